From an optimization exercise on the open Yosys and OpenROAD flow, aimed at small area; shortcuts taken in it are not production practice. Where RTL was checked, it was by simulation tests only, not by an equivalence proof against the original. Order is by start time. A run may have started before the one above it ended, and the first run may already hold edits. The series may have gaps, and a smaller design here may also do less where the tests do not look. For run 4, only the layout was checked, not whether the RTL still works.

==> flow/config.mk <==
export PLATFORM = sky130hd
export DESIGN_NAME = lcd_fsm
export DESIGN_NICKNAME = lcd_fsm
export VERILOG_FILES = /design/flow/design.v
export SDC_FILE = /design/flow/constraint.sdc
export NUM_CORES = 4
export LEC_CHECK = 0
export CAP_MARGIN = 20
export CORE_MARGIN = 2
export CORE_UTILIZATION = 40
export PLACE_DENSITY = 0.6
export SLEW_MARGIN = 20
==> flow/constraint.sdc <==
create_clock -name core_clock -period 5.0 [get_ports {clk}]
set_input_delay 1.0000 -clock core_clock [delete_from_list [all_inputs] [get_ports {clk}]]
set_output_delay 1.0000 -clock core_clock [all_outputs]
set_load 0.01 [all_outputs]
==> flow/design.v <==
`timescale 1ns / 1ps
module lcd_fsm(
    input clk,
    input reset,
    input play_sw,
    input mov_up, 
    input mov_dwn, 
    input sel, 
    input vol_dwn, 
    input vol_up,
    input wrt_ack,
    input audio_rdy,
    input data_present_bro,
    input ram_rdy,
    output reg wrt_req,
    output reg write_enb,
    output reg read_req,
    output reg read_ack,
    output reg[7:0] lcd_state, 
    output reg[4:0] vol_level,
    output reg[25:0] addr,
    output reg[7:0] leds
    );
    reg[25:0] tr1_end;
    reg[25:0] tr2_end;
    reg[25:0] tr3_end;
    reg[25:0] tr4_end;
    reg[25:0] tr5_end;
	parameter send_request =	    6'b000000;
	parameter get_ack =			    6'b000001;
	parameter hello =			    6'b000010;
	parameter play = 			    6'b000011;
	parameter record = 			    6'b000100;
	parameter delete =			    6'b000101;
	parameter delete_all = 		    6'b000110;
	parameter volume =			    6'b000111;
	parameter vol_lvl_1 =		    6'b001000;
	parameter vol_lvl_2 =		    6'b001001;
	parameter vol_lvl_3 =		    6'b001010;
    parameter memfull =             6'b001011;
    parameter trk_1_play =          6'b001100;
    parameter trk_2_play =          6'b001101;
    parameter trk_3_play =          6'b001110;
    parameter trk_4_play =          6'b001111;
    parameter trk_5_play =          6'b010000;
    parameter trk_1_del =           6'b010001;
    parameter trk_2_del =           6'b010010;
    parameter trk_3_del =           6'b010011;
    parameter trk_4_del =           6'b010100;
    parameter trk_5_del =           6'b010101;
    parameter back_play =           6'b010110;
    parameter back_del =            6'b010111;
    parameter write =               6'b011000;
    parameter write_disable =       6'b011001;
    parameter tr1_read_request =    6'b011010;
    parameter tr1_read_data =       6'b011011;
    parameter tr2_read_request =    6'b011100;
    parameter tr2_read_data =       6'b011101;
    parameter tr3_read_request =    6'b011110;
    parameter tr3_read_data =       6'b011111;
    parameter tr4_read_request =    6'b100000;
    parameter tr4_read_data =       6'b100001;
    parameter tr5_read_request =    6'b100010;
    parameter tr5_read_data =       6'b100011;
    parameter trk_1_rec =           6'b100100;
    parameter trk_2_rec =           6'b100101;
    parameter trk_3_rec =           6'b100110;
    parameter trk_4_rec =           6'b100111;
    parameter trk_5_rec =           6'b101000;
    parameter tr1_write =           6'b101001;
    parameter tr1_write_disable =   6'b101010;
    parameter tr2_write =           6'b101011;
    parameter tr2_write_disable =   6'b101100;
    parameter tr3_write =           6'b101101;
    parameter tr3_write_disable =   6'b101110;
    parameter tr4_write =           6'b101111;
    parameter tr4_write_disable =   6'b110000;
    parameter tr5_write =           6'b110001;
    parameter tr5_write_disable =   6'b110010;
    parameter back_rec =            6'b110011;
	reg[5:0] state;
	reg[5:0] return_state;
	always@ (posedge clk) begin
		if (reset) begin
			state <= hello;
			return_state <= play;
            lcd_state <= 8'h00;
			wrt_req <= 0;
			vol_level <= 0;
            write_enb <= 0;
            read_req <= 0;
            read_ack <= 0;
            addr <= 0;
            leds <= 0;
            tr1_end <= 0;
            tr2_end <= 0;
            tr3_end <= 0;
            tr4_end <= 0;
            tr5_end <= 0;
		end else begin
			case (state)
				hello: begin
					if (sel && ram_rdy) begin	
						state <= send_request;
						return_state <= play;
						lcd_state <= 8'h00;
                        vol_level <= 0;
                        wrt_req <= 0;
                        write_enb <= 0;
                        read_req <= 0;
                        read_ack <= 0;
                        addr <= 0;
                        leds <= 0;
					end
				end
				play: begin
					if (!mov_up && mov_dwn && !sel) begin
						state <= send_request;
						return_state <= record;
						lcd_state <= 8'h01;
					end else if (sel) begin
                        state <= send_request;
                        return_state <= trk_1_play;
                        lcd_state <= 8'h09;
                        addr <= 0;
                        write_enb <= 0;
                        read_req <= 1'b0;
                        read_ack <= 1'b0;
                        leds <= 0; 
					end
				end
				record: begin
					if (mov_up && !mov_dwn && !sel) begin
						state <= send_request;
						return_state <= play;
						lcd_state <= 8'h00;
					end else if (!mov_up && mov_dwn && !sel) begin
						state <= send_request;
						return_state <= delete;
						lcd_state <= 8'h02;
					end else if (sel) begin
                        state <= send_request;
                        return_state <= trk_1_rec;
                        lcd_state <= 8'h09;
					end
				end	              
				delete: begin
					if (mov_up && !mov_dwn && !sel) begin
						state <= send_request;
						return_state <= record;
						lcd_state <= 8'h01;
					end else if (!mov_up && mov_dwn && !sel) begin
						state <= send_request;
						return_state <= delete_all;
						lcd_state <= 8'h03;
					end else if (sel) begin
                        state <= send_request;
                        return_state <= trk_1_del;
                        lcd_state <= 8'h09;
					end
				end
				delete_all: begin
					if (mov_up && !mov_dwn && !sel) begin
						state <= send_request;
						return_state <= delete;
						lcd_state <= 8'h02;
					end else if (!mov_up && mov_dwn && !sel) begin
						state <= send_request;
						return_state <= volume;
						lcd_state <= 8'h04;
					end else if (sel) begin
                        tr1_end <= 0;
                        tr2_end <= 0;
                        tr3_end <= 0;
                        tr4_end <= 0;
                        tr5_end <= 0;
					end
				end
				volume: begin
					if (mov_up && !mov_dwn && !sel) begin
						state <= send_request;
						return_state <= delete_all;
						lcd_state <= 8'h03;
					end else if (sel) begin
						state <= send_request;
						case (vol_level)
							5'b00000: begin
								return_state <= vol_lvl_1;
								lcd_state <= 8'h05;
							end
							5'b00110: begin
								return_state <= vol_lvl_2;
								lcd_state <= 8'h06;
							end
							5'b01100: begin
								return_state <= vol_lvl_3;
								lcd_state <= 8'h07;
							end
							default: begin
								return_state <= vol_lvl_1;
								lcd_state <= 8'h05;
							end
						endcase	
					end
				end
				vol_lvl_1: begin
					if (vol_up && !sel) begin
						state <= send_request;
						return_state <= vol_lvl_2;
						lcd_state <= 8'h06;
					end else if (sel) begin
						state <= send_request;
						return_state <= volume;
						lcd_state <= 8'h04;
						vol_level <= 5'b00000;
					end
				end
				vol_lvl_2: begin
					if (vol_dwn && !vol_up && !sel) begin
						state <= send_request;
						return_state <= vol_lvl_1;
						lcd_state <= 8'h05;
					end else if (!vol_dwn && vol_up && !sel) begin
						state <= send_request;
						return_state <= vol_lvl_3;
						lcd_state <= 8'h07;
					end else if (sel) begin
						state <= send_request;
						return_state <= volume;
						lcd_state <= 8'h04;
						vol_level <= 5'b00110;
					end
				end
				vol_lvl_3: begin
					if (vol_dwn && !sel) begin
						state <= send_request;
						return_state <= vol_lvl_2;
						lcd_state <= 8'h06;
					end else if (sel) begin
						state <= send_request;
						return_state <= volume;
						lcd_state <= 8'h04;
						vol_level <= 5'b01100;
					end
				end
                trk_1_play: begin
                   if (!mov_up && mov_dwn) begin
						state <= send_request;
						return_state <= trk_2_play;
						lcd_state <= 8'h0A;
					end else if (play_sw) begin
                        addr <= 0;
                        state <= tr1_read_request;
					end
                end
                tr1_read_request: begin
                    write_enb <= 0;
                    read_ack <= 1'b0;
                    if (audio_rdy && (addr < tr1_end)) begin
                        read_req <= 1'b1;
                        state <= tr1_read_data;
                    end else if (addr == tr1_end || !play_sw) begin
                        state <= send_request;
                        return_state <= trk_1_play;
                        lcd_state <= 8'h09;
                    end
                end
                tr1_read_data: begin
                    write_enb <= 0;
                    read_req <= 1'b0;
                    if (data_present_bro && play_sw) begin
                        read_ack <= 1'b1;
                        addr <= addr + 1'b1;
                        leds <= leds + 1'b1;
                        state <= tr1_read_request;
                    end else if (!play_sw) begin
                        state <= send_request;
                        return_state <= trk_1_play;
                        lcd_state <= 8'h09;
                    end
                end
               trk_2_play: begin
                   if (mov_up && !mov_dwn) begin
						state <= send_request;
						return_state <= trk_1_play;
						lcd_state <= 8'h09;
					end else if (!mov_up && mov_dwn) begin
						state <= send_request;
						return_state <= trk_3_play;
						lcd_state <= 8'h0B;
					end else if (play_sw) begin
                        addr <= 8259553;
                        state <= tr2_read_request; 
					end
               end
               tr2_read_request: begin
                    write_enb <= 0;
                    read_ack <= 1'b0;
                    if (audio_rdy && (addr < tr2_end)) begin
                        read_req <= 1'b1;
                        state <= tr2_read_data;
                    end else if (addr == tr2_end || !play_sw) begin
                        state <= send_request;
                        return_state <= trk_2_play;
                        lcd_state <= 8'h0A;
                    end
                end
                tr2_read_data: begin
                    write_enb <= 0;
                    read_req <= 1'b0;
                    if (data_present_bro && play_sw) begin
                        read_ack <= 1'b1;
                        addr <= addr + 1'b1;
                        leds <= leds + 1'b1;
                        state <= tr2_read_request;
                    end else if (!play_sw) begin
                        state <= send_request;
                        return_state <= trk_2_play;
                        lcd_state <= 8'h0A;
                    end
                end
               trk_3_play: begin
                   if (mov_up && !mov_dwn) begin
						state <= send_request;
						return_state <= trk_2_play;
						lcd_state <= 8'h0A;
					end else if (!mov_up && mov_dwn) begin
						state <= send_request;
						return_state <= trk_4_play;
						lcd_state <= 8'h0C;
					end else if (play_sw) begin
                        addr <= 16519105;
                        state <= tr3_read_request;
					end
               end
               tr3_read_request: begin
                    write_enb <= 0;
                    read_ack <= 1'b0;
                    if (audio_rdy && (addr < tr3_end)) begin
                        read_req <= 1'b1;
                        state <= tr3_read_data;
                    end else if (addr == tr3_end || !play_sw) begin
                        state <= send_request;
                        return_state <= trk_3_play;
                        lcd_state <= 8'h0B;
                    end
                end
                tr3_read_data: begin
                    write_enb <= 0;
                    read_req <= 1'b0;
                    if (data_present_bro && play_sw) begin
                        read_ack <= 1'b1;
                        addr <= addr + 1'b1;
                        leds <= leds + 1'b1;
                        state <= tr3_read_request;
                    end else if (!play_sw) begin
                        state <= send_request;
                        return_state <= trk_3_play;
                        lcd_state <= 8'h0B;
                    end
                end
               trk_4_play: begin
                   if (mov_up && !mov_dwn) begin
						state <= send_request;
						return_state <= trk_3_play;
						lcd_state <= 8'h0B;
					end else if (!mov_up && mov_dwn) begin
						state <= send_request;
						return_state <= trk_5_play;
						lcd_state <= 8'h0D;
					end else if (play_sw) begin
                        addr <= 24778657;
                        state <= tr4_read_request; 
					end
               end
               tr4_read_request: begin
                    write_enb <= 0;
                    read_ack <= 1'b0;
                    if (audio_rdy && (addr < tr4_end)) begin
                        read_req <= 1'b1;
                        state <= tr4_read_data;
                    end else if (addr == tr4_end || !play_sw) begin
                        state <= send_request;
                        return_state <= trk_4_play;
                        lcd_state <= 8'h0C;
                    end
                end
                tr4_read_data: begin
                    write_enb <= 0;
                    read_req <= 1'b0;
                    if (data_present_bro && play_sw) begin
                        read_ack <= 1'b1;
                        addr <= addr + 1'b1;
                        leds <= leds + 1'b1;
                        state <= tr4_read_request;
                    end else if (!play_sw) begin
                        state <= send_request;
                        return_state <= trk_4_play;
                        lcd_state <= 8'h0C;
                    end
                end
               trk_5_play: begin
                   if (mov_up && !mov_dwn) begin
						state <= send_request;
						return_state <= trk_4_play;
						lcd_state <= 8'h0C;
					end else if (!mov_up && mov_dwn) begin
						state <= send_request;
						return_state <= back_play;
						lcd_state <= 8'h0E;
					end else if (play_sw) begin
                        addr <= 33038209;
                        state <= tr5_read_request;
					end
                end
               tr5_read_request: begin
                    write_enb <= 0;
                    read_ack <= 1'b0;
                    if (audio_rdy && (addr < tr5_end)) begin
                        read_req <= 1'b1;
                        state <= tr5_read_data;
                    end else if (addr == tr5_end || !play_sw) begin
                        state <= send_request;
                        return_state <= trk_5_play;
                        lcd_state <= 8'h0D;
                    end
                end
                tr5_read_data: begin
                    write_enb <= 0;
                    read_req <= 1'b0;
                    if (data_present_bro && play_sw) begin
                        read_ack <= 1'b1;
                        addr <= addr + 1'b1;
                        leds <= leds + 1'b1;
                        state <= tr5_read_request;
                    end else if (!play_sw) begin
                        state <= send_request;
                        return_state <= trk_5_play;
                        lcd_state <= 8'h0D;
                    end
                end
               back_play: begin
                    if (mov_up && !mov_dwn && !sel) begin
                        state <= send_request;
                        return_state <= trk_5_play;
                        lcd_state <= 8'h0D;
                    end else if (sel) begin
                        state <= send_request;
                        return_state <= play;
                        lcd_state <= 8'h00;
					end
               end
               memfull: begin
                    if (sel) begin
                        state <= send_request;
                        return_state <= play;
                        lcd_state <= 8'h00;
                    end
               end
               trk_1_rec: begin
                   if (!mov_up && mov_dwn && !sel) begin
						state <= send_request;
						return_state <= trk_2_rec;
						lcd_state <= 8'h0A;
					end else if (sel) begin
                        state <= send_request;
                        lcd_state <= 8'h08;
                        return_state <= tr1_write;
                        addr <= 0;
                        write_enb <= 0;
                        read_req <= 1'b0;
                        read_ack <= 1'b0;
					end
               end
                tr1_write: begin
                    if (sel) begin
                        state <= send_request;
                        return_state <= record;
                        lcd_state <= 8'h01;
                        tr1_end <= addr;
                    end else if (addr == 2999) begin
                        state <= send_request;
                        return_state <= memfull;
                        lcd_state <= 8'h0F;
                        tr1_end <= addr;
                    end else if (audio_rdy && (addr < 2999)) begin
                        write_enb <= 1'b1;
                        addr <= addr + 1'b1;
                        leds <= leds + 1'b1;
                        state <= tr1_write_disable;
                    end
                end
                tr1_write_disable: begin
                    write_enb <= 1'b0;
                    state <= tr1_write;
                end
               trk_2_rec: begin
                   if (mov_up && !mov_dwn && !sel) begin
						state <= send_request;
						return_state <= trk_1_rec;
						lcd_state <= 8'h09;
					end else if (!mov_up && mov_dwn && !sel) begin
						state <= send_request;
						return_state <= trk_3_rec;
						lcd_state <= 8'h0B;
					end else if (sel) begin
                        state <= send_request;
                        lcd_state <= 8'h08;
                        return_state <= tr2_write;
                        addr <= 8259553;
                        write_enb <= 0;
                        read_req <= 1'b0;
                        read_ack <= 1'b0;
					end
                end
               tr2_write: begin
                    if (sel) begin
                        state <= send_request;
                        return_state <= record;
                        lcd_state <= 8'h01;
                        tr2_end <= addr;
                    end else if (addr == 8262552) begin
                        state <= send_request;
                        return_state <= memfull;
                        lcd_state <= 8'h0F;
                        tr2_end <= addr;   
                    end else if (audio_rdy && (addr < 8262552)) begin
                        write_enb <= 1'b1;
                        addr <= addr + 1'b1;
                        leds <= leds + 1'b1;
                        state <= tr2_write_disable;
                    end
                end
                tr2_write_disable: begin
                    write_enb <= 1'b0;
                    state <= tr2_write;
                end
               trk_3_rec: begin
                   if (mov_up && !mov_dwn && !sel) begin
						state <= send_request;
						return_state <= trk_2_rec;
						lcd_state <= 8'h0A;
					end else if (!mov_up && mov_dwn && !sel) begin
						state <= send_request;
						return_state <= trk_4_rec;
						lcd_state <= 8'h0C;
					end else if (sel) begin
                        state <= send_request;
                        lcd_state <= 8'h08;
                        return_state <= tr3_write;
                        addr <= 16519105;
                        write_enb <= 0;
                        read_req <= 1'b0;
                        read_ack <= 1'b0;                    
					end
                end
               tr3_write: begin
                    if (sel) begin
                        state <= send_request;
                        return_state <= record;
                        lcd_state <= 8'h01;
                        tr3_end <= addr;
                    end else if (addr == 16522104) begin
                        state <= send_request;
                        return_state <= memfull;
                        lcd_state <= 8'h0F;
                        tr3_end <= addr;
                    end else if (audio_rdy && (addr < 16522104)) begin
                        write_enb <= 1'b1;
                        addr <= addr + 1'b1;
                        leds <= leds + 1'b1;
                        state <= tr3_write_disable;
                    end
                end
                tr3_write_disable: begin
                    write_enb <= 1'b0;
                    state <= tr3_write;
                end
               trk_4_rec: begin
                   if (mov_up && !mov_dwn && !sel) begin
						state <= send_request;
						return_state <= trk_3_rec;
						lcd_state <= 8'h0B;
					end else if (!mov_up && mov_dwn && !sel) begin
						state <= send_request;
						return_state <= trk_5_rec;
						lcd_state <= 8'h0D;
					end else if (sel) begin
                        state <= send_request;
                        lcd_state <= 8'h08;
                        return_state <= tr4_write;
                        addr <= 24778657;
                        write_enb <= 0;
                        read_req <= 1'b0;
                        read_ack <= 1'b0;
					end
                end
               tr4_write: begin
                    if (sel) begin
                        state <= send_request;
                        return_state <= record;
                        lcd_state <= 8'h01;
                        tr4_end <= addr;
                    end else if (addr == 24781656) begin
                        state <= send_request;
                        return_state <= memfull;
                        lcd_state <= 8'h0F;
                        tr4_end <= addr;
                    end else if (audio_rdy && (addr < 24781656)) begin
                        write_enb <= 1'b1;
                        addr <= addr + 1'b1;
                        leds <= leds + 1'b1;
                        state <= tr4_write_disable;
                    end
                end
                tr4_write_disable: begin
                    write_enb <= 1'b0;
                    state <= tr4_write;
                end
               trk_5_rec: begin
                   if (mov_up && !mov_dwn && !sel) begin
						state <= send_request;
						return_state <= trk_4_rec;
						lcd_state <= 8'h0C;
					end else if (!mov_up && mov_dwn && !sel) begin
						state <= send_request;
						return_state <= back_rec;
						lcd_state <= 8'h0E;
					end else if (sel) begin
                        state <= send_request;
                        lcd_state <= 8'h08;
                        return_state <= tr5_write;
                        addr <= 33038209;
                        write_enb <= 0;
                        read_req <= 1'b0;
                        read_ack <= 1'b0;
					end
               end
               tr5_write: begin
                    if (sel) begin
                        state <= send_request;
                        return_state <= record;
                        lcd_state <= 8'h01;
                        tr5_end <= addr;
                    end else if (addr == 33041208) begin
                        state <= send_request;
                        return_state <= memfull;
                        lcd_state <= 8'h0F;
                        tr5_end <= addr;
                    end else if (audio_rdy && (addr < 33041208)) begin
                        write_enb <= 1'b1;
                        addr <= addr + 1'b1;
                        leds <= leds + 1'b1;
                        state <= tr5_write_disable;
                    end
                end
                tr5_write_disable: begin
                    write_enb <= 1'b0;
                    state <= tr5_write;
                end
               back_rec: begin
                    if (mov_up && !mov_dwn && !sel) begin
                        state <= send_request;
                        return_state <= trk_5_rec;
                        lcd_state <= 8'h0D;
                    end else if (sel) begin
                        state <= send_request;
                        return_state <= record;
                        lcd_state <= 8'h01;
					end
               end
               trk_1_del: begin
                   if (!mov_up && mov_dwn && !sel) begin
						state <= send_request;
						return_state <= trk_2_del;
						lcd_state <= 8'h0A;
					end else if (sel) begin
                        tr1_end <= 0;
					end
                end
               trk_2_del: begin
                   if (mov_up && !mov_dwn && !sel) begin
						state <= send_request;
						return_state <= trk_1_del;
						lcd_state <= 8'h09;
					end else if (!mov_up && mov_dwn && !sel) begin
						state <= send_request;
						return_state <= trk_3_del;
						lcd_state <= 8'h0B;
					end else if (sel) begin
                        tr2_end <= 0;
					end
                end
               trk_3_del: begin
                   if (mov_up && !mov_dwn && !sel) begin
						state <= send_request;
						return_state <= trk_2_del;
						lcd_state <= 8'h0A;
					end else if (!mov_up && mov_dwn && !sel) begin
						state <= send_request;
						return_state <= trk_4_del;
						lcd_state <= 8'h0C;
					end else if (sel) begin
                        tr3_end <= 0;
					end
                end
               trk_4_del: begin
                   if (mov_up && !mov_dwn && !sel) begin
						state <= send_request;
						return_state <= trk_3_del;
						lcd_state <= 8'h0B;
					end else if (!mov_up && mov_dwn && !sel) begin
						state <= send_request;
						return_state <= trk_5_del;
						lcd_state <= 8'h0D;
					end else if (sel) begin
                        tr4_end <= 0;
					end
                end
               trk_5_del: begin
                   if (mov_up && !mov_dwn && !sel) begin
						state <= send_request;
						return_state <= trk_4_del;
						lcd_state <= 8'h0C;
					end else if (!mov_up && mov_dwn && !sel) begin
						state <= send_request;
						return_state <= back_del;
						lcd_state <= 8'h0E;
					end else if (sel) begin
                        tr5_end <= 0;
					end
                end
               back_del: begin
                    if (mov_up && !mov_dwn && !sel) begin
                        state <= send_request;
                        return_state <= trk_5_del;
                        lcd_state <= 8'h0D;
                    end else if (sel) begin
                        state <= send_request;
                        return_state <= delete;
                        lcd_state <= 8'h02;
					end
               end
				send_request: begin
					if (!mov_up && !mov_dwn && !sel && !vol_dwn && !vol_up) begin
						wrt_req <= 1'b1;
						state <= get_ack;
					end
				end
				get_ack: begin
					if (wrt_ack) begin
						wrt_req <= 1'b0;
						state <= return_state;
					end
				end
				default: begin
					state <= hello;
					return_state <= play;
					wrt_req <= 1'b0;
					lcd_state <= 8'h00;
                    write_enb <= 0;
                    read_req <= 0;
                    read_ack <= 0;
                    vol_level <= 0;
                    addr <= 0;
                    leds <= 0;
				end
			endcase
		end
	end
endmodule
==> flow/run.sh <==
#!/bin/bash
# synth_recipe.tcl (not shown) runs the flow's synth.tcl, then flattens the netlist and writes it again
# the make line also repeats each setting of config.mk as NAME=value (left out here)
make -C /OpenROAD-flow-scripts/flow DESIGN_CONFIG=/design/flow/config.mk WORK_HOME=/design/flow/orfs CLKGATE_MAP_FILE= SYNTH_SCRIPT=/design/flow/synth_recipe.tcl finish
==> qor.csv, run 1 <==
metric,value,unit
CTS tree,done,
area growth from synthesis to layout,12.7,%
Tcrit/Tclk final,0.785,
Final nets,2296,
Worst setup SP type,flip-flop,
Die Ht,199,um
setup bufs post-CTS,0,
fmax,255,MHz
die width,199,um
first-pass GRT wire length,94800,um
CP startpoint,state[5],
row cnt,71,
Total GRT Usage,0.314,
CTS Root Buffer Type,clkbuf_16,
drc violations,0,
routability cong.,1.03,
Boundary Pins,63,
"Setup violations, final",0,
sequential area share after synthesis,0.252,
Netlist cell types,91,
H-tree depth,4,
RR Startpoint,state[5],
post-DP HPWL,43900,um
post-route ant nets,0,
CP endpoint,read_req,
Die ar.,39600,um2
RSZ-0062 raised after global routing,false,
largest net degree at the start of global routing,101,
Worst Hold Class,flip-flop to flip-flop,
Core Area,37600,um2
Worst-path clk slew,0.07,ns
min cycle time layout,3.93,ns
Worst slew margin,0.286,
mean post-synth cell area,7.11,um2
CP arrival,4.32,ns
share of cells above drive strength 1,0.0838,
reg2reg path depth,8,
Post-Layout Inst Area,17100,um2
vias in the first global route,15800,
diode count,0,
nature of the critical path endpoint,flip-flop,
DRT iter0 DRCs,1842,
"Req. time, crit path",5.39,ns
fraction of registers with async set/reset,0,
"Hold Vio Cnt, Final",0,
Syn Inst Count,2137,
global route overflow,0,
routed wire length per instance,23.2,um
clock latency on the worst-skew pair,0.47,ns
Initial DRT Pass Iterations,8,
hold_ws,0.451,ns
max cap viols,0,
Hold Path Depth,2,
Max Transition Viols Final,0,
pre-CTS setup slack,0.924,ns
number of flops mapped to enable cells by yosys,0,
Worst Tran Pin Value,1.06,ns
Syn Std Cell Area,15200,um2
reg-to-reg endpoint,read_req,
"reg-to-reg slack, setup",1.07,ns
status,no timing/DRC/antenna violations,
initial antenna violation count,1,
vias per cell,6.28,
Vias,16800,
clk sink count,191,
leading register cell type out of synthesis,dfxtp_1,
hold-fix buffers at CTS,0,
"Cell Area, Placed",16500,um2
Synthesis Warnings,1,
crit-path max FO,21,
buffer depth of the longest clock path,2,
Final Skew,0.0188,ns
Port-buffer cells,60,
Initial Util,0.404,
post-cts repair resize count,0,
Post-Route WL,61900,um
worst setup margin,1.07,ns
#FFs+latches synth,191,
CTS buffer count,17,
CP Class,flip-flop to flip-flop,
TNS Setup,0,ns
FILL cells,3829,
[Yosys cell counts, types with 12 or more instances]
master / number / share of area
nand4_1: 44 / 0.018
and2_1: 14 / 0.0058
dfxtp_1: 191 / 0.25
ha_1: 136 / 0.11
nand3_1: 178 / 0.059
a21o_1: 15 / 0.0074
nand2b_1: 22 / 0.0091
nand2_1: 262 / 0.065
clkbuf_1: 102 / 0.025
nor4_1: 32 / 0.013
a21oi_1: 283 / 0.093
or3_1: 15 / 0.0062
nor2b_1: 26 / 0.011
a31oi_1: 21 / 0.0086
inv_1: 145 / 0.036
buf_2: 45 / 0.015
a211oi_1: 17 / 0.0084
o22ai_1: 12 / 0.0049
nor2_1: 103 / 0.025
nor3b_1: 13 / 0.0064
o21ai_0: 128 / 0.042
nor3_1: 44 / 0.014
a22oi_1: 15 / 0.0074
or4_1: 18 / 0.0089
and3_1: 16 / 0.0066
[through the flow]
stage / instances / utilization
CTS: 2671 / 0.454
finish: 2672 / 0.456
detailed placement: 2639 / 0.439
global placement: 2639 / 0.439
global route: 2672 / 0.456
floorplan: 2138 / -
[layout make-up]
type                       instances  area, um2  area share
clock buffer                      25        515      0.0301
clock inverter                     7       73.8     0.00431
inverter                         148        556      0.0325
multi-input combinational       1629      10100       0.591
sequential                       191       3830       0.224
tap                              511        639      0.0374
timing repair buffer             161       1390      0.0811
[worst min path at each step]
stage                startpoint  slack (ns)          end
finish              tr1_end[14]        0.45  tr1_end[14]
floorplan           tr1_end[11]        0.43  tr1_end[11]
detailed placement  tr1_end[14]        0.44  tr1_end[14]
CTS                 tr1_end[14]        0.45  tr1_end[14]
global route        tr5_end[14]        0.47  tr5_end[14]
global placement     tr1_end[5]        0.44   tr1_end[5]
[sequential cells by signal, indices dropped and copies added, names as in the netlist]
| signal | count |
|---|---|
| addr | 26 |
| tr1_end | 26 |
| tr2_end | 26 |
| tr3_end | 26 |
| tr4_end | 26 |
| tr5_end | 26 |
| lcd_state | 8 |
| leds | 8 |
| return_state | 6 |
| state | 6 |
| vol_level | 3 |
| read_ack | 1 |
| read_req | 1 |
| write_enb | 1 |
| wrt_req | 1 |
[cells in the final DEF (no fill, tap or decap), types with 11 or more instances in the layout]
| cell type | count |
|---|---|
| a21oi_1 | 280 |
| nand2_1 | 262 |
| dfxtp_1 | 189 |
| nand3_1 | 178 |
| inv_1 | 145 |
| ha_1 | 136 |
| o21ai_0 | 128 |
| nor2_1 | 103 |
| buf_4 | 99 |
| clkdlybuf4s50_1 | 58 |
| nand4_1 | 44 |
| nor3_1 | 44 |
| nor4_1 | 31 |
| nor2b_1 | 26 |
| nand2b_1 | 22 |
| a31oi_1 | 21 |
| or4_1 | 18 |
| clkbuf_16 | 17 |
| and3_1 | 16 |
| a211oi_1 | 16 |
| or3_1 | 15 |
| a21o_1 | 15 |
| a22oi_1 | 15 |
| and2_1 | 14 |
| nor3b_1 | 13 |
| o211ai_1 | 11 |
| o31ai_1 | 11 |
[worst max-delay path, cell delays in order, from the launching register on]
cell       delay, ns
dfxtp_1         0.83
clkinv_1        0.60
nor2_1          0.41
o21ai_0         0.30
nor3b_1         0.25
a211oi_2        0.41
o2111ai_1       0.31
or4b_1          0.56
a21oi_1         0.17
[routing by layer]
layer / vias up / track usage / wire length [um]
li1: 7763 / - / -
met1: 7943 / 0.391 / 25200
met2: 854 / 0.508 / 28100
met3: 230 / 0.0532 / 4580
met4: 0 / 0.186 / 3990
met5: - / 0 / 0
[cells by family after synthesis]
family | synth area share
flops | 0.252
compound gates | 0.249
buf+inv | 0.0867
fa+ha+maj | 0.112
simple gates | 0.294
mux | 0.00461
xor+xnor | 0.00173
other cells | 0.000247
Power of run 1 is not shown: the default activity estimate is doubtful for this run.
==> run 2: changes to the inputs <==
==> flow/design.v (replaced) <==
`timescale 1ns / 1ps
module lcd_fsm(
    input clk,
    input reset,
    input play_sw,
    input mov_up,
    input mov_dwn,
    input sel,
    input vol_dwn,
    input vol_up,
    input wrt_ack,
    input audio_rdy,
    input data_present_bro,
    input ram_rdy,
    output wrt_req,
    output write_enb,
    output reg read_req,
    output reg read_ack,
    output [7:0] lcd_state,
    output [4:0] vol_level,
    output [25:0] addr,
    output reg [7:0] leds
    );
    localparam [2:0] P_HELLO = 3'd0;    
    localparam [2:0] P_AT    = 3'd1;    
    localparam [2:0] P_SEND  = 3'd2;    
    localparam [2:0] P_ACK   = 3'd3;    
    localparam [2:0] P_WDIS  = 3'd4;    
    localparam [2:0] P_RREQ  = 3'd5;    
    localparam [2:0] P_RDATA = 3'd6;    
    localparam [1:0] K_PLAY = 2'd0;
    localparam [1:0] K_REC  = 2'd1;
    localparam [1:0] K_DEL  = 2'd2;
    reg [2:0]  ph;
    reg [3:0]  scr;         
    reg [1:0]  kind;        
    reg        v6, v12;     
    reg [2:0]  trk;         
    reg [11:0] alow;        
    reg [59:0] tend;        
    assign wrt_req   = (ph == P_ACK);
    assign write_enb = (ph == P_WDIS);
    assign lcd_state = {4'b0000, scr};
    assign vol_level = {1'b0, v12, v6 | v12, v6, 1'b0};
    wire wrapA = ~alow[11] & ~alow[10];
    wire wrapB = ~(alow[11] & alow[10]);
    reg [13:0] ahi;
    always @(*) begin
        case (trk)
            3'd1:    ahi = wrapA ? 14'd2017 : 14'd2016;
            3'd2:    ahi = wrapB ? 14'd4033 : 14'd4032;
            3'd3:    ahi = wrapA ? 14'd6050 : 14'd6049;
            3'd4:    ahi = wrapB ? 14'd8066 : 14'd8065;
            default: ahi = 14'd0;
        endcase
    end
    assign addr = {ahi, alow};
    function [11:0] base_low(input [2:0] t);
        case (t)
            3'd1:    base_low = 12'h7E1;
            3'd2:    base_low = 12'hFC1;
            3'd3:    base_low = 12'h7A1;
            3'd4:    base_low = 12'hF81;
            default: base_low = 12'h000;
        endcase
    endfunction
    reg [11:0] lim_low;
    always @(*) begin
        case (trk)
            3'd1:    lim_low = 12'h398;
            3'd2:    lim_low = 12'hB78;
            3'd3:    lim_low = 12'h358;
            3'd4:    lim_low = 12'hB38;
            default: lim_low = 12'hBB7;
        endcase
    end
    function [11:0] clr_val(input integer t);
        case (t)
            1, 3:    clr_val = 12'h400;
            2, 4:    clr_val = 12'hC00;
            default: clr_val = 12'h000;
        endcase
    endfunction
    reg [11:0] cur_end;
    always @(*) begin
        case (trk)
            3'd1:    cur_end = tend[23:12];
            3'd2:    cur_end = tend[35:24];
            3'd3:    cur_end = tend[47:36];
            3'd4:    cur_end = tend[59:48];
            default: cur_end = tend[11:0];
        endcase
    end
    wire end_empty = (trk != 3'd0) &&
                     (cur_end[11:9] == ((trk == 3'd1 || trk == 3'd3) ? 3'b010 : 3'b110));
    wire at_end    = (alow == cur_end);
    wire before_end = ~at_end & ~end_empty;
    wire up_only = mov_up & ~mov_dwn & ~sel;
    wire dn_only = ~mov_up & mov_dwn & ~sel;
    wire released = ~(mov_up | mov_dwn | sel | vol_dwn | vol_up);
    wire [2:0] pos = scr[2:0] - 3'd1;
    integer i;
    always @(posedge clk) begin
        if (reset) begin
            ph       <= P_HELLO;
            scr      <= 4'd0;
            v6       <= 1'b0;
            v12      <= 1'b0;
            trk      <= 3'd0;
            alow     <= 12'd0;
            leds     <= 8'd0;
            read_req <= 1'b0;
            read_ack <= 1'b0;
            for (i = 0; i < 5; i = i + 1)
                tend[i*12 +: 12] <= clr_val(i);
        end else begin
            read_req <= 1'b0;
            read_ack <= 1'b0;
            case (ph)
                P_HELLO:
                    if (sel && ram_rdy)
                        ph <= P_SEND;
                P_SEND:
                    if (released)
                        ph <= P_ACK;
                P_ACK:
                    if (wrt_ack)
                        ph <= P_AT;
                P_WDIS:
                    ph <= P_AT;
                P_RREQ:
                    if (audio_rdy && before_end) begin
                        read_req <= 1'b1;
                        ph <= P_RDATA;
                    end else if (at_end || !play_sw) begin
                        ph <= P_SEND;
                    end
                P_RDATA:
                    if (data_present_bro && play_sw) begin
                        read_ack <= 1'b1;
                        alow <= alow + 1'b1;
                        leds <= leds + 1'b1;
                        ph <= P_RREQ;
                    end else if (!play_sw) begin
                        ph <= P_SEND;
                    end
                default: begin  
                    case (scr)
                        4'd0:
                            if (dn_only) begin
                                ph <= P_SEND; scr <= 4'd1;
                            end else if (sel) begin
                                ph <= P_SEND; scr <= 4'd9; kind <= K_PLAY;
                                trk <= 3'd0; alow <= 12'd0; leds <= 8'd0;
                            end
                        4'd1:
                            if (up_only) begin
                                ph <= P_SEND; scr <= 4'd0;
                            end else if (dn_only) begin
                                ph <= P_SEND; scr <= 4'd2;
                            end else if (sel) begin
                                ph <= P_SEND; scr <= 4'd9; kind <= K_REC;
                            end
                        4'd2:
                            if (up_only) begin
                                ph <= P_SEND; scr <= 4'd1;
                            end else if (dn_only) begin
                                ph <= P_SEND; scr <= 4'd3;
                            end else if (sel) begin
                                ph <= P_SEND; scr <= 4'd9; kind <= K_DEL;
                            end
                        4'd3:
                            if (up_only) begin
                                ph <= P_SEND; scr <= 4'd2;
                            end else if (dn_only) begin
                                ph <= P_SEND; scr <= 4'd4;
                            end else if (sel) begin
                                for (i = 0; i < 5; i = i + 1)
                                    tend[i*12 +: 12] <= clr_val(i);
                            end
                        4'd4:
                            if (up_only) begin
                                ph <= P_SEND; scr <= 4'd3;
                            end else if (sel) begin
                                ph <= P_SEND; scr <= {2'b01, v6 | v12, ~v6};
                            end
                        4'd5:
                            if (vol_up && !sel) begin
                                ph <= P_SEND; scr <= 4'd6;
                            end else if (sel) begin
                                ph <= P_SEND; scr <= 4'd4; v6 <= 1'b0; v12 <= 1'b0;
                            end
                        4'd6:
                            if (vol_dwn && !vol_up && !sel) begin
                                ph <= P_SEND; scr <= 4'd5;
                            end else if (!vol_dwn && vol_up && !sel) begin
                                ph <= P_SEND; scr <= 4'd7;
                            end else if (sel) begin
                                ph <= P_SEND; scr <= 4'd4; v6 <= 1'b1; v12 <= 1'b0;
                            end
                        4'd7:
                            if (vol_dwn && !sel) begin
                                ph <= P_SEND; scr <= 4'd6;
                            end else if (sel) begin
                                ph <= P_SEND; scr <= 4'd4; v6 <= 1'b0; v12 <= 1'b1;
                            end
                        4'd8:  
                            if (sel) begin
                                ph <= P_SEND; scr <= 4'd1;
                                for (i = 0; i < 5; i = i + 1)
                                    if (trk == i) tend[i*12 +: 12] <= alow;
                            end else if (alow == lim_low) begin
                                ph <= P_SEND; scr <= 4'd15;
                                for (i = 0; i < 5; i = i + 1)
                                    if (trk == i) tend[i*12 +: 12] <= alow;
                            end else if (audio_rdy) begin
                                ph <= P_WDIS;
                                alow <= alow + 1'b1;
                                leds <= leds + 1'b1;
                            end
                        4'd15:  
                            if (sel) begin
                                ph <= P_SEND; scr <= 4'd0;
                            end
                        default:  
                            if (pos == 3'd5) begin
                                if (up_only) begin
                                    ph <= P_SEND; scr <= 4'd13;
                                end else if (sel) begin
                                    ph <= P_SEND;
                                    scr <= (kind == K_PLAY) ? 4'd0 :
                                           (kind == K_REC)  ? 4'd1 : 4'd2;
                                end
                            end else if (kind == K_PLAY) begin
                                if (!mov_up && mov_dwn) begin
                                    ph <= P_SEND; scr <= scr + 4'd1;
                                end else if (mov_up && !mov_dwn && pos != 3'd0) begin
                                    ph <= P_SEND; scr <= scr - 4'd1;
                                end else if (play_sw) begin
                                    ph <= P_RREQ;
                                    trk <= pos;
                                    alow <= base_low(pos);
                                end
                            end else begin
                                if (dn_only) begin
                                    ph <= P_SEND; scr <= scr + 4'd1;
                                end else if (up_only && pos != 3'd0) begin
                                    ph <= P_SEND; scr <= scr - 4'd1;
                                end else if (sel) begin
                                    if (kind == K_REC) begin
                                        ph <= P_SEND; scr <= 4'd8;
                                        trk <= pos;
                                        alow <= base_low(pos);
                                    end else begin
                                        for (i = 0; i < 5; i = i + 1)
                                            if (pos == i) tend[i*12 +: 12] <= clr_val(i);
                                    end
                                end
                            end
                    endcase
                end
            endcase
        end
    end
endmodule
==> run 2 against run 1 <==
Effect of this change: still clean on timing, DRC and antenna; register-to-register slack got worse by 0.06 ns; first-iteration DRC count shrank 63%; non-clock buffer count shrank 89; highest routed layer unchanged.
==> qor.csv, run 2 <==
metric,value,unit,change
Port-buffer cells,52,,was 60
Boundary Pins,63,,unchanged
Final nets,890,,was 2296
Initial Util,0.407,,was 0.404
Core Area,16500,um2,was 37600 um2
Synthesis Warnings,1,,unchanged
sequential area share after synthesis,0.289,,was 0.252
drc violations,0,,unchanged
die width,134,um,was 199 um
number of flops mapped to enable cells by yosys,2,,was 0
Worst Tran Pin Value,1.06,ns,about the same
Worst setup SP type,flip-flop,,unchanged
Worst slew margin,0.291,,was 0.286
vias in the first global route,6105,,was 15800
"Hold Vio Cnt, Final",0,,unchanged
Max Transition Viols Final,0,,unchanged
largest net degree at the start of global routing,48,,was 101
clk sink count,96,,was 191
routed wire length per instance,20.1,um,was 23.2 um
Synth top area share,0.280,,was 0.252
setup bufs post-CTS,0,,unchanged
min cycle time layout,3.99,ns,was 3.93 ns
Post-Route WL,22000,um,was 61900 um
Tcrit/Tclk final,0.798,,was 0.785
Final Skew,0.0116,ns,was 0.0188 ns
row cnt,47,,was 71
Die Ht,134,um,was 199 um
crit path cell chain,"inv_1, ha_1, nor2b_1, buf_4, and2_1, a21oi_1, a21oi_1, nand4_4, a221oi_4, mux2i_1, nor2_1",,"was clkinv_1, nor2_1, o21ai_0, nor3b_1, a211oi_2, o2111ai_1, or4b_1, a21oi_1"
max cap viols,0,,unchanged
Netlist cell types,82,,was 91
CP max stage cell,a221oi_4,,was dfxtp_1
"most common cell after layout, fill and taps aside",nor2_1,,was a21oi_1
routability cong.,0.954,,was 1.03
#FFs+latches synth,96,,was 191
Total GRT Usage,0.249,,was 0.314
clock latency on the worst-skew pair,0.36,ns,was 0.47 ns
initial antenna violation count,0,,was 1
"commonest non-fill, non-tap cells in the layout","nor2_1, dfxtp_1, nand2_1, mux2i_1, clkdlybuf4s50_1",,"was a21oi_1, nand2_1, dfxtp_1, nand3_1, inv_1"
global route overflow,0,,unchanged
buffer depth of the longest clock path,2,,unchanged
mean post-synth cell area,7.88,um2,was 7.11 um2
Worst-path clk slew,0.08,ns,was 0.07 ns
CTS buffer count,9,,was 17
Initial DRT Pass Iterations,6,,was 8
biggest regs,"tend x60, alow x12, leds x8",,
"Setup violations, final",0,,unchanged
DRT iter0 DRCs,683,,was 1842
Vias,6634,,was 16800
fraction of registers with async set/reset,0,,unchanged
fmax,251,MHz,was 255 MHz
RSZ-0062 raised after global routing,false,,unchanged
leading register cell type out of synthesis,dfxtp_1,,unchanged
CTS Root Buffer Type,clkbuf_16,,unchanged
Synth area leaders,"dfxtp_1, mux2i_1, nor2_1, nand2_1, a21oi_1",,"was dfxtp_1, ha_1, a21oi_1, nand2_1, nand3_1"
post-route ant nets,0,,unchanged
TNS Setup,0,ns,unchanged
status,no timing/DRC/antenna violations,,unchanged
"count leader, synth",nor2_1,,was a21oi_1
H-tree depth,3,,was 4
most frequent CP cell,a21oi_1,,
Slowest Stage Delay on Critical Path,0.85,ns,was 0.83 ns
Syn Inst Count,853,,was 2137
diode count,0,,unchanged
Die ar.,17900,um2,was 39600 um2
hold-fix buffers at CTS,0,,unchanged
vias per cell,6.06,,was 6.28
CTS tree,done,,unchanged
Biggest register,tend,,
share of cells above drive strength 1,0.0778,,was 0.0838
crit-path max FO,14,,was 21
"Req. time, crit path",5.23,ns,was 5.39 ns
first-pass GRT wire length,35000,um,was 94800 um
Worst Hold Class,flip-flop to flip-flop,,unchanged
post-DP HPWL,15000,um,was 43900 um
area growth from synthesis to layout,13.1,%,was 12.7%
Syn Std Cell Area,6720,um2,was 15200 um2
largest area contributor in the netlist,dfxtp_1,,unchanged
post-cts repair resize count,0,,unchanged
synth cell count leaders,"nor2_1, dfxtp_1, mux2i_1, nand2_1, a21oi_1",,"was a21oi_1, nand2_1, dfxtp_1, nand3_1, inv_1"
CP arrival,4.21,ns,was 4.32 ns
nature of the critical path endpoint,flip-flop,,unchanged
CP Class,flip-flop to flip-flop,,unchanged
max FFs per register,60,,
## run 2: cell count changes in the layout (fill, tap and decap cells not counted), moves of 96 or more
cell,change
a21oi_1,-233
o21ai_0,-96
nand2_1,-189
nand3_1,-147
ha_1,-127
inv_1,-126
## run 2: cell type report
cell class | count | area (um2)
clock buffers | 11 | 253
clock inverters | 5 | 37.5
fillers | 1670 | 8920
inverters | 22 | 82.6
multi-input cells | 668 | 4340
flip-flops and latches | 96 | 1940
well taps | 220 | 275
repair buffers | 72 | 666
## run 2: logic make-up (layout without fill, tap and decap cells)
logic type / after synthesis / in the layout / share of synthesized area
AND/OR/NAND/NOR: 338 / 338 / 0.247
AO/OA/AOI/OAI: 212 / 212 / 0.233
multiplexers: 75 / 75 / 0.112
flip-flops: 96 / 96 / 0.289
other: 1 / 10 / 0.000558
XOR/XNOR: 24 / 24 / 0.0313
buffers and inverters: 98 / 110 / 0.0704
adder cells (fa/ha/maj): 9 / 9 / 0.0168
## run 2: worst paths after layout
kind             from        to  slack, ns  depth (start not counted)
max            scr[0]   tend[1]       1.01                         11
min          tend[22]  tend[22]       0.49                          2
max reg2reg    scr[0]   tend[1]       1.01                         11
min reg2reg  tend[22]  tend[22]       0.49                          2
## run 2: per-stage QoR
step | instance area (um2) | util | hold WS, ns | cells | setup WS [ns]
after floorplan | 6760 | - | 0.441 | 862 | 2.12
after detailed placement | 7310 | 0.442 | 0.462 | 1078 | 0.991
after CTS | 7600 | 0.460 | 0.480 | 1094 | 1.11
after global routing | 7600 | 0.460 | 0.514 | 1094 | 0.814
final | 7600 | 0.460 | 0.487 | 1094 | 1.01
after global placement | 7310 | 0.442 | 0.460 | 1078 | 1.06
## run 2: routing by layer
layer,GRT usage,wire [um]
met1,0.357,10400
met4,0.103,643
met5,0,0
met2,0.372,9630
met3,0.0369,1410
## run 2: critical path, delay by kind of cell (launching register included)
kind | cells | cell delay, ns
fa+ha+maj | 1 | 0.47
compound gates | 3 | 1.35
flops | 1 | 0.48
simple gates | 4 | 0.73
buf+inv | 2 | 0.52
mux | 1 | 0.28
Power of run 2 is not shown: the default activity estimate is doubtful for this run.
==> run 3: changes to the inputs <==
--- a/flow/config.mk
+++ b/flow/config.mk
@@ -7,6 +7,7 @@
 export LEC_CHECK = 0
+export ABC_AREA = 1
 export CAP_MARGIN = 20
 export CORE_MARGIN = 2
-export CORE_UTILIZATION = 40
-export PLACE_DENSITY = 0.6
+export CORE_UTILIZATION = 70
+export PLACE_DENSITY = 0.8
 export SLEW_MARGIN = 20
==> run 3 against run 2 <==
Effect of this change: synthesized area down 1.9%; non-clock buffer count down 17; critical path depth down 5; sequential share of layout area up 1.5 points; utilization up 32 points; wire length down 5.0%; die area down 43%; critical path type is now flip-flop to output port; critical endpoint is now addr[22].
==> qor.csv, run 3 <==
metric,value,unit,change
Initial Util,0.717,,was 0.407
first-pass GRT wire length,33200,um,was 35000 um
largest area contributor in the netlist,dfxtp_1,,unchanged
Worst slew margin,0.403,,was 0.291
crit-path max FO,15,,was 14
Netlist cell types,54,,was 82
Syn Inst Count,1065,,was 853
fmax,245,MHz,was 251 MHz
routability cong.,1.00,,was 0.954
mean post-synth cell area,6.19,um2,was 7.88 um2
global route overflow,0,,unchanged
biggest regs,"tend x60, alow x12, leds x8",,unchanged
Final Skew,0.00911,ns,was 0.0116 ns
#FFs+latches synth,96,,unchanged
vias per cell,6.28,,was 6.06
Die ar.,10200,um2,was 17900 um2
hold-fix buffers at CTS,0,,unchanged
Worst Tran Pin Value,0.891,ns,was 1.06 ns
crit path cell chain,"nor2_1, nand2_1, nand2_4, nor2_8, inv_2, clkdlybuf4s50_1",,"was inv_1, ha_1, nor2b_1, buf_4, and2_1, a21oi_1, a21oi_1, nand4_4, a221oi_4, mux2i_1, nor2_1"
Final nets,1104,,was 890
leading register cell type out of synthesis,dfxtp_1,,unchanged
M1 wire length,7850,um,was 10400 um
Boundary Pins,63,,unchanged
diode count,0,,unchanged
Syn Std Cell Area,6590,um2,was 6720 um2
DRT iter0 DRCs,918,,was 683
share of cells above drive strength 1,0.0625,,was 0.0778
fraction of registers with async set/reset,0,,unchanged
largest net degree at the start of global routing,68,,was 48
Worst-path clk slew,0.11,ns,was 0.08 ns
"reg-to-reg slack, setup",1.55,ns,was 1.01 ns
Total GRT Usage,0.413,,was 0.249
xor/xnor share of the synthesized area,0.0186,,was 0.0313
nature of the critical path endpoint,output port,,was flip-flop
CP endpoint,addr[22],,was tend[1]
Synth top area share,0.285,,was 0.280
max cap viols,0,,unchanged
Die Ht,101,um,was 134 um
multi-input logic area,3970,um2,was 4340 um2
CP startpoint,trk[0],,was scr[0]
"Req. time, crit path",4.00,ns,was 5.23 ns
"Setup violations, final",0,,unchanged
status,no timing/DRC/antenna violations,,unchanged
Worst Hold Class,flip-flop to flip-flop,,unchanged
largest family of logic cells by synthesized area,simple AND/OR/NAND/NOR gates,,unchanged
vias in the first global route,6781,,was 6105
initial antenna violation count,0,,unchanged
post-route ant nets,0,,unchanged
max FFs per register,60,,unchanged
"Hold Vio Cnt, Final",0,,unchanged
Seq. cell area,1940,um2,unchanged
CP arrival,3.07,ns,was 4.21 ns
multiplexer area fraction after synthesis,0,,was 0.112
reg2reg path depth,13,,was 11
Biggest register,tend,,unchanged
CTS Root Buffer Type,clkbuf_8,,was clkbuf_16
clk sink count,96,,unchanged
Initial DRT Pass Iterations,9,,was 6
Vias,7535,,was 6634
CP max stage cell,nor2_1,,was a221oi_4
RSZ-0062 raised after global routing,false,,unchanged
Worst setup SP type,flip-flop,,unchanged
Post-Route WL,20900,um,was 22000 um
Core Area,9200,um2,was 16500 um2
Port-buffer cells,52,,unchanged
TNS Setup,0,ns,unchanged
"commonest non-fill, non-tap cells in the layout","nand2_1, nor2_1, nand3_1, a21oi_1, dfxtp_1",,"was nor2_1, dfxtp_1, nand2_1, mux2i_1, clkdlybuf4s50_1"
Slowest Stage Delay on Critical Path,0.60,ns,was 0.85 ns
area growth from synthesis to layout,8.92,%,was 13.1%
"most common cell after layout, fill and taps aside",nand2_1,,was nor2_1
sequential area share after synthesis,0.294,,was 0.289
Synth Area in Compound Gates,0.151,,was 0.233
post-cts repair resize count,0,,unchanged
setup bufs post-CTS,0,,unchanged
H-tree depth,3,,unchanged
min cycle time layout,4.07,ns,was 3.99 ns
simple-gate area share of the yosys netlist,0.410,,was 0.247
WL met3,2570,um,was 1410 um
reg-to-reg endpoint,tend[17],,was tend[1]
"count leader, synth",nand2_1,,was nor2_1
post-DP HPWL,14900,um,was 15000 um
row cnt,35,,was 47
synth cell count leaders,"nand2_1, nor2_1, a21oi_1, nand3_1, dfxtp_1",,"was nor2_1, dfxtp_1, mux2i_1, nand2_1, a21oi_1"
Synthesis Warnings,1,,unchanged
Tcrit/Tclk final,0.815,,was 0.798
FILL cells,735,,was 1670
CP Class,flip-flop to output port,,was flip-flop to flip-flop
DR top layer,met4,,unchanged
die width,101,um,was 134 um
buffer depth of the longest clock path,2,,unchanged
DR WL met2,9140,um,was 9630 um
Max Transition Viols Final,0,,unchanged
CTS buffer count,9,,unchanged
CTS tree,done,,unchanged
routed wire length per instance,17.5,um,was 20.1 um
Synth Area in Adders,0.0171,,was 0.0168
RR Startpoint,trk[0],,was scr[0]
Synth area leaders,"dfxtp_1, nand2_1, a21oi_1, nand3_1, nor2_1",,"was dfxtp_1, mux2i_1, nor2_1, nand2_1, a21oi_1"
number of flops mapped to enable cells by yosys,2,,unchanged
clock latency on the worst-skew pair,0.39,ns,was 0.36 ns
drc violations,0,,unchanged
[run 3: changes by cell type in the layout (fill, tap and decap cells not counted), sizes merged, moves of 10 or more]
cell	delta
xnor2	-12
nor2b	-10
and2	-11
nand2b	-13
nand3	+69
inv	+77
nand4	+23
buf	-17
a21oi	+52
mux2i	-73
o21ai	+16
nand2	+261
and3	-18
[run 3: worst min-delay path by stage]
stage               cells after the start       end  slack (ns)  startpoint
floorplan                               2  tend[28]        0.43    tend[28]
CTS                                     2   tend[6]        0.47     tend[6]
detailed placement                      2   tend[6]        0.45     tend[6]
global route                            2  tend[31]        0.48    tend[31]
finish                                  2  tend[30]        0.47    tend[30]
global placement                        2  tend[54]        0.44    tend[54]
[run 3: worst max-delay path, delay by kind of cell (launching register included)]
family	cells	cell delay, ns
AND/OR/NAND/NOR	4	1.53
buffers and inverters	2	0.70
flip-flops	1	0.46
[run 3: cell type report]
cell class	instances	share of cell area
tap	111	0.0193
multi-input combinational	824	0.553
inverter	97	0.0512
timing repair buffer	55	0.0749
clock inverter	6	0.0120
clock buffer	10	0.0192
sequential	96	0.270
[run 3: kinds of logic (layout without fill, tap and decap cells)]
| group | Yosys count | after routing |
|---|---|---|
| AOI/OAI and AO/OA | 178 | 178 |
| xor gates and xnor gates | 14 | 14 |
| adders and majority gates | 9 | 9 |
| buffers and inverters | 154 | 168 |
| DFF | 96 | 96 |
| other | 1 | 10 |
| and+or+nand+nor | 613 | 613 |
[run 3: through the flow]
stage          cells   util  worst slack (ns)  instance area, um2  hold WS [ns]
2_1_floorplan   1074      -              2.56                6630         0.425
3_3_place_gp    1183  0.757              1.30                6960         0.444
3_5_place_dp    1183  0.757              1.16                6960         0.453
4_1_cts         1199  0.781              1.04                7180         0.469
5_1_grt         1199  0.781             0.753                7180         0.481
6_report        1199  0.781             0.925                7180         0.469
[run 3: routing by layer]
layer | GRT usage | up-vias
met5 | 0.0103 | -
met4 | 0.244 | 0
met3 | 0.106 | 135
met2 | 0.643 | 546
met1 | 0.514 | 3340
li1 | - | 3514
Power of run 3 is not shown: the default activity estimate is doubtful for this run.
==> run 4: changes to the inputs <==
==> flow/design.v (replaced) <==
`timescale 1ns / 1ps
module lcd_fsm(
    input clk,
    input reset,
    input play_sw,
    input mov_up,
    input mov_dwn,
    input sel,
    input vol_dwn,
    input vol_up,
    input wrt_ack,
    input audio_rdy,
    input data_present_bro,
    input ram_rdy,
    output wrt_req,
    output write_enb,
    output reg read_req,
    output reg read_ack,
    output [7:0] lcd_state,
    output [4:0] vol_level,
    output [25:0] addr,
    output reg [7:0] leds
    );
    localparam [2:0] P_HELLO = 3'd0;    
    localparam [2:0] P_AT    = 3'd1;    
    localparam [2:0] P_SEND  = 3'd2;    
    localparam [2:0] P_ACK   = 3'd3;    
    localparam [2:0] P_WDIS  = 3'd4;    
    localparam [2:0] P_RREQ  = 3'd5;    
    localparam [2:0] P_RDATA = 3'd6;    
    localparam [1:0] K_PLAY = 2'd0;
    localparam [1:0] K_REC  = 2'd1;
    localparam [1:0] K_DEL  = 2'd2;
    reg [2:0]  ph;
    reg [3:0]  scr;         
    reg [1:0]  kind;        
    reg        v6, v12;     
    reg [2:0]  trk;         
    reg [11:0] alow;        
    reg [11:0] tend0, tend1, tend2, tend3, tend4;    
    assign wrt_req   = (ph == P_ACK);
    assign write_enb = (ph == P_WDIS);
    assign lcd_state = {4'b0000, scr};
    assign vol_level = {1'b0, v12, v6 | v12, v6, 1'b0};
    wire wrapA = ~alow[11] & ~alow[10];
    wire wrapB = ~(alow[11] & alow[10]);
    reg [13:0] ahi;
    always @(*) begin
        case (trk)
            3'd1:    ahi = wrapA ? 14'd2017 : 14'd2016;
            3'd2:    ahi = wrapB ? 14'd4033 : 14'd4032;
            3'd3:    ahi = wrapA ? 14'd6050 : 14'd6049;
            3'd4:    ahi = wrapB ? 14'd8066 : 14'd8065;
            default: ahi = 14'd0;
        endcase
    end
    assign addr = {ahi, alow};
    reg [11:0] lim_low;
    always @(*) begin
        case (trk)
            3'd1:    lim_low = 12'h398;
            3'd2:    lim_low = 12'hB78;
            3'd3:    lim_low = 12'h358;
            3'd4:    lim_low = 12'hB38;
            default: lim_low = 12'hBB7;
        endcase
    end
    wire at_lim = (alow == lim_low);
    wire [4:0] toh = {trk == 3'd4, trk == 3'd3, trk == 3'd2, trk == 3'd1, trk == 3'd0};
    wire [11:0] cur_end = ({12{toh[0]}} & tend0) | ({12{toh[1]}} & tend1) | ({12{toh[2]}} & tend2) |
                          ({12{toh[3]}} & tend3) | ({12{toh[4]}} & tend4);
    wire end_empty = (trk != 3'd0) &&
                     (cur_end[11:9] == ((trk == 3'd1 || trk == 3'd3) ? 3'b010 : 3'b110));
    wire at_end    = (alow == cur_end);
    wire before_end = ~at_end & ~end_empty;
    wire up_only = mov_up & ~mov_dwn & ~sel;
    wire dn_only = ~mov_up & mov_dwn & ~sel;
    wire released = ~(mov_up | mov_dwn | sel | vol_dwn | vol_up);
    wire at     = (ph == P_AT);
    wire s_list = scr[3] & (scr[2:0] != 3'd0) & (scr[2:0] != 3'd7);    
    wire s_back = (scr == 4'd14);
    wire s_trk  = s_list & ~s_back;                                     
    wire s_first = (scr == 4'd9);
    wire k_play = (kind == K_PLAY);
    wire k_rec  = (kind == K_REC);
    wire k_del  = ~k_play & ~k_rec;
    wire [2:0] pos = scr[2:0] - 3'd1;       
    reg m_inc, m_dec;
    always @(*) begin
        m_inc = 1'b0;
        m_dec = 1'b0;
        case (scr)
            4'd0:       m_inc = dn_only;
            4'd1, 4'd2, 4'd3: begin
                        m_inc = dn_only;
                        m_dec = up_only;
            end
            4'd4:       m_dec = up_only;
            4'd5:       m_inc = vol_up & ~sel;
            4'd6: begin
                        m_inc = ~vol_dwn & vol_up & ~sel;
                        m_dec = vol_dwn & ~vol_up & ~sel;
            end
            4'd7:       m_dec = vol_dwn & ~sel;
            4'd14:      m_dec = up_only;
            4'd9, 4'd10, 4'd11, 4'd12, 4'd13: begin
                if (k_play) begin
                        m_inc = ~mov_up & mov_dwn;
                        m_dec = mov_up & ~mov_dwn & ~s_first;
                end else begin
                        m_inc = dn_only;
                        m_dec = up_only & ~s_first;
                end
            end
            default: ;
        endcase
    end
    reg m_jmp;
    reg [3:0] jmp_to;
    always @(*) begin
        m_jmp = sel;
        case (scr)
            4'd0, 4'd1, 4'd2: jmp_to = 4'd9;
            4'd4:             jmp_to = {2'b01, v6 | v12, ~v6};
            4'd5, 4'd6, 4'd7: jmp_to = 4'd4;
            4'd8: begin
                              m_jmp  = sel | at_lim;
                              jmp_to = sel ? 4'd1 : 4'd15;
            end
            4'd14:            jmp_to = {2'b00, kind};
            4'd15:            jmp_to = 4'd0;
            4'd3:       begin m_jmp = 1'b0; jmp_to = 4'd0; end
            default:    begin m_jmp = sel & k_rec; jmp_to = 4'd8; end   
        endcase
    end
    wire go_send  = at & (m_inc | m_dec | m_jmp);
    wire rec_step = at & (scr == 4'd8) & ~sel & ~at_lim & audio_rdy;
    wire rec_stop = at & (scr == 4'd8) & (sel | at_lim);
    wire play_go  = at & s_trk & k_play & ~m_inc & ~m_dec & play_sw;
    wire rec_go   = at & s_trk & k_rec & sel;
    wire del_one  = at & s_trk & k_del & sel;
    wire del_all  = at & (scr == 4'd3) & sel;
    wire play_step = (ph == P_RDATA) & data_present_bro & play_sw;
    wire play_menu = at & (scr == 4'd0) & sel;
    wire step = rec_step | play_step;
    wire load_base = play_go | rec_go;
    reg [11:0] base_low;
    always @(*) begin
        case (pos)
            3'd1:    base_low = 12'h7E1;
            3'd2:    base_low = 12'hFC1;
            3'd3:    base_low = 12'h7A1;
            3'd4:    base_low = 12'hF81;
            default: base_low = 12'h000;
        endcase
    end
    always @(posedge clk) begin
        if (reset) begin
            ph       <= P_HELLO;
            scr      <= 4'd0;
            v6       <= 1'b0;
            v12      <= 1'b0;
            trk      <= 3'd0;
            alow     <= 12'd0;
            leds     <= 8'd0;
            read_req <= 1'b0;
            read_ack <= 1'b0;
        end else begin
            read_req <= (ph == P_RREQ) & audio_rdy & before_end;
            read_ack <= play_step;
            case (ph)
                P_HELLO: if (sel && ram_rdy) ph <= P_SEND;
                P_SEND:  if (released) ph <= P_ACK;
                P_ACK:   if (wrt_ack) ph <= P_AT;
                P_WDIS:  ph <= P_AT;
                P_RREQ:
                    if (audio_rdy && before_end) ph <= P_RDATA;
                    else if (at_end || !play_sw) ph <= P_SEND;
                P_RDATA:
                    if (data_present_bro && play_sw) ph <= P_RREQ;
                    else if (!play_sw) ph <= P_SEND;
                default:  
                    if (m_inc | m_dec | m_jmp) ph <= P_SEND;
                    else if (rec_step) ph <= P_WDIS;
                    else if (play_go) ph <= P_RREQ;
            endcase
            if (at) begin
                if (m_inc) scr <= scr + 4'd1;
                else if (m_dec) scr <= scr - 4'd1;
                else if (m_jmp) scr <= jmp_to;
            end
            if (at && sel && scr == 4'd0) kind <= K_PLAY;
            if (at && sel && scr == 4'd1) kind <= K_REC;
            if (at && sel && scr == 4'd2) kind <= K_DEL;
            if (at && sel && scr == 4'd5) begin v6 <= 1'b0; v12 <= 1'b0; end
            if (at && sel && scr == 4'd6) begin v6 <= 1'b1; v12 <= 1'b0; end
            if (at && sel && scr == 4'd7) begin v6 <= 1'b0; v12 <= 1'b1; end
            if (play_menu) begin
                trk  <= 3'd0;
                alow <= 12'd0;
            end else if (load_base) begin
                trk  <= pos;
                alow <= base_low;
            end else if (step) begin
                alow <= alow + 1'b1;
            end
            if (play_menu) leds <= 8'd0;
            else if (step) leds <= leds + 1'b1;
        end
    end
    wire clr_any = reset | del_all | del_one;
    wire [11:0] bus0 = alow & {12{~clr_any}};
    wire [11:0] busA = {bus0[11], alow[10] | clr_any, bus0[9:0]};             
    wire [11:0] busB = {alow[11] | clr_any, alow[10] | clr_any, bus0[9:0]};   
    wire [4:0] en;
    genvar g;
    generate
        for (g = 0; g < 5; g = g + 1) begin : g_en
            assign en[g] = reset | del_all | (del_one && pos == g) | (rec_stop && trk == g);
        end
    endgenerate
    always @(posedge clk) begin
        if (en[0]) tend0 <= bus0;
        if (en[1]) tend1 <= busA;
        if (en[2]) tend2 <= busB;
        if (en[3]) tend3 <= busA;
        if (en[4]) tend4 <= busB;
    end
endmodule
==> flow/flow/run.sh (new file) <==
#!/bin/bash
# Standard synthesis, then an area re-mapping of its combinational logic,
# then the standard layout with small port buffers.
set -euo pipefail
export BUFFER_PORTS_ARGS="-buffer_cell sky130_fd_sc_hd__buf_1"
bash standard.sh synth > synth.log 2>&1
R=$PWD/orfs/results/sky130hd/lcd_fsm/base
cp $R/1_2_yosys.v std_synth.v
REMAP_IN=$PWD/std_synth.v REMAP_OUT=$PWD/remapped.v REMAP_SCRIPT=$PWD/flow/area.abc \
  yosys -c flow/remap.tcl > remap.log 2>&1
cp remapped.v $R/1_2_yosys.v
bash standard.sh > layout.log 2>&1
==> flow/flow/area.abc (new file) <==
strash
dch -f
amap
==> flow/flow/remap.tcl (new file) <==
# Re-map the combinational logic of the standard synthesis netlist for area.
# Registers and tie cells are kept as they are (same cells, same names).
yosys -import
set lib $::env(FLOW_HOME)/platforms/sky130hd/lib/sky130_fd_sc_hd__tt_025C_1v80.lib
read_liberty -ignore_miss_func $lib
read_verilog $::env(REMAP_IN)
hierarchy -top $::env(FLOW_TOP)
blackbox sky130_fd_sc_hd__*df* sky130_fd_sc_hd__conb_1
flatten
opt -purge
abc -liberty $lib -dont_use *lpflow* -dont_use *probe* -script $::env(REMAP_SCRIPT)
opt_clean -purge
splitnets
opt_clean -purge
hilomap -singleton -hicell sky130_fd_sc_hd__conb_1 HI -locell sky130_fd_sc_hd__conb_1 LO
tee -o remap_stat.log stat -liberty $lib
write_verilog -noattr -nohex -nodec $::env(REMAP_OUT)
==> flow/standard.sh (new file) <==
#!/bin/bash
# synth_recipe.tcl (not shown) runs the flow's synth.tcl, then flattens the netlist and writes it again
# the make line also repeats each setting of config.mk as NAME=value (left out here)
make -C /OpenROAD-flow-scripts/flow DESIGN_CONFIG=/design/flow/config.mk WORK_HOME=/design/flow/orfs CLKGATE_MAP_FILE= SYNTH_SCRIPT=/design/flow/synth_recipe.tcl "${@:-finish}"
--- a/flow/config.mk
+++ b/flow/config.mk
@@ -7,7 +7,6 @@
 export LEC_CHECK = 0
-export ABC_AREA = 1
 export CAP_MARGIN = 20
 export CORE_MARGIN = 2
-export CORE_UTILIZATION = 70
-export PLACE_DENSITY = 0.8
+export CORE_UTILIZATION = 40
+export PLACE_DENSITY = 0.6
 export SLEW_MARGIN = 20
removed: flow/run.sh
==> run 4 against run 3 <==
Effect of this change: worst hold slack improved by 0.023 ns; critical endpoint is now alow[11]; largest cell class is now registers; sequential cell count unchanged; still clean; wire length decreased by 38%; clock skew about the same; synthesized area decreased by 31%; critical path depth increased by 15; final area decreased by 25%; synthesized cell count decreased by 55%; count of clock-buffer cells in the layout decreased by 1.
==> qor.csv, run 4 <==
metric,value,unit,change
status,no timing/DRC/antenna violations,,unchanged
clock latency on the worst-skew pair,0.35,ns,was 0.39 ns
Initial DRT Pass Iterations,5,,was 9
Worst Hold Class,flip-flop to flip-flop,,unchanged
CTS buffer count,9,,unchanged
post-route ant nets,0,,unchanged
Boundary Pins,63,,unchanged
RSZ-0062 raised after global routing,true,,was false
post-DP HPWL,9540,um,was 14900 um
"commonest non-fill, non-tap cells in the layout","nor2_1, clkinv_1, edfxtp_1, buf_1, nand2_1",,"was nand2_1, nor2_1, nand3_1, a21oi_1, dfxtp_1"
"Hold Vio Cnt, Final",0,,unchanged
routed wire length per instance,18.3,um,was 17.5 um
die width,110,um,was 101 um
CTS Root Buffer Type,clkbuf_16,,was clkbuf_8
fmax,215,MHz,was 245 MHz
Total GRT Usage,0.225,,was 0.413
Hold Path Depth,2,,unchanged
vias in the first global route,3703,,was 6781
Tcrit/Tclk final,0.930,,was 0.815
Die ar.,12200,um2,was 10200 um2
Post-Layout Inst Area,5360,um2,was 7180 um2
Slowest Stage Delay on Critical Path,0.76,ns,was 0.60 ns
Syn Inst Count,482,,was 1065
Max Transition Viols Final,0,,unchanged
global route overflow,0,,unchanged
CP arrival,4.88,ns,was 3.07 ns
nature of the critical path endpoint,flip-flop,,was output port
Worst slew margin,0.350,,was 0.403
drc violations,0,,unchanged
Final Skew,0.00866,ns,was 0.00911 ns
reg-to-reg endpoint,alow[11],,was tend[17]
crit-path max FO,13,,was 15
Buf/Inv on CP,4,,was 2
Vias,4148,,was 7535
Port-buffer cells,52,,unchanged
mean post-synth cell area,9.39,um2,was 6.19 um2
Syn Std Cell Area,4530,um2,was 6590 um2
reg2reg path depth,21,,was 13
Worst Tran Pin Value,0.950,ns,was 0.891 ns
CTS tree,done,,unchanged
vias per cell,5.83,,was 6.28
H-tree depth,3,,unchanged
share of cells above drive strength 1,0.0507,,was 0.0625
buffer depth of the longest clock path,2,,unchanged
min cycle time layout,4.65,ns,was 4.07 ns
clk sink count,96,,unchanged
CP top delay family,simple AND/OR/NAND/NOR gates,,unchanged
CP Class,flip-flop to flip-flop,,was flip-flop to output port
Cells after DPL,696,,was 1183
hold-fix buffers at CTS,0,,unchanged
Die Ht,110,um,was 101 um
area growth from synthesis to layout,18.5,%,was 8.92%
max cap viols,0,,unchanged
Worst setup SP type,flip-flop,,unchanged
"Cell Area, Placed",5030,um2,was 6960 um2
"Req. time, crit path",5.23,ns,was 4.00 ns
first-pass GRT wire length,20200,um,was 33200 um
Synthesis Warnings,1,,unchanged
initial antenna violation count,0,,unchanged
diode count,0,,unchanged
Core Area,10900,um2,was 9200 um2
crit path cell chain,"clkinv_1, nor2_1, clkinv_1, nor2_2, o2111ai_1, a31oi_1, a21oi_1, a2111oi_0, nor4_1, nor2_1, clkinv_1, nand2_1, nor2_1, clkinv_1, nor3_1, nand2_1, nor2_1, nand2_1, nor3_1, o2111ai_1, o31ai_1",,"was nor2_1, nand2_1, nand2_4, nor2_8, inv_2, clkdlybuf4s50_1"
"reg-to-reg slack, setup",0.35,ns,was 1.55 ns
Post-Route WL,13100,um,was 20900 um
CP max stage cell,a2111oi_0,,was nor2_1
hold path start,leds[3],,was tend[30]
RR Startpoint,trk[0],,unchanged
Non-Filler Instances,712,,was 1199
row cnt,38,,was 35
Initial Util,0.414,,was 0.717
DRT iter0 DRCs,437,,was 918
Hold Path Sink,leds[3],,was tend[30]
Worst-path clk slew,0.07,ns,was 0.11 ns
TNS Setup,0,ns,unchanged
"most common cell after layout, fill and taps aside",nor2_1,,was nand2_1
"Setup violations, final",0,,unchanged
Final nets,579,,was 1104
setup bufs post-CTS,0,,unchanged
routability cong.,0.953,,was 1.00
largest net degree at the start of global routing,18,,was 68
-- run 4: cell count changes in the layout (fill, tap and decap cells not counted), sizes merged, moves of 51 or more --
cell,previous run,this run
a21oi,100,26
inv,98,1
buf,4,65
dfxtp,94,34
nand3,100,7
nand2,334,36
edfxtp,2,62
clkdlybuf4s50,51,0
clkinv,4,64
-- run 4: how the worst max path moves through the flow --
stage | from | endpoint | slack [ns] | cells past startpoint
2_1_floorplan | trk[0] | tend0[0] | 1.08 | 12
3_3_place_gp | trk[0] | ph[2] | 0.36 | 15
3_5_place_dp | trk[0] | ph[2] | 0.20 | 15
4_1_cts | trk[0] | ph[2] | 0.16 | 15
5_1_grt | trk[1] | ph[2] | -0.03 | 18
6_report | trk[0] | alow[11] | 0.35 | 21
-- run 4: per-layer routing --
metal	GRT usage	up-vias	share of wire
met5	0	-	0
met4	0.0705	0	0.017
met3	0.0535	25	0.085
met2	0.319	222	0.43
met1	0.338	1940	0.46
li1	-	1961	-
-- run 4: what timing repair did --
item	in CTS	in global routing
endpoints found under the hold margin	0	0
resized for setup	0	2
endpoints found under the setup margin	0	11
-- run 4: stage by stage --
stage / setup slack (ns) / hold slack (ns) / util
floorplan: 1.08 / 0.484 / -
global placement: 0.363 / 0.459 / 0.460
detailed placement: 0.198 / 0.474 / 0.460
CTS: 0.160 / 0.492 / 0.490
global route: -0.0314 / 0.524 / 0.490
finish: 0.348 / 0.491 / 0.490
-- run 4: layout make-up --
class,instances,area [um2]
flip-flops and latches,96,2540
fillers,1056,5570
inverters,61,229
clock buffers,9,225
multi-input cells,334,1790
repair buffers,65,293
clock inverters,7,105
well taps,140,175
-- run 4: tightest hold or removal path, delay by kind of cell (launching register included) --
family                 cells  cell delay [ns]
buffers and inverters      1             0.06
AO/OA/AOI/OAI              1             0.06
flip-flops                 1             0.33
Power of run 4 is not shown: the default activity estimate is doubtful for this run.
==> run 5: changes to the inputs <==
--- a/flow/design.v
+++ b/flow/design.v
@@ -210,7 +210,3 @@
     end
-    wire clr_any = reset | del_all | del_one;
-    wire [11:0] bus0 = alow & {12{~clr_any}};
-    wire [11:0] busA = {bus0[11], alow[10] | clr_any, bus0[9:0]};             
-    wire [11:0] busB = {alow[11] | clr_any, alow[10] | clr_any, bus0[9:0]};   
-    wire [4:0] en;
+    wire [4:0] clr, ld, hold;
     genvar g;
@@ -218,11 +214,15 @@
         for (g = 0; g < 5; g = g + 1) begin : g_en
-            assign en[g] = reset | del_all | (del_one && pos == g) | (rec_stop && trk == g);
+            assign clr[g]  = reset | del_all | (del_one && pos == g);
+            assign ld[g]   = ~clr[g] & rec_stop & (trk == g);
+            assign hold[g] = ~clr[g] & ~ld[g];
         end
     endgenerate
+    wire [11:0] maskA = 12'h400;
+    wire [11:0] maskB = 12'hC00;
     always @(posedge clk) begin
-        if (en[0]) tend0 <= bus0;
-        if (en[1]) tend1 <= busA;
-        if (en[2]) tend2 <= busB;
-        if (en[3]) tend3 <= busA;
-        if (en[4]) tend4 <= busB;
+        tend0 <= ({12{ld[0]}} & alow) | ({12{hold[0]}} & tend0);
+        tend1 <= ({12{ld[1]}} & alow) | ({12{hold[1]}} & tend1) | ({12{clr[1]}} & maskA);
+        tend2 <= ({12{ld[2]}} & alow) | ({12{hold[2]}} & tend2) | ({12{clr[2]}} & maskB);
+        tend3 <= ({12{ld[3]}} & alow) | ({12{hold[3]}} & tend3) | ({12{clr[3]}} & maskA);
+        tend4 <= ({12{ld[4]}} & alow) | ({12{hold[4]}} & tend4) | ({12{clr[4]}} & maskB);
     end
--- a/flow/flow/run.sh
+++ b/flow/flow/run.sh
@@ -2,5 +2,7 @@
 # Standard synthesis, then an area re-mapping of its combinational logic,
-# then the standard layout with small port buffers.
+# then the standard layout with small port buffers and a clock tree without
+# dummy loads.
 set -euo pipefail
 export BUFFER_PORTS_ARGS="-buffer_cell sky130_fd_sc_hd__buf_1"
+export CTS_ARGS="-sink_clustering_enable -repair_clock_nets -buf_list sky130_fd_sc_hd__clkbuf_8 -dont_use_dummy_load"
 bash standard.sh synth > synth.log 2>&1
==> flow/flow/area.abc (replaced) <==
strash
&get -n
&deepsyn -T 60
&put
dch -f
amap
--- a/flow/config.mk
+++ b/flow/config.mk
@@ -7,6 +7,7 @@
 export LEC_CHECK = 0
-export CAP_MARGIN = 20
+export CAP_MARGIN = 0
 export CORE_MARGIN = 2
-export CORE_UTILIZATION = 40
-export PLACE_DENSITY = 0.6
-export SLEW_MARGIN = 20
+export CORE_UTILIZATION = 60
+export GPL_TIMING_DRIVEN = 0
+export PLACE_DENSITY = 0.75
+export SLEW_MARGIN = 0
==> run 5 against run 4 <==
Effect of this change: sequential share of layout area decreased by 6.9 points; register-to-register slack got worse by 0.02 ns; worst hold slack got worse by 0.036 ns; die area decreased by 36%; via count increased by 10%; synthesized cell count increased by 15%; non-clock buffer count decreased by 12.
==> qor.csv, run 5 <==
metric,value,unit,change
routability cong.,0.966,,was 0.953
drc violations,0,,unchanged
"Hold Vio Cnt, Final",0,,unchanged
routed wire length per instance,18.2,um,was 18.3 um
mean post-synth cell area,7.70,um2,was 9.39 um2
Worst Tran Pin Value,1.36,ns,was 0.950 ns
area growth from synthesis to layout,12.2,%,was 18.5%
Cells after DPL,713,,was 696
CTS buffer count,9,,unchanged
Core Area,6830,um2,was 10900 um2
share of cells above drive strength 1,0.0383,,was 0.0507
Synthesis Warnings,1,,unchanged
"most common cell after layout, fill and taps aside",clkinv_1,,was nor2_1
Worst setup SP type,flip-flop,,unchanged
CP max stage cell,a31oi_2,,was a2111oi_0
crit path cell chain,"nor2_2, clkinv_2, nor2_2, clkinv_2, nand2_1, nor2_1, clkinv_1, a21oi_1, nor4_1, nor2_1, nor3_1, nand3_1, a31oi_2, o22ai_1",,"was clkinv_1, nor2_1, clkinv_1, nor2_2, o2111ai_1, a31oi_1, a21oi_1, a2111oi_0, nor4_1, nor2_1, clkinv_1, nand2_1, nor2_1, clkinv_1, nor3_1, nand2_1, nor2_1, nand2_1, nor3_1, o2111ai_1, o31ai_1"
CP arrival,4.86,ns,was 4.88 ns
Post-Route WL,13100,um,about the same
vias per cell,6.34,,was 5.83
DRT iter0 DRCs,459,,was 437
Initial Util,0.625,,was 0.414
Total GRT Usage,0.343,,was 0.225
max cap viols,0,,unchanged
Worst slew margin,0.0918,,was 0.350
Worst-path clk slew,0.07,ns,about the same
Worst Hold Class,flip-flop to flip-flop,,unchanged
Initial DRT Pass Iterations,5,,unchanged
vias in the first global route,4150,,was 3703
row cnt,30,,was 38
Slowest Stage Delay on Critical Path,0.95,ns,was 0.76 ns
Buf/Inv on CP,3,,was 4
Die Ht,88.4,um,was 110 um
CP top delay family,simple AND/OR/NAND/NOR gates,,unchanged
Syn Std Cell Area,4270,um2,was 4530 um2
die width,88.4,um,was 110 um
Max Transition Viols Final,0,,unchanged
Vias,4576,,was 4148
H-tree depth,3,,unchanged
Syn Inst Count,555,,was 482
crit-path max FO,13,,unchanged
Seq. cell area,1940,um2,was 2540 um2
post-route ant nets,0,,unchanged
Final nets,640,,was 579
buffer depth of the longest clock path,2,,unchanged
Die ar.,7810,um2,was 12200 um2
first-pass GRT wire length,20400,um,was 20200 um
FILL cells,640,,was 1056
"Req. time, crit path",5.19,ns,was 5.23 ns
nature of the critical path endpoint,flip-flop,,unchanged
Boundary Pins,63,,unchanged
status,no timing/DRC/antenna violations,,unchanged
fmax,214,MHz,was 215 MHz
Final Skew,0.0226,ns,was 0.00866 ns
RR Startpoint,trk[1],,was trk[0]
min cycle time layout,4.67,ns,was 4.65 ns
CP startpoint,trk[1],,was trk[0]
CTS tree,done,,unchanged
multi-input logic area,1990,um2,was 1790 um2
diode count,0,,unchanged
CP Class,flip-flop to flip-flop,,unchanged
Non-Filler Instances,722,,was 712
post-DP HPWL,9200,um,was 9540 um
setup bufs post-CTS,0,,unchanged
global route overflow,0,,unchanged
Port-buffer cells,52,,unchanged
largest net degree at the start of global routing,16,,was 18
initial antenna violation count,0,,unchanged
clk sink count,96,,unchanged
CTS Root Buffer Type,clkbuf_8,,was clkbuf_16
clock latency on the worst-skew pair,0.37,ns,was 0.35 ns
"commonest non-fill, non-tap cells in the layout","clkinv_1, dfxtp_1, nor2_1, o22ai_1, buf_1",,"was nor2_1, clkinv_1, edfxtp_1, buf_1, nand2_1"
"Setup violations, final",0,,unchanged
hold path start,leds[7],,was leds[3]
Tcrit/Tclk final,0.935,,was 0.930
[run 5: layer usage]
metal / share of wire / track usage
met3: 0.090 / 0.0616
met4: 0.037 / 0.168
met5: 0 / 0
met2: 0.45 / 0.531
met1: 0.42 / 0.465
[run 5: area by class of cell]
cell class                      instances  share of cell area
Multi-Input combinational cell        359               0.415
Sequential cell                        96               0.405
Inverter                              109              0.0864
Timing Repair Buffer                   53              0.0423
Clock buffer                            9              0.0258
Tap cell                               96              0.0251
[run 5: final timing paths]
| kind | cells after the start | slack (ns) | end |
|---|---|---|---|
| setup reg to reg | 14 | 0.33 | tend1[5] |
| setup / recovery | 14 | 0.33 | tend1[5] |
| hold / removal | 1 | 0.45 | leds[7] |
| hold reg to reg | 1 | 0.45 | leds[7] |
[run 5: through the flow]
step                instance area, um2  setup WS, ns  hold slack, ns  TNS (ns)  utilization
global placement                  4620        -0.196           0.436     -2.27        0.677
finish                            4790         0.325           0.455         0        0.702
detailed placement                4630        -0.262           0.441     -2.71        0.678
floorplan                         4310         0.957           0.437         0            -
CTS                               4770         0.109           0.456         0        0.698
global route                      4790      -0.00250           0.475  -0.00250        0.702
[run 5: repair_timing]
item / CTS / global route
hold buffers: 0 / 0
gates resized for setup: 6 / 9
setup endpoints to repair: 14 / 32
pin swaps: 0 / 0
Power of run 5 is not shown: the default activity estimate is doubtful for this run.
==> run 6: changes to the inputs <==
--- a/flow/flow/run.sh
+++ b/flow/flow/run.sh
@@ -6,2 +6,3 @@
 export BUFFER_PORTS_ARGS="-buffer_cell sky130_fd_sc_hd__buf_1"
+export SKIP_REPAIR_TIE_FANOUT=1
 export CTS_ARGS="-sink_clustering_enable -repair_clock_nets -buf_list sky130_fd_sc_hd__clkbuf_8 -dont_use_dummy_load"
--- a/flow/config.mk
+++ b/flow/config.mk
@@ -9,5 +9,5 @@
 export CORE_MARGIN = 2
-export CORE_UTILIZATION = 60
+export CORE_UTILIZATION = 70
 export GPL_TIMING_DRIVEN = 0
-export PLACE_DENSITY = 0.75
+export PLACE_DENSITY = 0.85
 export SLEW_MARGIN = 0
==> run 6 against run 5 <==
Effect of this change: first-iteration DRC count rose by 27%; cell count fell by 4.2%; maximum frequency fell by 1.8%; still clean; worst hold slack better by 0.011 ns; clock skew is 0.0062 ns lower; via count rose by 4.1%; worst setup slack worse by 0.087 ns; wire length is 3.1% higher; count of clock-buffer cells in the layout stayed put; synthesized cell count unchanged; critical path depth down 1; highest routed layer unchanged.
==> qor.csv, run 6 <==
metric,value,unit,change
largest net degree at the start of global routing,16,,unchanged
Worst Hold Class,flip-flop to flip-flop,,unchanged
Initial DRT Pass Iterations,7,,was 5
CTS Root Buffer Type,clkbuf_8,,unchanged
Synthesis Warnings,1,,unchanged
CP endpoint,tend1[2],,was tend1[5]
DRT iter0 DRCs,581,,was 459
Syn Std Cell Area,4270,um2,unchanged
Tcrit/Tclk final,0.952,,was 0.935
CP Class,flip-flop to flip-flop,,unchanged
initial antenna violation count,0,,unchanged
global route overflow,0,,unchanged
reg-to-reg endpoint,tend1[2],,was tend1[5]
clk sink count,96,,unchanged
Max Transition Viols Final,0,,unchanged
H-tree depth,3,,unchanged
Boundary Pins,63,,unchanged
buffer depth of the longest clock path,2,,unchanged
CP arrival,4.97,ns,was 4.86 ns
Worst setup SP type,flip-flop,,unchanged
mean post-synth cell area,7.70,um2,unchanged
hold-fix buffers at CTS,0,,unchanged
"Hold Vio Cnt, Final",0,,unchanged
CTS buffer count,9,,unchanged
RSZ-0062 raised after global routing,false,,
drc violations,0,,unchanged
Final Skew,0.0165,ns,was 0.0226 ns
Worst slew margin,0.117,,was 0.0918
"most common cell after layout, fill and taps aside",clkinv_1,,unchanged
max cap viols,0,,unchanged
Core Area,5920,um2,was 6830 um2
first-pass GRT wire length,21100,um,was 20400 um
Die Ht,82.1,um,was 88.4 um
die width,82.1,um,was 88.4 um
clock latency on the worst-skew pair,0.38,ns,was 0.37 ns
reg2reg path depth,13,,was 14
diode count,0,,unchanged
Worst-path clk slew,0.09,ns,was 0.07 ns
post-route ant nets,0,,unchanged
vias per cell,6.89,,was 6.34
row cnt,28,,was 30
post-cts repair resize count,5,,was 6
fmax,210,MHz,was 214 MHz
Die ar.,6750,um2,was 7810 um2
FILL cells,392,,was 640
Post-Route WL,13500,um,was 13100 um
Worst Tran Pin Value,1.32,ns,was 1.36 ns
"Setup violations, final",0,,unchanged
Non-Filler Instances,692,,was 722
routability cong.,0.941,,was 0.966
setup bufs post-CTS,0,,unchanged
Vias,4765,,was 4576
"Req. time, crit path",5.21,ns,was 5.19 ns
"commonest non-fill, non-tap cells in the layout","clkinv_1, dfxtp_1, nor2_1, o22ai_1, buf_1",,unchanged
Initial Util,0.722,,was 0.625
routed wire length per instance,19.6,um,was 18.2 um
crit-path max FO,13,,unchanged
status,no timing/DRC/antenna violations,,unchanged
CP startpoint,trk[2],,was trk[1]
RR Startpoint,trk[2],,was trk[1]
area growth from synthesis to layout,11.0,%,was 12.2%
Cells after DPL,683,,was 713
nature of the critical path endpoint,flip-flop,,unchanged
CTS tree,done,,unchanged
Final nets,631,,was 640
vias in the first global route,4303,,was 4150
"reg-to-reg slack, setup",0.24,ns,was 0.33 ns
share of cells above drive strength 1,0.0373,,was 0.0383
Syn Inst Count,555,,unchanged
Total GRT Usage,0.418,,was 0.343
post-DP HPWL,9370,um,was 9200 um
Port-buffer cells,52,,unchanged
min cycle time layout,4.76,ns,was 4.67 ns
run 6: per-layer routing:
layer	GRT usage	routed length [um]	vias up
met5	0	0	-
met1	0.552	5230	2132
met3	0.0989	1790	100
li1	-	-	2135
met2	0.629	5740	398
met4	0.233	775	0
run 6: worst max-delay path, stage by stage (launching register included):
cell and delay [ns]:
dfxtp_1 0.59, clkinv_2 0.30, nor2_1 0.32, inv_4 0.14, nand2_1 0.14, nor2_1 0.05, clkinv_1 0.12, a21oi_1 0.09
nor4_1 0.34, nor2_1 0.13, nor3_1 0.52, nand3_1 0.67, a31oi_2 0.98, o22ai_1 0.20
run 6: area by class of cell:
class | count | area, um2 | share of cell area
Clock buffer | 9 | 124 | 0.0261
Timing Repair Buffer | 53 | 203 | 0.0427
Tap cell | 75 | 93.8 | 0.0198
Sequential cell | 96 | 1940 | 0.409
Multi-Input combinational cell | 350 | 1970 | 0.414
Inverter | 109 | 415 | 0.0876
run 6: worst min-delay path by stage:
stage | from | end | slack (ns) | cells after the start
CTS | tend4[2] | tend4[2] | 0.47 | 2
global placement | leds[7] | leds[7] | 0.43 | 1
detailed placement | tend0[0] | tend0[0] | 0.45 | 2
finish | tend0[0] | tend0[0] | 0.47 | 2
global route | tend4[2] | tend4[2] | 0.48 | 2
floorplan | tend2[8] | tend2[8] | 0.44 | 2
run 6: through the flow:
step	hold slack [ns]	cell area, um2	TNS [ns]	setup slack, ns	utilization
after detailed placement	0.450	4570	-2.26	-0.233	0.772
after floorplan	0.437	4270	0	0.957	-
after CTS	0.465	4700	0	0.00427	0.794
after global placement	0.434	4560	-3.05	-0.255	0.770
final	0.465	4740	0	0.238	0.801
after global routing	0.481	4740	0	0.0357	0.801
Power of run 6 is not shown: the default activity estimate is doubtful for this run.
==> run 7: changes to the inputs <==
--- a/flow/design.v
+++ b/flow/design.v
@@ -23,9 +23,9 @@
     );
-    localparam [2:0] P_HELLO = 3'd0;    
-    localparam [2:0] P_AT    = 3'd1;    
+    localparam [2:0] P_HELLO = 3'd6;    
+    localparam [2:0] P_AT    = 3'd0;    
     localparam [2:0] P_SEND  = 3'd2;    
     localparam [2:0] P_ACK   = 3'd3;    
-    localparam [2:0] P_WDIS  = 3'd4;    
-    localparam [2:0] P_RREQ  = 3'd5;    
-    localparam [2:0] P_RDATA = 3'd6;    
+    localparam [2:0] P_WDIS  = 3'd1;    
+    localparam [2:0] P_RREQ  = 3'd4;    
+    localparam [2:0] P_RDATA = 3'd5;    
     localparam [1:0] K_PLAY = 2'd0;
--- a/flow/flow/run.sh
+++ b/flow/flow/run.sh
@@ -1,5 +1,5 @@
 #!/bin/bash
-# Standard synthesis, then an area re-mapping of its combinational logic,
-# then the standard layout with small port buffers and a clock tree without
-# dummy loads.
+# Standard synthesis, then an area re-mapping of its combinational logic
+# (registers kept as they are), then the standard layout with small port
+# buffers, one shared tie cell and a clock tree without dummy loads.
 set -euo pipefail
@@ -13,3 +13,9 @@
   yosys -c flow/remap.tcl > remap.log 2>&1
-cp remapped.v $R/1_2_yosys.v
+# absorb inverters on register outputs; keep the result only if it is proven equal
+cp remapped.v final_synth.v
+if python3 flow/peephole.py remapped.v peephole.v > peephole.log 2>&1 && \
+   EQ_GOLD=$PWD/remapped.v EQ_GATE=$PWD/peephole.v yosys -c flow/equiv.tcl > equiv.log 2>&1; then
+  cp peephole.v final_synth.v
+fi
+cp final_synth.v $R/1_2_yosys.v
 bash standard.sh > layout.log 2>&1
==> flow/flow/equiv.tcl (new file) <==
# Prove that the peephole netlist does what the re-mapped netlist does
# (registers paired by name).
yosys -import
set lib $::env(FLOW_HOME)/platforms/sky130hd/lib/sky130_fd_sc_hd__tt_025C_1v80.lib
read_liberty -ignore_miss_func $lib
read_verilog $::env(EQ_GOLD)
rename $::env(FLOW_TOP) gold
read_verilog $::env(EQ_GATE)
rename $::env(FLOW_TOP) gate
flatten
opt_clean
equiv_make gold gate eq
hierarchy -top eq
equiv_simple -seq 2
equiv_induct
equiv_status -assert
==> flow/flow/peephole.py (new file) <==
#!/usr/bin/env python3
"""Absorb inverters on register outputs into the gates they feed.

Reads a flat gate-level netlist written by Yosys (one module, sky130hd
cells), and rewrites every

    inv(Q of a register) -> only load: one input of an o22ai

as a single o2bb2ai that takes the register output directly.  The partner
input of that o22ai input pair is needed inverted; it is taken from the input
of the inverter that drives it if there is one, else from a new inverter that
is shared by all the rewrites that need it.  The function of the netlist is
unchanged:

    o22ai:   Y = !((A1 | A2) & (B1 | B2))
    o2bb2ai: Y = !((!A1_N | !A2_N) & (B1 | B2))

usage: peephole.py IN.v OUT.v
"""
import re
import sys

P = "sky130_fd_sc_hd__"
CELL_RE = re.compile(r"^  (" + P + r"\w+) (\S+)\s+\((.*?)\n  \);\n", re.S | re.M)
PIN_RE = re.compile(r"\.(\w+)\(([^()]*?)\)")
OUT_PINS = ("X", "Y", "Q", "Q_N", "HI", "LO")


def esc(net):
    # escaped identifiers end at white space
    return net + " " if net.startswith("\\") else net


def main():
    src = open(sys.argv[1]).read()
    cells = []
    for m in CELL_RE.finditer(src):
        pins = {k: v.strip() for k, v in PIN_RE.findall(m.group(3))}
        cells.append({"type": m.group(1), "name": m.group(2), "pins": pins,
                      "span": m.span()})
    ports = set()
    for m in re.finditer(r"^\s*(?:input|output|inout)\s+(?:\[[^\]]*\]\s*)?(\w+)\s*;", src, re.M):
        ports.add(m.group(1))

    def base(net):
        return re.sub(r"\s*\[.*$", "", net.lstrip("\\")).strip()

    drv = {}
    loads = {}
    for c in cells:
        for k, v in c["pins"].items():
            if k in OUT_PINS:
                drv[v] = (c, k)
            else:
                loads.setdefault(v, []).append((c, k))
    # nets used by assign statements count as extra loads
    for m in re.finditer(r"^\s*assign\s+(.*?)\s*=\s*(.*?)\s*;", src, re.M):
        loads.setdefault(m.group(2).strip(), []).append((None, None))

    def is_inv(c):
        return re.match(P + r"(clk)?inv_\d+$", c["type"]) is not None

    def is_reg(c):
        return "df" in c["type"]

    new_invs = {}
    remove = set()
    replace = {}
    nrew = 0
    for c in cells:
        if not is_inv(c) or c["name"] in remove:
            continue
        q = c["pins"].get("A")
        nq = c["pins"].get("Y")
        if q not in drv or not is_reg(drv[q][0]):
            continue
        if base(nq) in ports:
            continue
        ld = loads.get(nq, [])
        if len(ld) != 1 or ld[0][0] is None:
            continue
        g, pin = ld[0]
        if not re.match(P + r"o22ai_1$", g["type"]) or g["name"] in replace:
            continue
        p = g["pins"]
        pair = {"A1": "A2", "A2": "A1", "B1": "B2", "B2": "B1"}
        partner = p[pair[pin]]
        other = ("B1", "B2") if pin in ("A1", "A2") else ("A1", "A2")
        # the partner, inverted
        if partner == nq:
            continue
        if partner in drv and is_inv(drv[partner][0]):
            npartner = drv[partner][0]["pins"]["A"]
        else:
            if partner not in new_invs:
                new_invs[partner] = "_peep_inv_%d_" % len(new_invs)
            npartner = new_invs[partner]
        replace[g["name"]] = {"A1_N": q, "A2_N": npartner,
                              "B1": p[other[0]], "B2": p[other[1]], "Y": p["Y"]}
        remove.add(c["name"])
        nrew += 1

    # rebuild the text
    out = []
    pos = 0
    for c in cells:
        s, e = c["span"]
        out.append(src[pos:s])
        pos = e
        if c["name"] in remove:
            continue
        if c["name"] in replace:
            r = replace[c["name"]]
            body = ",\n".join("    .%s(%s)" % (k, esc(r[k])) for k in ("A1_N", "A2_N", "B1", "B2", "Y"))
            out.append("  %so2bb2ai_1 _peep_%s_ (\n%s\n  );\n" % (P, c["name"].strip("\\_ "), body))
        else:
            out.append(src[s:e])
    out.append(src[pos:])
    text = "".join(out)
    if new_invs:
        decl = "".join("  wire %s;\n" % w for w in new_invs.values())
        insts = "".join("  %sinv_1 %s (\n    .A(%s),\n    .Y(%s)\n  );\n" % (P, w + "cell", esc(n), w)
                        for n, w in new_invs.items())
        i = text.index("\nendmodule")
        text = text[:i] + "\n" + insts + text[i:]
        # declarations right after the module header
        j = text.index(");\n", text.index("module ")) + 3
        text = text[:j] + decl + text[j:]
    open(sys.argv[2], "w").write(text)
    print("rewrites %d, new inverters %d" % (nrew, len(new_invs)))


if __name__ == "__main__":
    main()
==> run 7 against run 6 <==
Effect of this change: non-clock buffer count rose by 7; worst setup slack improved by 0.012 ns; global-route usage fell by 3.1 points; synthesized area fell by 0.73%; sequential share of layout area fell by 0.075 points; critical path depth rose by 9; register-to-register slack barely moved; die area fell by 0.70%; first-iteration DRC count fell by 12%; count of clock-buffer cells in the layout did not move.
==> qor.csv, run 7 <==
metric,value,unit,change
Initial Util,0.721,,was 0.722
Vias,4631,,was 4765
M1 wire length,4720,um,was 5230 um
Final nets,638,,was 631
first-pass GRT wire length,19500,um,was 21100 um
"commonest non-fill, non-tap cells in the layout","clkinv_1, dfxtp_1, nor2_1, o22ai_1, buf_1",,unchanged
reg2reg path depth,22,,was 13
Max Transition Viols Final,0,,unchanged
diode count,0,,unchanged
crit path cell chain,"clkinv_1, nor3_4, clkinvlp_4, nand3_1, nor2_1, a21oi_1, o21ai_1, nor3_1, a21oi_1, clkinv_1, nand2_1, nor2_1, nand2_1, nor2_1, nand2_1, nor2_1, clkinv_1, nor2_1, nand4_1, nor2_1, o21ai_0, o22ai_1",,"was clkinv_2, nor2_1, inv_4, nand2_1, nor2_1, clkinv_1, a21oi_1, nor4_1, nor2_1, nor3_1, nand3_1, a31oi_2, o22ai_1"
buffer depth of the longest clock path,2,,unchanged
Hold Path Depth,2,,unchanged
row cnt,28,,unchanged
drc violations,0,,unchanged
Post-Route WL,12800,um,was 13500 um
Hold Path Sink,tend3[7],,was tend0[0]
status,no timing/DRC/antenna violations,,unchanged
"most common cell after layout, fill and taps aside",clkinv_1,,unchanged
"Req. time, crit path",5.27,ns,was 5.21 ns
H-tree depth,3,,unchanged
largest net degree at the start of global routing,17,,was 16
die width,81.8,um,was 82.1 um
Boundary Pins,63,,unchanged
Worst Hold Class,flip-flop to flip-flop,,unchanged
Synthesis Warnings,1,,unchanged
DR WL met2,5830,um,was 5740 um
routed wire length per instance,18.2,um,was 19.6 um
reg-to-reg endpoint,alow[11],,was tend1[2]
vias in the first global route,3931,,was 4303
Syn Std Cell Area,4240,um2,was 4270 um2
global route overflow,0,,unchanged
post-DP HPWL,8700,um,was 9370 um
CTS tree,done,,unchanged
hold-fix buffers at CTS,0,,unchanged
vias per cell,6.63,,was 6.89
mean post-synth cell area,7.64,um2,was 7.70 um2
Port-buffer cells,52,,unchanged
routability cong.,0.961,,was 0.941
WL met3,1490,um,was 1790 um
post-route ant nets,0,,unchanged
CP max stage cell,nor3_4,,was a31oi_2
CP Class,flip-flop to flip-flop,,unchanged
Cells after DPL,686,,was 683
Syn Inst Count,555,,unchanged
fmax,211,MHz,was 210 MHz
Worst slew margin,0.252,,was 0.117
area growth from synthesis to layout,12.0,%,was 11.0%
CP arrival,5.02,ns,was 4.97 ns
"Setup violations, final",0,,unchanged
nature of the critical path endpoint,flip-flop,,unchanged
Worst setup SP type,flip-flop,,unchanged
Non-Filler Instances,699,,was 692
Worst Tran Pin Value,1.11,ns,was 1.32 ns
DRT iter0 DRCs,513,,was 581
share of cells above drive strength 1,0.0369,,was 0.0373
hold path start,tend3[7],,was tend0[0]
RR Startpoint,trk[2],,unchanged
max cap viols,0,,unchanged
Initial DRT Pass Iterations,6,,was 7
most frequent CP cell,nor2_1,,unchanged
crit-path max FO,11,,was 13
clk sink count,96,,unchanged
Total GRT Usage,0.387,,was 0.418
CTS buffer count,9,,unchanged
min cycle time layout,4.75,ns,was 4.76 ns
Die Ht,81.8,um,was 82.1 um
"reg-to-reg slack, setup",0.25,ns,was 0.24 ns
initial antenna violation count,0,,unchanged
"Hold Vio Cnt, Final",0,,unchanged
Die ar.,6700,um2,was 6750 um2
CTS Root Buffer Type,clkbuf_8,,unchanged
FILL cells,415,,was 392
Final Skew,0.0250,ns,was 0.0165 ns
Slowest Stage Delay on Critical Path,0.43,ns,was 0.98 ns
Tcrit/Tclk final,0.950,,was 0.952
Core Area,5890,um2,was 5920 um2
Worst-path clk slew,0.08,ns,was 0.09 ns
DR top layer,met4,,unchanged
clock latency on the worst-skew pair,0.36,ns,was 0.38 ns
==> run 7: what timing repair did <==
item,in CTS,in global routing
endpoints found under the hold margin,0,0
buffers inserted,0,4
setup endpoints to repair,5,23
resized for setup,1,7
pin swaps,0,0
==> run 7: worst max path at each step <==
stage	from	endpoint	slack, ns	cells after the start
after global routing	trk[1]	alow[11]	-0.008	22
after CTS	trk[0]	alow[11]	0.04	23
after floorplan	trk[2]	alow[11]	1.01	22
final	trk[2]	alow[11]	0.25	22
after detailed placement	trk[2]	alow[11]	-0.27	22
after global placement	trk[2]	alow[11]	-0.05	22
==> run 7: layout make-up <==
cell class | instances | area (um2) | share of cell area
multi-input cells | 346 | 1900 | 0.400
inverters | 113 | 432 | 0.0908
repair buffers | 60 | 259 | 0.0545
well taps | 75 | 93.8 | 0.0197
flip-flops and latches | 96 | 1940 | 0.409
clock buffers | 9 | 124 | 0.0261
==> run 7: through the flow <==
step	TNS [ns]	instance area [um2]	setup WS, ns	hold slack, ns	utilization
after floorplan	0	4240	1.01	0.445	-
after global placement	-0.0494	4530	-0.0494	0.446	0.770
after detailed placement	-0.583	4570	-0.271	0.455	0.776
after CTS	0	4700	0.0389	0.468	0.798
after global routing	-0.00833	4750	-0.00833	0.483	0.807
final	0	4750	0.250	0.470	0.807
==> run 7: worst max-delay path, delay by kind of cell, from the launching register on <==
family	cells	cell delay, ns
buffers and inverters	4	0.80
DFF	1	0.37
AOI/OAI and AO/OA	5	0.79
and+or+nand+nor	13	2.70
==> run 7: layer usage <==
layer	up-vias	track usage
li1	2113	-
met3	93	0.0593
met1	2044	0.501
met4	0	0.215
met5	-	0
met2	381	0.616
Power of run 7 is not shown: the default activity estimate is doubtful for this run.
==> run 8: changes to the inputs <==
--- a/flow/flow/run.sh
+++ b/flow/flow/run.sh
@@ -11,4 +11,17 @@
 cp $R/1_2_yosys.v std_synth.v
-REMAP_IN=$PWD/std_synth.v REMAP_OUT=$PWD/remapped.v REMAP_SCRIPT=$PWD/flow/area.abc \
-  yosys -c flow/remap.tcl > remap.log 2>&1
+# re-map with a few seeds of ABC's deep synthesis; keep the smallest
+for s in 1 2 3 4; do
+  sed "s/SEED/$s/" flow/area.abc > remap_$s.abc
+  REMAP_IN=$PWD/std_synth.v REMAP_OUT=$PWD/remapped_$s.v REMAP_SCRIPT=$PWD/remap_$s.abc \
+  REMAP_STAT=$PWD/remap_stat_$s.log yosys -c flow/remap.tcl > remap_$s.log 2>&1 &
+done
+wait
+best=""; besta=""
+for s in 1 2 3 4; do
+  a=$(awk '/Chip area/ {print $NF}' remap_stat_$s.log 2>/dev/null || true)
+  [[ -n "$a" ]] || continue
+  if [[ -z "$besta" ]] || awk "BEGIN {exit !($a < $besta)}"; then best=$s; besta=$a; fi
+done
+echo "seed $best area $besta" > remap_choice.log
+cp remapped_$best.v remapped.v
 # absorb inverters on register outputs; keep the result only if it is proven equal
==> flow/flow/area.abc (replaced) <==
strash
&get -n
&deepsyn -T 30 -S SEED
&put
dch -f
amap
--- a/flow/flow/equiv.tcl
+++ b/flow/flow/equiv.tcl
@@ -6,5 +6,5 @@
 read_verilog $::env(EQ_GOLD)
-rename $::env(FLOW_TOP) gold
+yosys rename $::env(FLOW_TOP) gold
 read_verilog $::env(EQ_GATE)
-rename $::env(FLOW_TOP) gate
+yosys rename $::env(FLOW_TOP) gate
 flatten
--- a/flow/flow/remap.tcl
+++ b/flow/flow/remap.tcl
@@ -15,3 +15,3 @@
 hilomap -singleton -hicell sky130_fd_sc_hd__conb_1 HI -locell sky130_fd_sc_hd__conb_1 LO
-tee -o remap_stat.log stat -liberty $lib
+tee -o $::env(REMAP_STAT) stat -liberty $lib
 write_verilog -noattr -nohex -nodec $::env(REMAP_OUT)
==> run 8 against run 7 <==
Effect of this change: sequential cell count unchanged; wire length down 3.5%; maximum frequency rose by 0.41%; final area shrank 1.6%; first-iteration DRC count is 6.6% higher; critical path depth shrank 3; die area is 1.1% lower; worst hold slack worse by 0.0042 ns; synthesized area is 1.2% lower; highest routed layer unchanged.
==> qor.csv, run 8 <==
metric,value,unit,change
mean post-synth cell area,7.85,um2,was 7.64 um2
Worst slew margin,0.175,,was 0.252
initial antenna violation count,0,,unchanged
CP startpoint,trk[0],,was trk[2]
hold_ws,0.465,ns,was 0.470 ns
grt peak-use layer,met2,,unchanged
Worst setup SP type,flip-flop,,unchanged
FILL cells,404,,was 415
reg-to-reg endpoint,ph[1],,was alow[11]
vias per cell,6.53,,was 6.63
fmax,211,MHz,about the same
reg2reg path depth,19,,was 22
CTS tree,done,,unchanged
first-pass GRT wire length,18700,um,was 19500 um
status,no timing/DRC/antenna violations,,unchanged
Vias,4411,,was 4631
Worst Tran Pin Value,1.22,ns,was 1.11 ns
RSZ-0062 raised after global routing,false,,
routability cong.,0.970,,was 0.961
"Cell Area, Placed",4500,um2,was 4570 um2
area growth from synthesis to layout,11.6,%,was 12.0%
diode count,0,,unchanged
share of cells above drive strength 1,0.0316,,was 0.0369
Boundary Pins,63,,unchanged
post-route ant nets,0,,unchanged
"Setup violations, final",0,,unchanged
Core Area,5850,um2,was 5890 um2
post-DP HPWL,8670,um,was 8700 um
CTS Root Buffer Type,clkbuf_8,,unchanged
max cap viols,0,,unchanged
"commonest non-fill, non-tap cells in the layout","dfxtp_1, clkinv_1, nor2_1, o22ai_1, buf_1",,"was clkinv_1, dfxtp_1, nor2_1, o22ai_1, buf_1"
met3 Use GR,0.0711,,was 0.0593
CTS buffer count,9,,unchanged
crit-path max FO,11,,unchanged
clock latency on the worst-skew pair,0.37,ns,was 0.36 ns
drc violations,0,,unchanged
Cells after DPL,662,,was 686
Final nets,615,,was 638
met1 usage,0.467,,was 0.501
DRT iter0 DRCs,547,,was 513
Die ar.,6620,um2,was 6700 um2
die width,81.4,um,was 81.8 um
CP endpoint,ph[1],,was alow[11]
met2 usage,0.611,,was 0.616
Post-Route WL,12300,um,was 12800 um
Final Skew,0.0258,ns,was 0.0250 ns
Die Ht,81.4,um,was 81.8 um
"Req. time, crit path",5.31,ns,was 5.27 ns
CP arrival,5.04,ns,was 5.02 ns
Tcrit/Tclk final,0.946,,was 0.950
CP Class,flip-flop to flip-flop,,unchanged
routed wire length per instance,18.2,um,about the same
row cnt,28,,unchanged
nature of the critical path endpoint,flip-flop,,unchanged
"Hold Vio Cnt, Final",0,,unchanged
Post-Layout Inst Area,4680,um2,was 4750 um2
Port-buffer cells,52,,unchanged
"most common cell after layout, fill and taps aside",dfxtp_1,,was clkinv_1
Syn Inst Count,534,,was 555
hold-fix buffers at CTS,0,,unchanged
H-tree depth,3,,unchanged
global route overflow,0,,unchanged
Worst Hold Class,flip-flop to flip-flop,,unchanged
Total GRT Usage,0.374,,was 0.387
"reg-to-reg slack, setup",0.27,ns,was 0.25 ns
RR Startpoint,trk[0],,was trk[2]
buffer depth of the longest clock path,2,,unchanged
vias in the first global route,3928,,was 3931
Initial Util,0.716,,was 0.721
Initial DRT Pass Iterations,5,,was 6
Syn Std Cell Area,4190,um2,was 4240 um2
largest net degree at the start of global routing,17,,unchanged
clk sink count,96,,unchanged
Worst-path clk slew,0.08,ns,about the same
Max Transition Viols Final,0,,unchanged
Non-Filler Instances,676,,was 699
Synthesis Warnings,1,,unchanged
min cycle time layout,4.73,ns,was 4.75 ns
## run 8: area by class of cell
class                      count  area [um2]  area share
sequential                    96        1940       0.415
multi-input combinational    342        1920       0.410
inverter                      96         360      0.0771
timing repair buffer          58         240      0.0514
clock buffer                   9         124      0.0265
tap                           75        93.8      0.0201
## run 8: stage by stage
stage	setup WS, ns	TNS (ns)	util
after floorplan	0.863	0	-
after global placement	-1.13	-4.50	0.766
after detailed placement	-0.391	-0.873	0.769
after CTS	0.0115	0	0.792
after global routing	0.0347	0	0.799
final	0.269	0	0.799
## run 8: how the worst min path moves through the flow
stage,start,endpoint,slack (ns),cells after the start
4_1_cts,tend0[7],tend0[7],0.47,2
3_3_place_gp,tend1[1],tend1[1],0.44,1
5_1_grt,tend4[5],tend4[5],0.48,1
6_report,tend0[7],tend0[7],0.47,2
2_1_floorplan,tend4[6],tend4[6],0.43,1
3_5_place_dp,tend4[8],tend4[8],0.45,1
## run 8: critical path: stages, from the launching register on
cell and delay [ns]:
dfxtp_1 0.41, clkinv_1 0.22, nor2_1 0.25, clkinv_1 0.26
nor2_1 0.36, clkinv_1 0.48, o22ai_1 0.32, a2111oi_1 0.11
nand2_1 0.09, o21ai_0 0.13, a221oi_1 0.25, o2111ai_1 0.15
nor4b_1 0.53, a211oi_1 0.19, o311ai_0 0.23, nand3_1 0.15
a21oi_1 0.20, clkinv_1 0.11, a21oi_1 0.12, or3_1 0.11
## run 8: layer usage
| layer | share of wire | vias up |
|---|---|---|
| met1 | 0.39 | 2009 |
| li1 | - | 2052 |
| met5 | 0 | - |
| met2 | 0.46 | 293 |
| met3 | 0.11 | 57 |
| met4 | 0.041 | 0 |
## run 8: what timing repair did
item	4_1_cts	5_1_grt
endpoints found under the hold margin	0	0
endpoints found under the setup margin	4	4
resized for setup	3	2
cloned	0	0
pin swaps	0	2
buffers inserted	0	5
Power of run 8 is not shown: the default activity estimate is doubtful for this run.
==> run 9: changes to the inputs <==
--- a/flow/design.v
+++ b/flow/design.v
@@ -39,3 +39,4 @@
     reg [11:0] alow;        
-    reg [11:0] tend0, tend1, tend2, tend3, tend4;    
+    reg [11:0] tendn0, tendn1, tendn2, tendn3, tendn4;
+    wire [11:0] tend0 = ~tendn0, tend1 = ~tendn1, tend2 = ~tendn2, tend3 = ~tendn3, tend4 = ~tendn4;
     assign wrt_req   = (ph == P_ACK);
@@ -222,7 +223,7 @@
     always @(posedge clk) begin
-        tend0 <= ({12{ld[0]}} & alow) | ({12{hold[0]}} & tend0);
-        tend1 <= ({12{ld[1]}} & alow) | ({12{hold[1]}} & tend1) | ({12{clr[1]}} & maskA);
-        tend2 <= ({12{ld[2]}} & alow) | ({12{hold[2]}} & tend2) | ({12{clr[2]}} & maskB);
-        tend3 <= ({12{ld[3]}} & alow) | ({12{hold[3]}} & tend3) | ({12{clr[3]}} & maskA);
-        tend4 <= ({12{ld[4]}} & alow) | ({12{hold[4]}} & tend4) | ({12{clr[4]}} & maskB);
+        tendn0 <= ({12{ld[0]}} & ~alow) | ({12{hold[0]}} & tendn0) | ({12{clr[0]}});
+        tendn1 <= ({12{ld[1]}} & ~alow) | ({12{hold[1]}} & tendn1) | ({12{clr[1]}} & ~maskA);
+        tendn2 <= ({12{ld[2]}} & ~alow) | ({12{hold[2]}} & tendn2) | ({12{clr[2]}} & ~maskB);
+        tendn3 <= ({12{ld[3]}} & ~alow) | ({12{hold[3]}} & tendn3) | ({12{clr[3]}} & ~maskA);
+        tendn4 <= ({12{ld[4]}} & ~alow) | ({12{hold[4]}} & tendn4) | ({12{clr[4]}} & ~maskB);
     end
==> flow/flow/area.abc (replaced) <==
strash
&get -n
&deepsyn -T 30 -S SEED
&put
dch -f
amap
strash
dch -f
amap
==> run 9 against run 8 <==
Effect of this change: via count is essentially flat; synthesized cell count unchanged; count of clock-buffer cells in the layout unchanged; first-iteration DRC count is 6.9% lower; sequential share of layout area increased by 0.99 points; global-route usage increased by 1.1 points; register-to-register slack worse by 0.03 ns.
==> qor.csv, run 9 <==
metric,value,unit,change
status,no timing/DRC/antenna violations,,unchanged
Core Area,5820,um2,was 5850 um2
Worst Hold Class,flip-flop to flip-flop,,unchanged
CP max stage cell,clkinv_1,,was nor4b_1
Synthesis Warnings,1,,unchanged
max cap viols,0,,unchanged
reg-to-reg endpoint,alow[11],,was ph[1]
CP arrival,4.98,ns,was 5.04 ns
global route overflow,0,,unchanged
post-cts repair resize count,0,,was 3
FILL cells,446,,was 404
Hold Path Sink,tendn3[10],,was tend0[7]
RSZ-0062 raised after global routing,false,,unchanged
hold path start,tendn3[10],,was tend0[7]
Final nets,610,,was 615
hold-fix buffers at CTS,0,,unchanged
Die ar.,6560,um2,was 6620 um2
Port-buffer cells,52,,unchanged
first-pass GRT wire length,19100,um,was 18700 um
Worst setup SP type,flip-flop,,unchanged
Final Skew,0.0225,ns,was 0.0258 ns
cell depth of the worst setup path,16,,was 19
CP Class,flip-flop to flip-flop,,unchanged
Worst-path clk slew,0.07,ns,was 0.08 ns
CP startpoint,trk[2],,was trk[0]
fmax,210,MHz,was 211 MHz
CTS Root Buffer Type,clkbuf_8,,unchanged
"Hold Vio Cnt, Final",0,,unchanged
CTS tree,done,,unchanged
mean post-synth cell area,7.76,um2,was 7.85 um2
most frequent CP cell,clkinv_1,,unchanged
Vias,4414,,was 4411
routability cong.,0.965,,was 0.970
die width,81.0,um,was 81.4 um
Worst slew margin,0.0611,,was 0.175
TNS Setup,0,ns,unchanged
"reg-to-reg slack, setup",0.24,ns,was 0.27 ns
post-DP HPWL,8510,um,was 8670 um
Die Ht,81.0,um,was 81.4 um
crit path cell chain,"clkinv_1, nor3_1, clkinv_1, a21oi_1, or4_1, o21ai_0, nor4_1, nor2b_1, nor3_1, nand3_1, nor4_1, nand4_1, nor2_1, clkinv_1, o221ai_1, o21ai_0",,"was clkinv_1, nor2_1, clkinv_1, nor2_1, clkinv_1, o22ai_1, a2111oi_1, nand2_1, o21ai_0, a221oi_1, o2111ai_1, nor4b_1, a211oi_1, o311ai_0, nand3_1, a21oi_1, clkinv_1, a21oi_1, or3_1"
post-route ant nets,0,,unchanged
Tcrit/Tclk final,0.952,,was 0.946
DRT iter0 DRCs,509,,was 547
"commonest non-fill, non-tap cells in the layout","nor2_1, dfxtp_1, a21oi_1, clkinv_1, buf_1",,"was dfxtp_1, clkinv_1, nor2_1, o22ai_1, buf_1"
nature of the critical path endpoint,flip-flop,,unchanged
CP top delay family,simple AND/OR/NAND/NOR gates,,was compound AO/OA/AOI/OAI gates
CTS buffer count,9,,unchanged
"most common cell after layout, fill and taps aside",nor2_1,,was dfxtp_1
Total GRT Usage,0.384,,was 0.374
Slowest Stage Delay on Critical Path,0.55,ns,was 0.53 ns
H-tree depth,3,,unchanged
vias in the first global route,3987,,was 3928
clock latency on the worst-skew pair,0.36,ns,was 0.37 ns
initial antenna violation count,0,,unchanged
reg2reg path depth,16,,was 19
Syn Std Cell Area,4150,um2,was 4190 um2
Worst Tran Pin Value,1.40,ns,was 1.22 ns
"Req. time, crit path",5.22,ns,was 5.31 ns
Post-Route WL,12300,um,about the same
crit-path max FO,14,,was 11
share of cells above drive strength 1,0.0168,,was 0.0316
Initial DRT Pass Iterations,5,,unchanged
vias per cell,6.58,,was 6.53
diode count,0,,unchanged
"Setup violations, final",0,,unchanged
Max Transition Viols Final,0,,unchanged
clk sink count,96,,unchanged
buffer depth of the longest clock path,2,,unchanged
min cycle time layout,4.76,ns,was 4.73 ns
routed wire length per instance,18.3,um,was 18.2 um
Initial Util,0.713,,was 0.716
Boundary Pins,63,,unchanged
Syn Inst Count,534,,unchanged
RR Startpoint,trk[2],,was trk[0]
largest net degree at the start of global routing,17,,unchanged
Buf/Inv on CP,3,,was 4
setup bufs post-CTS,0,,unchanged
drc violations,0,,unchanged
Hold Path Depth,2,,unchanged
area growth from synthesis to layout,10.1,%,was 11.6%
row cnt,28,,unchanged
[run 9: area by class of cell]
class / count / area (um2) / share of cell area
well taps: 75 / 93.8 / 0.0205
multi-input cells: 382 / 1990 / 0.437
repair buffers: 53 / 203 / 0.0444
inverters: 56 / 210 / 0.0460
flip-flops and latches: 96 / 1940 / 0.425
clock buffers: 9 / 124 / 0.0271
[run 9: worst register-to-register path: cells and delay by family (launching register included)]
| kind | cells | cell delay, ns |
|---|---|---|
| AO/OA/AOI/OAI | 4 | 0.71 |
| buffers and inverters | 3 | 0.83 |
| AND/OR/NAND/NOR | 9 | 2.69 |
| flip-flops | 1 | 0.41 |
[run 9: how the worst max path moves through the flow]
stage | to | slack [ns]
6_report | alow[11] | 0.24
5_1_grt | tendn2[6] | 0.06
4_1_cts | alow[11] | 0.46
3_5_place_dp | tendn1[9] | 0.40
3_3_place_gp | tendn1[1] | 0.49
2_1_floorplan | alow[11] | 1.53
[run 9: layer usage]
layer  global-route usage  wire [um]  vias to the layer above
met5                    0          0                        -
met4                0.193        575                        0
met3               0.0733       1340                       69
met2                0.622       5670                      297
met1                0.492       4710                     1990
li1                     -          -                     2058
[run 9: per-stage QoR]
| step | utilization | hold WS, ns | worst slack [ns] | instance area (um2) | instances |
|---|---|---|---|---|---|
| after detailed placement | 0.764 | 0.451 | 0.398 | 4440 | 662 |
| final | 0.785 | 0.465 | 0.238 | 4570 | 671 |
| after floorplan | - | 0.433 | 1.53 | 4150 | 534 |
| after CTS | 0.785 | 0.462 | 0.456 | 4570 | 671 |
| after global placement | 0.763 | 0.448 | 0.495 | 4440 | 661 |
| after global routing | 0.785 | 0.488 | 0.0583 | 4570 | 671 |
Power of run 9 is not shown: the default activity estimate is doubtful for this run.
==> run 10: changes to the inputs <==
--- a/flow/flow/peephole.py
+++ b/flow/flow/peephole.py
@@ -68,2 +68,3 @@
     replace = {}
+    undo = {}
     nrew = 0
@@ -100,3 +101,17 @@
         remove.add(c["name"])
+        undo[g["name"]] = c["name"]
         nrew += 1
+
+    users = {}
+    for gname, r in replace.items():
+        if r["A2_N"] in new_invs.values():
+            users.setdefault(r["A2_N"], []).append(gname)
+    for w, gl in users.items():
+        if len(gl) * 1.25 <= 3.75:
+            for gname in gl:
+                del replace[gname]
+                remove.discard(undo[gname])
+                nrew -= 1
+            for n in [n for n, x in new_invs.items() if x == w]:
+                del new_invs[n]
 
--- a/flow/config.mk
+++ b/flow/config.mk
@@ -9,5 +9,5 @@
 export CORE_MARGIN = 2
-export CORE_UTILIZATION = 70
+export CORE_UTILIZATION = 85
 export GPL_TIMING_DRIVEN = 0
-export PLACE_DENSITY = 0.85
+export PLACE_DENSITY = 0.92
 export SLEW_MARGIN = 0
==> run 10 against run 9 <==
Effect of this change: synthesized cell count unchanged; the flow now stops in global placement without I/O (3_1_place_gp_skip_io); synthesized area shrank 0.12%.
==> qor.csv, run 10 <==
metric,value,unit,change
die width,73.8,um,was 81.0 um
First Err,[ERROR GPL-0301] Utilization 102.805 % exceeds 100%.,,
Syn Inst Count,534,,unchanged
status,aborted with a tool error,,was no timing/DRC/antenna violations
Last stage,global placement without I/O (3_1_place_gp_skip_io),,
Initial Util,0.877,,was 0.713
row cnt,25,,was 28
Die Ht,73.8,um,was 81.0 um
Syn Std Cell Area,4140,um2,was 4150 um2
mean post-synth cell area,7.76,um2,about the same
Synthesis Warnings,1,,unchanged
==> run 11: changes to the inputs <==
--- a/flow/design.v
+++ b/flow/design.v
@@ -16,4 +16,4 @@
     output write_enb,
-    output reg read_req,
-    output reg read_ack,
+    output read_req,
+    output read_ack,
     output [7:0] lcd_state,
@@ -23,9 +23,8 @@
     );
-    localparam [2:0] P_HELLO = 3'd6;    
-    localparam [2:0] P_AT    = 3'd0;    
-    localparam [2:0] P_SEND  = 3'd2;    
-    localparam [2:0] P_ACK   = 3'd3;    
-    localparam [2:0] P_WDIS  = 3'd1;    
-    localparam [2:0] P_RREQ  = 3'd4;    
-    localparam [2:0] P_RDATA = 3'd5;    
+    localparam [3:0] S_HELLO = 4'b0011;
+    localparam [3:0] S_WDIS  = 4'b0111;
+    localparam [3:0] S_RREQ  = 4'b1100;
+    localparam [3:0] S_RREQ1 = 4'b1101;
+    localparam [3:0] S_RDATA = 4'b1110;
+    localparam [3:0] S_RDAT1 = 4'b1111;
     localparam [1:0] K_PLAY = 2'd0;
@@ -33,5 +32,4 @@
     localparam [1:0] K_DEL  = 2'd2;
-    reg [2:0]  ph;
+    reg [3:0]  st;
     reg [3:0]  scr;         
-    reg [1:0]  kind;        
     reg        v6, v12;     
@@ -41,4 +39,16 @@
     wire [11:0] tend0 = ~tendn0, tend1 = ~tendn1, tend2 = ~tendn2, tend3 = ~tendn3, tend4 = ~tendn4;
-    assign wrt_req   = (ph == P_ACK);
-    assign write_enb = (ph == P_WDIS);
+    wire [1:0] kind = st[1:0];      
+    wire c_at    = (st[3:2] == 2'b00);
+    wire at      = c_at & ~(st[1] & st[0]);
+    wire hello   = c_at & st[1] & st[0];
+    wire c_send  = (st[3:2] == 2'b01);
+    wire send    = c_send & ~(st[1] & st[0]);
+    wire wdis    = c_send & st[1] & st[0];
+    wire ack     = (st[3:2] == 2'b10);
+    wire in_rreq  = (st[3:1] == 3'b110);
+    wire in_rdata = (st[3:1] == 3'b111);
+    assign wrt_req   = ack;
+    assign write_enb = wdis;
+    assign read_req  = in_rdata & st[0];
+    assign read_ack  = in_rreq & st[0];
     assign lcd_state = {4'b0000, scr};
@@ -79,3 +89,2 @@
     wire released = ~(mov_up | mov_dwn | sel | vol_dwn | vol_up);
-    wire at     = (ph == P_AT);
     wire s_list = scr[3] & (scr[2:0] != 3'd0) & (scr[2:0] != 3'd7);    
@@ -143,3 +152,3 @@
     wire del_all  = at & (scr == 4'd3) & sel;
-    wire play_step = (ph == P_RDATA) & data_present_bro & play_sw;
+    wire play_step = in_rdata & data_present_bro & play_sw;
     wire play_menu = at & (scr == 4'd0) & sel;
@@ -159,3 +168,3 @@
         if (reset) begin
-            ph       <= P_HELLO;
+            st       <= S_HELLO;
             scr      <= 4'd0;
@@ -166,23 +175,27 @@
             leds     <= 8'd0;
-            read_req <= 1'b0;
-            read_ack <= 1'b0;
         end else begin
-            read_req <= (ph == P_RREQ) & audio_rdy & before_end;
-            read_ack <= play_step;
-            case (ph)
-                P_HELLO: if (sel && ram_rdy) ph <= P_SEND;
-                P_SEND:  if (released) ph <= P_ACK;
-                P_ACK:   if (wrt_ack) ph <= P_AT;
-                P_WDIS:  ph <= P_AT;
-                P_RREQ:
-                    if (audio_rdy && before_end) ph <= P_RDATA;
-                    else if (at_end || !play_sw) ph <= P_SEND;
-                P_RDATA:
-                    if (data_present_bro && play_sw) ph <= P_RREQ;
-                    else if (!play_sw) ph <= P_SEND;
-                default:  
-                    if (m_inc | m_dec | m_jmp) ph <= P_SEND;
-                    else if (rec_step) ph <= P_WDIS;
-                    else if (play_go) ph <= P_RREQ;
-            endcase
+            if (hello) begin
+                if (sel && ram_rdy) st <= {2'b01, K_PLAY};
+            end else if (send) begin
+                if (released) st <= {2'b10, kind};
+            end else if (ack) begin
+                if (wrt_ack) st <= {2'b00, kind};
+            end else if (wdis) begin
+                st <= {2'b00, K_PLAY};
+            end else if (in_rreq) begin
+                if (audio_rdy && before_end) st <= S_RDAT1;
+                else if (at_end || !play_sw) st <= {2'b01, K_PLAY};
+                else st <= S_RREQ;
+            end else if (in_rdata) begin
+                if (data_present_bro && play_sw) st <= S_RREQ1;
+                else if (!play_sw) st <= {2'b01, K_PLAY};
+                else st <= S_RDATA;
+            end else begin  
+                if (m_inc | m_dec | m_jmp)
+                    st <= {2'b01, (sel && scr == 4'd0) ? K_PLAY :
+                                  (sel && scr == 4'd1) ? K_REC :
+                                  (sel && scr == 4'd2) ? K_DEL : kind};
+                else if (rec_step) st <= S_WDIS;
+                else if (play_go) st <= S_RREQ;
+            end
             if (at) begin
@@ -192,5 +205,2 @@
             end
-            if (at && sel && scr == 4'd0) kind <= K_PLAY;
-            if (at && sel && scr == 4'd1) kind <= K_REC;
-            if (at && sel && scr == 4'd2) kind <= K_DEL;
             if (at && sel && scr == 4'd5) begin v6 <= 1'b0; v12 <= 1'b0; end
--- a/flow/config.mk
+++ b/flow/config.mk
@@ -9,5 +9,5 @@
 export CORE_MARGIN = 2
-export CORE_UTILIZATION = 85
+export CORE_UTILIZATION = 70
 export GPL_TIMING_DRIVEN = 0
-export PLACE_DENSITY = 0.92
+export PLACE_DENSITY = 0.85
 export SLEW_MARGIN = 0
==> run 11 against run 10 <==
Effect of this change: now clean on timing, DRC and antenna; synthesized area fell by 1.4%; synthesized cell count increased by 5.1%.
==> qor.csv, run 11 <==
metric,value,unit,change
status,no timing/DRC/antenna violations,,was aborted with a tool error
FILL cells,362,,
max cap viols,0,,
WL met3,1660,um,
Worst Tran Pin Value,1.12,ns,
TNS Setup,0,ns,
drc violations,0,,
clock latency on the worst-skew pair,0.38,ns,
multi-input logic area,2060,um2,
Final Skew,0.0269,ns,
routability cong.,0.958,,
CP Class,flip-flop to flip-flop,,
hold-fix buffers at CTS,0,,
row cnt,27,,was 25
nature of the critical path endpoint,flip-flop,,
"Hold Vio Cnt, Final",0,,
Initial Util,0.733,,was 0.877
diode count,0,,
clk sink count,93,,
crit-path max FO,15,,
Core Area,5570,um2,
Final Util,0.816,,
initial antenna violation count,0,,
Total GRT Usage,0.415,,
CP arrival,5.06,ns,
Post-Route WL,13400,um,
fmax,209,MHz,
DR WL met2,6120,um,
Final nets,638,,
RSZ-0062 raised after global routing,false,,
share of cells above drive strength 1,0.0337,,
Buf/Inv on CP,4,,
Die ar.,6460,um2,
Slowest Stage Delay on Critical Path,0.41,ns,
hold_ws,0.475,ns,
area growth from synthesis to layout,11.4,%,
Cells after DPL,687,,
post-DP HPWL,8940,um,
H-tree depth,3,,
Worst Hold Class,flip-flop to flip-flop,,
DR top layer,met4,,
vias per cell,6.75,,
Tcrit/Tclk final,0.955,,
global route overflow,0,,
Worst-path clk slew,0.10,ns,
DRT iter0 DRCs,703,,
"commonest non-fill, non-tap cells in the layout","nor2_1, dfxtp_1, a21oi_1, clkinv_1, buf_1",,
vias in the first global route,4393,,
CTS tree,done,,
Die Ht,80.4,um,was 73.8 um
Boundary Pins,63,,
"Req. time, crit path",5.29,ns,
Syn Std Cell Area,4080,um2,was 4140 um2
routed wire length per instance,19.3,um,
Seq. cell area,1860,um2,
Syn Inst Count,561,,was 534
CP top delay family,simple AND/OR/NAND/NOR gates,,
Synthesis Warnings,1,,unchanged
die width,80.4,um,was 73.8 um
CTS Root Buffer Type,clkbuf_8,,
Max Transition Viols Final,0,,
mean post-synth cell area,7.28,um2,was 7.76 um2
Worst setup SP type,flip-flop,,
first-pass GRT wire length,20500,um,
post-route ant nets,0,,
M1 wire length,4830,um,
CP max stage cell,nor4_1,,
Initial DRT Pass Iterations,16,,
Port-buffer cells,52,,
"Setup violations, final",0,,
Non-Filler Instances,696,,
crit path cell chain,"clkinv_1, nor2_1, nand2_2, nand2_1, nor2_1, o22ai_1, a2111oi_1, nor4_1, a31oi_1, clkinv_1, nand2_1, nor3_2, nand2_1, nor2_1, clkinv_1, nor3_1, nand2_1, clkinv_1, nand3_1, nor2_1, o221ai_1, o21ai_0",,
Worst slew margin,0.248,,
"most common cell after layout, fill and taps aside",nor2_1,,
largest net degree at the start of global routing,19,,
min cycle time layout,4.77,ns,
Vias,4695,,
buffer depth of the longest clock path,2,,
CTS buffer count,9,,
-- run 11: worst reg2reg max path, stage by stage, from the launching register on --
cell and delay [ns]:
dfxtp_1 0.35, clkinv_1 0.24, nor2_1 0.30, nand2_2 0.31, nand2_1 0.18, nor2_1 0.11, o22ai_1 0.21, a2111oi_1 0.12
nor4_1 0.41, a31oi_1 0.13, clkinv_1 0.14, nand2_1 0.14, nor3_2 0.24, nand2_1 0.18, nor2_1 0.27, clkinv_1 0.12
nor3_1 0.40, nand2_1 0.13, clkinv_1 0.11, nand3_1 0.14, nor2_1 0.21, o221ai_1 0.14, o21ai_0 0.11
-- run 11: metal layers --
layer,up-vias,track usage
met4,0,0.278
met5,-,0
li1,2094,-
met2,433,0.678
met3,108,0.0843
met1,2060,0.489
-- run 11: repair_timing --
item / CTS / global route
setup buffers: 0 / 0
setup endpoints to repair: 0 / 61
gates resized for setup: 0 / 9
-- run 11: final cells by class --
| cell class | count | area share |
|---|---|---|
| repair buffers | 54 | 0.0470 |
| flip-flops and latches | 93 | 0.409 |
| inverters | 53 | 0.0437 |
| well taps | 72 | 0.0198 |
| clock buffers | 9 | 0.0272 |
| multi-input cells | 415 | 0.453 |
-- run 11: final timing paths --
kind           start        to  slack (ns)  cells past startpoint
min          leds[7]   leds[7]        0.47                      1
min reg2reg  leds[7]   leds[7]        0.47                      1
max reg2reg   trk[1]  alow[11]        0.23                     22
max           trk[1]  alow[11]        0.23                     22
-- run 11: through the flow --
stage | setup slack [ns] | cell area, um2
floorplan | 1.38 | 4080
global placement | 0.252 | 4370
detailed placement | 0.174 | 4400
CTS | 0.0183 | 4520
global route | 0.0435 | 4550
finish | 0.227 | 4550
Power of run 11 is not shown: the default activity estimate is doubtful for this run.
==> run 12: changes to the inputs <==
--- a/flow/flow/run.sh
+++ b/flow/flow/run.sh
@@ -12,10 +12,12 @@
 # re-map with a few seeds of ABC's deep synthesis; keep the smallest
-for s in 1 2 3 4; do
-  sed "s/SEED/$s/" flow/area.abc > remap_$s.abc
-  REMAP_IN=$PWD/std_synth.v REMAP_OUT=$PWD/remapped_$s.v REMAP_SCRIPT=$PWD/remap_$s.abc \
-  REMAP_STAT=$PWD/remap_stat_$s.log yosys -c flow/remap.tcl > remap_$s.log 2>&1 &
+for batch in "1 2 3 4" "5 6 7 8"; do
+  for s in $batch; do
+    sed "s/SEED/$s/" flow/area.abc > remap_$s.abc
+    REMAP_IN=$PWD/std_synth.v REMAP_OUT=$PWD/remapped_$s.v REMAP_SCRIPT=$PWD/remap_$s.abc \
+    REMAP_STAT=$PWD/remap_stat_$s.log yosys -c flow/remap.tcl > remap_$s.log 2>&1 &
+  done
+  wait
 done
-wait
 best=""; besta=""
-for s in 1 2 3 4; do
+for s in 1 2 3 4 5 6 7 8; do
   a=$(awk '/Chip area/ {print $NF}' remap_stat_$s.log 2>/dev/null || true)
==> run 12 against run 11 <==
Effect of this change: now fails the layout checks on setup timing; wire length shrank 1.6%; via count shrank 0.11%; register-to-register slack lost 0.24 ns; global-route usage grew 0.97 points; worst hold slack is essentially flat; maximum frequency shrank 4.7%; count of clock-buffer cells in the layout is the same; critical path type unchanged; largest cell class unchanged.
==> qor.csv, run 12 <==
metric,value,unit,change
Initial DRT Pass Iterations,6,,was 16
RR Startpoint,trk[0],,was trk[1]
Vias,4690,,was 4695
vias in the first global route,4471,,was 4393
"Req. time, crit path",5.28,ns,was 5.29 ns
global route overflow,0,,unchanged
reg2reg path depth,15,,was 22
Initial Util,0.730,,was 0.733
area growth from synthesis to layout,12.3,%,was 11.4%
first-pass GRT wire length,21000,um,was 20500 um
Final Skew,0.0244,ns,was 0.0269 ns
max cap viols,0,,unchanged
Syn Inst Count,548,,was 561
crit-path max FO,16,,was 15
H-tree depth,3,,unchanged
CP endpoint,tendn2[0],,was alow[11]
CTS tree,done,,unchanged
CTS Root Buffer Type,clkbuf_8,,unchanged
Worst-path clk slew,0.08,ns,was 0.10 ns
Total GRT Usage,0.424,,was 0.415
"commonest non-fill, non-tap cells in the layout","nor2_1, dfxtp_1, a21oi_1, clkinv_1, buf_1",,unchanged
clock latency on the worst-skew pair,0.37,ns,was 0.38 ns
routability cong.,0.934,,was 0.958
row cnt,27,,unchanged
Seq. cell area,1860,um2,unchanged
Worst slew margin,0.156,,was 0.248
CP startpoint,trk[0],,was trk[1]
FILL cells,364,,was 362
Post-Route WL,13200,um,was 13400 um
Die ar.,6440,um2,was 6460 um2
Worst Tran Pin Value,1.25,ns,was 1.12 ns
buffer depth of the longest clock path,2,,unchanged
clk sink count,93,,unchanged
Port-buffer cells,52,,unchanged
Synthesis Warnings,1,,unchanged
min cycle time layout,5.01,ns,was 4.77 ns
post-DP HPWL,8940,um,about the same
"Hold Vio Cnt, Final",0,,unchanged
multi-input logic area,2070,um2,was 2060 um2
"Setup violations, final",1,,was 0
Boundary Pins,63,,unchanged
TNS Setup,-0.0102,ns,was 0 ns
nature of the critical path endpoint,flip-flop,,unchanged
hold-fix buffers at CTS,0,,unchanged
Worst Hold Class,flip-flop to flip-flop,,unchanged
layout check failures,setup timing,,
status,"complete, but fails checks",,was no timing/DRC/antenna violations
Core Area,5570,um2,unchanged
Tcrit/Tclk final,1.00,,was 0.955
DRT iter0 DRCs,673,,was 703
RSZ-0062 raised after global routing,true,,was false
"most common cell after layout, fill and taps aside",nor2_1,,unchanged
share of cells above drive strength 1,0.0392,,was 0.0337
routed wire length per instance,19.3,um,about the same
hold_ws,0.475,ns,about the same
drc violations,0,,unchanged
Die Ht,80.3,um,was 80.4 um
CP arrival,5.29,ns,was 5.06 ns
pre-CTS setup slack,-0.0551,ns,was 0.174 ns
"reg-to-reg slack, setup",-0.01,ns,was 0.23 ns
reg-to-reg endpoint,tendn2[0],,was alow[11]
vias per cell,6.85,,was 6.75
worst setup margin,-0.0102,ns,was 0.227 ns
die width,80.3,um,was 80.4 um
Worst setup SP type,flip-flop,,unchanged
initial antenna violation count,0,,unchanged
CTS buffer count,9,,unchanged
Max Transition Viols Final,0,,unchanged
Final nets,627,,was 638
fmax,200,MHz,was 209 MHz
Syn Std Cell Area,4070,um2,was 4080 um2
post-route ant nets,0,,unchanged
mean post-synth cell area,7.43,um2,was 7.28 um2
CP Class,flip-flop to flip-flop,,unchanged
largest net degree at the start of global routing,18,,was 19
diode count,0,,unchanged
==> run 12: cell count changes in the layout (fill, tap and decap cells not counted), sizes merged, moves of 3 or more <==
cell     change
a2111oi      +3
a21oi        -3
a2111o       +3
nor2         -8
nor3         -9
nand3        -3
==> run 12: through the flow <==
step / utilization / cells / instance area (um2)
after floorplan: - / 548 / 4070
after global routing: 0.820 / 685 / 4570
final: 0.820 / 685 / 4570
after detailed placement: 0.789 / 676 / 4400
after CTS: 0.812 / 685 / 4520
after global placement: 0.782 / 672 / 4360
==> run 12: critical path, cell delays in order, from the launching register on <==
cell       delay [ns]
dfxtp_1          0.43
clkinv_1         0.15
nor2_1           0.24
nand2_1          0.49
a2111o_1         0.58
a2111oi_0        0.41
a31oi_1          0.12
nor4_2           0.37
nor2_1           0.08
or3_1            0.58
nor2_4           0.45
nor2_1           0.08
o21ai_1          0.41
buf_4            0.29
nor2_1           0.08
a21oi_1          0.16
==> run 12: metal layers <==
| metal | wire (um) | GRT usage | share of wire | vias to the layer above |
|---|---|---|---|---|
| met3 | 1530 | 0.115 | 0.12 | 113 |
| met5 | 0 | 0 | 0 | - |
| li1 | - | - | - | 2084 |
| met4 | 939 | 0.276 | 0.071 | 0 |
| met2 | 6000 | 0.685 | 0.45 | 399 |
| met1 | 4730 | 0.494 | 0.36 | 2094 |
==> run 12: cell type report <==
class,instances,area share
multi-input combinational,401,0.452
sequential,93,0.407
timing repair buffer,56,0.0501
inverter,54,0.0443
clock buffer,9,0.0271
tap,72,0.0197
==> run 12: worst min-delay path by stage <==
stage,slack (ns),depth (start not counted),startpoint,to
floorplan,0.44,2,tendn3[10],tendn3[10]
global placement,0.45,1,leds[7],leds[7]
detailed placement,0.46,2,tendn3[10],tendn3[10]
CTS,0.48,2,tendn4[10],tendn4[10]
global route,0.50,2,tendn4[10],tendn4[10]
finish,0.47,2,tendn4[10],tendn4[10]
==> run 12: what timing repair did <==
action                                  4_1_cts  5_1_grt
hold endpoints to repair                      0        0
endpoints found under the setup margin       12       58
gates resized for setup                       2       13
pin swaps                                     0        1
setup buffers                                 0        0
Power of run 12 is not shown: the default activity estimate is doubtful for this run.
==> run 13: changes to the inputs <==
--- a/flow/config.mk
+++ b/flow/config.mk
@@ -10,3 +10,3 @@
 export CORE_UTILIZATION = 70
-export GPL_TIMING_DRIVEN = 0
+export GPL_TIMING_DRIVEN = 1
 export PLACE_DENSITY = 0.85
==> run 13 against run 12 <==
Effect of this change: now clean on timing, DRC and antenna; sequential share of layout area is 0.30 points lower; maximum frequency up 6.9%; cell count grew 1.8%; register-to-register slack better by 0.32 ns; worst hold slack worse by 0.0050 ns; synthesized area unchanged; non-clock buffer count grew 12; synthesized cell count is the same; utilization increased by 0.61 points; count of clock-buffer cells in the layout stayed put; final area is 0.74% higher; critical path type unchanged.
==> qor.csv, run 13 <==
metric,value,unit,change
status,no timing/DRC/antenna violations,,"was complete, but fails checks"
Final nets,639,,was 627
CP max stage cell,dfxtp_1,,was a2111o_1
mean post-synth cell area,7.43,um2,unchanged
Initial Util,0.730,,unchanged
buffer depth of the longest clock path,2,,unchanged
Boundary Pins,63,,unchanged
Worst setup SP type,flip-flop,,unchanged
area growth from synthesis to layout,13.2,%,was 12.3%
H-tree depth,3,,unchanged
TNS Setup,0,ns,was -0.0102 ns
global route overflow,0,,unchanged
Worst-path clk slew,0.07,ns,was 0.08 ns
Port-buffer cells,52,,unchanged
vias per cell,6.60,,was 6.85
Syn Std Cell Area,4070,um2,unchanged
die width,80.3,um,unchanged
routability cong.,1.01,,was 0.934
clock latency on the worst-skew pair,0.36,ns,was 0.37 ns
"Req. time, crit path",5.25,ns,was 5.28 ns
initial antenna violation count,0,,unchanged
row cnt,27,,unchanged
Vias,4597,,was 4690
CP top delay family,simple AND/OR/NAND/NOR gates,,unchanged
Post-Layout Inst Area,4610,um2,was 4570 um2
Worst Hold Class,flip-flop to flip-flop,,unchanged
pre-CTS setup slack,0.494,ns,was -0.0551 ns
min cycle time layout,4.69,ns,was 5.01 ns
Worst Tran Pin Value,0.610,ns,was 1.25 ns
nature of the critical path endpoint,flip-flop,,unchanged
CP arrival,4.94,ns,was 5.29 ns
Die Ht,80.3,um,unchanged
routed wire length per instance,18.2,um,was 19.3 um
CTS tree,done,,unchanged
Slowest Stage Delay on Critical Path,0.37,ns,was 0.58 ns
Max Transition Viols Final,0,,unchanged
post-cts repair resize count,0,,was 2
worst setup margin,0.313,ns,was -0.0102 ns
max cap viols,0,,unchanged
RSZ-0062 raised after global routing,false,,was true
"most common cell after layout, fill and taps aside",nor2_1,,unchanged
post-route ant nets,0,,unchanged
crit-path max FO,5,,was 16
Die ar.,6440,um2,unchanged
CP Class,flip-flop to flip-flop,,unchanged
most frequent CP cell,nor2_1,,unchanged
Synthesis Warnings,1,,unchanged
setup bufs post-CTS,0,,unchanged
Tcrit/Tclk final,0.937,,was 1.00
hold-fix buffers at CTS,0,,unchanged
CTS Root Buffer Type,clkbuf_8,,unchanged
Syn Inst Count,548,,unchanged
Worst slew margin,0.589,,was 0.156
vias in the first global route,4247,,was 4471
drc violations,0,,unchanged
Buf/Inv on CP,3,,was 2
Core Area,5570,um2,unchanged
Total GRT Usage,0.402,,was 0.424
diode count,0,,unchanged
"commonest non-fill, non-tap cells in the layout","nor2_1, dfxtp_1, a21oi_1, clkinv_1, buf_1",,unchanged
largest net degree at the start of global routing,17,,was 18
crit path cell chain,"clkinv_1, nor2_1, clkinv_1, nor2_1, nor2_1, o21ai_1, o22ai_1, a31oi_1, nor4_1, nor4_2, a31oi_1, clkinv_1, nand2_1, nor2_1, nand2_1, nor2_1, nand2_1, nor2_1, nand2_1, nor2_1, nand2_1, nor2_1, nor2_1, o32ai_1",,"was clkinv_1, nor2_1, nand2_1, a2111o_1, a2111oi_0, a31oi_1, nor4_2, nor2_1, or3_1, nor2_4, nor2_1, o21ai_1, buf_4, nor2_1, a21oi_1"
"Setup violations, final",0,,was 1
share of cells above drive strength 1,0.0416,,was 0.0392
Final Skew,0.0244,ns,about the same
post-DP HPWL,8790,um,was 8940 um
clk sink count,93,,unchanged
CTS buffer count,9,,unchanged
"Hold Vio Cnt, Final",0,,unchanged
fmax,213,MHz,was 200 MHz
DRT iter0 DRCs,686,,was 673
"Cell Area, Placed",4480,um2,was 4400 um2
Post-Route WL,12700,um,was 13200 um
first-pass GRT wire length,19800,um,was 21000 um
Initial DRT Pass Iterations,7,,was 6
## run 13: cell types whose count changed in the layout (fill, tap and decap cells not counted), sizes merged
cell,delta
buf,+12
## run 13: worst reg2reg max path, stage by stage (launching register included)
cell and delay, ns:
dfxtp_1 0.37, clkinv_1 0.15, nor2_1 0.22, clkinv_1 0.12, nor2_1 0.29, nor2_1 0.17
o21ai_1 0.24, o22ai_1 0.14, a31oi_1 0.20, nor4_1 0.11, nor4_2 0.37, a31oi_1 0.11
clkinv_1 0.11, nand2_1 0.10, nor2_1 0.28, nand2_1 0.14, nor2_1 0.22, nand2_1 0.10
nor2_1 0.18, nand2_1 0.11, nor2_1 0.24, nand2_1 0.13, nor2_1 0.18, nor2_1 0.06
o32ai_1 0.23
## run 13: area by class of cell
type,instances,area (um2)
multi-input cells,401,2010
well taps,72,90.1
clock buffers,9,124
fillers,361,967
flip-flops and latches,93,1860
repair buffers,68,315
inverters,54,203
## run 13: routing by layer
layer / share of wire / track usage / vias to the layer above
li1: - / - / 2113
met1: 0.38 / 0.491 / 2046
met2: 0.45 / 0.647 / 359
met3: 0.12 / 0.0865 / 79
met4: 0.050 / 0.241 / 0
met5: 0 / 0 / -
## run 13: worst paths after layout
kind                 from  cells after the start  slack, ns  endpoint
setup reg to reg   trk[1]                     24       0.31  alow[11]
hold reg to reg   leds[7]                      1       0.47   leds[7]
hold / removal    leds[7]                      1       0.47   leds[7]
setup / recovery   trk[1]                     24       0.31  alow[11]
## run 13: per-stage QoR
| step | utilization | cells | hold slack (ns) |
|---|---|---|---|
| after global routing | 0.826 | 697 | 0.497 |
| final | 0.826 | 697 | 0.470 |
| after global placement | 0.803 | 688 | 0.446 |
| after floorplan | - | 548 | 0.442 |
| after detailed placement | 0.803 | 688 | 0.462 |
| after CTS | 0.825 | 697 | 0.472 |
Power of run 13 is not shown: the default activity estimate is doubtful for this run.

-- separate check: timing with driven ports --
How much do the figures lean on ideal ports? The routed layouts below were timed once more, with nothing changed but the port constraints. Step 1 sets driving cells, clkbuf_16 on the clock port and buf_2 on the other inputs (assumed; they add their load-dependent delay and slew). Step 2 moves the port delays by t, midway between the first and last clock arrival at a register: inputs arrive t later, outputs are due t later. That takes back most of the time a late clock gives input paths. a / b / c = ideal ports / drivers / drivers and shift; a / b = the first two.
| run | t (ns) | setup WS [ns] | worst register clock-pin slew, ns | worst slew at a driven data input, ns | pins driven straight from the clock port |
|---|---|---|---|---|---|
| run 1 | 0.518 | 1.074 / 1.074 / 0.691 | 0.08 / 0.08 | 0.05 | 1 |
| run 2 | 0.403 | 1.011 / 1.011 / 0.941 | 0.08 / 0.08 | 0.03 | 1 |
| run 3 | 0.415 | 0.925 / 0.891 / 1.059 | 0.11 / 0.11 | 0.03 | 1 |
| run 4 | 0.382 | 0.348 / 0.348 / 0.348 | 0.07 / 0.07 | 0.03 | 1 |
| run 5 | 0.391 | 0.325 / 0.325 / 0.325 | 0.10 / 0.10 | 0.03 | 1 |
| run 6 | 0.402 | 0.238 / 0.238 / 0.238 | 0.09 / 0.09 | 0.03 | 1 |
| run 7 | 0.383 | 0.250 / 0.250 / 0.250 | 0.10 / 0.10 | 0.03 | 1 |
| run 8 | 0.391 | 0.269 / 0.269 / 0.269 | 0.10 / 0.10 | 0.03 | 1 |
| run 9 | 0.385 | 0.238 / 0.238 / 0.166 | 0.09 / 0.09 | 0.03 | 1 |
| run 11 | 0.398 | 0.227 / 0.227 / 0.227 | 0.10 / 0.10 | 0.03 | 1 |
| run 12 | 0.386 | -0.010 / -0.010 / -0.010 | 0.10 / 0.10 | 0.03 | 1 |
| run 13 | 0.383 | 0.313 / 0.313 / 0.313 | 0.10 / 0.10 | 0.03 | 1 |
The setup slack of run 1, which loses most, moves by 0.000 ns with the drivers and by -0.383 ns with both steps.
